This design comes from an exercise in tuning for small area and a short achievable clock period on the open sky130 flow, not from production work.
RTL that was checked went through simulation tests only; none was proved equivalent to the original.
Order is by start time. A run may have started before the one above it ended, and the first run may already hold edits.
The series may have gaps, and a smaller design here may also do less where the tests do not look.
The RTL of runs 3, 4, 7 to 9 and 15 was laid out without a check of its function.

<file path="flow/design.v">
module cinema_system(
    input clk,
    input reset,
    input [1:0] theater_id,     
    input [3:0] row,
    input [3:0] col,
    input book_seat,
    input cancel_seat,
    input [1:0] seat_category,  
    input [1:0] time_slot,      
    input [2:0] day_type,       
    output reg [7:0] seat_status_out,
    output reg [7:0] total_booked,
    output reg [7:0] total_available,
    output reg [15:0] revenue,
    output reg [15:0] total_revenue
);
    parameter AVAILABLE = 1'b0;
    parameter BOOKED = 1'b1;
    parameter STANDARD = 2'b00;
    parameter PREMIUM = 2'b01;
    parameter VIP = 2'b10;
    parameter MORNING = 2'b00;
    parameter AFTERNOON = 2'b01;
    parameter EVENING = 2'b10;
    parameter WEEKDAY = 3'b000;
    parameter WEEKEND = 3'b001;
    parameter HOLIDAY = 3'b010;
    parameter BASE_STANDARD = 16'd150;
    parameter BASE_PREMIUM = 16'd200;
    parameter BASE_VIP = 16'd300;
    parameter MORNING_MULT = 8'd80;     
    parameter AFTERNOON_MULT = 8'd100;  
    parameter EVENING_MULT = 8'd120;    
    parameter WEEKDAY_MULT = 8'd100;    
    parameter WEEKEND_MULT = 8'd120;    
    parameter HOLIDAY_MULT = 8'd150;    
    reg [255:0] seat_status;
    reg [27:0] booked_count;
    reg [63:0] theater_revenue;
    reg [15:0] base_price;
    reg [7:0] time_multiplier;
    reg [7:0] day_multiplier;
    wire [15:0] calculated_price;
    reg [255:0] seat_status_n;
    reg [6:0] booked_n;
    reg [15:0] revenue_n;
    reg [15:0] total_revenue_n;
    wire in_range = (row < 8) && (col < 8);
    wire [7:0] seat_idx = {theater_id, row[2:0], col[2:0]};
    wire [4:0] row_idx = {theater_id, row[2:0]};
    always @(*) begin
        case(seat_category)
            STANDARD: base_price = BASE_STANDARD;
            PREMIUM: base_price = BASE_PREMIUM;
            VIP: base_price = BASE_VIP;
            default: base_price = BASE_STANDARD;
        endcase
        case(time_slot)
            MORNING: time_multiplier = MORNING_MULT;
            AFTERNOON: time_multiplier = AFTERNOON_MULT;
            EVENING: time_multiplier = EVENING_MULT;
            default: time_multiplier = AFTERNOON_MULT;
        endcase
        case(day_type)
            WEEKDAY: day_multiplier = WEEKDAY_MULT;
            WEEKEND: day_multiplier = WEEKEND_MULT;
            HOLIDAY: day_multiplier = HOLIDAY_MULT;
            default: day_multiplier = WEEKDAY_MULT;
        endcase
    end
    assign calculated_price = ({16'd0, base_price} * time_multiplier * day_multiplier) / 32'd10000;
    always @(*) begin
        seat_status_n = seat_status;
        booked_n = booked_count[theater_id*7 +: 7];
        revenue_n = theater_revenue[theater_id*16 +: 16];
        total_revenue_n = total_revenue;
        if (book_seat && in_range) begin
            if (!seat_status_n[seat_idx]) begin
                seat_status_n[seat_idx] = BOOKED;
                booked_n = booked_n + 1;
                revenue_n = revenue_n + calculated_price;
                total_revenue_n = total_revenue_n + calculated_price;
            end
        end
        if (cancel_seat && in_range) begin
            if (seat_status_n[seat_idx]) begin
                seat_status_n[seat_idx] = AVAILABLE;
                booked_n = booked_n - 1;
                revenue_n = revenue_n - calculated_price;
                total_revenue_n = total_revenue_n - calculated_price;
            end
        end
    end
    always @(posedge clk or posedge reset) begin
        if (reset) begin
            seat_status <= 256'd0;
            booked_count <= 28'd0;
            theater_revenue <= 64'd0;
            seat_status_out <= 8'd0;
            total_booked <= 8'd0;
            total_available <= 8'd64;
            revenue <= 16'd0;
            total_revenue <= 16'd0;
        end
        else begin
            seat_status <= seat_status_n;
            booked_count[theater_id*7 +: 7] <= booked_n;
            theater_revenue[theater_id*16 +: 16] <= revenue_n;
            total_revenue <= total_revenue_n;
            total_booked <= {1'b0, booked_n};
            total_available <= 8'd64 - {1'b0, booked_n};
            revenue <= revenue_n;
            seat_status_out <= (row < 8) ? seat_status_n[row_idx*8 +: 8] : 8'd0;
        end
    end
endmodule
</file>
<file path="flow/run.sh">
#!/bin/bash
# synth_recipe.tcl (not shown) runs the flow's synth.tcl, then flattens the netlist and writes it again
# the make line also repeats each setting of config.mk as NAME=value (left out here)
make -C /OpenROAD-flow-scripts/flow DESIGN_CONFIG=/design/flow/config.mk WORK_HOME=/design/flow/orfs CLKGATE_MAP_FILE= SYNTH_SCRIPT=/design/flow/synth_recipe.tcl finish
</file>
<file path="flow/config.mk">
export PLATFORM = sky130hd
export DESIGN_NAME = cinema_system
export DESIGN_NICKNAME = cinema_system
export VERILOG_FILES = /design/flow/design.v
export SDC_FILE = /design/flow/constraint.sdc
export NUM_CORES = 4
export LEC_CHECK = 0
export CAP_MARGIN = 20
export CORE_MARGIN = 2
export CORE_UTILIZATION = 40
export SLEW_MARGIN = 20
</file>
<file path="flow/constraint.sdc">
create_clock -name core_clock -period 32.0 [get_ports {clk}]
set_input_delay 6.4000 -clock core_clock [delete_from_list [all_inputs] [get_ports {clk}]]
set_output_delay 6.4000 -clock core_clock [all_outputs]
set_load 0.01 [all_outputs]
</file>
==> metrics.md, run 1 <==
| Metric | Value |
|---|---|
| Compound-Gate Fraction of Synth Area | 24.23% |
| Slew HR | 21.79% |
| Count of input and output buffers | 75 |
| Clk buf depth | 3 |
| CTS tree | built |
| Hold_sp | theater_revenue[9] |
| Tcrit/Tclk final | 95.92% |
| Antenna cell count | 0 |
| Mapped Cells | 3774 |
| Total Routing Usage GR | 26.17% |
| Synth Area in XOR/XNOR | 3.890% |
| Clk_skew | 0.03533 ns |
| CP startpoint | seat_category[0] |
| Ports | 77 |
| Total Wirelength | 119900 um |
| Fmax | 0.03258 GHz |
| First drt pass iteration count | 6 |
| Synth cell count leaders | a21oi_1 (683), dfrtp_1 (401), inv_1 (282) |
| Largest stage delay on the critical path | 0.57 ns |
| Starting Density | 40.39% |
| DR vias/cell | 6.276 |
| DR DRC count | 0 |
| Initial antenna violation count | 1 |
| Syn-to-layout area delta | 14.47% |
| Later-pin clock latency in the skew report | 0.62 ns |
| Synthesized area per cell | 9.299 um2 |
| Remaining Overflow, GRT | 0 |
| Detailed-route via count | 31590 |
| Ratio of cells with drive above 1 in the final layout | 18.51% |
| Hold crit path type | register to register |
| Initial DRC Count | 3341 |
| Die ar. | 90120 um2 |
| Most instantiated library cell after synthesis | a21oi_1 |
| Sink Count | 402 |
| Largest family of logic cells by synthesized area | compound AO/OA/AOI/OAI gates |
| Crit. End Element | register |
| GPL Wtd Cong | 0.9931 |
| Netlist Area Pre-Place | 35090 um2 |
| Num CTS Buffers | 44 |
| Sequential area share after synthesis | 28.67% |
| FFs w/ async S/R, synth | 100.0% |
| Largest net degree at the start of global routing | 116 |
| # rows | 108 |
| Synth warn | 1 |
| Primary FF master, synth | dfrtp_1 |
| Worst R2R Start | seat_status[128] |
| Routed length per instance | 23.83 um |
| Cell taking the most area after synthesis | dfrtp_1 |
| Slowest stage cell on the critical path | or4_4 |
| Die W | 300.2 um |
| Clock Root Buffer | clkbuf_16 |
| Nets | 4113 |
| Final hold vios | 0 |
| CP required | 32.42 ns |
| Startpoint types | input port |
| Slew @ Worst Pin | 1.173 ns |
| Fill count | 8293 |
| Minimum clock period | 30.69 ns |
| Final core utilization | 46.24% |
| CP arrival | 31.12 ns |
| Synth Area in Simple Gates | 11.50% |
| Die Ht | 300.2 um |
| Max cap viols | 0 |
| Synth top area cells | dfrtp_1 (29%), mux4_2 (13%), a21oi_1 (9.7%) |
| CP max FO | 11 |
| Max-slew violation count | 0 |
| Adder-Cell Fraction of Synth Area | 10.68% |
| First-pass GRT wire length | 184200 um |
| Core box area | 86890 um2 |
| Final setup viols | 0 |
| Mux contribution to synthesized area | 15.19% |
| Post-route ant nets | 0 |
| Share of the synthesized area in the top cell type | 28.59% |
| Post-DP HPWL | 86410 um |
| Worst-path clk slew | 0.06 ns |
| WS Path Type | input port to register |
| Vias in the first global route | 30290 |
| Synth Register Bits | 402 |
| Status | complete, no violations |
| Htree depth | 2 |
| Unique masters post-synth | 127 |
| EDFF count, synth | 0 |
==> routing by layer <==
metal | vias up | part of all wire [%] | track usage [%]
met5 | - | 0.011 | 0
met4 | 2 | 4.9 | 10.81
met3 | 251 | 8.9 | 4.885
met2 | 1626 | 45 | 40.36
met1 | 15520 | 42 | 36.24
li1 | 14190 | - | -
==> registers in the layout, summed over array words and instances, names as in the netlist <==
name	cells
total_booked	6
booked_count	28
seat_status	256
seat_status_out	8
theater_revenue	64
total_available	8
total_revenue	16
revenue	16
==> path summary, 6_finish.rpt <==
path	endpoint	slack [ns]	cells after the start
min reg2reg	theater_revenue[9]	0.53	2
min	theater_revenue[9]	0.53	2
max reg2reg	seat_status_out[7]	21.85	26
max	theater_revenue[63]	1.31	107
min in group asynchronous	total_revenue[6]	6.33	2
max in group asynchronous	seat_status[125]	23.43	4
==> layout make-up <==
class                      instances  area (um2)  area share (%)
clock buffer                      60        1241           3.089
clock inverter                    20       249.0          0.6198
inverter                         290        1101           2.741
multi-input combinational       2849       23980           59.69
sequential                       402       10060           25.04
tap                             1155        1445           3.597
timing repair buffer             257        2097           5.220
==> repair_timing <==
action	4_1_cts	5_1_grt
hold buffers	0	0
buffers inserted	0	26
setup endpoints to repair	0	76
gates resized for setup	0	171
==> kinds of logic after synthesis <==
group	Yosys count
flip-flops	402
XOR/XNOR	149
adder cells (fa/ha/maj)	251
multiplexers	283
AO/OA/AOI/OAI	1347
other	1
buffers and inverters	524
AND/OR/NAND/NOR	817
==> critical path: cells and delay by family <==
kind / cells / cell delay [ns]
and+or+nand+nor: 30 / 6.60
adders and majority gates: 15 / 5.84
muxes: 1 / 0.28
AOI/OAI and AO/OA: 40 / 8.94
xor gates and xnor gates: 6 / 1.06
buffers and inverters: 15 / 1.97
==> stage by stage <==
step	worst slack, ns	instances	setup TNS, ns	area, um2	hold slack, ns
detailed placement	-0.3198	4927	-3.211	37590	0.5189
CTS	0.1854	5007	0	39080	0.5285
global placement	-0.06802	4926	-0.2395	37580	0.5111
floorplan	1.557	3775	0	35100	0.5012
global route	-0.1487	5033	-1.097	40170	0.5404
finish	1.307	5033	0	40170	0.5274
==> placed cells by master (no fill, tap or decap), types with 56 or more instances in the layout <==
master and n:
nand3_1 56, inv_1 279, clkdlybuf4s50_1 67, o21ai_0 85, and2_1 84, dfrtp_1 401, nor2_1 231, buf_4 184
xnor2_1 90, ha_1 162, a21oi_1 671, mux4_2 196, o22ai_1 105, nand2_1 200, fa_1 82
Power of run 1 is left out: the tool's default activity adds up to more than one toggle a clock period on the data nets, which glitch-free logic cannot reach.
==> inputs of run 2 (changes only) <==
==> flow/design.v (replaced) <==
module cinema_system(
    input clk,
    input reset,
    input [1:0] theater_id,     
    input [3:0] row,
    input [3:0] col,
    input book_seat,
    input cancel_seat,
    input [1:0] seat_category,  
    input [1:0] time_slot,      
    input [2:0] day_type,       
    output [7:0] seat_status_out,
    output [7:0] total_booked,
    output [7:0] total_available,
    output [15:0] revenue,
    output [15:0] total_revenue
);
    reg [255:0] seat_status;
    reg [6:0]  cnt0, cnt1, cnt2, cnt3;
    reg [15:0] rev0, rev1, rev2, rev3;
    reg [15:0] trev;
    reg [1:0]  p_theater;
    reg [9:0]  p_price;
    reg        p_add, p_sub;
    reg [7:0]  status_q;
    reg [9:0] price;
    always @(*) begin
        case ({seat_category == 2'd2 ? 2'd2 : seat_category == 2'd1 ? 2'd1 : 2'd0,
               time_slot == 2'd0 ? 2'd0 : time_slot == 2'd2 ? 2'd2 : 2'd1,
               day_type == 3'd1 ? 2'd1 : day_type == 3'd2 ? 2'd2 : 2'd0})
            6'b00_00_00: price = 10'd120;
            6'b00_00_01: price = 10'd144;
            6'b00_00_10: price = 10'd180;
            6'b00_01_00: price = 10'd150;
            6'b00_01_01: price = 10'd180;
            6'b00_01_10: price = 10'd225;
            6'b00_10_00: price = 10'd180;
            6'b00_10_01: price = 10'd216;
            6'b00_10_10: price = 10'd270;
            6'b01_00_00: price = 10'd160;
            6'b01_00_01: price = 10'd192;
            6'b01_00_10: price = 10'd240;
            6'b01_01_00: price = 10'd200;
            6'b01_01_01: price = 10'd240;
            6'b01_01_10: price = 10'd300;
            6'b01_10_00: price = 10'd240;
            6'b01_10_01: price = 10'd288;
            6'b01_10_10: price = 10'd360;
            6'b10_00_00: price = 10'd240;
            6'b10_00_01: price = 10'd288;
            6'b10_00_10: price = 10'd360;
            6'b10_01_00: price = 10'd300;
            6'b10_01_01: price = 10'd360;
            6'b10_01_10: price = 10'd450;
            6'b10_10_00: price = 10'd360;
            6'b10_10_01: price = 10'd432;
            6'b10_10_10: price = 10'd540;
            default:     price = 10'bx;
        endcase
    end
    wire       row_ok = ~row[3];
    wire       col_ok = ~col[3];
    wire [4:0] row_idx = {theater_id, row[2:0]};
    wire [7:0] row_old = seat_status[row_idx*8 +: 8];
    wire [7:0] col_sel = (8'd1 << col[2:0]) & {8{row_ok & col_ok}};
    wire       old_bit = |(row_old & col_sel);
    wire       new_bit = ~cancel_seat & (old_bit | book_seat);
    wire [7:0] row_new = (row_old & ~col_sel) | (col_sel & {8{new_bit}});
    wire       op_add = |col_sel & ~old_bit & book_seat & ~cancel_seat;
    wire       op_sub = |col_sel & old_bit & cancel_seat;
    reg [6:0]  cnt_sel;
    reg [15:0] rev_sel;
    always @(*) begin
        case (p_theater)
            2'd0: begin cnt_sel = cnt0; rev_sel = rev0; end
            2'd1: begin cnt_sel = cnt1; rev_sel = rev1; end
            2'd2: begin cnt_sel = cnt2; rev_sel = rev2; end
            default: begin cnt_sel = cnt3; rev_sel = rev3; end
        endcase
    end
    wire [15:0] delta = p_sub ? ~{6'd0, p_price} : {6'd0, p_price & {10{p_add}}};
    wire [15:0] rev_now  = rev_sel + delta + {15'd0, p_sub};
    wire [15:0] trev_now = trev + delta + {15'd0, p_sub};
    wire [6:0]  cnt_now  = cnt_sel + {{6{p_sub}}, p_add | p_sub};
    assign seat_status_out = status_q;
    assign total_booked    = {1'b0, cnt_now};
    assign total_available = 8'd64 - {1'b0, cnt_now};
    assign revenue         = rev_now;
    assign total_revenue   = trev_now;
    integer i;
    always @(posedge clk or posedge reset) begin
        if (reset) begin
            seat_status <= 256'd0;
            cnt0 <= 7'd0; cnt1 <= 7'd0; cnt2 <= 7'd0; cnt3 <= 7'd0;
            rev0 <= 16'd0; rev1 <= 16'd0; rev2 <= 16'd0; rev3 <= 16'd0;
            trev <= 16'd0;
            p_theater <= 2'd0;
            p_price <= 10'd0;
            p_add <= 1'b0;
            p_sub <= 1'b0;
            status_q <= 8'd0;
        end else begin
            for (i = 0; i < 32; i = i + 1)
                if (row_idx == i) seat_status[i*8 +: 8] <= row_new;
            case (p_theater)
                2'd0: begin cnt0 <= cnt_now; rev0 <= rev_now; end
                2'd1: begin cnt1 <= cnt_now; rev1 <= rev_now; end
                2'd2: begin cnt2 <= cnt_now; rev2 <= rev_now; end
                default: begin cnt3 <= cnt_now; rev3 <= rev_now; end
            endcase
            trev <= trev_now;
            p_theater <= theater_id;
            p_price <= price;
            p_add <= op_add;
            p_sub <= op_sub;
            status_q <= row_ok ? row_new : 8'd0;
        end
    end
endmodule
==> metrics.md, run 2 <==
| Metric | Value |
|---|---|
| Post-DP HPWL | 30260 um (-65%) |
| Initial antenna violation count | 0 (-1) |
| Final hold vios | 0 (unchanged) |
| # rows | 80 (-26%) |
| Primary FF master, synth | dfrtp_1 |
| CTS tree | built |
| CTS-repair resized insts | 0 (unchanged) |
| Starting Density | 40.44% (+0.048 points) |
| Mapped Cells | 1850 (-51%) |
| Worst-path clk slew | 0.06 ns (about the same) |
| DR vias/cell | 5.364 (-15%) |
| CP max FO | 23 (+12) |
| Max FFs per register | 256 (unchanged) |
| Post-route setup slack | 20.17 ns (+18.87 ns) |
| CP arrival | 5.43 ns (-25.69 ns) |
| Max cap viols | 0 (unchanged) |
| Most instantiated library cell after synthesis | nand2_1 |
| Die ar. | 49940 um2 (-45%) |
| GPL Wtd Cong | 0.8592 (-13%) |
| Most frequent cells in the layout | nand2_1 (422), dfrtp_1 (385), o21ai_0 (213) |
| Num CTS Buffers | 43 (-2.3%) |
| Sink Count | 386 (-4.0%) |
| Remaining Overflow, GRT | 0 (unchanged) |
| Core box area | 47650 um2 (-45%) |
| Htree depth | 2 (unchanged) |
| RSZ-0062 raised after global routing | false |
| WS Path Type | register to output port |
| Hold-fix buffers, CTS | 0 (unchanged) |
| Die W | 223.5 um (-26%) |
| Most flops, register | seat_status |
| Ratio of cells with drive above 1 in the final layout | 16.11% (-2.4 points) |
| Final setup viols | 0 (unchanged) |
| Synth warn | 1 (unchanged) |
| Detailed-route via count | 13420 (-58%) |
| Share of the synthesized area in the top cell type | 50.13% (+22 points) |
| Die Ht | 223.5 um (-26%) |
| Final setup TNS | 0 ns (unchanged) |
| Layout Cells excl Fill | 2502 (-50%) |
| Setup Buffers After CTS | 0 (unchanged) |
| Synth Register Bits | 386 (-4.0%) |
| CP required | 25.60 ns (-6.82 ns) |
| Fmax | 0.08456 GHz (+160%) |
| Initial DRC Count | 806 (-76%) |
| Clock Root Buffer | clkbuf_16 |
| Status | complete, no violations |
| Max-slew violation count | 0 (unchanged) |
| Slew HR | 29.85% (+8.1 points) |
| Most common cell after layout, fill and taps aside | nand2_1 |
| Sequential area share after synthesis | 50.13% (+21 points) |
| First-pass GRT wire length | 75310 um (-59%) |
| Largest net degree at the start of global routing | 178 (+53%) |
| Synth top area cells | dfrtp_1 (50%), nand2_1 (8.2%), mux4_2 (7.4%) |
| Synthesized area per cell | 10.41 um2 (+12%) |
| Hold crit path type | register to register |
| First drt pass iteration count | 5 (-1) |
| Count of input and output buffers | 75 (unchanged) |
| Routed length per instance | 18.41 um (-23%) |
| Minimum clock period | 11.83 ns (-18.87 ns) |
| Cell taking the most area after synthesis | dfrtp_1 |
| FFs w/ async S/R, synth | 100.0% (unchanged) |
| Later-pin clock latency in the skew report | 0.57 ns (-0.05 ns) |
| Clk buf depth | 3 (unchanged) |
| Total Wirelength | 46070 um (-62%) |
| Total Routing Usage GR | 18.98% (-7.2 points) |
| Final core utilization | 45.23% (-1.0 points) |
| Unique masters post-synth | 61 (-52%) |
| Nets | 1922 (-53%) |
| Placed cells | 2428 (-51%) |
| Setup slack at placement | 20.26 ns (+20.58 ns) |
| Ports | 77 (unchanged) |
| Vias in the first global route | 13580 (-55%) |
| Fill count | 4505 (-46%) |
| Tcrit/Tclk final | 36.96% (-59 points) |
| Syn-to-layout area delta | 11.86% |
| DR DRC count | 0 (unchanged) |
| Synth cell count leaders | nand2_1 (423), dfrtp_1 (386), o21ai_0 (213) |
| EDFF count, synth | 0 (unchanged) |
| Slew @ Worst Pin | 1.049 ns (-0.1239 ns) |
| Crit. End Element | output port |
| Clk_skew | 0.02224 ns (-0.01310 ns) |
| Netlist Area Pre-Place | 19270 um2 (-45%) |
| Startpoint types | register |
| Post-route ant nets | 0 (unchanged) |
| Antenna cell count | 0 (unchanged) |
-- run 2: worst paths after layout --
check	from	end	slack (ns)	depth (start not counted)
max reg2reg	p_sub	rev0[14]	27.39	14
min	seat_status[63]	seat_status[63]	0.47	2
max	p_sub	revenue[14]	20.17	15
min in group asynchronous	reset	cnt1[0]	6.47	2
min reg2reg	seat_status[63]	seat_status[63]	0.47	2
max in group asynchronous	reset	seat_status[104]	24.06	3
-- run 2: cell type report --
type | count | area, um2 | share of cell area, %
clock buffers | 62 | 1239 | 5.747
clock inverters | 12 | 81.33 | 0.3774
inverters | 45 | 176.4 | 0.8186
multi-input cells | 1288 | 8723 | 40.48
flip-flops and latches | 386 | 9661 | 44.82
well taps | 615 | 769.5 | 3.570
repair buffers | 94 | 902.1 | 4.186
-- run 2: per-stage QoR --
stage	cell area (um2)	hold WS (ns)
after floorplan	19270	0.4444
after global placement	20220	0.4542
after detailed placement	20230	0.4599
after CTS	21550	0.4728
after global routing	21550	0.4860
final	21550	0.4720
-- run 2: cell families after synthesis --
kind of cell             Yosys count  share of synthesized area (%)
AND/OR/NAND/NOR                  565                          12.12
XOR/XNOR                          41                          1.864
AO/OA/AOI/OAI                    514                          17.54
adder cells (fa/ha/maj)           44                          3.039
other                              1                        0.01946
flip-flops                       386                          50.13
buffers and inverters            176                          4.617
multiplexers                     123                          10.66
-- run 2: critical path, cell delays in order (launching register included) --
cell and delay [ns]:
dfrtp_2 0.77, nor2b_1 0.30, nand2_1 0.13, o21ai_0 0.20, fa_1 0.48, inv_1 0.10
fa_1 0.21, nor2b_1 0.05, o21ai_0 0.25, a21boi_0 0.19, o41ai_1 0.54, o211ai_1 0.29
a31o_2 0.29, a211oi_1 0.48, inv_1 0.09, clkdlybuf4s50_1 0.49
-- run 2: metal layers --
| metal | track usage (%) | vias to the layer above | share of wire (%) |
|---|---|---|---|
| li1 | - | 6529 | - |
| met1 | 25.76 | 6586 | 46 |
| met2 | 31.49 | 236 | 48 |
| met4 | 6.366 | 0 | 2.8 |
| met3 | 2.529 | 70 | 3.6 |
| met5 | 0 | - | 0 |
Power of run 2 is not shown: the default activity estimate is doubtful for this run.
==> inputs of run 3 (changes only) <==
==> flow/design.v (replaced) <==
module hold_reg #(parameter W = 8) (
    input clk,
    input wr,
    input keep,
    input [W-1:0] n,
    output reg [W-1:0] q,
    output [W-1:0] d
);
    assign d = ({W{wr}} & n) | ({W{keep}} & q);
    always @(posedge clk) q <= d;
endmodule
module cinema_system(
    input clk,
    input reset,
    input [1:0] theater_id,     
    input [3:0] row,
    input [3:0] col,
    input book_seat,
    input cancel_seat,
    input [1:0] seat_category,  
    input [1:0] time_slot,      
    input [2:0] day_type,       
    output [7:0] seat_status_out,
    output [7:0] total_booked,
    output [7:0] total_available,
    output [15:0] revenue,
    output [15:0] total_revenue
);
    reg        valid;
    reg [1:0]  p_theater;
    reg [6:0]  p_cnt;
    reg [15:0] p_rev;
    reg [9:0]  p_price;
    reg        p_add, p_sub;
    reg [15:0] trev;
    reg [7:0]  status_q;
    reg [9:0] price;
    always @(*) begin
        case ({seat_category == 2'd2 ? 2'd2 : seat_category == 2'd1 ? 2'd1 : 2'd0,
               time_slot == 2'd0 ? 2'd0 : time_slot == 2'd2 ? 2'd2 : 2'd1,
               day_type == 3'd1 ? 2'd1 : day_type == 3'd2 ? 2'd2 : 2'd0})
            6'b00_00_00: price = 10'd120;
            6'b00_00_01: price = 10'd144;
            6'b00_00_10: price = 10'd180;
            6'b00_01_00: price = 10'd150;
            6'b00_01_01: price = 10'd180;
            6'b00_01_10: price = 10'd225;
            6'b00_10_00: price = 10'd180;
            6'b00_10_01: price = 10'd216;
            6'b00_10_10: price = 10'd270;
            6'b01_00_00: price = 10'd160;
            6'b01_00_01: price = 10'd192;
            6'b01_00_10: price = 10'd240;
            6'b01_01_00: price = 10'd200;
            6'b01_01_01: price = 10'd240;
            6'b01_01_10: price = 10'd300;
            6'b01_10_00: price = 10'd240;
            6'b01_10_01: price = 10'd288;
            6'b01_10_10: price = 10'd360;
            6'b10_00_00: price = 10'd240;
            6'b10_00_01: price = 10'd288;
            6'b10_00_10: price = 10'd360;
            6'b10_01_00: price = 10'd300;
            6'b10_01_01: price = 10'd360;
            6'b10_01_10: price = 10'd450;
            6'b10_10_00: price = 10'd360;
            6'b10_10_01: price = 10'd432;
            6'b10_10_10: price = 10'd540;
            default:     price = 10'bx;
        endcase
    end
    wire        row_ok = ~row[3];
    wire        col_ok = ~col[3];
    wire [4:0]  row_idx = {theater_id, row[2:0]};
    wire [31:0] row_wr = 32'd1 << row_idx;
    wire [31:0] row_keep = ~row_wr & {32{valid}};
    wire [255:0] seat_q;
    wire [7:0]  row_new;
    genvar g;
    generate for (g = 0; g < 32; g = g + 1) begin : seat_rows
        wire [7:0] unused_d;
        hold_reg #(8) u (.clk(clk), .wr(row_wr[g]), .keep(row_keep[g]), .n(row_new),
                         .q(seat_q[g*8 +: 8]), .d(unused_d));
    end endgenerate
    wire [7:0] row_old = seat_q[row_idx*8 +: 8] & {8{valid}};
    wire [7:0] col_sel = (8'd1 << col[2:0]) & {8{row_ok & col_ok}};
    wire       old_bit = |(row_old & col_sel);
    wire       new_bit = ~cancel_seat & (old_bit | book_seat);
    assign     row_new = (row_old & ~col_sel) | (col_sel & {8{new_bit}});
    wire       op_add = |col_sel & ~old_bit & book_seat & ~cancel_seat;
    wire       op_sub = |col_sel & old_bit & cancel_seat;
    wire [15:0] delta = {{6{p_sub}}, p_sub ? ~p_price : (p_price & {10{p_add}})};
    wire [16:0] rev_sum  = {p_rev, 1'b1} + {delta, p_sub};
    wire [16:0] trev_sum = {trev, 1'b1} + {delta, p_sub};
    wire [15:0] rev_now  = rev_sum[16:1];
    wire [15:0] trev_now = trev_sum[16:1];
    wire [6:0]  cnt_now  = p_cnt + {{6{p_sub}}, p_add | p_sub};
    wire [6:0]  avail_now = ~p_cnt + (p_add ? 7'd64 : p_sub ? 7'd66 : 7'd65);
    assign seat_status_out = status_q;
    assign total_booked    = {1'b0, cnt_now};
    assign total_available = {1'b0, avail_now};
    assign revenue         = rev_now;
    assign total_revenue   = trev_now;
    wire [3:0]  th_wr = 4'd1 << p_theater;
    wire [3:0]  th_keep = ~th_wr & {4{valid}};
    wire [22:0] th_d [0:3];
    generate for (g = 0; g < 4; g = g + 1) begin : theaters
        wire [22:0] q;
        hold_reg #(23) u (.clk(clk), .wr(th_wr[g]), .keep(th_keep[g]), .n({cnt_now, rev_now}),
                          .q(q), .d(th_d[g]));
    end endgenerate
    wire [22:0] th_sel = th_d[theater_id];
    always @(posedge clk or posedge reset) begin
        if (reset) begin
            valid <= 1'b0;
            trev <= 16'd0;
            p_theater <= 2'd0;
            p_cnt <= 7'd0;
            p_rev <= 16'd0;
            p_price <= 10'd0;
            p_add <= 1'b0;
            p_sub <= 1'b0;
            status_q <= 8'd0;
        end else begin
            valid <= 1'b1;
            trev <= trev_now;
            p_theater <= theater_id;
            {p_cnt, p_rev} <= th_sel;
            p_price <= price;
            p_add <= op_add;
            p_sub <= op_sub;
            status_q <= row_ok ? row_new : 8'd0;
        end
    end
endmodule
==> flow/flow/run.sh (new file) <==
#!/bin/bash
# Standard ORFS layout (standard.sh, standard synthesis), with the
# buffers ABC inserts removed at floorplan and timing repair asked to reach a
# setup slack margin, so that the achieved period is pushed down.
set -euo pipefail
MARGIN=$(cat flow/margin.txt)
TNS=$(cat flow/tns.txt)
bash standard.sh REMOVE_ABC_BUFFERS=1 SETUP_SLACK_MARGIN=$MARGIN TNS_END_PERCENT=$TNS finish > make_finish.log 2>&1
==> flow/flow/margin.txt (new file) <==
22
==> flow/flow/tns.txt (new file) <==
100
==> flow/standard.sh (new file) <==
#!/bin/bash
# synth_recipe.tcl (not shown) runs the flow's synth.tcl, then flattens the netlist and writes it again
# the make line also repeats each setting of config.mk as NAME=value (left out here)
make -C /OpenROAD-flow-scripts/flow DESIGN_CONFIG=/design/flow/config.mk WORK_HOME=/design/flow/orfs CLKGATE_MAP_FILE= SYNTH_SCRIPT=/design/flow/synth_recipe.tcl "${@:-finish}"
--- a/flow/config.mk
+++ b/flow/config.mk
@@ -7,5 +7,6 @@
 export LEC_CHECK = 0
 export CAP_MARGIN = 20
 export CORE_MARGIN = 2
-export CORE_UTILIZATION = 40
+export CORE_UTILIZATION = 50
 export SLEW_MARGIN = 20
+export SYNTH_HIERARCHICAL = 1
removed: flow/run.sh
==> metrics.md, run 3 <==
| Metric | Value |
|---|---|
| Status | complete, no violations |
| Die Ht | 196.5 um (-12%) |
| FFs w/ async S/R, synth | 15.12% (-85 points) |
| Initial antenna violation count | 0 (unchanged) |
| Synth Area in XOR/XNOR | 1.750% (-0.11 points) |
| First drt pass iteration count | 5 (unchanged) |
| Slew @ Worst Pin | 1.105 ns (+0.05522 ns) |
| Netlist Area Pre-Place | 18520 um2 (-3.9%) |
| CP arrival | 3.63 ns (-1.80 ns) |
| Clk buf depth | 3 (unchanged) |
| Minimum clock period | 10.03 ns (-1.794 ns) |
| Final setup TNS | 0 ns (unchanged) |
| Antenna cell count | 0 (unchanged) |
| Die W | 196.5 um (-12%) |
| Initial DRC Count | 1080 (+34%) |
| Core box area | 36520 um2 (-23%) |
| Syn-to-layout area delta | 16.39% |
| Synth cell count leaders | dfxtp_1 (348), a22o_1 (342), nor2_1 (121) |
| Final hold vios | 0 (unchanged) |
| Total Routing Usage GR | 26.72% (+7.7 points) |
| Remaining Overflow, GRT | 0 (unchanged) |
| Max FFs per register | 256 (unchanged) |
| Crit. End Element | output port |
| First-pass GRT wire length | 81520 um (+8.2%) |
| DR DRC count | 0 (unchanged) |
| Max cap viols | 0 (unchanged) |
| Clk_skew | 0.02437 ns (+0.002133 ns) |
| Post-DP HPWL | 31050 um (+2.6%) |
| Most frequent cells in the layout | dfxtp_1 (348), a22o_1 (342), nor2_1 (111) |
| Synth Register Bits | 410 (+6.2%) |
| Largest net degree at the start of global routing | 63 (-65%) |
| Largest family of logic cells by synthesized area | compound AO/OA/AOI/OAI gates |
| Tcrit/Tclk final | 31.35% (-5.6 points) |
| Count of input and output buffers | 74 (-1.3%) |
| Synth warn | 9 (+8) |
| WS Path Type | register to output port |
| Biggest regs | seat_rows.u.q: 256 flops, theaters.u.q: 92 flops |
| Synth Area in Simple Gates | 8.864% (-3.3 points) |
| Max-slew violation count | 0 (unchanged) |
| CTS tree | built |
| Later-pin clock latency in the skew report | 0.55 ns (-0.02 ns) |
| Slew HR | 25.80% (-4.1 points) |
| Unique masters post-synth | 72 (+18%) |
| Fmax | 0.09968 GHz (+18%) |
| # rows | 70 (-13%) |
| Nets | 1775 (-7.6%) |
| DR vias/cell | 6.362 (+19%) |
| Most instantiated library cell after synthesis | dfxtp_1 |
| Hold crit path type | register to register |
| Mux contribution to synthesized area | 9.411% (-1.3 points) |
| Most common cell after layout, fill and taps aside | dfxtp_1 |
| Detailed-route via count | 14070 (+4.9%) |
| Startpoint types | register |
| CP max FO | 5 (-78%) |
| GPL Wtd Cong | 0.8958 (+4.3%) |
| Clock Root Buffer | clkbuf_16 |
| Ratio of cells with drive above 1 in the final layout | 19.90% (+3.8 points) |
| Ports | 77 (unchanged) |
| Synth top area cells | dfxtp_1 (38%), a22o_1 (16%), mux4_2 (8.4%) |
| CP required | 25.60 ns (about the same) |
| Final setup viols | 0 (unchanged) |
| Num CTS Buffers | 44 (+2.3%) |
| EDFF count, synth | 0 (unchanged) |
| Sequential area share after synthesis | 45.99% (-4.1 points) |
| Vias in the first global route | 14100 (+3.9%) |
| Mapped Cells | 1660 (-10%) |
| Compound-Gate Fraction of Synth Area | 24.48% (+6.9 points) |
| Sink Count | 410 (+6.2%) |
| Starting Density | 50.71% (+10 points) |
| Worst-path clk slew | 0.06 ns (about the same) |
| Hold slack | 0.4616 ns (-0.01035 ns) |
| Routed length per instance | 23.50 um (+28%) |
| Post-route ant nets | 0 (unchanged) |
| DP Area | 19150 um2 (-5.3%) |
| Reg-to-reg slack, setup | 28.18 ns (+0.79 ns) |
| Most flops, register | seat_rows.u.q |
| RSZ-0062 raised after global routing | true |
| Primary FF master, synth | dfxtp_1 |
| Htree depth | 2 (unchanged) |
| Synthesized area per cell | 11.16 um2 (+7.1%) |
| Total Wirelength | 51980 um (+13%) |
| Hold-fix buffers, CTS | 0 (unchanged) |
| Share of the synthesized area in the top cell type | 37.62% (-13 points) |
| Cell taking the most area after synthesis | dfxtp_1 |
| Fill count | 2980 (-34%) |
| Die ar. | 38600 um2 (-23%) |
| Design area | 21560 um2 (about the same) |
| Adder-Cell Fraction of Synth Area | 3.135% (+0.096 points) |
==> run 3: changes by cell type after synthesis, moves of 47 or more <==
cell / change
nand2_1: -368
dfxtp_1: +348
a22o_1: +334
dfrtp_1: -324
o21ai_0: -182
o21ai_2: -111
nor2_1: +78
o21ai_1: -54
clkbuf_1: -47
==> run 3: worst paths after layout <==
| check | startpoint | end | cells past startpoint |
|---|---|---|---|
| min in group asynchronous | reset | status_q[4] | 3 |
| hold reg to reg | theaters[2].u.q[20] | theaters[2].u.q[20] | 1 |
| max in group asynchronous | reset | p_rev[11] | 3 |
| setup / recovery | p_sub | revenue[15] | 15 |
| hold / removal | theaters[2].u.q[20] | theaters[2].u.q[20] | 1 |
| setup reg to reg | p_sub | p_rev[13] | 18 |
==> run 3: timing repair <==
| item | CTS | global route |
|---|---|---|
| pin swaps | 28 | 16 |
| buffers inserted | 31 | 13 |
| endpoints found under the setup margin | 295 | 275 |
| cloned | 1 | 0 |
| gates resized for setup | 121 | 41 |
==> run 3: logic make-up after synthesis <==
logic type / Yosys count
AND/OR/NAND/NOR: 336
adder cells (fa/ha/maj): 44
buffers and inverters: 180
flip-flops: 410
multiplexers: 87
AO/OA/AOI/OAI: 564
other: 2
XOR/XNOR: 37
==> run 3: final cells by class <==
cell class	count	area, um2	area share (%)
clock buffers	75	1410	6.542
clock inverters	5	32.53	0.1509
inverters	33	127.6	0.5921
multi-input cells	1071	9535	44.24
flip-flops and latches	410	8519	39.52
well taps	468	585.6	2.717
repair buffers	150	1345	6.240
==> run 3: per-layer routing <==
layer	vias to the layer above	track usage [%]	share of wire [%]
met5	-	0	0
li1	6475	-	-
met3	87	3.217	4.6
met4	0	9.035	2.9
met1	7066	36.59	45
met2	445	44.08	48
==> run 3: critical path, stage by stage, from the launching register on <==
cell	delay (ns)
dfrtp_2	0.38
buf_12	0.12
clkinvlp_4	0.14
buf_4	0.18
o21ai_4	0.15
buf_4	0.15
ha_4	0.20
nor2b_4	0.14
o31ai_4	0.24
a211oi_4	0.11
a2111oi_2	0.35
buf_4	0.21
nor3_4	0.06
o211a_1	0.28
a211oi_4	0.19
buf_2	0.17
==> run 3: stage by stage <==
stage	util (%)	cells	setup slack, ns
after floorplan	-	1514	21.89
after global placement	52.42	2087	20.88
after detailed placement	52.42	2087	20.80
after CTS	58.32	2199	21.86
after global routing	59.02	2212	21.83
final	59.02	2212	21.97
Power of run 3 is not shown: the default activity estimate is doubtful for this run.
==> inputs of run 4 (changes only) <==
==> flow/flow/margin.txt (replaced) <==
0
==> metrics.md, run 4 <==
| Metric | Value |
|---|---|
| Status | complete, no violations |
| Vias in the first global route | 13710 (-2.8%) |
| CP max FO | 25 (+20) |
| EDFF count, synth | 0 (unchanged) |
| DP Area | 19150 um2 (unchanged) |
| Hold-fix buffers, CTS | 0 (unchanged) |
| WHS Path Cells | 1 (unchanged) |
| DR DRC count | 0 (unchanged) |
| Final setup TNS | 0 ns (unchanged) |
| Largest stage delay on the critical path | 0.67 ns (+0.29 ns) |
| Critical path, cell by cell | buf_4, nor2b_1, nand2_1, o21ai_0, inv_1, fa_1, nor2b_1, o31ai_1, a211oi_1, a2111oi_0, buf_4, nor3_1, nor2_1, a211oi_1, clkdlybuf4s50_1 |
| Design area | 20610 um2 (-4.4%) |
| Syn-to-layout area delta | 11.29% |
| Most common cell after layout, fill and taps aside | dfxtp_1 |
| Total Routing Usage GR | 25.96% (-0.77 points) |
| Die W | 196.5 um (unchanged) |
| Routed length per instance | 23.21 um (-1.3%) |
| Clk_skew | 0.02684 ns (+0.002467 ns) |
| Ratio of cells with drive above 1 in the final layout | 13.00% (-6.9 points) |
| Synth cell count leaders | dfxtp_1 (348), a22o_1 (342), nor2_1 (121) |
| Starting Density | 50.71% (unchanged) |
| Post-route setup slack | 20.31 ns (-1.660 ns) |
| WS Path Type | register to output port |
| Max-slew violation count | 0 (unchanged) |
| CTS tree | built |
| Post-DP HPWL | 31050 um (unchanged) |
| Mapped Cells | 1660 (unchanged) |
| Die Ht | 196.5 um (unchanged) |
| Slew HR | 26.33% (+0.53 points) |
| CP startpoint | p_sub |
| Synth warn | 9 (unchanged) |
| DR vias/cell | 6.385 (+0.36%) |
| Final setup viols | 0 (unchanged) |
| Clock Root Buffer | clkbuf_16 |
| Initial DRC Count | 1135 (+5.1%) |
| FFs w/ async S/R, synth | 15.12% (unchanged) |
| Htree depth | 2 (unchanged) |
| Netlist Area Pre-Place | 18520 um2 (unchanged) |
| Die ar. | 38600 um2 (unchanged) |
| CP arrival | 5.29 ns (+1.66 ns) |
| Cell taking the most area after synthesis | dfxtp_1 |
| Crit path buf inv count | 4 (-2) |
| Setup slack at placement | 20.80 ns (unchanged) |
| First drt pass iteration count | 6 (+1) |
| Biggest regs | seat_rows.u.q: 256 flops, theaters.u.q: 92 flops |
| CP required | 25.60 ns (about the same) |
| Most flops, register | seat_rows.u.q |
| Most instantiated library cell after synthesis | dfxtp_1 |
| Setup Buffers After CTS | 0 (-100%) |
| Unique masters post-synth | 72 (unchanged) |
| Synth Register Bits | 410 (unchanged) |
| GPL Wtd Cong | 0.8958 (unchanged) |
| Crit Reg-Reg Endpoint | p_rev[15] |
| Primary FF master, synth | dfxtp_1 |
| Largest net degree at the start of global routing | 63 (unchanged) |
| CTS-repair resized insts | 0 (-100%) |
| Hold_sp | theaters[2].u.q[20] |
| Ports | 77 (unchanged) |
| Most frequent cells in the layout | dfxtp_1 (348), a22o_1 (342), nor2_1 (113) |
| Synthesized area per cell | 11.16 um2 (unchanged) |
| First-pass GRT wire length | 79250 um (-2.8%) |
| Nets | 1731 (-2.5%) |
| R2R cell count | 16 (-2) |
| Initial antenna violation count | 0 (unchanged) |
| Remaining Overflow, GRT | 0 (unchanged) |
| Core box area | 36520 um2 (unchanged) |
| Fill count | 3088 (+3.6%) |
| Minimum clock period | 11.69 ns (+1.660 ns) |
| Final hold vios | 0 (unchanged) |
| Post-route ant nets | 0 (unchanged) |
| # rows | 70 (unchanged) |
| Detailed-route via count | 13840 (-1.6%) |
| Max cap viols | 0 (unchanged) |
| Reg-to-reg slack, setup | 27.33 ns (-0.85 ns) |
| Later-pin clock latency in the skew report | 0.55 ns (about the same) |
| Num CTS Buffers | 44 (unchanged) |
| Sequential area share after synthesis | 45.99% (unchanged) |
| Fmax | 0.08552 GHz (-14%) |
| Worst-path clk slew | 0.06 ns (about the same) |
| Sink Count | 410 (unchanged) |
| RSZ-0062 raised after global routing | false |
| Slew @ Worst Pin | 1.097 ns (-0.007927 ns) |
| Crit. End Element | output port |
| Max FFs per register | 256 (unchanged) |
| Hold crit path type | register to register |
| Total Wirelength | 50310 um (-3.2%) |
| Largest delay share family, worst path | compound AO/OA/AOI/OAI gates |
| Clk buf depth | 3 (unchanged) |
| Startpoint types | register |
| Worst R2R Start | p_sub |
| Count of input and output buffers | 74 (unchanged) |
| Antenna cell count | 0 (unchanged) |
| Hold EP | theaters[2].u.q[20] |
| Synth top area cells | dfxtp_1 (38%), a22o_1 (16%), mux4_2 (8.4%) |
| Tcrit/Tclk final | 36.54% (+5.2 points) |
| Share of the synthesized area in the top cell type | 37.62% (unchanged) |
| Slowest stage cell on the critical path | clkdlybuf4s50_1 |
-- run 4: worst max-delay path by stage --
stage | endpoint | slack [ns] | depth (start not counted)
floorplan | revenue[15] | 21.89 | 10
global placement | revenue[15] | 20.88 | 15
detailed placement | revenue[15] | 20.80 | 15
CTS | revenue[15] | 20.24 | 15
global route | revenue[15] | 19.85 | 15
finish | revenue[15] | 20.31 | 15
-- run 4: cell families after synthesis --
kind of cell / after synthesis / synth area share, %
AOI/OAI and AO/OA: 564 / 24.48
xor gates and xnor gates: 37 / 1.750
adders and majority gates: 44 / 3.135
buffers and inverters: 180 / 6.323
DFF: 410 / 45.99
muxes: 87 / 9.411
other: 2 / 0.04055
and+or+nand+nor: 336 / 8.864
-- run 4: cell type report --
type	count	area, um2	area share [%]
sequential	410	8518	41.33
clock inverter	5	32.53	0.1578
inverter	33	123.9	0.6010
tap	468	585.6	2.841
timing repair buffer	106	968.4	4.699
clock buffer	75	1410	6.841
multi-input combinational	1071	8972	43.53
-- run 4: routing by layer --
| metal | wire length (um) | share of wire [%] | up-vias | global-route usage (%) |
|---|---|---|---|---|
| met4 | 1323 | 2.6 | 0 | 8.418 |
| li1 | - | - | 6380 | - |
| met3 | 2666 | 5.3 | 70 | 3.097 |
| met2 | 23790 | 47 | 473 | 42.41 |
| met5 | 0 | 0 | - | 0 |
| met1 | 22530 | 45 | 6920 | 36.03 |
-- run 4: stage by stage --
stage / util [%] / hold slack, ns / instances
after global placement: 52.42 / 0.4429 / 2087
final: 56.43 / 0.4617 / 2168
after global routing: 56.43 / 0.4751 / 2168
after detailed placement: 52.42 / 0.4468 / 2087
after CTS: 56.37 / 0.4614 / 2167
after floorplan: - / 0.4310 / 1514
Power of run 4 is not shown: the default activity estimate is doubtful for this run.
==> inputs of run 5 (changes only) <==
--- a/flow/design.v
+++ b/flow/design.v
@@ -30,10 +30,12 @@
     reg [1:0]  p_theater;
     reg [6:0]  p_cnt;
     reg [15:0] p_rev;
-    reg [9:0]  p_price;
+    reg [9:0]  p_delta;    
     reg        p_add, p_sub;
     reg [15:0] trev;
     reg [7:0]  status_q;
+    reg        p_wr;
+    reg [4:0]  p_row;
     reg [9:0] price;
     always @(*) begin
         case ({seat_category == 2'd2 ? 2'd2 : seat_category == 2'd1 ? 2'd1 : 2'd0,
@@ -72,24 +74,24 @@
     wire        row_ok = ~row[3];
     wire        col_ok = ~col[3];
     wire [4:0]  row_idx = {theater_id, row[2:0]};
-    wire [31:0] row_wr = 32'd1 << row_idx;
+    wire [31:0] row_wr = {31'd0, p_wr} << p_row;
     wire [31:0] row_keep = ~row_wr & {32{valid}};
     wire [255:0] seat_q;
-    wire [7:0]  row_new;
     genvar g;
     generate for (g = 0; g < 32; g = g + 1) begin : seat_rows
         wire [7:0] unused_d;
-        hold_reg #(8) u (.clk(clk), .wr(row_wr[g]), .keep(row_keep[g]), .n(row_new),
+        hold_reg #(8) u (.clk(clk), .wr(row_wr[g]), .keep(row_keep[g]), .n(status_q),
                          .q(seat_q[g*8 +: 8]), .d(unused_d));
     end endgenerate
-    wire [7:0] row_old = seat_q[row_idx*8 +: 8] & {8{valid}};
+    wire       fwd = p_wr & (p_row == row_idx);
+    wire [7:0] row_old = fwd ? status_q : seat_q[row_idx*8 +: 8] & {8{valid}};
     wire [7:0] col_sel = (8'd1 << col[2:0]) & {8{row_ok & col_ok}};
     wire       old_bit = |(row_old & col_sel);
     wire       new_bit = ~cancel_seat & (old_bit | book_seat);
-    assign     row_new = (row_old & ~col_sel) | (col_sel & {8{new_bit}});
+    wire [7:0] row_new = (row_old & ~col_sel) | (col_sel & {8{new_bit}});
     wire       op_add = |col_sel & ~old_bit & book_seat & ~cancel_seat;
     wire       op_sub = |col_sel & old_bit & cancel_seat;
-    wire [15:0] delta = {{6{p_sub}}, p_sub ? ~p_price : (p_price & {10{p_add}})};
+    wire [15:0] delta = {{6{p_sub}}, p_delta};
     wire [16:0] rev_sum  = {p_rev, 1'b1} + {delta, p_sub};
     wire [16:0] trev_sum = {trev, 1'b1} + {delta, p_sub};
     wire [15:0] rev_now  = rev_sum[16:1];
@@ -110,26 +112,30 @@
                           .q(q), .d(th_d[g]));
     end endgenerate
     wire [22:0] th_sel = th_d[theater_id];
+    always @(posedge clk) begin
+        p_theater <= theater_id;
+        p_row <= row_idx;
+    end
     always @(posedge clk or posedge reset) begin
         if (reset) begin
             valid <= 1'b0;
             trev <= 16'd0;
-            p_theater <= 2'd0;
             p_cnt <= 7'd0;
             p_rev <= 16'd0;
-            p_price <= 10'd0;
+            p_delta <= 10'd0;
             p_add <= 1'b0;
             p_sub <= 1'b0;
             status_q <= 8'd0;
+            p_wr <= 1'b0;
         end else begin
             valid <= 1'b1;
             trev <= trev_now;
-            p_theater <= theater_id;
             {p_cnt, p_rev} <= th_sel;
-            p_price <= price;
+            p_delta <= op_sub ? ~price : op_add ? price : 10'd0;
             p_add <= op_add;
             p_sub <= op_sub;
             status_q <= row_ok ? row_new : 8'd0;
+            p_wr <= row_ok;
         end
     end
 endmodule
==> flow/flow/run.sh (replaced) <==
#!/bin/bash
# Standard ORFS layout (standard.sh, standard synthesis) with:
#  - the buffers ABC inserts removed at floorplan (REMOVE_ABC_BUFFERS),
#  - small port buffers,
#  - timing repair asked to reach a setup slack margin, so that the achieved
#    period is pushed down (the SDC and clock period are unchanged).
set -euo pipefail
MARGIN=$(cat flow/margin.txt)
bash standard.sh REMOVE_ABC_BUFFERS=1 SETUP_SLACK_MARGIN=$MARGIN \
  "BUFFER_PORTS_ARGS=-buffer_cell $(cat flow/portbuf.txt)" finish > make_finish.log 2>&1
==> flow/flow/margin.txt (replaced) <==
25
==> flow/flow/portbuf.txt (new file) <==
sky130_fd_sc_hd__buf_2
--- a/flow/config.mk
+++ b/flow/config.mk
@@ -7,6 +7,7 @@
 export LEC_CHECK = 0
 export CAP_MARGIN = 20
 export CORE_MARGIN = 2
-export CORE_UTILIZATION = 50
+export CORE_UTILIZATION = 60
+export CTS_BUF_LIST = sky130_fd_sc_hd__clkbuf_4 sky130_fd_sc_hd__clkbuf_8
 export SLEW_MARGIN = 20
 export SYNTH_HIERARCHICAL = 1
removed: flow/flow/tns.txt
==> metrics.md, run 5 <==
| Metric | Value |
|---|---|
| Status | complete, no violations |
| Reg-to-reg slack, setup | 28.44 ns (+1.11 ns) |
| Worst R2R Start | p_delta[0] |
| CTS tree | built |
| Routing usage on met2 | 54.66% (+12 points) |
| CP arrival | 3.28 ns (-2.01 ns) |
| Crit. End Element | output port |
| Most instantiated library cell after synthesis | dfxtp_1 |
| Slew HR | 27.61% (+1.3 points) |
| Synthesized area per cell | 11.41 um2 (+2.3%) |
| Core box area | 30430 um2 (-17%) |
| Max FFs per register | 256 (unchanged) |
| Later-pin clock latency in the skew report | 0.60 ns (+0.05 ns) |
| R2R cell count | 13 (-3) |
| Routed length per instance | 25.23 um (+8.7%) |
| Hold-fix buffers, CTS | 0 (unchanged) |
| Ports | 77 (unchanged) |
| Synth Register Bits | 414 (+0.98%) |
| Most common cell after layout, fill and taps aside | dfxtp_1 |
| Most frequent cells in the layout | dfxtp_1 (353), a22o_1 (343), buf_4 (110) |
| RSZ-0062 raised after global routing | true |
| Htree depth | 3 (+1) |
| Sink Count | 414 (+0.98%) |
| Worst-path clk slew | 0.06 ns (about the same) |
| Primary FF master, synth | dfxtp_1 |
| CP required | 25.60 ns (about the same) |
| DR DRC count | 0 (unchanged) |
| Initial DRC Count | 1501 (+32%) |
| Clk buf depth | 3 (unchanged) |
| Crit Reg-Reg Endpoint | p_rev[12] |
| Initial antenna violation count | 0 (unchanged) |
| WS Path Type | register to output port |
| Netlist Area Pre-Place | 18420 um2 (-0.55%) |
| Synth top area cells | dfxtp_1 (38%), a22o_1 (16%), mux4_2 (9.3%) |
| Slew @ Worst Pin | 1.085 ns (-0.01190 ns) |
| Clock Root Buffer | clkbuf_8 |
| Antenna cell count | 0 (unchanged) |
| Hold_sp | theaters[2].u.q[22] |
| Met1 usage | 45.44% (+9.4 points) |
| Die Ht | 179.2 um (-8.8%) |
| Post-DP HPWL | 31310 um (+0.81%) |
| FFs w/ async S/R, synth | 14.73% (-0.39 points) |
| GR peak layer | met2 |
| Ratio of cells with drive above 1 in the final layout | 32.30% (+19 points) |
| Post-route ant nets | 0 (unchanged) |
| Fill count | 2067 (-33%) |
| Synth cell count leaders | dfxtp_1 (353), a22o_1 (343), nor2_1 (116) |
| Count of input and output buffers | 74 (unchanged) |
| CP max FO | 2 (-92%) |
| Clk_skew | 0.03809 ns (+0.01125 ns) |
| Max cap viols | 0 (unchanged) |
| Vias in the first global route | 14170 (+3.3%) |
| Die W | 179.2 um (-8.8%) |
| Final setup viols | 0 (unchanged) |
| Share of the synthesized area in the top cell type | 38.37% (+0.75 points) |
| Biggest regs | seat_rows.u.q: 256 flops, theaters.u.q: 92 flops |
| Most flops, register | seat_rows.u.q |
| Syn-to-layout area delta | 22.56% |
| Met3 Resource Use GR | 6.361% (+3.3 points) |
| Fmax | 0.1034 GHz (+21%) |
| GPL Wtd Cong | 0.9173 (+2.4%) |
| Hold EP | theaters[2].u.q[22] |
| Cell taking the most area after synthesis | dfxtp_1 |
| Synth warn | 9 (unchanged) |
| Detailed-route via count | 14770 (+6.7%) |
| Max-slew violation count | 0 (unchanged) |
| Final hold vios | 0 (unchanged) |
| Remaining Overflow, GRT | 0 (unchanged) |
| Nets | 1852 (+7.0%) |
| Die ar. | 32110 um2 (-17%) |
| Mapped Cells | 1614 (-2.8%) |
| Num CTS Buffers | 70 (+59%) |
| Total Wirelength | 56400 um (+12%) |
| Final setup TNS | 0 ns (unchanged) |
| Hold crit path type | register to register |
| Unique masters post-synth | 64 (-11%) |
| Total Routing Usage GR | 34.20% (+8.2 points) |
| EDFF count, synth | 0 (unchanged) |
| First drt pass iteration count | 6 (unchanged) |
| Tcrit/Tclk final | 30.24% (-6.3 points) |
| WHS Path Cells | 1 (unchanged) |
| First-pass GRT wire length | 83570 um (+5.5%) |
| Minimum clock period | 9.676 ns (-2.017 ns) |
| Largest net degree at the start of global routing | 62 (-1.6%) |
| Starting Density | 60.53% (+9.8 points) |
| Register area | 8605 um2 (+1.0%) |
| DR vias/cell | 6.609 (+3.5%) |
| Startpoint types | register |
| # rows | 64 (-8.6%) |
| Sequential area share after synthesis | 46.66% (+0.66 points) |
| Multi-input gate area | 9527 um2 (+6.2%) |
## run 5: cell types whose count changed in the layout (fill, tap and decap cells not counted), sizes merged, moves of 7 or more
cell / previous run / this run
bufbuf: 0 / 8
mux4: 69 / 76
and3: 12 / 2
nor3: 47 / 27
mux2i: 11 / 38
clkdlybuf4s50: 69 / 0
nand2: 55 / 65
o31ai: 23 / 9
clkbuf: 75 / 112
buf: 37 / 227
## run 5: cells by family after synthesis
family / Yosys count / synth area share [%]
flops: 414 / 46.66
simple gates: 303 / 7.690
compound gates: 528 / 23.15
xor+xnor: 42 / 1.997
buf+inv: 166 / 5.897
mux: 116 / 11.48
other cells: 2 / 0.04078
fa+ha+maj: 43 / 3.084
## run 5: layer usage
| layer | routed length (um) | vias to the layer above |
|---|---|---|
| met1 | 23220 | 7303 |
| met3 | 4458 | 182 |
| met4 | 2776 | 0 |
| met5 | 0 | - |
| li1 | - | 6514 |
| met2 | 25940 | 772 |
## run 5: worst max path at each step
stage,startpoint,endpoint,cells after the start
5_1_grt,p_delta[0],total_revenue[12],12
2_1_floorplan,p_sub,revenue[15],10
4_1_cts,p_delta[0],revenue[14],10
3_5_place_dp,row[0],p_delta[8],11
6_report,p_delta[0],total_revenue[14],12
3_3_place_gp,row[0],p_delta[8],11
## run 5: area by class of cell
cell class / count / area share (%)
clock buffers: 111 / 6.103
clock inverters: 12 / 0.3825
inverters: 31 / 0.5709
multi-input cells: 1035 / 42.20
flip-flops and latches: 414 / 38.12
well taps: 396 / 2.195
repair buffers: 236 / 10.43
## run 5: through the flow
stage / instance area (um2) / instances / worst slack, ns / hold WS (ns) / util (%)
final: 22570 / 2235 / 22.32 / 0.4601 / 74.18
after global routing: 22570 / 2235 / 22.16 / 0.4724 / 74.18
after CTS: 22020 / 2198 / 22.23 / 0.4620 / 72.36
after detailed placement: 18500 / 1972 / 21.92 / 0.4475 / 60.80
after global placement: 18500 / 1972 / 21.96 / 0.4428 / 60.78
after floorplan: 17450 / 1480 / 22.68 / 0.4331 / -
## run 5: critical path, cell delays in order (launching register included)
cell       delay [ns]
dfrtp_1          0.41
buf_4            0.16
ha_1             0.28
a21oi_2          0.17
o21ai_2          0.10
o41a_1           0.34
a41o_1           0.24
o41ai_4          0.24
buf_4            0.17
o2111ai_2        0.11
a21oi_2          0.16
xnor2_1          0.15
buf_2            0.16
## run 5: timing repair
item	in CTS	in global routing
gates resized for setup	212	49
gates cloned	17	1
buffers inserted	86	36
setup endpoints to repair	98	74
pin swaps	77	52
Power of run 5 is not shown: the default activity estimate is doubtful for this run.
==> inputs of run 6 (changes only) <==
==> flow/flow/margin.txt (replaced) <==
23
==> metrics.md, run 6 <==
| Metric | Value |
|---|---|
| Status | complete, no violations |
| # rows | 64 (unchanged) |
| Tcrit/Tclk final | 30.31% (+0.070 points) |
| Post-route ant nets | 0 (unchanged) |
| Netlist Area Pre-Place | 18420 um2 (unchanged) |
| Core box area | 30430 um2 (unchanged) |
| First drt pass iteration count | 8 (+2) |
| Htree depth | 3 (unchanged) |
| Clock Root Buffer | clkbuf_8 |
| Biggest regs | seat_rows.u.q: 256 flops, theaters.u.q: 92 flops |
| Remaining Overflow, GRT | 0 (unchanged) |
| Fmax | 0.1031 GHz (-0.23%) |
| Vias in the first global route | 13550 (-4.3%) |
| Later-pin clock latency in the skew report | 0.60 ns (about the same) |
| FFs w/ async S/R, synth | 14.73% (unchanged) |
| Largest family of logic cells by synthesized area | compound AO/OA/AOI/OAI gates |
| CP required | 25.60 ns (about the same) |
| CP arrival | 3.30 ns (+0.02 ns) |
| Die W | 179.2 um (unchanged) |
| Synth Register Bits | 414 (unchanged) |
| Sink Count | 414 (unchanged) |
| First-pass GRT wire length | 77290 um (-7.5%) |
| WS Path Type | register to output port |
| Clk_skew | 0.04020 ns (+0.002108 ns) |
| Initial antenna violation count | 0 (unchanged) |
| Hold crit path type | register to register |
| Synth cell count leaders | dfxtp_1 (353), a22o_1 (343), nor2_1 (116) |
| Starting Density | 60.53% (unchanged) |
| Post-DP HPWL | 31310 um (unchanged) |
| Synth warn | 9 (unchanged) |
| Mux contribution to synthesized area | 11.48% (unchanged) |
| Final setup TNS | 0 ns (unchanged) |
| Primary FF master, synth | dfxtp_1 |
| Share of the synthesized area in the top cell type | 38.37% (unchanged) |
| DR vias/cell | 6.487 (-1.8%) |
| GPL Wtd Cong | 0.9173 (unchanged) |
| Nets | 1780 (-3.9%) |
| Worst-path clk slew | 0.06 ns (about the same) |
| Synth Area in XOR/XNOR | 1.997% (unchanged) |
| Final setup viols | 0 (unchanged) |
| Routed length per instance | 23.52 um (-6.8%) |
| Most frequent cells in the layout | dfxtp_1 (353), a22o_1 (343), nor2_1 (104) |
| Num CTS Buffers | 70 (unchanged) |
| Ratio of cells with drive above 1 in the final layout | 26.43% (-5.9 points) |
| Total Routing Usage GR | 31.06% (-3.1 points) |
| Max-slew violation count | 0 (unchanged) |
| Cell taking the most area after synthesis | dfxtp_1 |
| Most common cell after layout, fill and taps aside | dfxtp_1 |
| Compound-Gate Fraction of Synth Area | 23.15% (unchanged) |
| Die ar. | 32110 um2 (unchanged) |
| EDFF count, synth | 0 (unchanged) |
| Most instantiated library cell after synthesis | dfxtp_1 |
| RSZ-0062 raised after global routing | true |
| CP max FO | 5 (+3) |
| Largest net degree at the start of global routing | 62 (unchanged) |
| Slew HR | 26.54% (-1.1 points) |
| Crit. End Element | output port |
| Max cap viols | 0 (unchanged) |
| Reg-to-reg slack, setup | 28.39 ns (-0.05 ns) |
| Mapped Cells | 1614 (unchanged) |
| Minimum clock period | 9.698 ns (+0.02240 ns) |
| Max FFs per register | 256 (unchanged) |
| CTS tree | built |
| Clk buf depth | 3 (unchanged) |
| Ports | 77 (unchanged) |
| Most flops, register | seat_rows.u.q |
| Synthesized area per cell | 11.41 um2 (unchanged) |
| Slew @ Worst Pin | 1.101 ns (+0.01595 ns) |
| Adder-Cell Fraction of Synth Area | 3.084% (unchanged) |
| Count of input and output buffers | 74 (unchanged) |
| Sequential area share after synthesis | 46.66% (unchanged) |
| Unique masters post-synth | 64 (unchanged) |
| Total Wirelength | 50880 um (-9.8%) |
| Startpoint types | register |
| Syn-to-layout area delta | 14.33% |
| Die Ht | 179.2 um (unchanged) |
| Synth top area cells | dfxtp_1 (38%), a22o_1 (16%), mux4_2 (9.3%) |
| Antenna cell count | 0 (unchanged) |
| DR DRC count | 0 (unchanged) |
| Initial DRC Count | 1175 (-22%) |
| Detailed-route via count | 14030 (-5.0%) |
| Fill count | 2289 (+11%) |
| Synth Area in Simple Gates | 7.690% (unchanged) |
| Final hold vios | 0 (unchanged) |
## run 6: cell counts after synthesis
No cell type changed its count.
## run 6: cells by family (layout without fill, tap and decap cells)
kind of cell / count (synthesis) / count (layout)
AOI/OAI and AO/OA: 528 / 528
DFF: 414 / 414
and+or+nand+nor: 303 / 303
buffers and inverters: 166 / 318
muxes: 116 / 116
adders and majority gates: 43 / 43
xor gates and xnor gates: 42 / 42
other: 2 / 3
## run 6: cell type report
| cell class | count | area [um2] | area share [%] |
|---|---|---|---|
| timing repair buffer | 164 | 1147 | 5.449 |
| clock buffer | 111 | 1378 | 6.542 |
| sequential | 414 | 8594 | 40.81 |
| clock inverter | 12 | 86.33 | 0.4100 |
| multi-input combinational | 1035 | 9234 | 43.85 |
| tap | 396 | 495.5 | 2.353 |
| inverter | 31 | 122.6 | 0.5823 |
## run 6: critical path: stages (launching register included)
cell and delay (ns):
dfrtp_1 0.42, ha_1 0.35, and2_1 0.16, a22o_1 0.23, o41a_1 0.36, a41o_1 0.24
o41ai_4 0.32, o2111ai_2 0.15, a21oi_2 0.18, xnor2_2 0.16, buf_2 0.17
## run 6: through the flow
stage | hold slack [ns] | cell area (um2) | util, % | worst slack (ns) | cells
5_1_grt | 0.4724 | 21060 | 69.20 | 22.16 | 2163
6_report | 0.4597 | 21060 | 69.20 | 22.30 | 2163
2_1_floorplan | 0.4331 | 17450 | - | 22.68 | 1480
3_3_place_gp | 0.4428 | 18500 | 60.78 | 21.96 | 1972
4_1_cts | 0.4622 | 20680 | 67.95 | 22.23 | 2139
3_5_place_dp | 0.4475 | 18500 | 60.80 | 21.92 | 1972
## run 6: routing by layer
layer,track usage [%],wire length [um],vias up
met3,5.789,3414,107
met2,49.54,23680,571
li1,-,-,6373
met5,0,0,-
met4,12.57,1740,0
met1,41.86,22040,6981
## run 6: repair_timing
action                     CTS  global route
hold buffers                 0             0
cloned                       1             0
setup endpoints to repair   52            49
buffers inserted            43            24
pin swaps                   51            44
gates resized for setup     78            42
## run 6: final timing paths
kind,start,end,cells past startpoint
min in group asynchronous,reset,trev[13],3
max reg2reg,p_delta[2],p_rev[12],13
min,theaters[2].u.q[22],theaters[2].u.q[22],1
min reg2reg,theaters[2].u.q[22],theaters[2].u.q[22],1
max in group asynchronous,reset,p_sub,3
max,p_delta[2],revenue[14],10
Power of run 6 is not shown: the default activity estimate is doubtful for this run.
==> inputs of run 7 (changes only) <==
--- a/flow/design.v
+++ b/flow/design.v
@@ -8,6 +8,25 @@
 );
     assign d = ({W{wr}} & n) | ({W{keep}} & q);
     always @(posedge clk) q <= d;
+endmodule
+module rev_adder (
+    input [15:0] a,
+    input [9:0] d,
+    input s,
+    output [15:0] y
+);
+    wire [16:0] sum = {a, 1'b1} + {{6{s}}, d, s};
+    assign y = sum[16:1];
+endmodule
+module cnt_adder (
+    input [6:0] c,
+    input add,
+    input sub,
+    output [6:0] booked,
+    output [6:0] avail
+);
+    assign booked = c + {{6{sub}}, add | sub};
+    assign avail = ~c + (add ? 7'd64 : sub ? 7'd66 : 7'd65);
 endmodule
 module cinema_system(
     input clk,
@@ -91,13 +110,11 @@
     wire [7:0] row_new = (row_old & ~col_sel) | (col_sel & {8{new_bit}});
     wire       op_add = |col_sel & ~old_bit & book_seat & ~cancel_seat;
     wire       op_sub = |col_sel & old_bit & cancel_seat;
-    wire [15:0] delta = {{6{p_sub}}, p_delta};
-    wire [16:0] rev_sum  = {p_rev, 1'b1} + {delta, p_sub};
-    wire [16:0] trev_sum = {trev, 1'b1} + {delta, p_sub};
-    wire [15:0] rev_now  = rev_sum[16:1];
-    wire [15:0] trev_now = trev_sum[16:1];
-    wire [6:0]  cnt_now  = p_cnt + {{6{p_sub}}, p_add | p_sub};
-    wire [6:0]  avail_now = ~p_cnt + (p_add ? 7'd64 : p_sub ? 7'd66 : 7'd65);
+    wire [15:0] rev_now, trev_now;
+    wire [6:0]  cnt_now, avail_now;
+    rev_adder u_rev (.a(p_rev), .d(p_delta), .s(p_sub), .y(rev_now));
+    rev_adder u_trev (.a(trev), .d(p_delta), .s(p_sub), .y(trev_now));
+    cnt_adder u_cnt (.c(p_cnt), .add(p_add), .sub(p_sub), .booked(cnt_now), .avail(avail_now));
     assign seat_status_out = status_q;
     assign total_booked    = {1'b0, cnt_now};
     assign total_available = {1'b0, avail_now};
--- a/flow/config.mk
+++ b/flow/config.mk
@@ -8,6 +8,8 @@
 export CAP_MARGIN = 20
 export CORE_MARGIN = 2
 export CORE_UTILIZATION = 60
-export CTS_BUF_LIST = sky130_fd_sc_hd__clkbuf_4 sky130_fd_sc_hd__clkbuf_8
+export CTS_BUF_LIST = sky130_fd_sc_hd__clkbuf_8 sky130_fd_sc_hd__clkbuf_16
+export CTS_CLUSTER_DIAMETER = 60
+export CTS_CLUSTER_SIZE = 20
 export SLEW_MARGIN = 20
 export SYNTH_HIERARCHICAL = 1
==> metrics.md, run 7 <==
| Metric | Value |
|---|---|
| Nets | 1699 (-4.6%) |
| Count of input and output buffers | 74 (unchanged) |
| Final setup TNS | 0 ns (unchanged) |
| CP arrival | 2.79 ns (-0.51 ns) |
| Max FFs per register | 256 (unchanged) |
| GR peak layer | met2 |
| Slowest stage cell on the critical path | dfrtp_1 |
| DP Area | 18540 um2 (+0.19%) |
| Most instantiated library cell after synthesis | dfxtp_1 |
| Starting Density | 60.73% (+0.20 points) |
| Core box area | 30430 um2 (unchanged) |
| Hold slack | 0.4663 ns (+0.006610 ns) |
| Die W | 179.5 um (+0.16%) |
| Final hold vios | 0 (unchanged) |
| CP max FO | 7 (+2) |
| Num CTS Buffers | 36 (-49%) |
| Max cap viols | 0 (unchanged) |
| RSZ-0062 raised after global routing | true |
| Startpoint types | register |
| Ratio of cells with drive above 1 in the final layout | 23.36% (-3.1 points) |
| Routed length per instance | 24.71 um (+5.1%) |
| Synth top area cells | dfxtp_1 (38%), a22o_1 (16%), mux4_2 (9.5%) |
| Worst-path clk slew | 0.08 ns (+0.02 ns) |
| # rows | 64 (unchanged) |
| Cell taking the most area after synthesis | dfxtp_1 |
| Synthesized area per cell | 11.63 um2 (+1.9%) |
| CP required | 25.60 ns (about the same) |
| Max-slew violation count | 0 (unchanged) |
| Remaining Overflow, GRT | 0 (unchanged) |
| First-pass GRT wire length | 77410 um (+0.15%) |
| First drt pass iteration count | 5 (-3) |
| Synth warn | 9 (unchanged) |
| Later-pin clock latency in the skew report | 0.54 ns (-0.06 ns) |
| Post-DP HPWL | 31750 um (+1.4%) |
| Fmax | 0.1088 GHz (+5.5%) |
| Htree depth | 2 (-1) |
| Synth Register Bits | 414 (unchanged) |
| Synth cell count leaders | dfxtp_1 (353), a22o_1 (341), nor2_1 (109) |
| Biggest regs | seat_rows.u.q: 256 flops, theaters.u.q: 92 flops |
| Met3 Resource Use GR | 3.748% (-2.0 points) |
| Post-route ant nets | 0 (unchanged) |
| Met1 usage | 41.59% (-0.26 points) |
| Crit. End Element | output port |
| WS Path Type | register to output port |
| Clk_skew | 0.02211 ns (-0.01808 ns) |
| Design area | 20750 um2 (-1.5%) |
| Critical path, cell by cell | buf_12, fa_2, nand3_2, a21oi_2, o41a_1, nor4b_2, nor3_2, xor2_1, buf_2 |
| Mapped Cells | 1589 (-1.5%) |
| Clock Root Buffer | clkbuf_16 |
| Most flops, register | seat_rows.u.q |
| Total Routing Usage GR | 30.23% (-0.83 points) |
| Total Wirelength | 50880 um (about the same) |
| Initial antenna violation count | 3 (+3) |
| CTS tree | built |
| DR DRC count | 0 (unchanged) |
| Status | complete, no violations |
| Netlist Area Pre-Place | 18480 um2 (+0.33%) |
| Ports | 77 (unchanged) |
| Largest net degree at the start of global routing | 62 (unchanged) |
| Sink Count | 414 (unchanged) |
| Placed cells | 1947 (-1.3%) |
| Detailed-route via count | 13590 (-3.2%) |
| Sequential area share after synthesis | 46.50% (-0.15 points) |
| Initial DRC Count | 1084 (-7.7%) |
| Slew HR | 29.62% (+3.1 points) |
| Die ar. | 32220 um2 (+0.32%) |
| R2R cell count | 6 (-7) |
| Layout Cells excl Fill | 2059 (-4.8%) |
| Syn-to-layout area delta | 12.30% |
| Hold crit path type | register to register |
| Minimum clock period | 9.194 ns (-0.5038 ns) |
| GPL Wtd Cong | 0.9151 (-0.24%) |
| EDFF count, synth | 0 (unchanged) |
| Share of the synthesized area in the top cell type | 38.24% (-0.13 points) |
| Clk buf depth | 3 (unchanged) |
| Largest stage delay on the critical path | 0.41 ns (about the same) |
| Die Ht | 179.5 um (+0.16%) |
| Most common cell after layout, fill and taps aside | dfxtp_1 |
| WHS Path Cells | 1 (unchanged) |
| Routing usage on met2 | 49.33% (-0.20 points) |
| Slew @ Worst Pin | 1.055 ns (-0.04614 ns) |
| Most frequent cells in the layout | dfxtp_1 (353), a22o_1 (341), nor2_1 (105) |
| Primary FF master, synth | dfxtp_1 |
| Vias in the first global route | 13120 (-3.2%) |
| Tcrit/Tclk final | 28.73% (-1.6 points) |
| Unique masters post-synth | 67 (+4.7%) |
| DR vias/cell | 6.599 (+1.7%) |
| Final setup viols | 0 (unchanged) |
| FFs w/ async S/R, synth | 14.73% (unchanged) |
-- run 7: cell types whose count changed in the layout (fill, tap and decap cells not counted), sizes merged, moves of 6 or more --
| cell | previous run | this run |
|---|---|---|
| o21ai | 28 | 36 |
| nor2 | 116 | 109 |
| clkbuf | 111 | 38 |
| o31ai | 9 | 0 |
| buf | 163 | 140 |
| a211oi | 6 | 20 |
| nor2b | 10 | 16 |
| nand2 | 65 | 55 |
| mux2i | 38 | 54 |
| nor3 | 27 | 11 |
| a22oi | 16 | 3 |
| clkinv | 8 | 14 |
-- run 7: final timing paths --
kind / endpoint / from / slack (ns)
worst min-delay path: theaters[3].u.q[22] / theaters[3].u.q[22] / 0.47
max in group asynchronous: p_delta[0] / reset / 25.24
worst min register to register: theaters[3].u.q[22] / theaters[3].u.q[22] / 0.47
worst max-delay path: revenue[11] / p_sub / 22.81
min in group asynchronous: trev[15] / reset / 6.13
worst max register to register: p_rev[0] / p_row[3] / 28.78
-- run 7: cell families (layout without fill, tap and decap cells) --
| family | Yosys count | count (layout) | synth area share (%) |
|---|---|---|---|
| fa+ha+maj | 43 | 43 | 3.074 |
| other cells | 2 | 5 | 0.04064 |
| buf+inv | 154 | 225 | 5.755 |
| compound gates | 531 | 531 | 23.05 |
| simple gates | 262 | 262 | 6.649 |
| xor+xnor | 48 | 48 | 2.316 |
| flops | 414 | 414 | 46.50 |
| mux | 135 | 135 | 12.61 |
-- run 7: routing by layer --
| layer | vias to the layer above | routed length [um] |
|---|---|---|
| met5 | - | 7 |
| met4 | 2 | 1962 |
| met3 | 112 | 3140 |
| met2 | 526 | 23930 |
| met1 | 6754 | 21840 |
| li1 | 6193 | - |
-- run 7: final cells by class --
cell class              count  area (um2)
fillers                  2311        9678
multi-input cells        1022        9371
flip-flops and latches    414        8594
repair buffers            141       979.7
clock buffers              37       925.9
well taps                 396       495.5
clock inverters            27       304.0
inverters                  20       75.07
diodes                      2       5.005
-- run 7: metrics by stage --
step	util (%)	worst slack, ns
after floorplan	-	23.03
after global placement	60.90	21.97
after detailed placement	60.91	21.94
after CTS	66.44	22.82
after global routing	68.19	22.69
final	68.19	22.81
-- run 7: per-module statistics from Yosys (local to each module, per instance), excerpt --
module         times used  cell area [um2]  flops+latches
cinema_system           1             5901             66
rev_adder               2            724.4              0
cnt_adder               1            404.1              0
-- run 7: worst max-delay path: cells and delay by family (launching register included) --
kind,cells,cell delay (ns)
XOR/XNOR,1,0.23
AND/OR/NAND/NOR,3,0.46
adder cells (fa/ha/maj),1,0.35
AO/OA/AOI/OAI,2,0.47
flip-flops,1,0.41
buffers and inverters,2,0.34
-- run 7: repair_timing --
action	in CTS	in global routing
cloned	1	1
gates resized for setup	47	56
setup endpoints to repair	41	35
buffers inserted	19	25
pin swaps	18	24
hold buffers	0	0
Power of run 7 is not shown: the default activity estimate is doubtful for this run.
==> inputs of run 8 (changes only) <==
--- a/flow/design.v
+++ b/flow/design.v
@@ -25,8 +25,20 @@
     output [6:0] booked,
     output [6:0] avail
 );
-    assign booked = c + {{6{sub}}, add | sub};
-    assign avail = ~c + (add ? 7'd64 : sub ? 7'd66 : 7'd65);
+    wire [6:0] t, u;
+    assign t[0] = add | sub;
+    assign u[0] = ~add & ~sub;
+    genvar i;
+    generate for (i = 1; i < 7; i = i + 1) begin : g
+        assign t[i] = (add & (&c[i-1:0])) | (sub & ~(|c[i-1:0]));
+        if (i == 1) begin : g1
+            assign u[i] = (~add & ~sub & ~c[0]) | sub;
+        end else begin : g2
+            assign u[i] = (~add & ~sub & ~(|c[i-1:0])) | (sub & ~(|c[i-1:1]));
+        end
+    end endgenerate
+    assign booked = c ^ t;
+    assign avail = ~c ^ u ^ 7'b1000000;
 endmodule
 module cinema_system(
     input clk,
==> flow/config.mk (replaced) <==
export PLATFORM = sky130hd
export DESIGN_NAME = cinema_system
export DESIGN_NICKNAME = cinema_system
export VERILOG_FILES = /design/flow/design.v
export SDC_FILE = /design/flow/constraint.sdc
export NUM_CORES = 4
export LEC_CHECK = 0
export CAP_MARGIN = 20
export CORE_MARGIN = 2
export CORE_UTILIZATION = 65
export CTS_BUF_LIST = sky130_fd_sc_hd__clkbuf_16
export CTS_CLUSTER_DIAMETER = 100
export CTS_CLUSTER_SIZE = 30
export SLEW_MARGIN = 20
export SYNTH_HIERARCHICAL = 1
==> metrics.md, run 8 <==
| Metric | Value |
|---|---|
| Status | complete, but fails checks |
| SO Faults | antenna violations |
| EDFF count, synth | 0 (unchanged) |
| Max cap viols | 0 (unchanged) |
| WS Path Type | register to output port |
| Critical path, cell by cell | ha_2, a21oi_1, nor2_1, a211o_1, a31oi_2, a21o_1, xnor2_2, buf_2 |
| RSZ-0062 raised after global routing | true |
| Largest stage delay on the critical path | 0.47 ns (+0.06 ns) |
| Worst-path clk slew | 0.11 ns (+0.03 ns) |
| CP max FO | 5 (-2) |
| Final hold vios | 0 (unchanged) |
| Most instantiated library cell after synthesis | dfxtp_1 |
| Hold-fix buffers, CTS | 0 (unchanged) |
| Most frequent cells in the layout | dfxtp_1 (353), a22o_1 (341), nor2_1 (104) |
| Syn-to-layout area delta | 7.838% |
| Later-pin clock latency in the skew report | 0.57 ns (+0.03 ns) |
| CTS tree | built |
| # rows | 61 (-4.7%) |
| Critical Path Sink | total_revenue[15] |
| Synth Area in XOR/XNOR | 2.431% (+0.12 points) |
| Num CTS Buffers | 18 (-50%) |
| Synth top area cells | dfxtp_1 (38%), a22o_1 (16%), mux4_2 (9.6%) |
| First drt pass iteration count | 5 (unchanged) |
| Max-slew violation count | 0 (unchanged) |
| Unique masters post-synth | 67 (unchanged) |
| Htree depth | 1 (-1) |
| Sequential area share after synthesis | 46.77% (+0.26 points) |
| Crit. End Element | output port |
| Post-route ant nets | 1 (+1) |
| Max FFs per register | 256 (unchanged) |
| Synth warn | 9 (unchanged) |
| Ports | 77 (unchanged) |
| Starting Density | 66.14% (+5.4 points) |
| DR vias/cell | 6.857 (+3.9%) |
| CP startpoint | p_delta[8] |
| Vias in the first global route | 12580 (-4.1%) |
| Clock Root Buffer | clkbuf_16 |
| Clk_skew | 0.04046 ns (+0.01834 ns) |
| Slew @ Worst Pin | 1.073 ns (+0.01864 ns) |
| Met2 WL | 23270 um (-2.7%) |
| Synthesized area per cell | 11.65 um2 (+0.19%) |
| Routed met1 length | 20760 um (-4.9%) |
| Die Ht | 172.1 um (-4.1%) |
| R2R cell count | 11 (+5) |
| CP required | 25.60 ns (about the same) |
| First-pass GRT wire length | 74100 um (-4.3%) |
| Initial antenna violation count | 1 (-2) |
| Final setup viols | 0 (unchanged) |
| Biggest regs | seat_rows.u.q: 256 flops, theaters.u.q: 92 flops |
| Netlist Area Pre-Place | 18380 um2 (-0.56%) |
| Total Routing Usage GR | 32.36% (+2.1 points) |
| Routed length per instance | 24.82 um (+0.45%) |
| Synth Register Bits | 414 (unchanged) |
| Die W | 172.1 um (-4.1%) |
| Total Wirelength | 49190 um (-3.3%) |
| Die ar. | 29630 um2 (-8.0%) |
| Startpoint types | register |
| Tcrit/Tclk final | 28.67% (-0.058 points) |
| Final setup TNS | 0 ns (unchanged) |
| Metal3 WL | 3377 um (+7.5%) |
| Mapped Cells | 1577 (-0.76%) |
| Slew HR | 28.38% (-1.2 points) |
| Compound-Gate Fraction of Synth Area | 22.89% (-0.16 points) |
| CP arrival | 2.78 ns (about the same) |
| Synth cell count leaders | dfxtp_1 (353), a22o_1 (341), nor2_1 (108) |
| Mux contribution to synthesized area | 12.79% (+0.18 points) |
| Initial DRC Count | 1268 (+17%) |
| FFs w/ async S/R, synth | 14.73% (unchanged) |
| Minimum clock period | 9.176 ns (-0.01860 ns) |
| Largest net degree at the start of global routing | 62 (unchanged) |
| Share of the synthesized area in the top cell type | 38.46% (+0.22 points) |
| Slowest stage cell on the critical path | dfrtp_1 |
| Clk buf depth | 3 (unchanged) |
| Hold crit path type | register to register |
| Core box area | 27780 um2 (-8.7%) |
| DR DRC count | 0 (unchanged) |
| Most common cell after layout, fill and taps aside | dfxtp_1 |
| Worst R2R Start | p_delta[8] |
| Ratio of cells with drive above 1 in the final layout | 20.78% (-2.6 points) |
| Nets | 1644 (-3.2%) |
| Fmax | 0.1090 GHz (+0.20%) |
| Count of input and output buffers | 74 (unchanged) |
| Primary FF master, synth | dfxtp_1 |
| Synth Area in Simple Gates | 6.877% (+0.23 points) |
| DR top layer | met4 |
| Most flops, register | seat_rows.u.q |
| Adder-Cell Fraction of Synth Area | 2.397% (-0.68 points) |
| Post-DP HPWL | 30670 um (-3.4%) |
| Remaining Overflow, GRT | 0 (unchanged) |
| Cell taking the most area after synthesis | dfxtp_1 |
| Detailed-route via count | 13590 (+0.029%) |
| GPL Wtd Cong | 0.9341 (+2.1%) |
| Crit Reg-Reg Endpoint | p_rev[15] |
| Sink Count | 414 (unchanged) |
| Reg-to-reg slack, setup | 28.91 ns (+0.13 ns) |
| Largest family of logic cells by synthesized area | compound AO/OA/AOI/OAI gates |
-- run 8: cell count changes after synthesis, sizes merged, moves of 2 or more --
cell,change
fa,-2
a21oi,-4
o21ai,-2
nand3b,+3
xnor2,-2
mux2i,+2
ha,-7
xor2,+5
o22ai,+2
inv,-5
buf,+2
-- run 8: stage by stage --
| stage | instances | worst slack (ns) | utilization [%] | instance area, um2 | hold slack [ns] |
|---|---|---|---|---|---|
| floorplan | 1441 | 23.27 | - | 17370 | 0.4332 |
| global placement | 1912 | 22.05 | 66.11 | 18370 | 0.4443 |
| detailed placement | 1912 | 21.92 | 66.11 | 18370 | 0.4472 |
| CTS | 1957 | 22.82 | 69.50 | 19310 | 0.4748 |
| global route | 1976 | 22.72 | 71.27 | 19800 | 0.4851 |
| finish | 1982 | 22.82 | 71.33 | 19820 | 0.4748 |
-- run 8: kinds of logic (layout without fill, tap and decap cells) --
family                     count (synthesis)  count (layout)
xor gates and xnor gates                  51              51
muxes                                    137             137
AOI/OAI and AO/OA                        522             522
and+or+nand+nor                          265             265
buffers and inverters                    152             172
other                                      2               9
DFF                                      414             414
adders and majority gates                 34              34
-- run 8: worst max-delay path: cells and delay by family (launching register included) --
family                     cells  cell delay, ns
AOI/OAI and AO/OA              4            1.04
adders and majority gates      1            0.36
xor gates and xnor gates       1            0.12
DFF                            1            0.47
and+or+nand+nor                1            0.09
buffers and inverters          1            0.15
-- run 8: layer usage --
| metal | track usage, % | vias to the layer above |
|---|---|---|
| met4 | 11.29 | 0 |
| met5 | 0 | - |
| met1 | 45.55 | 6883 |
| met3 | 4.097 | 103 |
| met2 | 51.95 | 571 |
| li1 | - | 6034 |
-- run 8: worst min path at each step --
stage	startpoint	to	slack, ns	cells after the start
2_1_floorplan	theaters[2].u.q[0]	theaters[2].u.q[0]	0.43	1
3_3_place_gp	theaters[3].u.q[22]	theaters[3].u.q[22]	0.44	1
3_5_place_dp	theaters[0].u.q[2]	theaters[0].u.q[2]	0.45	1
4_1_cts	theaters[0].u.q[0]	theaters[0].u.q[0]	0.47	1
5_1_grt	theaters[2].u.q[22]	theaters[2].u.q[22]	0.49	1
6_report	theaters[2].u.q[15]	theaters[2].u.q[15]	0.47	1
-- run 8: timing repair --
| item | 4_1_cts | 5_1_grt |
|---|---|---|
| cloned | 1 | 0 |
| setup buffers | 15 | 18 |
| resized for setup | 41 | 56 |
| endpoints found under the setup margin | 36 | 36 |
| pin swaps | 14 | 27 |
-- run 8: area by class of cell --
cell class | instances | area, um2
Antenna cell | 6 | 15.01
Clock buffer | 18 | 450.4
Clock inverter | 11 | 87.58
Fill cell | 1993 | 7966
Inverter | 15 | 56.30
Multi-Input combinational cell | 1012 | 9269
Sequential cell | 414 | 8596
Tap cell | 378 | 473.0
Timing Repair Buffer | 128 | 868.3
-- run 8: per-module statistics from Yosys, one instance, submodules excluded, a selection --
| module | cells | flip-flops and latches | cell area, um2 | copies in the design |
|---|---|---|---|---|
| cnt_adder | 40 | 0 | 300.3 | 1 |
| rev_adder | 96 | 0 | 724.4 | 2 |
| cinema_system | 569 | 66 | 5901 | 1 |
Power of run 8 is not shown: the default activity estimate is doubtful for this run.
==> inputs of run 9 (changes only) <==
==> flow/flow/portbuf.txt (replaced) <==
sky130_fd_sc_hd__buf_1
--- a/flow/config.mk
+++ b/flow/config.mk
@@ -8,8 +8,8 @@
 export CAP_MARGIN = 20
 export CORE_MARGIN = 2
 export CORE_UTILIZATION = 65
-export CTS_BUF_LIST = sky130_fd_sc_hd__clkbuf_16
-export CTS_CLUSTER_DIAMETER = 100
-export CTS_CLUSTER_SIZE = 30
+export CTS_BUF_LIST = sky130_fd_sc_hd__clkbuf_8
+export CTS_CLUSTER_DIAMETER = 50
+export CTS_CLUSTER_SIZE = 16
 export SLEW_MARGIN = 20
 export SYNTH_HIERARCHICAL = 1
==> metrics.md, run 9 <==
| Metric | Value |
|---|---|
| Slowest stage cell on the critical path | dfrtp_2 |
| Minimum clock period | 9.276 ns (+0.1001 ns) |
| Htree depth | 2 (+1) |
| Register area | 8596 um2 (unchanged) |
| Synth top area cells | dfxtp_1 (38%), a22o_1 (16%), mux4_2 (9.6%) |
| Final hold vios | 0 (unchanged) |
| Slew HR | 27.50% (-0.88 points) |
| Total Routing Usage GR | 32.87% (+0.52 points) |
| Mapped Cells | 1577 (unchanged) |
| Routed length per instance | 24.72 um (-0.41%) |
| Cell taking the most area after synthesis | dfxtp_1 |
| Setup slack at placement | 21.93 ns (+0.006400 ns) |
| Worst-path clk slew | 0.10 ns (about the same) |
| Crit. End Element | output port |
| Post-DP HPWL | 30620 um (-0.18%) |
| DR vias/cell | 6.805 (-0.75%) |
| Synthesized area per cell | 11.65 um2 (unchanged) |
| Initial antenna violation count | 0 (-1) |
| Design area | 20100 um2 (+1.4%) |
| First-pass GRT wire length | 74810 um (+0.96%) |
| RSZ-0062 raised after global routing | true |
| Largest stage delay on the critical path | 0.44 ns (-0.03 ns) |
| Tcrit/Tclk final | 28.99% (+0.31 points) |
| Starting Density | 66.14% (unchanged) |
| # rows | 61 (unchanged) |
| Biggest regs | seat_rows.u.q: 256 flops, theaters.u.q: 92 flops |
| Die ar. | 29630 um2 (unchanged) |
| DR DRC count | 0 (unchanged) |
| Most instantiated library cell after synthesis | dfxtp_1 |
| Clk buf depth | 3 (unchanged) |
| Clk_skew | 0.02881 ns (-0.01165 ns) |
| Remaining Overflow, GRT | 0 (unchanged) |
| First drt pass iteration count | 5 (unchanged) |
| EDFF count, synth | 0 (unchanged) |
| Hold-fix buffers, CTS | 0 (unchanged) |
| Detailed-route via count | 13750 (+1.1%) |
| CTS tree | built |
| CP arrival | 2.88 ns (+0.10 ns) |
| Largest net degree at the start of global routing | 62 (unchanged) |
| Max cap viols | 0 (unchanged) |
| Fill count | 1980 (-0.65%) |
| Status | complete, no violations |
| Clock Root Buffer | clkbuf_8 |
| Post-route ant nets | 0 (-1) |
| Share of the synthesized area in the top cell type | 38.46% (unchanged) |
| Vias in the first global route | 13010 (+3.4%) |
| Synth warn | 9 (unchanged) |
| Count of input and output buffers | 74 (unchanged) |
| Hold slack | 0.4690 ns (-0.005787 ns) |
| Max FFs per register | 256 (unchanged) |
| Ratio of cells with drive above 1 in the final layout | 20.23% (-0.54 points) |
| Final setup viols | 0 (unchanged) |
| Multi-input gate area | 9291 um2 (+0.24%) |
| Initial DRC Count | 1444 (+14%) |
| Critical path, cell by cell | buf_12, fa_2, nand3_4, a21oi_2, o41a_1, nor4b_2, nor3_1, xor2_1, clkbuf_2 |
| Most common cell after layout, fill and taps aside | dfxtp_1 |
| Post-route setup slack | 22.72 ns (-0.1001 ns) |
| WS Path Type | register to output port |
| DP Area | 18290 um2 (-0.40%) |
| Nets | 1669 (+1.5%) |
| WHS Path Cells | 1 (unchanged) |
| Max-slew violation count | 0 (unchanged) |
| Most flops, register | seat_rows.u.q |
| Sequential area share after synthesis | 46.77% (unchanged) |
| Die W | 172.1 um (unchanged) |
| Unique masters post-synth | 67 (unchanged) |
| Sink Count | 414 (unchanged) |
| FFs w/ async S/R, synth | 14.73% (unchanged) |
| Slew @ Worst Pin | 1.086 ns (+0.01319 ns) |
| Primary FF master, synth | dfxtp_1 |
| Total Wirelength | 49930 um (+1.5%) |
| Synth cell count leaders | dfxtp_1 (353), a22o_1 (341), nor2_1 (108) |
| Startpoint types | register |
| Later-pin clock latency in the skew report | 0.58 ns (about the same) |
| Most frequent cells in the layout | dfxtp_1 (353), a22o_1 (341), nor2_1 (103) |
| Final setup TNS | 0 ns (unchanged) |
| Netlist Area Pre-Place | 18380 um2 (unchanged) |
| Hold crit path type | register to register |
| Syn-to-layout area delta | 9.397% |
| Core box area | 27780 um2 (unchanged) |
| Ports | 77 (unchanged) |
| Num CTS Buffers | 39 (+21) |
| Synth Register Bits | 414 (unchanged) |
| CP required | 25.60 ns (about the same) |
| GPL Wtd Cong | 0.8981 (-3.9%) |
| Die Ht | 172.1 um (unchanged) |
| CP max FO | 5 (unchanged) |
| Fmax | 0.1078 GHz (-1.1%) |
| R2R cell count | 12 (+1) |
run 9: cell types whose count changed in the layout (fill, tap and decap cells not counted), sizes merged:
cell	change
buf	-2
bufinv	+3
clkbuf	+30
clkinv	+5
clkinvlp	+3
diode	-5
inv	+4
run 9: final cells by class:
class	instances	area share [%]
Sequential cell	414	42.76
Clock buffer	42	2.876
Antenna cell	1	0.01245
Multi-Input combinational cell	1012	46.22
Clock inverter	26	1.338
Inverter	15	0.2801
Tap cell	378	2.353
Timing Repair Buffer	132	4.158
run 9: stage by stage:
| stage | utilization (%) | instances |
|---|---|---|
| final | 72.36 | 2020 |
| after global routing | 72.35 | 2019 |
| after CTS | 70.98 | 2003 |
| after detailed placement | 65.84 | 1913 |
| after global placement | 65.83 | 1913 |
| after floorplan | - | 1441 |
run 9: final timing paths:
| path | from | end | slack (ns) |
|---|---|---|---|
| worst max register to register | p_sub | p_rev[11] | 28.78 |
| worst min register to register | theaters[3].u.q[22] | theaters[3].u.q[22] | 0.47 |
| min in group asynchronous | reset | trev[13] | 6.05 |
| worst min-delay path | theaters[3].u.q[22] | theaters[3].u.q[22] | 0.47 |
| worst max-delay path | p_sub | revenue[11] | 22.72 |
| max in group asynchronous | reset | p_delta[0] | 25.34 |
run 9: layer usage:
| layer | global-route usage, % | vias to the layer above | routed length, um |
|---|---|---|---|
| li1 | - | 6103 | - |
| met1 | 44.61 | 6856 | 21170 |
| met2 | 52.31 | 655 | 22940 |
| met3 | 6.180 | 133 | 3760 |
| met4 | 13.30 | 0 | 2061 |
| met5 | 0 | - | 0 |
run 9: repair_timing:
item                       CTS  global route
buffers inserted            21            16
pin swaps                   25            21
setup endpoints to repair   38            36
gates cloned                 1             0
gates resized for setup     67            59
run 9: cell families (layout without fill, tap and decap cells):
family	Yosys count	after routing	synth area share [%]
compound gates	522	522	22.89
xor+xnor	51	51	2.431
fa+ha+maj	34	34	2.397
buf+inv	152	215	5.808
flops	414	414	46.77
mux	137	137	12.79
other cells	2	4	0.04087
simple gates	265	265	6.877
run 9: Yosys stat by module (local to each module, per instance), a selection:
| module | cells inside | copies in the design | flip-flops and latches |
|---|---|---|---|
| cinema_system | 569 | 1 | 66 |
| rev_adder | 96 | 2 | 0 |
| cnt_adder | 40 | 1 | 0 |
run 9: worst max-delay path: cells and delay by family (launching register included):
kind,cells,cell delay (ns)
compound gates,2,0.48
flops,1,0.44
fa+ha+maj,1,0.42
xor+xnor,1,0.21
simple gates,3,0.46
buf+inv,2,0.31
Power of run 9 is not shown: the default activity estimate is doubtful for this run.
==> inputs of run 10 (changes only) <==
--- a/flow/design.v
+++ b/flow/design.v
@@ -39,6 +39,12 @@
     end endgenerate
     assign booked = c ^ t;
     assign avail = ~c ^ u ^ 7'b1000000;
+endmodule
+module aoi3 (
+    input a0, s0, a1, s1, a2, s2,
+    output y
+);
+    assign y = ~((a0 & s0) | (a1 & s1) | (a2 & s2));
 endmodule
 module cinema_system(
     input clk,
@@ -114,8 +120,29 @@
         hold_reg #(8) u (.clk(clk), .wr(row_wr[g]), .keep(row_keep[g]), .n(status_q),
                          .q(seat_q[g*8 +: 8]), .d(unused_d));
     end endgenerate
-    wire       fwd = p_wr & (p_row == row_idx);
-    wire [7:0] row_old = fwd ? status_q : seat_q[row_idx*8 +: 8] & {8{valid}};
+    wire [3:0]  th_dec = 4'd1 << theater_id;
+    wire [7:0]  rw_dec = 8'd1 << row[2:0];
+    wire [31:0] row_rd;
+    generate for (g = 0; g < 32; g = g + 1) begin : rd
+        assign row_rd[g] = th_dec[g / 8] & rw_dec[g % 8] & row_keep[g];
+    end endgenerate
+    wire        fwd = p_wr & (p_row == row_idx);
+    wire [32:0] rd_sel = {fwd, row_rd};
+    wire [7:0]  row_old;
+    genvar b;
+    generate for (b = 0; b < 8; b = b + 1) begin : rdb
+        wire [32:0] v;
+        wire [10:0] n;
+        for (g = 0; g < 32; g = g + 1) begin : vv
+            assign v[g] = seat_q[g*8 + b];
+        end
+        assign v[32] = status_q[b];
+        for (g = 0; g < 11; g = g + 1) begin : t
+            aoi3 u (.a0(v[3*g]), .s0(rd_sel[3*g]), .a1(v[3*g+1]), .s1(rd_sel[3*g+1]),
+                    .a2(v[3*g+2]), .s2(rd_sel[3*g+2]), .y(n[g]));
+        end
+        assign row_old[b] = ~&n;
+    end endgenerate
     wire [7:0] col_sel = (8'd1 << col[2:0]) & {8{row_ok & col_ok}};
     wire       old_bit = |(row_old & col_sel);
     wire       new_bit = ~cancel_seat & (old_bit | book_seat);
==> metrics.md, run 10 <==
| Metric | Value |
|---|---|
| Startpoint types | register |
| Tcrit/Tclk final | 29.26% (+0.27 points) |
| RSZ-0062 raised after global routing | true |
| Register area | 8598 um2 (about the same) |
| DR vias/cell | 7.083 (+4.1%) |
| First-pass GRT wire length | 74840 um (about the same) |
| Share of the synthesized area in the top cell type | 40.18% (+1.7 points) |
| Crit. End Element | output port |
| Total Wirelength | 49710 um (-0.45%) |
| Ports | 77 (unchanged) |
| Most instantiated library cell after synthesis | dfxtp_1 |
| DR DRC count | 0 (unchanged) |
| Hold-fix buffers, CTS | 0 (unchanged) |
| Fmax | 0.1068 GHz (-0.93%) |
| Final hold vios | 0 (unchanged) |
| Starting Density | 65.81% (-0.33 points) |
| Most common cell after layout, fill and taps aside | dfxtp_1 |
| Antenna cell count | 0 (-1) |
| Detailed-route via count | 14070 (+2.4%) |
| CP max FO | 3 (-2) |
| Hold crit path type | register to register |
| FFs w/ async S/R, synth | 14.73% (unchanged) |
| Total Routing Usage GR | 33.40% (+0.53 points) |
| Max cap viols | 0 (unchanged) |
| Largest net degree at the start of global routing | 62 (unchanged) |
| CTS tree | built |
| Post-route ant nets | 0 (unchanged) |
| Initial DRC Count | 1720 (+19%) |
| Sequential area share after synthesis | 48.86% (+2.1 points) |
| # rows | 60 (-1.6%) |
| Synth warn | 9 (unchanged) |
| Later-pin clock latency in the skew report | 0.58 ns (about the same) |
| Sink Count | 414 (unchanged) |
| Netlist Area Pre-Place | 17590 um2 (-4.3%) |
| Slew @ Worst Pin | 1.204 ns (+0.1176 ns) |
| CP arrival | 2.96 ns (+0.08 ns) |
| Status | complete, no violations |
| Synth Register Bits | 414 (unchanged) |
| Htree depth | 2 (unchanged) |
| Core box area | 26730 um2 (-3.8%) |
| Synth cell count leaders | dfxtp_1 (353), a22o_1 (342), a222oi_1 (88) |
| GPL Wtd Cong | 0.9978 (+11%) |
| Count of input and output buffers | 74 (unchanged) |
| Biggest regs | seat_rows.u.q: 256 flops, theaters.u.q: 92 flops |
| Minimum clock period | 9.363 ns (+0.08720 ns) |
| Syn-to-layout area delta | 11.80% |
| Unique masters post-synth | 68 (+1.5%) |
| Remaining Overflow, GRT | 0 (unchanged) |
| Vias in the first global route | 13230 (+1.7%) |
| Final setup viols | 0 (unchanged) |
| Num CTS Buffers | 39 (unchanged) |
| Nets | 1675 (+0.36%) |
| Multi-input gate area | 8773 um2 (-5.6%) |
| Clk_skew | 0.04093 ns (+0.01212 ns) |
| Max-slew violation count | 0 (unchanged) |
| Initial antenna violation count | 0 (unchanged) |
| Slew HR | 19.73% (-7.8 points) |
| Synthesized area per cell | 11.31 um2 (-2.9%) |
| Worst-path clk slew | 0.09 ns (about the same) |
| Cell taking the most area after synthesis | dfxtp_1 |
| Die W | 168.5 um (-2.1%) |
| Primary FF master, synth | dfxtp_1 |
| Most flops, register | seat_rows.u.q |
| Clk buf depth | 3 (unchanged) |
| Die Ht | 168.5 um (-2.1%) |
| Ratio of cells with drive above 1 in the final layout | 19.56% (-0.67 points) |
| Synth top area cells | dfxtp_1 (40%), a22o_1 (17%), dfrtp_1 (8.7%) |
| Clock Root Buffer | clkbuf_8 |
| Fill count | 1861 (-6.0%) |
| First drt pass iteration count | 11 (+6) |
| CP required | 25.60 ns (about the same) |
| Post-DP HPWL | 30760 um (+0.47%) |
| Most frequent cells in the layout | dfxtp_1 (353), a22o_1 (342), a222oi_1 (88) |
| WS Path Type | register to output port |
| Max FFs per register | 256 (unchanged) |
| Final setup TNS | 0 ns (unchanged) |
| EDFF count, synth | 0 (unchanged) |
| Mapped Cells | 1555 (-1.4%) |
| Die ar. | 28390 um2 (-4.2%) |
| Routed length per instance | 25.02 um (+1.2%) |
-- run 10: cell count changes in the layout (fill, tap and decap cells not counted), sizes merged, moves of 8 or more --
cell    previous run  this run
a211oi            19        10
nand4              8        20
mux2i             56         7
nor2             108        70
nand2             55        36
nand3             20        29
a21oi             49        41
nor2b             16        47
a222oi             0        88
mux4              78        23
nor3              10        47
buf              123       140
-- run 10: critical path, cell delays in order (launching register included) --
cell and delay (ns):
dfrtp_2 0.44, buf_12 0.14, fa_2 0.38, nand3_4 0.09, a21oi_2 0.07, o41a_1 0.53
nor4b_2 0.28, nor3_2 0.07, xor2_1 0.23, buf_2 0.18
-- run 10: routing by layer --
| metal | track usage (%) | routed length, um |
|---|---|---|
| met1 | 46.04 | 21010 |
| met2 | 53.53 | 22920 |
| met3 | 4.349 | 3698 |
| met4 | 14.13 | 2079 |
| met5 | 0 | 0 |
-- run 10: kinds of logic after synthesis --
group | share of synthesized area, %
compound gates | 27.64
other cells | 0.04270
xor+xnor | 2.490
flops | 48.86
buf+inv | 5.577
mux | 3.344
simple gates | 9.419
fa+ha+maj | 2.632
-- run 10: Yosys stat by module, one instance, submodules excluded, excerpt --
module         flops+latches  cells  cell area, um2
rev_adder                  0     96           724.4
cnt_adder                  0     40           300.3
cinema_system             66    459            4233
aoi3                       0      1           10.01
-- run 10: worst paths after layout --
path                                     start             endpoint  slack (ns)  depth (start not counted)
max                                      p_sub          revenue[11]       22.64                          9
min                        theaters[0].u.q[13]  theaters[0].u.q[13]        0.48                          1
max reg2reg                           p_row[1]           p_delta[9]       27.58                         10
min reg2reg                theaters[0].u.q[13]  theaters[0].u.q[13]        0.48                          1
max in group asynchronous                reset                p_sub       25.29                          3
min in group asynchronous                reset          status_q[2]        6.04                          3
-- run 10: per-stage QoR --
step / instances / hold slack [ns] / worst slack, ns / util [%] / cell area (um2)
3_3_place_gp: 1860 / 0.4445 / 21.72 / 65.35 / 17470
6_report: 1987 / 0.4762 / 22.64 / 73.58 / 19660
5_1_grt: 1987 / 0.4839 / 22.56 / 73.58 / 19660
2_1_floorplan: 1432 / 0.4332 / 23.22 / - / 16660
4_1_cts: 1960 / 0.4733 / 22.68 / 71.31 / 19060
3_5_place_dp: 1860 / 0.4496 / 21.60 / 65.35 / 17470
-- run 10: timing repair --
item                       in CTS  in global routing
pin swaps                      37                 59
hold endpoints to repair        0                  0
gates cloned                    1                  1
gates resized for setup        88                 95
setup buffers                  31                 26
setup endpoints to repair      45                 42
-- run 10: layout make-up --
class                      instances  share of cell area (%)
timing repair buffer             145                   4.753
sequential                       414                   43.73
inverter                          13                  0.2482
clock buffer                      44                   3.080
tap                              341                   2.170
clock inverter                    24                   1.406
multi-input combinational       1006                   44.62
Power of run 10 is not shown: the default activity estimate is doubtful for this run.
==> inputs of run 11 (changes only) <==
==> flow/flow/run.sh (replaced) <==
#!/bin/bash
# Standard ORFS layout (standard.sh, so the standard synthesis,
# floorplan, power grid and tap cells are unchanged), with extra make
# variables from flow/knobs.txt, one VAR=value per line:
#  - REMOVE_ABC_BUFFERS=1: drop the buffers ABC inserts (resizer rebuffers),
#  - BUFFER_PORTS_ARGS: small port buffers,
#  - SETUP_SLACK_MARGIN / TNS_END_PERCENT: timing repair asked to reach a
#    setup slack margin, which pushes the achieved period down (the SDC and
#    the clock period are unchanged),
#  - CTS_ARGS: clock tree with large clusters and no dummy loads.
# make's output goes to make_finish.log; ORFS keeps each step's log under
# orfs/logs.
set -euo pipefail
args=()
while IFS= read -r line; do
  [[ -z "$line" || "$line" == \#* ]] && continue
  args+=("$line")
done < flow/knobs.txt
bash standard.sh "${args[@]}" finish > make_finish.log 2>&1
==> flow/flow/knobs.txt (new file) <==
REMOVE_ABC_BUFFERS=1
BUFFER_PORTS_ARGS=-buffer_cell sky130_fd_sc_hd__buf_1
SETUP_SLACK_MARGIN=23
TNS_END_PERCENT=100
CTS_ARGS=-sink_clustering_enable -repair_clock_nets -sink_clustering_size 24 -sink_clustering_max_diameter 80 -buf_list sky130_fd_sc_hd__clkbuf_16 -dont_use_dummy_load
--- a/flow/config.mk
+++ b/flow/config.mk
@@ -8,8 +8,5 @@
 export CAP_MARGIN = 20
 export CORE_MARGIN = 2
 export CORE_UTILIZATION = 65
-export CTS_BUF_LIST = sky130_fd_sc_hd__clkbuf_8
-export CTS_CLUSTER_DIAMETER = 50
-export CTS_CLUSTER_SIZE = 16
 export SLEW_MARGIN = 20
 export SYNTH_HIERARCHICAL = 1
removed: flow/flow/margin.txt
removed: flow/flow/portbuf.txt
==> metrics.md, run 11 <==
| Metric | Value |
|---|---|
| Largest net degree at the start of global routing | 62 (unchanged) |
| Slowest stage cell on the critical path | o41a_1 |
| FFs w/ async S/R, synth | 14.73% (unchanged) |
| Core box area | 26730 um2 (unchanged) |
| Crit path buf inv count | 1 (-1) |
| DR vias/cell | 7.159 (+1.1%) |
| Setup slack at placement | 21.60 ns (unchanged) |
| Sink Count | 414 (unchanged) |
| EDFF count, synth | 0 (unchanged) |
| WS Path Type | register to output port |
| Detailed-route via count | 13880 (-1.4%) |
| Later-pin clock latency in the skew report | 0.53 ns (-0.05 ns) |
| CP arrival | 2.88 ns (-0.08 ns) |
| Vias in the first global route | 12950 (-2.1%) |
| Antenna cell count | 0 (unchanged) |
| Routed length per instance | 25.25 um (+0.92%) |
| Startpoint types | register |
| Die Ht | 168.5 um (unchanged) |
| Hold slack | 0.4732 ns (-0.002989 ns) |
| # rows | 60 (unchanged) |
| Synthesized area per cell | 11.31 um2 (unchanged) |
| CTS tree | built |
| Clk_skew | 0.03400 ns (-0.006925 ns) |
| Primary FF master, synth | dfxtp_1 |
| Synth Register Bits | 414 (unchanged) |
| Remaining Overflow, GRT | 0 (unchanged) |
| Adder-Cell Fraction of Synth Area | 2.632% (unchanged) |
| Total Wirelength | 48930 um (-1.6%) |
| Post-route ant nets | 0 (unchanged) |
| Biggest regs | seat_rows.u.q: 256 flops, theaters.u.q: 92 flops |
| Tcrit/Tclk final | 29.01% (-0.25 points) |
| Total Routing Usage GR | 32.86% (-0.54 points) |
| Max-slew violation count | 0 (unchanged) |
| Count of input and output buffers | 74 (unchanged) |
| Netlist Area Pre-Place | 17590 um2 (unchanged) |
| GPL Wtd Cong | 0.9978 (unchanged) |
| Crit. End Element | output port |
| CP required | 25.60 ns (about the same) |
| Largest family of logic cells by synthesized area | compound AO/OA/AOI/OAI gates |
| Synth warn | 9 (unchanged) |
| Htree depth | 1 (-1) |
| Most used cell, CP | a21oi_2 |
| DR DRC count | 0 (unchanged) |
| Cell taking the most area after synthesis | dfxtp_1 |
| Register area | 8598 um2 (unchanged) |
| CP max FO | 4 (+1) |
| Hold-fix buffers, CTS | 0 (unchanged) |
| Minimum clock period | 9.284 ns (-0.07860 ns) |
| Hold crit path type | register to register |
| Critical path, cell by cell | ha_1, a21oi_2, a21oi_2, o41a_1, nor4b_2, nor3_2, xor2_1, buf_2 |
| Final setup viols | 0 (unchanged) |
| Most instantiated library cell after synthesis | dfxtp_1 |
| Initial antenna violation count | 0 (unchanged) |
| Clock Root Buffer | clkbuf_16 |
| Status | complete, no violations |
| Compound-Gate Fraction of Synth Area | 27.64% (unchanged) |
| Die W | 168.5 um (unchanged) |
| Most flops, register | seat_rows.u.q |
| Starting Density | 65.81% (unchanged) |
| RSZ-0062 raised after global routing | true |
| Fill count | 1919 (+3.1%) |
| Synth Area in XOR/XNOR | 2.490% (unchanged) |
| Synth cell count leaders | dfxtp_1 (353), a22o_1 (342), a222oi_1 (88) |
| Post-route setup slack | 22.72 ns (+0.07860 ns) |
| Largest stage delay on the critical path | 0.47 ns (-0.06 ns) |
| First drt pass iteration count | 10 (-1) |
| Multi-input gate area | 8680 um2 (-1.1%) |
| Synth Area in Simple Gates | 9.419% (unchanged) |
| Max cap viols | 0 (unchanged) |
| Mux contribution to synthesized area | 3.344% (unchanged) |
| Worst-path clk slew | 0.10 ns (about the same) |
| Clk buf depth | 3 (unchanged) |
| Fmax | 0.1077 GHz (+0.85%) |
| Unique masters post-synth | 68 (unchanged) |
| Mapped Cells | 1555 (unchanged) |
| Slew @ Worst Pin | 1.170 ns (-0.03383 ns) |
| Nets | 1655 (-1.2%) |
| Most common cell after layout, fill and taps aside | dfxtp_1 |
| Final hold vios | 0 (unchanged) |
| Synth top area cells | dfxtp_1 (40%), a22o_1 (17%), dfrtp_1 (8.7%) |
| Post-DP HPWL | 30760 um (unchanged) |
| Slew HR | 21.99% (+2.3 points) |
| Final core utilization | 71.84% (-1.7 points) |
| Largest delay share family, worst path | compound AO/OA/AOI/OAI gates |
| Most frequent cells in the layout | dfxtp_1 (353), a22o_1 (342), a222oi_1 (88) |
| Max FFs per register | 256 (unchanged) |
| Syn-to-layout area delta | 9.156% |
| Final setup TNS | 0 ns (unchanged) |
| Num CTS Buffers | 21 (-46%) |
| Share of the synthesized area in the top cell type | 40.18% (unchanged) |
| Die ar. | 28390 um2 (unchanged) |
| Sequential area share after synthesis | 48.86% (unchanged) |
| First-pass GRT wire length | 73700 um (-1.5%) |
| Ports | 77 (unchanged) |
| Ratio of cells with drive above 1 in the final layout | 16.72% (-2.8 points) |
| Initial DRC Count | 1808 (+5.1%) |
[run 11: changes by cell type in the layout (fill, tap and decap cells not counted), moves of 5 or more]
cell	before	now
nor3_1	7	12
inv_1	18	12
clkbuf_16	0	22
clkbuf_8	44	0
inv_6	5	0
[run 11: worst register-to-register path: stages (launching register included)]
cell      delay, ns
dfxtp_1        0.43
nor2b_1        0.21
nand3_1        0.28
nor2_1         0.66
nor3_2         0.22
a222oi_1       0.57
nand4_1        0.33
nor3_2         0.29
o22ai_2        0.16
buf_4          0.17
or4_4          0.57
o31ai_2        0.25
[run 11: worst paths after layout]
kind / from / end / slack (ns) / cells after the start
max in group asynchronous: reset / p_sub / 25.28 / 3
max: p_rev[2] / revenue[11] / 22.72 / 8
min reg2reg: theaters[0].u.q[13] / theaters[0].u.q[13] / 0.47 / 1
min: theaters[0].u.q[13] / theaters[0].u.q[13] / 0.47 / 1
min in group asynchronous: reset / status_q[0] / 6.07 / 3
max reg2reg: p_row[1] / p_delta[8] / 27.75 / 11
[run 11: layout make-up]
class	instances	area share [%]
Multi-Input combinational cell	1006	45.21
Sequential cell	414	44.79
Timing Repair Buffer	143	4.790
Clock buffer	21	2.737
Tap cell	341	2.222
Inverter	13	0.2542
[run 11: through the flow]
| step | std cells | area (um2) |
|---|---|---|
| 6_report | 1938 | 19200 |
| 5_1_grt | 1938 | 19200 |
| 4_1_cts | 1910 | 18640 |
| 3_5_place_dp | 1860 | 17470 |
| 3_3_place_gp | 1860 | 17470 |
| 2_1_floorplan | 1432 | 16660 |
[run 11: what timing repair did]
item,4_1_cts,5_1_grt
setup endpoints to repair,44,42
gates resized for setup,86,77
cloned,2,0
setup buffers,27,28
pin swaps,34,52
[run 11: per-layer routing]
layer	global-route usage (%)	part of all wire, %	vias up
met5	0	0	-
met1	45.35	42	6818
met4	12.74	4.0	0
met2	53.23	46	736
met3	4.185	7.4	120
li1	-	-	6201
[run 11: cells by family after synthesis]
family,after synthesis
buffers and inverters,137
AO/OA/AOI/OAI,578
flip-flops,414
AND/OR/NAND/NOR,308
adder cells (fa/ha/maj),36
multiplexers,30
other,2
XOR/XNOR,50
[run 11: Yosys stat by module, one instance, submodules excluded, a selection]
| module | cells | area (um2) |
|---|---|---|
| cnt_adder | 40 | 300.3 |
| rev_adder | 96 | 724.4 |
| aoi3 | 1 | 10.01 |
| cinema_system | 459 | 4233 |
Power of run 11 is not shown: the default activity estimate is doubtful for this run.
==> inputs of run 12 (changes only) <==
==> flow/flow/knobs.txt (replaced) <==
REMOVE_ABC_BUFFERS=1
BUFFER_PORTS_ARGS=-buffer_cell sky130_fd_sc_hd__buf_1
SETUP_SLACK_MARGIN=22.8
TNS_END_PERCENT=20
CTS_ARGS=-sink_clustering_enable -repair_clock_nets -sink_clustering_size 24 -sink_clustering_max_diameter 80 -buf_list sky130_fd_sc_hd__clkbuf_16 -dont_use_dummy_load
==> metrics.md, run 12 <==
| Metric | Value |
|---|---|
| WS Path Type | input port to register |
| Primary FF master, synth | dfxtp_1 |
| Placed cells | 1860 (unchanged) |
| DR DRC count | 0 (unchanged) |
| Remaining Overflow, GRT | 0 (unchanged) |
| Vias in the first global route | 12750 (-1.6%) |
| Nets | 1617 (-2.3%) |
| Worst-path clk slew | 0.09 ns (about the same) |
| Later-pin clock latency in the skew report | 0.54 ns (about the same) |
| Die Ht | 168.5 um (unchanged) |
| Slew HR | 22.49% (+0.50 points) |
| Most frequent cells in the layout | dfxtp_1 (353), a22o_1 (342), a222oi_1 (88) |
| R2R cell count | 10 (-1) |
| Worst R2R Start | p_row[1] |
| Post-DP HPWL | 30760 um (unchanged) |
| Setup slack at placement | 21.60 ns (unchanged) |
| Post-route ant nets | 0 (unchanged) |
| Max FFs per register | 256 (unchanged) |
| GR peak layer | met2 |
| Layout Cells excl Fill | 1900 (-2.0%) |
| Startpoint types | input port |
| Synth cell count leaders | dfxtp_1 (353), a22o_1 (342), a222oi_1 (88) |
| Sink Count | 414 (unchanged) |
| Core box area | 26730 um2 (unchanged) |
| Fmax | 0.1084 GHz (+0.68%) |
| Largest net degree at the start of global routing | 62 (unchanged) |
| DR vias/cell | 7.145 (-0.20%) |
| Biggest regs | seat_rows.u.q: 256 flops, theaters.u.q: 92 flops |
| Routing usage on met2 | 51.39% (-1.8 points) |
| Status | complete, no violations |
| First drt pass iteration count | 12 (+2) |
| Max cap viols | 0 (unchanged) |
| Clk_skew | 0.03712 ns (+0.003112 ns) |
| Synth Register Bits | 414 (unchanged) |
| Minimum clock period | 9.222 ns (-0.06240 ns) |
| Share of the synthesized area in the top cell type | 40.18% (unchanged) |
| Final setup viols | 0 (unchanged) |
| Htree depth | 1 (unchanged) |
| # rows | 60 (unchanged) |
| Synth warn | 9 (unchanged) |
| CP max FO | 15 (+11) |
| CP arrival | 9.67 ns (+6.79 ns) |
| Syn-to-layout area delta | 4.809% |
| Unique masters post-synth | 68 (unchanged) |
| Hold crit path type | register to register |
| Crit Reg-Reg Endpoint | p_delta[9] |
| GPL Wtd Cong | 0.9978 (unchanged) |
| Initial antenna violation count | 0 (unchanged) |
| Total Routing Usage GR | 32.10% (-0.77 points) |
| Synthesized area per cell | 11.31 um2 (unchanged) |
| Sequential area share after synthesis | 48.86% (unchanged) |
| Most instantiated library cell after synthesis | dfxtp_1 |
| Hold EP | theaters[3].u.q[22] |
| Die ar. | 28390 um2 (unchanged) |
| Design area | 18430 um2 (-4.0%) |
| Antenna cell count | 0 (unchanged) |
| WHS Path Cells | 1 (unchanged) |
| Tcrit/Tclk final | 28.82% (-0.20 points) |
| Most common cell after layout, fill and taps aside | dfxtp_1 |
| Most flops, register | seat_rows.u.q |
| Die W | 168.5 um (unchanged) |
| Num CTS Buffers | 21 (unchanged) |
| Hold-fix buffers, CTS | 0 (unchanged) |
| Hold_sp | theaters[3].u.q[22] |
| RSZ-0062 raised after global routing | true |
| Reg-to-reg slack, setup | 27.62 ns (-0.13 ns) |
| Total Wirelength | 47210 um (-3.5%) |
| FFs w/ async S/R, synth | 14.73% (unchanged) |
| Ratio of cells with drive above 1 in the final layout | 9.750% (-7.0 points) |
| Post-route setup slack | 22.78 ns (+0.06240 ns) |
| Crit. End Element | register |
| Detailed-route via count | 13580 (-2.2%) |
| Netlist Area Pre-Place | 17590 um2 (unchanged) |
| Final hold vios | 0 (unchanged) |
| Initial DRC Count | 1783 (-1.4%) |
| Routed length per instance | 24.84 um (-1.6%) |
| Met3 Resource Use GR | 3.671% (-0.51 points) |
| Slew @ Worst Pin | 1.163 ns (-0.007567 ns) |
| CP required | 32.45 ns (+6.85 ns) |
| Count of input and output buffers | 74 (unchanged) |
| Max-slew violation count | 0 (unchanged) |
| Cell taking the most area after synthesis | dfxtp_1 |
| First-pass GRT wire length | 72290 um (-1.9%) |
| Clk buf depth | 3 (unchanged) |
| Final setup TNS | 0 ns (unchanged) |
| DP Area | 17470 um2 (unchanged) |
| Synth top area cells | dfxtp_1 (40%), a22o_1 (17%), dfrtp_1 (8.7%) |
| Mapped Cells | 1555 (unchanged) |
| EDFF count, synth | 0 (unchanged) |
| Ports | 77 (unchanged) |
| Starting Density | 65.81% (unchanged) |
| Clock Root Buffer | clkbuf_16 |
| Met1 usage | 44.62% (-0.72 points) |
| CTS tree | built |
==> run 12: cell count changes in the layout (fill, tap and decap cells not counted), sizes merged <==
cell    previous run  this run
buf              136       100
bufbuf             1         0
or4                3         2
==> run 12: routing by layer <==
| metal | up-vias | routed length, um |
|---|---|---|
| met3 | 122 | 3283 |
| met1 | 6664 | 20330 |
| li1 | 6128 | - |
| met2 | 662 | 21670 |
| met4 | 0 | 1914 |
| met5 | - | 0 |
==> run 12: cell families after synthesis <==
kind of cell             share of synthesized area [%]
adder cells (fa/ha/maj)                          2.632
other                                          0.04270
AND/OR/NAND/NOR                                  9.419
flip-flops                                       48.86
multiplexers                                     3.344
XOR/XNOR                                         2.490
AO/OA/AOI/OAI                                    27.64
buffers and inverters                            5.577
==> run 12: worst max-delay path by stage <==
stage,cells after the start,slack (ns),from,endpoint
3_5_place_dp,10,21.60,theater_id[1],status_q[7]
3_3_place_gp,10,21.72,theater_id[1],status_q[7]
2_1_floorplan,9,23.22,theater_id[0],p_delta[1]
4_1_cts,9,22.70,p_sub,total_revenue[15]
5_1_grt,8,22.69,p_delta[0],revenue[8]
6_report,12,22.78,theater_id[0],p_delta[1]
==> run 12: through the flow <==
| step | hold WS [ns] | utilization [%] |
|---|---|---|
| 2_1_floorplan | 0.4332 | - |
| 3_3_place_gp | 0.4445 | 65.35 |
| 3_5_place_dp | 0.4496 | 65.35 |
| 4_1_cts | 0.4715 | 67.96 |
| 5_1_grt | 0.4829 | 68.97 |
| 6_report | 0.4707 | 68.97 |
==> run 12: repair_timing <==
action,CTS,global route
cloned,0,1
pin swaps,11,24
endpoints found under the setup margin,34,33
buffers inserted,10,7
gates resized for setup,22,38
==> run 12: cell type report <==
type	count	area [um2]
flip-flops and latches	414	8596
fillers	2049	8292
multi-input cells	1005	8237
repair buffers	106	600.6
clock buffers	21	525.5
well taps	341	426.7
inverters	13	48.80
==> run 12: critical path, cell delays in order <==
cell and delay (ns):
clkbuf_2 0.16, buf_12 0.19, nand3b_1 0.19, buf_4 0.20
nor3_1 0.76, a222oi_1 0.36, nand3_1 0.22, nor3_2 0.08
o22ai_1 0.33, nor4_4 0.13, or4_1 0.53, o21ai_1 0.08
==> run 12: modules after synthesis (local to each module, per instance), excerpt <==
module / area (um2) / times used / cells inside / flip-flops and latches
cnt_adder: 300.3 / 1 / 40 / 0
rev_adder: 724.4 / 2 / 96 / 0
aoi3: 10.01 / 88 / 1 / 0
cinema_system: 4233 / 1 / 459 / 66
Power of run 12 is not shown: the default activity estimate is doubtful for this run.
==> inputs of run 13 (changes only) <==
==> flow/flow/knobs.txt (replaced) <==
REMOVE_ABC_BUFFERS=1
BUFFER_PORTS_ARGS=-buffer_cell sky130_fd_sc_hd__buf_1
SETUP_SLACK_MARGIN=23
TNS_END_PERCENT=5
CTS_ARGS=-sink_clustering_enable -repair_clock_nets -sink_clustering_size 24 -sink_clustering_max_diameter 80 -buf_list sky130_fd_sc_hd__clkbuf_16 -dont_use_dummy_load
==> metrics.md, run 13 <==
| Metric | Value |
|---|---|
| Status | complete, no violations |
| Most instantiated library cell after synthesis | dfxtp_1 |
| Ports | 77 (unchanged) |
| Vias in the first global route | 12790 (+0.28%) |
| Cell taking the most area after synthesis | dfxtp_1 |
| Starting Density | 65.81% (unchanged) |
| CP max FO | 15 (unchanged) |
| Post-route ant nets | 0 (unchanged) |
| Clk_skew | 0.04165 ns (+0.004532 ns) |
| Total Routing Usage GR | 32.34% (+0.24 points) |
| Most flops, register | seat_rows.u.q |
| Initial antenna violation count | 0 (unchanged) |
| FFs w/ async S/R, synth | 14.73% (unchanged) |
| Max cap viols | 0 (unchanged) |
| Unique masters post-synth | 68 (unchanged) |
| Sequential area share after synthesis | 48.86% (unchanged) |
| Num CTS Buffers | 21 (unchanged) |
| Initial DRC Count | 1655 (-7.2%) |
| Slew HR | 22.08% (-0.41 points) |
| Reg-to-reg slack, setup | 27.59 ns (-0.03 ns) |
| CTS tree | built |
| EDFF count, synth | 0 (unchanged) |
| Synth Register Bits | 414 (unchanged) |
| Ratio of cells with drive above 1 in the final layout | 9.692% (-0.058 points) |
| Hold crit path type | register to register |
| Antenna cell count | 0 (unchanged) |
| Met3 Resource Use GR | 3.764% (+0.094 points) |
| Largest net degree at the start of global routing | 62 (unchanged) |
| GR peak layer | met2 |
| Remaining Overflow, GRT | 0 (unchanged) |
| CP required | 32.45 ns (about the same) |
| Slowest stage cell on the critical path | nor3_1 |
| Hold EP | theaters[3].u.q[22] |
| Mapped Cells | 1555 (unchanged) |
| Primary FF master, synth | dfxtp_1 |
| Detailed-route via count | 13470 (-0.77%) |
| WHS Path Cells | 1 (unchanged) |
| Syn-to-layout area delta | 4.738% (about the same) |
| Fmax | 0.1083 GHz (-0.10%) |
| Crit Reg-Reg Endpoint | p_delta[9] |
| Later-pin clock latency in the skew report | 0.54 ns (about the same) |
| Most common cell after layout, fill and taps aside | dfxtp_1 |
| Clk buf depth | 3 (unchanged) |
| Synth warn | 9 (unchanged) |
| Clock Root Buffer | clkbuf_16 |
| Met1 usage | 44.98% (+0.36 points) |
| Crit. End Element | register |
| Biggest regs | seat_rows.u.q: 256 flops, theaters.u.q: 92 flops |
| First drt pass iteration count | 10 (-2) |
| Synth top area cells | dfxtp_1 (40%), a22o_1 (17%), dfrtp_1 (8.7%) |
| Startpoint types | input port |
| Die W | 168.5 um (unchanged) |
| GPL Wtd Cong | 0.9978 (unchanged) |
| Netlist Area Pre-Place | 17590 um2 (unchanged) |
| Count of input and output buffers | 74 (unchanged) |
| Die ar. | 28390 um2 (unchanged) |
| Post-DP HPWL | 30760 um (unchanged) |
| Final hold vios | 0 (unchanged) |
| Die Ht | 168.5 um (unchanged) |
| Routing usage on met2 | 51.96% (+0.57 points) |
| Synth cell count leaders | dfxtp_1 (353), a22o_1 (342), a222oi_1 (88) |
| Sink Count | 414 (unchanged) |
| Most frequent cells in the layout | dfxtp_1 (353), a22o_1 (342), a222oi_1 (88) |
| Slew @ Worst Pin | 1.169 ns (+0.006156 ns) |
| CP arrival | 9.68 ns (about the same) |
| Minimum clock period | 9.231 ns (+0.009500 ns) |
| Hold-fix buffers, CTS | 0 (unchanged) |
| # rows | 60 (unchanged) |
| First-pass GRT wire length | 72710 um (+0.57%) |
| Synthesized area per cell | 11.31 um2 (unchanged) |
| Max FFs per register | 256 (unchanged) |
| DR DRC count | 0 (unchanged) |
| Worst R2R Start | p_row[1] |
| Core box area | 26730 um2 (unchanged) |
| Total Wirelength | 47370 um (+0.35%) |
| Final setup TNS | 0 ns (unchanged) |
| Share of the synthesized area in the top cell type | 40.18% (unchanged) |
| Htree depth | 1 (unchanged) |
| Hold_sp | theaters[3].u.q[22] |
| R2R cell count | 10 (unchanged) |
| RSZ-0062 raised after global routing | true |
| Final setup viols | 0 (unchanged) |
| Tcrit/Tclk final | 28.85% (+0.030 points) |
| Max-slew violation count | 0 (unchanged) |
| Largest stage delay on the critical path | 0.69 ns (-0.07 ns) |
| Critical path, cell by cell | clkbuf_2, buf_12, or3b_4, nor3_1, a222oi_1, nand4_1, nor3_2, o22ai_1, nor4_4, or4_1, o21ai_1 |
| Worst-path clk slew | 0.09 ns (about the same) |
| Routed length per instance | 24.95 um (+0.40%) |
| Nets | 1616 (-0.062%) |
| WS Path Type | input port to register |
| DR vias/cell | 7.094 (-0.71%) |
## run 13: cell count changes in the layout (fill, tap and decap cells not counted), sizes merged
cell    change
clkbuf      -4
bufbuf      +1
buf         +2
## run 13: kinds of logic after synthesis
family | count (synthesis) | share of synthesized area [%]
compound gates | 578 | 27.64
flops | 414 | 48.86
simple gates | 308 | 9.419
buf+inv | 137 | 5.577
xor+xnor | 50 | 2.490
fa+ha+maj | 36 | 2.632
mux | 30 | 3.344
other cells | 2 | 0.04270
## run 13: layout make-up
cell class / count / area (um2)
clock buffers: 21 / 525.5
fillers: 2048 / 8304
inverters: 13 / 48.80
multi-input cells: 1005 / 8247
flip-flops and latches: 414 / 8596
well taps: 341 / 426.7
repair buffers: 105 / 578.1
## run 13: worst max-delay path by stage
stage	cells after the start	slack, ns	from	end
3_5_place_dp	10	21.60	theater_id[1]	status_q[7]
5_1_grt	8	22.67	p_delta[0]	revenue[8]
6_report	11	22.77	theater_id[0]	p_delta[1]
4_1_cts	9	22.74	p_sub	revenue[11]
3_3_place_gp	10	21.72	theater_id[1]	status_q[7]
2_1_floorplan	9	23.22	theater_id[0]	p_delta[1]
## run 13: per-stage QoR
| stage | instance area (um2) | std cells | hold WS (ns) | util (%) | setup WS [ns] |
|---|---|---|---|---|---|
| after floorplan | 16660 | 1432 | 0.4332 | - | 23.22 |
| after global placement | 17470 | 1860 | 0.4445 | 65.35 | 21.72 |
| after detailed placement | 17470 | 1860 | 0.4496 | 65.35 | 21.60 |
| after CTS | 18290 | 1898 | 0.4715 | 68.44 | 22.74 |
| after global routing | 18420 | 1899 | 0.4829 | 68.93 | 22.67 |
| final | 18420 | 1899 | 0.4696 | 68.93 | 22.77 |
## run 13: layer usage
layer	vias up	part of all wire, %	routed length [um]
met5	-	0	0
met4	0	4.0	1903
met3	120	7.1	3371
met2	652	46	21790
met1	6575	43	20300
li1	6125	-	-
## run 13: Yosys stat by module, one instance, submodules excluded, a selection
| module | cells | flip-flops and latches | copies in the design | cell area [um2] |
|---|---|---|---|---|
| cnt_adder | 40 | 0 | 1 | 300.3 |
| cinema_system | 459 | 66 | 1 | 4233 |
| aoi3 | 1 | 0 | 88 | 10.01 |
| rev_adder | 96 | 0 | 2 | 724.4 |
## run 13: timing repair
item | in CTS | in global routing
setup endpoints to repair | 44 | 43
setup buffers | 16 | 1
resized for setup | 36 | 24
cloned | 1 | 0
pin swaps | 20 | 8
## run 13: worst max-delay path, delay by kind of cell
kind | cells | cell delay (ns)
AND/OR/NAND/NOR | 6 | 2.25
AO/OA/AOI/OAI | 3 | 0.68
buffers and inverters | 2 | 0.34
Power of run 13 is not shown: the default activity estimate is doubtful for this run.
==> inputs of run 14 (changes only) <==
--- a/flow/config.mk
+++ b/flow/config.mk
@@ -8,5 +8,6 @@
 export CAP_MARGIN = 20
 export CORE_MARGIN = 2
 export CORE_UTILIZATION = 65
+export PLACE_DENSITY = 0.75
 export SLEW_MARGIN = 20
 export SYNTH_HIERARCHICAL = 1
==> metrics.md, run 14 <==
| Metric | Value |
|---|---|
| Most common cell after layout, fill and taps aside | dfxtp_1 |
| Max cap viols | 0 (unchanged) |
| R2R cell count | 10 (unchanged) |
| Compound-Gate Fraction of Synth Area | 27.64% (unchanged) |
| CTS tree | built |
| Largest family of logic cells by synthesized area | compound AO/OA/AOI/OAI gates |
| Synth cell count leaders | dfxtp_1 (353), a22o_1 (342), a222oi_1 (88) |
| Die ar. | 28390 um2 (unchanged) |
| CP arrival | 2.87 ns (-6.81 ns) |
| Share of the synthesized area in the top cell type | 40.18% (unchanged) |
| Largest delay share family, worst path | compound AO/OA/AOI/OAI gates |
| # rows | 60 (unchanged) |
| Remaining Overflow, GRT | 0 (unchanged) |
| FFs w/ async S/R, synth | 14.73% (unchanged) |
| Netlist Area Pre-Place | 17590 um2 (unchanged) |
| Crit path buf inv count | 3 (+1) |
| Biggest regs | seat_rows.u.q: 256 flops, theaters.u.q: 92 flops |
| Total Routing Usage GR | 31.72% (-0.62 points) |
| Slew HR | 23.99% (+1.9 points) |
| Num CTS Buffers | 21 (unchanged) |
| Startpoint types | register |
| CP max FO | 4 (-11) |
| Die Ht | 168.5 um (unchanged) |
| Max-slew violation count | 0 (unchanged) |
| Ratio of cells with drive above 1 in the final layout | 9.731% (+0.039 points) |
| Largest net degree at the start of global routing | 62 (unchanged) |
| Synthesized area per cell | 11.31 um2 (unchanged) |
| Adder-Cell Fraction of Synth Area | 2.632% (unchanged) |
| Slowest stage cell on the critical path | o41a_1 |
| Reg-to-reg slack, setup | 27.52 ns (-0.07 ns) |
| Tcrit/Tclk final | 28.98% (+0.13 points) |
| Most instantiated library cell after synthesis | dfxtp_1 |
| Mux contribution to synthesized area | 3.344% (unchanged) |
| Post-DP HPWL | 30380 um (-1.3%) |
| Htree depth | 1 (unchanged) |
| Synth warn | 9 (unchanged) |
| DR DRC count | 0 (unchanged) |
| Critical Path Sink | revenue[11] |
| Final hold vios | 0 (unchanged) |
| CP Depth | 10 (-1) |
| Sink Count | 414 (unchanged) |
| WS Path Type | register to output port |
| CP startpoint | p_sub |
| Synth Area in XOR/XNOR | 2.490% (unchanged) |
| Crit. End Element | output port |
| Later-pin clock latency in the skew report | 0.54 ns (about the same) |
| Sequential area share after synthesis | 48.86% (unchanged) |
| Synth Area in Simple Gates | 9.419% (unchanged) |
| Starting Density | 65.81% (unchanged) |
| Core box area | 26730 um2 (unchanged) |
| Status | complete, no violations |
| Clk_skew | 0.03494 ns (-0.006712 ns) |
| Cell taking the most area after synthesis | dfxtp_1 |
| Synth top area cells | dfxtp_1 (40%), a22o_1 (17%), dfrtp_1 (8.7%) |
| Die W | 168.5 um (unchanged) |
| Routed length per instance | 24.84 um (-0.44%) |
| Clock Root Buffer | clkbuf_16 |
| Hold crit path type | register to register |
| Clk buf depth | 3 (unchanged) |
| Final setup viols | 0 (unchanged) |
| Crit Reg-Reg Endpoint | p_delta[9] |
| GPL Wtd Cong | 1.007 (+0.88%) |
| Final setup TNS | 0 ns (unchanged) |
| CP required | 25.60 ns (-6.85 ns) |
| EDFF count, synth | 0 (unchanged) |
| RSZ-0062 raised after global routing | true |
| Total Wirelength | 47260 um (-0.23%) |
| Critical path, cell by cell | buf_12, fa_2, nand3_4, a21oi_2, o41a_1, buf_6, nor4b_4, nor3_1, xor2_1, buf_2 |
| Fmax | 0.1078 GHz (-0.45%) |
| Initial antenna violation count | 0 (unchanged) |
| First drt pass iteration count | 13 (+3) |
| Count of input and output buffers | 74 (unchanged) |
| Worst R2R Start | p_wr |
| Slew @ Worst Pin | 1.140 ns (-0.02863 ns) |
| Ports | 77 (unchanged) |
| Nets | 1620 (+0.25%) |
| Most flops, register | seat_rows.u.q |
| First-pass GRT wire length | 71740 um (-1.3%) |
| Vias in the first global route | 12500 (-2.3%) |
| Synth Register Bits | 414 (unchanged) |
| Most frequent cells in the layout | dfxtp_1 (353), a22o_1 (342), a222oi_1 (88) |
| Max FFs per register | 256 (unchanged) |
| Primary FF master, synth | dfxtp_1 |
| Minimum clock period | 9.273 ns (+0.04170 ns) |
| Syn-to-layout area delta | 4.873% |
| Worst-path clk slew | 0.09 ns (about the same) |
| Largest stage delay on the critical path | 0.46 ns (-0.23 ns) |
| Detailed-route via count | 13750 (+2.1%) |
| DR vias/cell | 7.226 (+1.9%) |
| Post-route ant nets | 0 (unchanged) |
| Unique masters post-synth | 68 (unchanged) |
| Mapped Cells | 1555 (unchanged) |
| Antenna cell count | 0 (unchanged) |
| Initial DRC Count | 1915 (+16%) |
-- run 14: what timing repair did --
| item | CTS | global route |
|---|---|---|
| setup endpoints to repair | 44 | 44 |
| gates resized for setup | 23 | 38 |
| pin swaps | 10 | 23 |
| setup buffers | 12 | 10 |
| gates cloned | 0 | 2 |
| hold buffers | 0 | 0 |
-- run 14: how the worst min path moves through the flow --
stage / start / endpoint / slack (ns) / cells past startpoint
after detailed placement: theaters[0].u.q[5] / theaters[0].u.q[5] / 0.45 / 1
final: theaters[2].u.q[10] / theaters[2].u.q[10] / 0.47 / 1
after floorplan: theaters[2].u.q[0] / theaters[2].u.q[0] / 0.43 / 1
after global routing: theaters[3].u.q[0] / theaters[3].u.q[0] / 0.49 / 1
after CTS: theaters[2].u.q[11] / theaters[2].u.q[11] / 0.47 / 1
after global placement: theaters[2].u.q[0] / theaters[2].u.q[0] / 0.44 / 1
-- run 14: Yosys stat by module (local to each module, per instance), a selection --
module / cells inside / flip-flops and latches
cinema_system: 459 / 66
rev_adder: 96 / 0
cnt_adder: 40 / 0
aoi3: 1 / 0
-- run 14: per-stage QoR --
step	worst slack, ns	hold slack (ns)	instance area [um2]	util [%]	std cells
finish	22.73	0.4738	18450	69.02	1903
global route	22.58	0.4868	18450	69.02	1903
CTS	22.74	0.4737	18160	67.94	1891
detailed placement	21.67	0.4472	17450	65.29	1858
global placement	21.77	0.4414	17450	65.29	1858
floorplan	23.22	0.4332	16660	-	1432
-- run 14: cell type report --
class / instances / area (um2)
fillers: 1982 / 8280
repair buffers: 108 / 599.3
clock buffers: 21 / 525.5
well taps: 341 / 426.7
inverters: 13 / 48.80
flip-flops and latches: 414 / 8596
multi-input cells: 1006 / 8249
-- run 14: worst register-to-register path, stage by stage, from the launching register on --
cell	delay, ns
dfrtp_1	0.52
nor2b_1	0.30
nand2_1	0.21
nor2_1	0.58
nor3_1	0.31
a222oi_1	0.54
nand4_1	0.34
nor3_1	0.36
o22ai_1	0.25
or4_4	0.55
o41ai_2	0.40
-- run 14: cells by family (layout without fill, tap and decap cells) --
group	count (synthesis)	after routing
other	2	3
muxes	30	30
DFF	414	414
AOI/OAI and AO/OA	578	578
and+or+nand+nor	308	309
xor gates and xnor gates	50	50
buffers and inverters	137	142
adders and majority gates	36	36
-- run 14: layer usage --
layer  GRT usage (%)  routed length (um)
met5               0                   0
met2           50.37               21280
met3           3.484                4493
met1           45.82               19830
met4           10.31                1654
Power of run 14 is not shown: the default activity estimate is doubtful for this run.
==> inputs of run 15 (changes only) <==
--- a/flow/design.v
+++ b/flow/design.v
@@ -45,6 +45,27 @@
     output y
 );
     assign y = ~((a0 & s0) | (a1 & s1) | (a2 & s2));
+endmodule
+module nand11 (
+    input [10:0] n,
+    output y
+);
+    assign y = ~&n;
+endmodule
+module col_pick (
+    input [7:0] r,
+    input [7:0] sel,
+    output y
+);
+    assign y = |(r & sel);
+endmodule
+module sel2 #(parameter W = 1) (
+    input s,
+    input [W-1:0] a,
+    input [W-1:0] b,
+    output [W-1:0] y
+);
+    assign y = s ? a : b;
 endmodule
 module cinema_system(
     input clk,
@@ -141,14 +162,22 @@
             aoi3 u (.a0(v[3*g]), .s0(rd_sel[3*g]), .a1(v[3*g+1]), .s1(rd_sel[3*g+1]),
                     .a2(v[3*g+2]), .s2(rd_sel[3*g+2]), .y(n[g]));
         end
-        assign row_old[b] = ~&n;
-    end endgenerate
-    wire [7:0] col_sel = (8'd1 << col[2:0]) & {8{row_ok & col_ok}};
-    wire       old_bit = |(row_old & col_sel);
-    wire       new_bit = ~cancel_seat & (old_bit | book_seat);
-    wire [7:0] row_new = (row_old & ~col_sel) | (col_sel & {8{new_bit}});
-    wire       op_add = |col_sel & ~old_bit & book_seat & ~cancel_seat;
-    wire       op_sub = |col_sel & old_bit & cancel_seat;
+        nand11 u_or (.n(n), .y(row_old[b]));
+    end endgenerate
+    wire       in_rng = row_ok & col_ok;
+    wire [7:0] col_sel = (8'd1 << col[2:0]) & {8{in_rng}};
+    wire       old_bit;
+    col_pick u_col (.r(row_old), .sel(col_sel), .y(old_bit));
+    wire [7:0] row_new = (row_old & ~col_sel) |
+                         (col_sel & {8{~cancel_seat}} & (row_old | {8{book_seat}}));
+    wire       bk = in_rng & book_seat & ~cancel_seat;
+    wire       cn = in_rng & cancel_seat;
+    wire [9:0] d_free = {10{bk}} & price;
+    wire [9:0] d_booked = {10{cn}} & ~price;
+    wire       op_add, op_sub;
+    wire [9:0] op_delta;
+    sel2 #(12) u_op (.s(old_bit), .a({d_booked, 1'b0, cn}), .b({d_free, bk, 1'b0}),
+                     .y({op_delta, op_add, op_sub}));
     wire [15:0] rev_now, trev_now;
     wire [6:0]  cnt_now, avail_now;
     rev_adder u_rev (.a(p_rev), .d(p_delta), .s(p_sub), .y(rev_now));
@@ -187,7 +216,7 @@
             valid <= 1'b1;
             trev <= trev_now;
             {p_cnt, p_rev} <= th_sel;
-            p_delta <= op_sub ? ~price : op_add ? price : 10'd0;
+            p_delta <= op_delta;
             p_add <= op_add;
             p_sub <= op_sub;
             status_q <= row_ok ? row_new : 8'd0;
--- a/flow/config.mk
+++ b/flow/config.mk
@@ -8,6 +8,5 @@
 export CAP_MARGIN = 20
 export CORE_MARGIN = 2
 export CORE_UTILIZATION = 65
-export PLACE_DENSITY = 0.75
 export SLEW_MARGIN = 20
 export SYNTH_HIERARCHICAL = 1
==> metrics.md, run 15 <==
| Metric | Value |
|---|---|
| Compound-Gate Fraction of Synth Area | 27.48% (-0.15 points) |
| Status | complete, no violations |
| Count of input and output buffers | 74 (unchanged) |
| Largest net degree at the start of global routing | 62 (unchanged) |
| Slew @ Worst Pin | 1.107 ns (-0.03287 ns) |
| Vias in the first global route | 12930 (+3.4%) |
| Num CTS Buffers | 21 (unchanged) |
| Nets | 1622 (+0.12%) |
| Mapped Cells | 1569 (+0.90%) |
| Detailed-route via count | 13740 (-0.073%) |
| WS Path Type | input port to register |
| Most common cell after layout, fill and taps aside | dfxtp_1 |
| Minimum clock period | 9.254 ns (-0.01940 ns) |
| Ports | 77 (unchanged) |
| Die Ht | 169.3 um (+0.48%) |
| FFs w/ async S/R, synth | 14.73% (unchanged) |
| Post-DP HPWL | 31930 um (+5.1%) |
| Fmax | 0.1081 GHz (+0.21%) |
| Clock Root Buffer | clkbuf_16 |
| Synth warn | 9 (unchanged) |
| Mux contribution to synthesized area | 4.001% (+0.66 points) |
| Primary FF master, synth | dfxtp_1 |
| Core box area | 26880 um2 (+0.56%) |
| Clk_skew | 0.05173 ns (+0.01679 ns) |
| Post-route ant nets | 0 (unchanged) |
| Final setup TNS | 0 ns (unchanged) |
| Slew HR | 26.18% (+2.2 points) |
| RSZ-0062 raised after global routing | true |
| CP arrival | 9.64 ns (+6.77 ns) |
| Max FFs per register | 256 (unchanged) |
| Fill count | 2041 (+3.0%) |
| First drt pass iteration count | 12 (-1) |
| Crit Reg-Reg Endpoint | p_delta[8] |
| Remaining Overflow, GRT | 0 (unchanged) |
| GR peak layer | met2 |
| Max cap viols | 0 (unchanged) |
| Final core utilization | 69.21% (+0.19 points) |
| DR DRC count | 0 (unchanged) |
| Max-slew violation count | 0 (unchanged) |
| Total Routing Usage GR | 33.27% (+1.6 points) |
| Startpoint types | input port |
| Crit. End Element | register |
| Later-pin clock latency in the skew report | 0.55 ns (about the same) |
| Worst-path clk slew | 0.09 ns (about the same) |
| Initial DRC Count | 1805 (-5.7%) |
| Hold EP | theaters[0].u.q[0] |
| Most frequent cells in the layout | dfxtp_1 (353), a22o_1 (340), a222oi_1 (88) |
| Syn-to-layout area delta | 4.712% |
| Final hold vios | 0 (unchanged) |
| First-pass GRT wire length | 75400 um (+5.1%) |
| Synth Area in XOR/XNOR | 2.465% (-0.025 points) |
| Htree depth | 1 (unchanged) |
| Total Wirelength | 48870 um (+3.4%) |
| Placed cells | 1868 (+0.54%) |
| Synth cell count leaders | dfxtp_1 (353), a22o_1 (340), a222oi_1 (88) |
| Die W | 169.3 um (+0.48%) |
| Most flops, register | seat_rows.u.q |
| Ratio of cells with drive above 1 in the final layout | 10.86% (+1.1 points) |
| Synth Area in Simple Gates | 9.312% (-0.11 points) |
| CTS tree | built |
| WHS Path Cells | 1 (unchanged) |
| Routing usage on met2 | 52.97% (+2.6 points) |
| Synth Register Bits | 414 (unchanged) |
| # rows | 60 (unchanged) |
| Final setup viols | 0 (unchanged) |
| Met1 usage | 45.70% (-0.12 points) |
| Most instantiated library cell after synthesis | dfxtp_1 |
| Met3 Resource Use GR | 4.151% (+0.67 points) |
| CP required | 32.39 ns (+6.79 ns) |
| Netlist Area Pre-Place | 17760 um2 (+1.0%) |
| Sink Count | 414 (unchanged) |
| Initial antenna violation count | 1 (+1) |
| Share of the synthesized area in the top cell type | 39.78% (-0.40 points) |
| R2R cell count | 11 (+1) |
| Cell taking the most area after synthesis | dfxtp_1 |
| DR vias/cell | 7.206 (-0.28%) |
| EDFF count, synth | 0 (unchanged) |
| Starting Density | 66.09% (+0.28 points) |
| Unique masters post-synth | 70 (+2.9%) |
| Layout Cells excl Fill | 1907 (+0.21%) |
| Synth top area cells | dfxtp_1 (40%), a22o_1 (17%), dfrtp_1 (8.6%) |
| Adder-Cell Fraction of Synth Area | 2.536% (-0.096 points) |
| Reg-to-reg slack, setup | 27.87 ns (+0.35 ns) |
| GPL Wtd Cong | 1.047 (+4.0%) |
| Hold crit path type | register to register |
| Biggest regs | seat_rows.u.q: 256 flops, theaters.u.q: 92 flops |
| Clk buf depth | 3 (unchanged) |
| Routed length per instance | 25.63 um (+3.2%) |
| Hold-fix buffers, CTS | 0 (unchanged) |
| Hold_sp | theaters[0].u.q[0] |
| Largest family of logic cells by synthesized area | compound AO/OA/AOI/OAI gates |
| Tcrit/Tclk final | 28.92% (-0.061 points) |
| Synthesized area per cell | 11.32 um2 (about the same) |
| Die ar. | 28670 um2 (+0.97%) |
| Worst R2R Start | p_wr |
| Sequential area share after synthesis | 48.38% (-0.48 points) |
| CP max FO | 29 (+25) |
run 15: Yosys stat by module, one instance, submodules excluded, a selection:
module / cells / flops+latches
cnt_adder: 40 / 0
cinema_system: 423 / 66
rev_adder: 96 / 0
col_pick: 5 / 0
aoi3: 1 / 0
nand11: 4 / 0
run 15: worst max path at each step:
stage	startpoint	endpoint	cells past startpoint
detailed placement	theater_id[1]	p_delta[2]	10
finish	theater_id[1]	p_delta[8]	11
CTS	p_sub	total_revenue[15]	9
floorplan	theater_id[0]	p_delta[7]	8
global placement	theater_id[0]	p_delta[5]	10
global route	p_sub	total_revenue[15]	9
run 15: timing repair:
item,4_1_cts,5_1_grt
gates resized for setup,45,18
setup buffers,16,1
setup endpoints to repair,43,36
pin swaps,12,0
run 15: area by class of cell:
| type | instances | area, um2 | area share (%) |
|---|---|---|---|
| clock buffer | 21 | 525.5 | 2.825 |
| timing repair buffer | 102 | 519.2 | 2.792 |
| tap | 341 | 426.7 | 2.294 |
| antenna | 1 | 2.502 | 0.01345 |
| inverter | 16 | 60.06 | 0.3229 |
| sequential | 414 | 8600 | 46.23 |
| multi-input combinational | 1012 | 8467 | 45.52 |
run 15: kinds of logic after synthesis:
logic type / Yosys count
adder cells (fa/ha/maj): 35
flip-flops: 414
AO/OA/AOI/OAI: 579
AND/OR/NAND/NOR: 306
XOR/XNOR: 50
multiplexers: 37
buffers and inverters: 146
other: 2
run 15: per-layer routing:
layer  wire length [um]  part of all wire [%]
met3               4179                   8.6
met2              22550                    46
met1              20030                    41
met5                  0                     0
met4               2111                   4.3
run 15: through the flow:
| stage | instance area, um2 | hold slack (ns) | setup slack (ns) |
|---|---|---|---|
| final | 18600 | 0.4694 | 22.75 |
| after global routing | 18600 | 0.4798 | 22.72 |
| after CTS | 18490 | 0.4667 | 22.85 |
| after detailed placement | 17600 | 0.4468 | 21.55 |
| after global placement | 17600 | 0.4441 | 21.57 |
| after floorplan | 16810 | 0.4332 | 23.02 |
run 15: critical path, cell delays in order:
cell and delay [ns]:
clkbuf_2 0.07, buf_4 0.40, or3b_2 0.42, nor3_1 0.21, a222oi_1 0.51, nand4_1 0.27
or3_1 0.44, a22oi_1 0.24, nand4_1 0.11, buf_4 0.23, mux2_4 0.31
Power of run 15 is not shown: the default activity estimate is doubtful for this run.
==> inputs of run 16 (changes only) <==
--- a/flow/design.v
+++ b/flow/design.v
@@ -45,27 +45,6 @@
     output y
 );
     assign y = ~((a0 & s0) | (a1 & s1) | (a2 & s2));
-endmodule
-module nand11 (
-    input [10:0] n,
-    output y
-);
-    assign y = ~&n;
-endmodule
-module col_pick (
-    input [7:0] r,
-    input [7:0] sel,
-    output y
-);
-    assign y = |(r & sel);
-endmodule
-module sel2 #(parameter W = 1) (
-    input s,
-    input [W-1:0] a,
-    input [W-1:0] b,
-    output [W-1:0] y
-);
-    assign y = s ? a : b;
 endmodule
 module cinema_system(
     input clk,
@@ -162,22 +141,14 @@
             aoi3 u (.a0(v[3*g]), .s0(rd_sel[3*g]), .a1(v[3*g+1]), .s1(rd_sel[3*g+1]),
                     .a2(v[3*g+2]), .s2(rd_sel[3*g+2]), .y(n[g]));
         end
-        nand11 u_or (.n(n), .y(row_old[b]));
+        assign row_old[b] = ~&n;
     end endgenerate
-    wire       in_rng = row_ok & col_ok;
-    wire [7:0] col_sel = (8'd1 << col[2:0]) & {8{in_rng}};
-    wire       old_bit;
-    col_pick u_col (.r(row_old), .sel(col_sel), .y(old_bit));
-    wire [7:0] row_new = (row_old & ~col_sel) |
-                         (col_sel & {8{~cancel_seat}} & (row_old | {8{book_seat}}));
-    wire       bk = in_rng & book_seat & ~cancel_seat;
-    wire       cn = in_rng & cancel_seat;
-    wire [9:0] d_free = {10{bk}} & price;
-    wire [9:0] d_booked = {10{cn}} & ~price;
-    wire       op_add, op_sub;
-    wire [9:0] op_delta;
-    sel2 #(12) u_op (.s(old_bit), .a({d_booked, 1'b0, cn}), .b({d_free, bk, 1'b0}),
-                     .y({op_delta, op_add, op_sub}));
+    wire [7:0] col_sel = (8'd1 << col[2:0]) & {8{row_ok & col_ok}};
+    wire       old_bit = |(row_old & col_sel);
+    wire       new_bit = ~cancel_seat & (old_bit | book_seat);
+    wire [7:0] row_new = (row_old & ~col_sel) | (col_sel & {8{new_bit}});
+    wire       op_add = |col_sel & ~old_bit & book_seat & ~cancel_seat;
+    wire       op_sub = |col_sel & old_bit & cancel_seat;
     wire [15:0] rev_now, trev_now;
     wire [6:0]  cnt_now, avail_now;
     rev_adder u_rev (.a(p_rev), .d(p_delta), .s(p_sub), .y(rev_now));
@@ -216,7 +187,7 @@
             valid <= 1'b1;
             trev <= trev_now;
             {p_cnt, p_rev} <= th_sel;
-            p_delta <= op_delta;
+            p_delta <= op_sub ? ~price : op_add ? price : 10'd0;
             p_add <= op_add;
             p_sub <= op_sub;
             status_q <= row_ok ? row_new : 8'd0;
==> flow/flow/knobs.txt (replaced) <==
REMOVE_ABC_BUFFERS=1
BUFFER_PORTS_ARGS=-buffer_cell sky130_fd_sc_hd__buf_1
SETUP_SLACK_MARGIN=23.3
TNS_END_PERCENT=5
CTS_ARGS=-sink_clustering_enable -repair_clock_nets -sink_clustering_size 24 -sink_clustering_max_diameter 80 -buf_list sky130_fd_sc_hd__clkbuf_16 -dont_use_dummy_load
--- a/flow/config.mk
+++ b/flow/config.mk
@@ -7,6 +7,6 @@
 export LEC_CHECK = 0
 export CAP_MARGIN = 20
 export CORE_MARGIN = 2
-export CORE_UTILIZATION = 65
+export CORE_UTILIZATION = 70
 export SLEW_MARGIN = 20
 export SYNTH_HIERARCHICAL = 1
==> metrics.md, run 16 <==
| Metric | Value |
|---|---|
| Most common cell after layout, fill and taps aside | dfxtp_1 |
| Sink Count | 414 (unchanged) |
| Count of input and output buffers | 74 (unchanged) |
| Hold_sp | theaters[1].u.q[0] |
| Htree depth | 1 (unchanged) |
| Crit. End Element | output port |
| Nets | 1625 (+0.18%) |
| Starting Density | 70.66% (+4.6 points) |
| Hold EP | theaters[1].u.q[0] |
| Max cap viols | 0 (unchanged) |
| Status | complete, no violations |
| Unique masters post-synth | 68 (-2.9%) |
| Total Wirelength | 48810 um (-0.12%) |
| Antenna cell count | 0 (-1) |
| Synth Area in Simple Gates | 9.419% (+0.11 points) |
| Adder-Cell Fraction of Synth Area | 2.632% (+0.096 points) |
| R2R cell count | 11 (unchanged) |
| Startpoint types | register |
| Hold-fix buffers, CTS | 0 (unchanged) |
| Worst R2R Start | p_row[1] |
| Most frequent cells in the layout | dfxtp_1 (353), a22o_1 (342), a222oi_1 (88) |
| Die W | 162.5 um (-4.0%) |
| WS Path Type | register to output port |
| Crit path buf inv count | 3 (unchanged) |
| Die ar. | 26410 um2 (-7.9%) |
| # rows | 58 (-3.3%) |
| Compound-Gate Fraction of Synth Area | 27.64% (+0.15 points) |
| Minimum clock period | 9.219 ns (-0.03450 ns) |
| Primary FF master, synth | dfxtp_1 |
| Final setup viols | 0 (unchanged) |
| Critical path, cell by cell | buf_12, buf_4, ha_1, nand3_1, nor2_1, a211o_1, a31oi_4, xnor2_1, buf_1 |
| Most instantiated library cell after synthesis | dfxtp_1 |
| Die Ht | 162.5 um (-4.0%) |
| Fmax | 0.1085 GHz (+0.37%) |
| Remaining Overflow, GRT | 0 (unchanged) |
| Clk_skew | 0.04553 ns (-0.006204 ns) |
| Mapped Cells | 1555 (-0.89%) |
| FFs w/ async S/R, synth | 14.73% (unchanged) |
| Crit Reg-Reg Endpoint | status_q[7] |
| CP max FO | 5 (-83%) |
| Max-slew violation count | 0 (unchanged) |
| DR DRC count | 0 (unchanged) |
| CP arrival | 2.82 ns (-6.82 ns) |
| Initial antenna violation count | 1 (unchanged) |
| Slew @ Worst Pin | 1.101 ns (-0.005968 ns) |
| Largest family of logic cells by synthesized area | compound AO/OA/AOI/OAI gates |
| Fill count | 1746 (-14%) |
| GPL Wtd Cong | 1.010 (-3.6%) |
| Synth Register Bits | 414 (unchanged) |
| Synth top area cells | dfxtp_1 (40%), a22o_1 (17%), dfrtp_1 (8.7%) |
| Clk buf depth | 3 (unchanged) |
| Synth Area in XOR/XNOR | 2.490% (+0.025 points) |
| Share of the synthesized area in the top cell type | 40.18% (+0.40 points) |
| Synth warn | 9 (unchanged) |
| Multi-input gate area | 8327 um2 (-1.7%) |
| Tcrit/Tclk final | 28.81% (-0.11 points) |
| Later-pin clock latency in the skew report | 0.56 ns (about the same) |
| Num CTS Buffers | 21 (unchanged) |
| Ports | 77 (unchanged) |
| CTS tree | built |
| Total Routing Usage GR | 34.91% (+1.6 points) |
| Largest net degree at the start of global routing | 62 (unchanged) |
| Vias in the first global route | 12880 (-0.38%) |
| Detailed-route via count | 13940 (+1.4%) |
| Post-route ant nets | 0 (unchanged) |
| Ratio of cells with drive above 1 in the final layout | 11.30% (+0.43 points) |
| Largest delay share family, worst path | compound AO/OA/AOI/OAI gates |
| Largest stage delay on the critical path | 0.44 ns (-0.07 ns) |
| Hold crit path type | register to register |
| Max FFs per register | 256 (unchanged) |
| Worst-path clk slew | 0.09 ns (about the same) |
| CP required | 25.60 ns (-6.79 ns) |
| Final hold vios | 0 (unchanged) |
| Syn-to-layout area delta | 5.841% |
| Slew HR | 26.58% (+0.40 points) |
| Final setup TNS | 0 ns (unchanged) |
| Sequential area share after synthesis | 48.86% (+0.48 points) |
| Cell taking the most area after synthesis | dfxtp_1 |
| Reg-to-reg slack, setup | 27.54 ns (-0.33 ns) |
| Mux contribution to synthesized area | 3.344% (-0.66 points) |
| WHS Path Cells | 1 (unchanged) |
| Slowest stage cell on the critical path | dfrtp_2 |
| Synth cell count leaders | dfxtp_1 (353), a22o_1 (342), a222oi_1 (88) |
| RSZ-0062 raised after global routing | true |
| Post-DP HPWL | 30980 um (-3.0%) |
| Netlist Area Pre-Place | 17590 um2 (-0.99%) |
| Synthesized area per cell | 11.31 um2 (about the same) |
| Biggest regs | seat_rows.u.q: 256 flops, theaters.u.q: 92 flops |
| Core box area | 24890 um2 (-7.4%) |
| Register area | 8597 um2 (about the same) |
| First-pass GRT wire length | 72930 um (-3.3%) |
| First drt pass iteration count | 12 (unchanged) |
| Routed length per instance | 25.73 um (+0.41%) |
| Most flops, register | seat_rows.u.q |
| Initial DRC Count | 2058 (+14%) |
| Clock Root Buffer | clkbuf_16 |
| EDFF count, synth | 0 (unchanged) |
| DR vias/cell | 7.349 (+2.0%) |
-- run 16: cell count changes after synthesis, sizes merged, moves of 5 or more --
cell,change
mux2,-12
nand2,+11
a211oi,-9
o21ai,+8
or3,-7
a21oi,-6
o22ai,+6
buf,-5
mux2i,+5
nand3,+5
o31ai,+5
-- run 16: timing repair --
action,CTS,global route
gates resized for setup,25,72
pin swaps,7,32
setup endpoints to repair,52,51
cloned,0,3
buffers inserted,10,16
-- run 16: per-module statistics from Yosys, one instance, submodules excluded, a selection --
module	flops+latches	copies in the design	cell area, um2
aoi3	0	88	10.01
cnt_adder	0	1	300.3
cinema_system	66	1	4233
rev_adder	0	2	724.4
-- run 16: layout make-up --
class	count	share of cell area, %
Sequential cell	414	46.18
Multi-Input combinational cell	1006	44.73
Inverter	13	0.2621
Tap cell	330	2.218
Timing Repair Buffer	113	3.784
Clock buffer	21	2.823
-- run 16: worst max-delay path by stage --
stage	start	end	slack, ns	cells past startpoint
finish	p_sub	revenue[13]	22.78	9
global route	p_sub	total_revenue[15]	22.69	9
CTS	p_delta[0]	revenue[8]	22.75	8
detailed placement	theater_id[1]	status_q[6]	21.73	10
global placement	theater_id[1]	status_q[6]	21.81	10
floorplan	theater_id[0]	p_delta[1]	23.22	9
-- run 16: routing by layer --
metal / share of wire [%] / global-route usage [%] / wire [um]
met1: 41 / 47.69 / 19790
met2: 45 / 56.09 / 22190
met3: 9.8 / 5.679 / 4762
met4: 4.2 / 13.72 / 2054
met5: 0.027 / 0 / 13
-- run 16: cell families (layout without fill, tap and decap cells) --
kind of cell	Yosys count	count (layout)
other cells	2	3
fa+ha+maj	36	36
flops	414	414
simple gates	308	309
mux	30	30
buf+inv	137	147
compound gates	578	578
xor+xnor	50	50
-- run 16: metrics by stage --
step / area, um2 / utilization [%] / setup WS, ns / hold slack (ns) / std cells
after global routing: 18620 / 74.79 / 22.69 / 0.4857 / 1897
after CTS: 18150 / 72.91 / 22.75 / 0.4684 / 1878
after global placement: 17440 / 70.05 / 21.81 / 0.4429 / 1847
after detailed placement: 17440 / 70.05 / 21.73 / 0.4480 / 1847
after floorplan: 16660 / - / 23.22 / 0.4332 / 1432
final: 18620 / 74.79 / 22.78 / 0.4716 / 1897
Power of run 16 is not shown: the default activity estimate is doubtful for this run.
==> inputs of run 17 (changes only) <==
--- a/flow/config.mk
+++ b/flow/config.mk
@@ -7,6 +7,6 @@
 export LEC_CHECK = 0
 export CAP_MARGIN = 20
 export CORE_MARGIN = 2
-export CORE_UTILIZATION = 70
+export CORE_UTILIZATION = 65
 export SLEW_MARGIN = 20
 export SYNTH_HIERARCHICAL = 1
==> metrics.md, run 17 <==
| Metric | Value |
|---|---|
| Final hold vios | 0 (unchanged) |
| Clk_skew | 0.03807 ns (-0.007461 ns) |
| Unique masters post-synth | 68 (unchanged) |
| WHS Path Cells | 1 (unchanged) |
| Final setup TNS | 0 ns (unchanged) |
| Crit Reg-Reg Endpoint | p_delta[8] |
| Tcrit/Tclk final | 28.77% (-0.038 points) |
| Primary FF master, synth | dfxtp_1 |
| Hold crit path type | register to register |
| Detailed-route via count | 13630 (-2.2%) |
| Max cap viols | 0 (unchanged) |
| Count of input and output buffers | 74 (unchanged) |
| Hold EP | theaters[3].u.q[22] |
| Hold_sp | theaters[3].u.q[22] |
| Crit. End Element | output port |
| Antenna cell count | 0 (unchanged) |
| Core box area | 26730 um2 (+7.4%) |
| Synth Register Bits | 414 (unchanged) |
| Max-slew violation count | 0 (unchanged) |
| Later-pin clock latency in the skew report | 0.53 ns (-0.03 ns) |
| Starting Density | 65.81% (-4.8 points) |
| CP Depth | 9 (unchanged) |
| Largest net degree at the start of global routing | 62 (unchanged) |
| Worst-path clk slew | 0.09 ns (about the same) |
| Num CTS Buffers | 21 (unchanged) |
| Die W | 168.5 um (+3.7%) |
| Most frequent cells in the layout | dfxtp_1 (353), a22o_1 (342), a222oi_1 (88) |
| Synth top area cells | dfxtp_1 (40%), a22o_1 (17%), dfrtp_1 (8.7%) |
| DR DRC count | 0 (unchanged) |
| Reg-to-reg slack, setup | 27.62 ns (+0.08 ns) |
| Final setup viols | 0 (unchanged) |
| Slowest stage cell on the critical path | o41a_1 |
| Synthesized area per cell | 11.31 um2 (unchanged) |
| Hold-fix buffers, CTS | 0 (unchanged) |
| Worst R2R Start | p_row[1] |
| Post-DP HPWL | 30760 um (-0.69%) |
| DR vias/cell | 7.148 (-2.7%) |
| Crit path buf inv count | 2 (-1) |
| Critical path, cell by cell | buf_12, fa_2, nand3_4, a21oi_2, o41a_1, nor4b_2, nor3_2, xor2_1, buf_2 |
| Clk buf depth | 3 (unchanged) |
| Slew @ Worst Pin | 1.164 ns (+0.06286 ns) |
| Largest delay share family, worst path | compound AO/OA/AOI/OAI gates |
| Minimum clock period | 9.207 ns (-0.01230 ns) |
| Synth warn | 9 (unchanged) |
| RSZ-0062 raised after global routing | true |
| First-pass GRT wire length | 73180 um (+0.35%) |
| First drt pass iteration count | 10 (-2) |
| FFs w/ async S/R, synth | 14.73% (unchanged) |
| Ports | 77 (unchanged) |
| Total Routing Usage GR | 32.67% (-2.2 points) |
| CP startpoint | p_sub |
| Die ar. | 28390 um2 (+7.5%) |
| Nets | 1624 (-0.062%) |
| Share of the synthesized area in the top cell type | 40.18% (unchanged) |
| Largest stage delay on the critical path | 0.47 ns (+0.03 ns) |
| Syn-to-layout area delta | 5.833% (about the same) |
| Netlist Area Pre-Place | 17590 um2 (unchanged) |
| Routed length per instance | 25.21 um (-2.0%) |
| Die Ht | 168.5 um (+3.7%) |
| Mapped Cells | 1555 (unchanged) |
| Fill count | 2025 (+16%) |
| Final core utilization | 69.65% (-5.1 points) |
| GPL Wtd Cong | 0.9978 (-1.2%) |
| Status | complete, no violations |
| Biggest regs | seat_rows.u.q: 256 flops, theaters.u.q: 92 flops |
| Remaining Overflow, GRT | 0 (unchanged) |
| # rows | 60 (+3.4%) |
| Initial antenna violation count | 0 (-1) |
| CP max FO | 3 (-2) |
| Total Wirelength | 48070 um (-1.5%) |
| Clock Root Buffer | clkbuf_16 |
| Max FFs per register | 256 (unchanged) |
| Htree depth | 1 (unchanged) |
| Initial DRC Count | 1738 (-16%) |
| Most flops, register | seat_rows.u.q |
| Post-route ant nets | 0 (unchanged) |
| Startpoint types | register |
| Ratio of cells with drive above 1 in the final layout | 11.17% (-0.12 points) |
| CP arrival | 2.81 ns (about the same) |
| Synth cell count leaders | dfxtp_1 (353), a22o_1 (342), a222oi_1 (88) |
| WS Path Type | register to output port |
| Sink Count | 414 (unchanged) |
| Cell taking the most area after synthesis | dfxtp_1 |
| Sequential area share after synthesis | 48.86% (unchanged) |
| CP required | 25.60 ns (about the same) |
| Slew HR | 22.39% (-4.2 points) |
| Most common cell after layout, fill and taps aside | dfxtp_1 |
| EDFF count, synth | 0 (unchanged) |
| Most instantiated library cell after synthesis | dfxtp_1 |
| R2R cell count | 10 (-1) |
| Vias in the first global route | 12830 (-0.38%) |
| Fmax | 0.1086 GHz (+0.13%) |
| CTS tree | built |
==> run 17: cell counts after synthesis <==
Identical to the previous run, type by type.
==> run 17: metrics by stage <==
| step | hold WS [ns] | cell area (um2) | std cells | worst slack, ns |
|---|---|---|---|---|
| 2_1_floorplan | 0.4332 | 16660 | 1432 | 23.22 |
| 3_3_place_gp | 0.4445 | 17470 | 1860 | 21.72 |
| 5_1_grt | 0.4829 | 18610 | 1907 | 22.69 |
| 4_1_cts | 0.4715 | 18450 | 1905 | 22.74 |
| 6_report | 0.4698 | 18610 | 1907 | 22.79 |
| 3_5_place_dp | 0.4496 | 17470 | 1860 | 21.60 |
==> run 17: cell families after synthesis <==
logic type / Yosys count / share of synthesized area [%]
AOI/OAI and AO/OA: 578 / 27.64
DFF: 414 / 48.86
and+or+nand+nor: 308 / 9.419
buffers and inverters: 137 / 5.577
xor gates and xnor gates: 50 / 2.490
adders and majority gates: 36 / 2.632
muxes: 30 / 3.344
other: 2 / 0.04270
==> run 17: worst max-delay path by stage <==
stage / endpoint
after floorplan: p_delta[1]
after global placement: status_q[7]
after detailed placement: status_q[7]
after CTS: revenue[11]
after global routing: revenue[15]
final: revenue[11]
==> run 17: per-layer routing <==
layer,track usage [%],wire (um),share of wire [%],up-vias
met5,0,0,0,-
met4,13.76,1901,4.0,0
met3,4.138,3495,7.3,119
met2,52.10,21950,46,695
met1,45.33,20720,43,6660
li1,-,-,-,6157
==> run 17: modules after synthesis, one instance, submodules excluded, excerpt <==
module,flip-flops and latches,cell area (um2),cells,copies in the design
cinema_system,66,4233,459,1
cnt_adder,0,300.3,40,1
rev_adder,0,724.4,96,2
aoi3,0,10.01,1,88
==> run 17: timing repair <==
action	in CTS	in global routing
gates resized for setup	53	34
pin swaps	28	9
setup buffers	21	2
endpoints found under the setup margin	53	52
gates cloned	3	0
==> run 17: layout make-up <==
class | instances | area, um2 | area share (%)
Inverter | 13 | 48.80 | 0.2621
Multi-Input combinational cell | 1006 | 8341 | 44.81
Clock buffer | 21 | 525.5 | 2.823
Timing Repair Buffer | 112 | 675.6 | 3.630
Tap cell | 341 | 426.7 | 2.292
Sequential cell | 414 | 8597 | 46.19
==> run 17: worst reg2reg max path, delay by kind of cell (launching register included) <==
| family | cells | cell delay (ns) |
|---|---|---|
| compound gates | 3 | 1.03 |
| flops | 1 | 0.43 |
| simple gates | 7 | 2.81 |
Power of run 17 is not shown: the default activity estimate is doubtful for this run.
==> inputs of run 18 (changes only) <==
==> flow/flow/knobs.txt (replaced) <==
REMOVE_ABC_BUFFERS=1
BUFFER_PORTS_ARGS=-buffer_cell sky130_fd_sc_hd__buf_1
SETUP_SLACK_MARGIN=23
TNS_END_PERCENT=5
CTS_ARGS=-sink_clustering_enable -repair_clock_nets -sink_clustering_size 24 -sink_clustering_max_diameter 80 -buf_list sky130_fd_sc_hd__clkbuf_16 -dont_use_dummy_load
--- a/flow/config.mk
+++ b/flow/config.mk
@@ -7,6 +7,6 @@
 export LEC_CHECK = 0
 export CAP_MARGIN = 20
 export CORE_MARGIN = 2
-export CORE_UTILIZATION = 65
+export CORE_UTILIZATION = 70
 export SLEW_MARGIN = 20
 export SYNTH_HIERARCHICAL = 1
==> metrics.md, run 18 <==
| Metric | Value |
|---|---|
| Worst R2R Start | p_row[1] |
| First drt pass iteration count | 10 (unchanged) |
| Biggest regs | seat_rows.u.q: 256 flops, theaters.u.q: 92 flops |
| CP required | 25.60 ns (about the same) |
| Sink Count | 414 (unchanged) |
| Slew @ Worst Pin | 1.087 ns (-0.07692 ns) |
| Final hold vios | 0 (unchanged) |
| Hold crit path type | register to register |
| Netlist Area Pre-Place | 17590 um2 (unchanged) |
| Ratio of cells with drive above 1 in the final layout | 10.32% (-0.85 points) |
| Most instantiated library cell after synthesis | dfxtp_1 |
| Multi-input gate area | 8260 um2 (-0.96%) |
| Clk buf depth | 3 (unchanged) |
| FFs w/ async S/R, synth | 14.73% (unchanged) |
| Syn-to-layout area delta | 4.866% |
| Count of input and output buffers | 74 (unchanged) |
| Slew HR | 27.52% (+5.1 points) |
| Clock Root Buffer | clkbuf_16 |
| Minimum clock period | 9.221 ns (+0.01410 ns) |
| Synthesized area per cell | 11.31 um2 (unchanged) |
| Most common cell after layout, fill and taps aside | dfxtp_1 |
| Fmax | 0.1084 GHz (-0.15%) |
| Tcrit/Tclk final | 28.82% (+0.044 points) |
| Worst-path clk slew | 0.09 ns (about the same) |
| Die W | 162.5 um (-3.6%) |
| Sequential area share after synthesis | 48.86% (unchanged) |
| Most flops, register | seat_rows.u.q |
| Largest net degree at the start of global routing | 62 (unchanged) |
| Register area | 8597 um2 (unchanged) |
| Htree depth | 1 (unchanged) |
| Die ar. | 26410 um2 (-7.0%) |
| Final setup TNS | 0 ns (unchanged) |
| CP max FO | 5 (+2) |
| Cell taking the most area after synthesis | dfxtp_1 |
| Hold-fix buffers, CTS | 0 (unchanged) |
| Max-slew violation count | 0 (unchanged) |
| Nets | 1618 (-0.37%) |
| First-pass GRT wire length | 72930 um (-0.35%) |
| Synth warn | 9 (unchanged) |
| Total Wirelength | 48460 um (+0.82%) |
| CP arrival | 2.82 ns (about the same) |
| Mapped Cells | 1555 (unchanged) |
| Final setup viols | 0 (unchanged) |
| Clk_skew | 0.04047 ns (+0.002400 ns) |
| Initial antenna violation count | 1 (+1) |
| CTS tree | built |
| Core box area | 24890 um2 (-6.9%) |
| Share of the synthesized area in the top cell type | 40.18% (unchanged) |
| Crit. End Element | output port |
| Max FFs per register | 256 (unchanged) |
| Max cap viols | 0 (unchanged) |
| R2R cell count | 11 (+1) |
| Crit Reg-Reg Endpoint | status_q[7] |
| # rows | 58 (-3.3%) |
| Hold_sp | theaters[1].u.q[0] |
| Most frequent cells in the layout | dfxtp_1 (353), a22o_1 (342), a222oi_1 (88) |
| Synth top area cells | dfxtp_1 (40%), a22o_1 (17%), dfrtp_1 (8.7%) |
| WS Path Type | register to output port |
| Fill count | 1762 (-13%) |
| Detailed-route via count | 13910 (+2.0%) |
| WHS Path Cells | 1 (unchanged) |
| Hold EP | theaters[1].u.q[0] |
| GPL Wtd Cong | 1.010 (+1.2%) |
| Starting Density | 70.66% (+4.8 points) |
| Startpoint types | register |
| Routed length per instance | 25.64 um (+1.7%) |
| Later-pin clock latency in the skew report | 0.55 ns (+0.02 ns) |
| EDFF count, synth | 0 (unchanged) |
| Unique masters post-synth | 68 (unchanged) |
| DR vias/cell | 7.357 (+2.9%) |
| Antenna cell count | 0 (unchanged) |
| Num CTS Buffers | 21 (unchanged) |
| RSZ-0062 raised after global routing | true |
| Synth cell count leaders | dfxtp_1 (353), a22o_1 (342), a222oi_1 (88) |
| DR DRC count | 0 (unchanged) |
| Vias in the first global route | 12880 (+0.38%) |
| Die Ht | 162.5 um (-3.6%) |
| Post-DP HPWL | 30980 um (+0.69%) |
| Status | complete, no violations |
| Total Routing Usage GR | 34.91% (+2.2 points) |
| Synth Register Bits | 414 (unchanged) |
| Initial DRC Count | 2096 (+21%) |
| Reg-to-reg slack, setup | 27.58 ns (-0.04 ns) |
| Primary FF master, synth | dfxtp_1 |
| Remaining Overflow, GRT | 0 (unchanged) |
| Post-route ant nets | 0 (unchanged) |
| Ports | 77 (unchanged) |
-- run 18: cell types whose count changed in the layout (fill, tap and decap cells not counted), sizes merged --
cell    delta
buf        -7
bufbuf     -1
clkbuf     +2
-- run 18: worst max-delay path by stage --
stage / start / end / slack [ns] / cells after the start
final: p_sub / revenue[13] / 22.78 / 9
after detailed placement: theater_id[1] / status_q[6] / 21.73 / 10
after global placement: theater_id[1] / status_q[6] / 21.81 / 10
after CTS: p_delta[0] / revenue[8] / 22.75 / 8
after floorplan: theater_id[0] / p_delta[1] / 23.22 / 9
after global routing: p_sub / total_revenue[15] / 22.69 / 9
-- run 18: metal layers --
layer	share of wire, %	up-vias	track usage, %
li1	-	6128	-
met1	41	6815	47.69
met2	46	807	56.09
met3	9.4	153	5.679
met4	3.8	2	13.72
met5	0.027	-	0
-- run 18: layout make-up --
| cell class | instances | area share, % |
|---|---|---|
| Timing Repair Buffer | 106 | 3.249 |
| Tap cell | 330 | 2.239 |
| Sequential cell | 414 | 46.61 |
| Multi-Input combinational cell | 1006 | 44.79 |
| Inverter | 13 | 0.2646 |
| Clock buffer | 21 | 2.849 |
-- run 18: stage by stage --
step / std cells / utilization [%] / cell area [um2] / hold WS [ns] / worst slack, ns
floorplan: 1432 / - / 16660 / 0.4332 / 23.22
global placement: 1847 / 70.05 / 17440 / 0.4429 / 21.81
detailed placement: 1847 / 70.05 / 17440 / 0.4480 / 21.73
CTS: 1878 / 72.91 / 18150 / 0.4684 / 22.75
global route: 1890 / 74.10 / 18440 / 0.4857 / 22.69
finish: 1890 / 74.10 / 18440 / 0.4694 / 22.78
-- run 18: critical path, cell delays in order (launching register included) --
cell     delay, ns
dfrtp_2       0.44
buf_12        0.14
buf_4         0.14
ha_1          0.36
nand3_1       0.16
nor2_1        0.07
a211o_1       0.33
a31oi_4       0.18
xnor2_1       0.27
buf_1         0.20
-- run 18: timing repair --
item,in CTS,in global routing
buffers inserted,10,10
gates resized for setup,25,44
endpoints found under the setup margin,44,46
gates cloned,0,2
pin swaps,7,22
-- run 18: kinds of logic (layout without fill, tap and decap cells) --
family | Yosys count | count (layout) | synth area share, %
XOR/XNOR | 50 | 50 | 2.490
buffers and inverters | 137 | 140 | 5.577
AND/OR/NAND/NOR | 308 | 309 | 9.419
flip-flops | 414 | 414 | 48.86
other | 2 | 3 | 0.04270
multiplexers | 30 | 30 | 3.344
AO/OA/AOI/OAI | 578 | 578 | 27.64
adder cells (fa/ha/maj) | 36 | 36 | 2.632
-- run 18: modules after synthesis, one instance, submodules excluded, a selection --
module / flops+latches / cells inside / times used / area (um2)
cnt_adder: 0 / 40 / 1 / 300.3
rev_adder: 0 / 96 / 2 / 724.4
aoi3: 0 / 1 / 88 / 10.01
cinema_system: 66 / 459 / 1 / 4233
Power of run 18 is not shown: the default activity estimate is doubtful for this run.
==> inputs of run 19 (changes only) <==
==> flow/flow/knobs.txt (replaced) <==
REMOVE_ABC_BUFFERS=1
BUFFER_PORTS_ARGS=-buffer_cell sky130_fd_sc_hd__buf_1
SETUP_SLACK_MARGIN=23
TNS_END_PERCENT=5
CTS_ARGS=-sink_clustering_enable -repair_clock_nets -sink_clustering_size 28 -sink_clustering_max_diameter 90 -buf_list sky130_fd_sc_hd__clkbuf_16 -dont_use_dummy_load
==> metrics.md, run 19 <==
| Metric | Value |
|---|---|
| Max-slew violation count | 0 (unchanged) |
| Unique masters post-synth | 68 (unchanged) |
| Synth top area cells | dfxtp_1 (40%), a22o_1 (17%), dfrtp_1 (8.7%) |
| Slew HR | 27.31% (-0.21 points) |
| CP arrival | 2.82 ns (about the same) |
| Detailed-route via count | 13830 (-0.58%) |
| EDFF count, synth | 0 (unchanged) |
| DR vias/cell | 7.346 (-0.15%) |
| Later-pin clock latency in the skew report | 0.55 ns (about the same) |
| Clock Root Buffer | clkbuf_16 |
| Max cap viols | 0 (unchanged) |
| Starting Density | 70.66% (unchanged) |
| Worst R2R Start | p_row[1] |
| Initial antenna violation count | 1 (unchanged) |
| FFs w/ async S/R, synth | 14.73% (unchanged) |
| Routed length per instance | 25.59 um (-0.19%) |
| Synth Register Bits | 414 (unchanged) |
| Worst-path clk slew | 0.10 ns (about the same) |
| Netlist Area Pre-Place | 17590 um2 (unchanged) |
| Fmax | 0.1085 GHz (about the same) |
| Antenna cell count | 0 (unchanged) |
| Nets | 1610 (-0.49%) |
| Most instantiated library cell after synthesis | dfxtp_1 |
| Cell taking the most area after synthesis | dfxtp_1 |
| Slew @ Worst Pin | 1.090 ns (+0.003166 ns) |
| Clk buf depth | 3 (unchanged) |
| Post-DP HPWL | 30980 um (unchanged) |
| Count of input and output buffers | 74 (unchanged) |
| Synth warn | 9 (unchanged) |
| Most frequent cells in the layout | dfxtp_1 (353), a22o_1 (342), a222oi_1 (88) |
| Post-route setup slack | 22.78 ns (+0.004800 ns) |
| Register area | 8597 um2 (unchanged) |
| Final core utilization | 73.68% (-0.42 points) |
| Num CTS Buffers | 18 (-14%) |
| Die ar. | 26410 um2 (unchanged) |
| Final setup TNS | 0 ns (unchanged) |
| Hold_sp | theaters[1].u.q[0] |
| Startpoint types | register |
| Fill count | 1775 (+0.74%) |
| Initial DRC Count | 2158 (+3.0%) |
| Vias in the first global route | 12790 (-0.70%) |
| Hold crit path type | register to register |
| Ports | 77 (unchanged) |
| Max FFs per register | 256 (unchanged) |
| Core box area | 24890 um2 (unchanged) |
| Syn-to-layout area delta | 4.276% |
| CP max FO | 5 (unchanged) |
| First-pass GRT wire length | 72500 um (-0.59%) |
| Htree depth | 1 (unchanged) |
| WS Path Type | register to output port |
| Total Routing Usage GR | 34.64% (-0.27 points) |
| Biggest regs | seat_rows.u.q: 256 flops, theaters.u.q: 92 flops |
| Clk_skew | 0.05966 ns (+0.01919 ns) |
| Mapped Cells | 1555 (unchanged) |
| Minimum clock period | 9.216 ns (-0.004800 ns) |
| Setup slack at placement | 21.73 ns (unchanged) |
| DR DRC count | 0 (unchanged) |
| Final setup viols | 0 (unchanged) |
| Multi-input gate area | 8260 um2 (unchanged) |
| Sequential area share after synthesis | 48.86% (unchanged) |
| CTS tree | built |
| # rows | 58 (unchanged) |
| Most common cell after layout, fill and taps aside | dfxtp_1 |
| Primary FF master, synth | dfxtp_1 |
| Remaining Overflow, GRT | 0 (unchanged) |
| Crit. End Element | output port |
| Share of the synthesized area in the top cell type | 40.18% (unchanged) |
| Die W | 162.5 um (unchanged) |
| First drt pass iteration count | 15 (+5) |
| CP startpoint | p_rev[0] |
| Largest net degree at the start of global routing | 62 (unchanged) |
| Sink Count | 414 (unchanged) |
| Most flops, register | seat_rows.u.q |
| Synth cell count leaders | dfxtp_1 (353), a22o_1 (342), a222oi_1 (88) |
| RSZ-0062 raised after global routing | true |
| GPL Wtd Cong | 1.010 (unchanged) |
| Tcrit/Tclk final | 28.80% (about the same) |
| CP required | 25.60 ns (about the same) |
| Ratio of cells with drive above 1 in the final layout | 9.729% (-0.59 points) |
| Hold-fix buffers, CTS | 0 (unchanged) |
| Status | complete, no violations |
| Synthesized area per cell | 11.31 um2 (unchanged) |
| Total Wirelength | 48170 um (-0.62%) |
| Post-route ant nets | 0 (unchanged) |
| Final hold vios | 0 (unchanged) |
| Die Ht | 162.5 um (unchanged) |
run 19: repair_timing:
action	in CTS	in global routing
buffers inserted	9	6
cloned	0	2
pin swaps	7	22
resized for setup	27	39
setup endpoints to repair	43	43
run 19: path summary, 6_finish.rpt:
path                                      end  slack (ns)  cells after the start
max in group asynchronous          p_delta[0]       25.30                      3
min                        theaters[1].u.q[0]        0.47                      1
min in group asynchronous            p_rev[0]        6.08                      3
max                                revenue[8]       22.78                      8
max reg2reg                       status_q[0]       27.50                     11
min reg2reg                theaters[1].u.q[0]        0.47                      1
run 19: logic make-up (layout without fill, tap and decap cells):
kind of cell	count (synthesis)	count (layout)	share of synthesized area, %
fa+ha+maj	36	36	2.632
buf+inv	137	132	5.577
xor+xnor	50	50	2.490
mux	30	30	3.344
compound gates	578	578	27.64
simple gates	308	309	9.419
other cells	2	3	0.04270
flops	414	414	48.86
run 19: stage by stage:
| step | area, um2 | std cells | hold slack, ns |
|---|---|---|---|
| final | 18340 | 1882 | 0.4736 |
| after global routing | 18340 | 1882 | 0.4891 |
| after CTS | 18080 | 1874 | 0.4707 |
| after detailed placement | 17440 | 1847 | 0.4480 |
| after global placement | 17440 | 1847 | 0.4429 |
| after floorplan | 16660 | 1432 | 0.4332 |
run 19: per-module statistics from Yosys, one instance, submodules excluded, a selection:
module         cell area (um2)  cells inside  flops+latches  times used
aoi3                     10.01             1              0          88
cinema_system             4233           459             66           1
rev_adder                724.4            96              0           2
cnt_adder                300.3            40              0           1
run 19: worst max-delay path, cell delays in order, from the launching register on:
cell and delay (ns):
dfrtp_1 0.42, ha_1 0.32, a211oi_1 0.31, o211ai_1 0.21, and2_1 0.21, a21o_1 0.18, a21oi_1 0.23, xnor2_2 0.20
clkbuf_2 0.20
run 19: layer usage:
layer | GRT usage, % | share of wire [%] | up-vias
li1 | - | - | 6111
met1 | 47.80 | 41 | 6734
met2 | 55.94 | 46 | 832
met3 | 4.813 | 8.9 | 146
met4 | 13.19 | 4.0 | 2
met5 | 0 | 0.025 | -
run 19: cell type report:
cell class,count,share of cell area [%]
inverters,13,0.2661
well taps,330,2.251
multi-input cells,1006,45.04
flip-flops and latches,414,46.88
repair buffers,101,3.111
clock buffers,18,2.456
Power of run 19 is not shown: the default activity estimate is doubtful for this run.
==> inputs of run 20 (changes only) <==
==> flow/flow/knobs.txt (replaced) <==
REMOVE_ABC_BUFFERS=1
BUFFER_PORTS_ARGS=-buffer_cell sky130_fd_sc_hd__buf_1
SETUP_SLACK_MARGIN=23
TNS_END_PERCENT=0
CTS_ARGS=-sink_clustering_enable -repair_clock_nets -sink_clustering_size 24 -sink_clustering_max_diameter 80 -buf_list sky130_fd_sc_hd__clkbuf_16 -dont_use_dummy_load
==> metrics.md, run 20 <==
| Metric | Value |
|---|---|
| Synth warn | 9 (unchanged) |
| Clk_skew | 0.04361 ns (-0.01605 ns) |
| Netlist Area Pre-Place | 17590 um2 (unchanged) |
| Synth Register Bits | 414 (unchanged) |
| Count of input and output buffers | 74 (unchanged) |
| Antenna cell count | 0 (unchanged) |
| Clock Root Buffer | clkbuf_16 |
| Fmax | 0.1081 GHz (-0.33%) |
| Hold EP | theaters[3].u.q[11] |
| Final hold vios | 0 (unchanged) |
| Sink Count | 414 (unchanged) |
| Minimum clock period | 9.247 ns (+0.03040 ns) |
| Synth cell count leaders | dfxtp_1 (353), a22o_1 (342), a222oi_1 (88) |
| Mapped Cells | 1555 (unchanged) |
| Tcrit/Tclk final | 28.90% (+0.095 points) |
| Status | complete, no violations |
| Nets | 1605 (-0.31%) |
| Unique masters post-synth | 68 (unchanged) |
| Die W | 162.5 um (unchanged) |
| Reg-to-reg slack, setup | 27.49 ns (about the same) |
| Detailed-route via count | 13710 (-0.82%) |
| CP max FO | 15 (+10) |
| First drt pass iteration count | 14 (-1) |
| Post-DP HPWL | 30980 um (unchanged) |
| Starting Density | 70.66% (unchanged) |
| Vias in the first global route | 12860 (+0.52%) |
| # rows | 58 (unchanged) |
| Most instantiated library cell after synthesis | dfxtp_1 |
| Crit. End Element | output port |
| CP required | 25.60 ns (about the same) |
| Sequential area share after synthesis | 48.86% (unchanged) |
| Routed length per instance | 25.44 um (-0.59%) |
| Worst R2R Start | p_row[1] |
| Slew @ Worst Pin | 1.084 ns (-0.006529 ns) |
| Largest net degree at the start of global routing | 62 (unchanged) |
| Most common cell after layout, fill and taps aside | dfxtp_1 |
| First-pass GRT wire length | 72870 um (+0.51%) |
| Fill count | 1782 (+0.39%) |
| Hold_sp | theaters[3].u.q[11] |
| CP arrival | 2.85 ns (+0.03 ns) |
| Hold-fix buffers, CTS | 0 (unchanged) |
| CTS tree | built |
| Syn-to-layout area delta | 3.614% |
| Share of the synthesized area in the top cell type | 40.18% (unchanged) |
| DR DRC count | 0 (unchanged) |
| Ports | 77 (unchanged) |
| Max-slew violation count | 0 (unchanged) |
| EDFF count, synth | 0 (unchanged) |
| Crit Reg-Reg Endpoint | status_q[7] |
| DR vias/cell | 7.305 (-0.56%) |
| Die ar. | 26410 um2 (unchanged) |
| Hold crit path type | register to register |
| Most flops, register | seat_rows.u.q |
| Most frequent cells in the layout | dfxtp_1 (353), a22o_1 (342), a222oi_1 (88) |
| Final setup viols | 0 (unchanged) |
| Total Wirelength | 47760 um (-0.85%) |
| Initial DRC Count | 2115 (-2.0%) |
| Num CTS Buffers | 21 (+3) |
| RSZ-0062 raised after global routing | true |
| FFs w/ async S/R, synth | 14.73% (unchanged) |
| Htree depth | 1 (unchanged) |
| Cell taking the most area after synthesis | dfxtp_1 |
| Synth top area cells | dfxtp_1 (40%), a22o_1 (17%), dfrtp_1 (8.7%) |
| Ratio of cells with drive above 1 in the final layout | 8.339% (-1.4 points) |
| Die Ht | 162.5 um (unchanged) |
| Initial antenna violation count | 1 (unchanged) |
| GPL Wtd Cong | 1.010 (unchanged) |
| Post-route ant nets | 0 (unchanged) |
| Core box area | 24890 um2 (unchanged) |
| Later-pin clock latency in the skew report | 0.55 ns (about the same) |
| Total Routing Usage GR | 34.91% (+0.26 points) |
| Primary FF master, synth | dfxtp_1 |
| Startpoint types | register |
| WHS Path Cells | 1 (unchanged) |
| WS Path Type | register to output port |
| Final setup TNS | 0 ns (unchanged) |
| Max FFs per register | 256 (unchanged) |
| Slew HR | 27.74% (+0.44 points) |
| Clk buf depth | 3 (unchanged) |
| Remaining Overflow, GRT | 0 (unchanged) |
| Max cap viols | 0 (unchanged) |
| Biggest regs | seat_rows.u.q: 256 flops, theaters.u.q: 92 flops |
| Worst-path clk slew | 0.09 ns (about the same) |
| R2R cell count | 11 (unchanged) |
| Synthesized area per cell | 11.31 um2 (unchanged) |
run 20: cell counts after synthesis:
No cell type changed its count.
run 20: worst max path at each step:
stage	startpoint	slack [ns]	to	cells past startpoint
6_report	p_sub	22.75	revenue[11]	9
5_1_grt	p_sub	22.65	revenue[11]	9
4_1_cts	p_sub	22.75	revenue[11]	9
3_5_place_dp	theater_id[1]	21.73	status_q[6]	10
3_3_place_gp	theater_id[1]	21.81	status_q[6]	10
2_1_floorplan	theater_id[0]	23.22	p_delta[1]	9
run 20: repair_timing:
item                                    4_1_cts  5_1_grt
resized for setup                            22       22
setup buffers                                 7        2
pin swaps                                     7        1
endpoints found under the setup margin       44       41
run 20: modules after synthesis (local to each module, per instance), excerpt:
module	times used	cell area (um2)
rev_adder	2	724.4
cinema_system	1	4233
aoi3	88	10.01
cnt_adder	1	300.3
run 20: metrics by stage:
step	hold WS (ns)	area (um2)	setup slack, ns	util, %	cells
finish	0.4714	18220	22.75	73.21	1877
global route	0.4857	18220	22.65	73.21	1877
CTS	0.4684	18110	22.75	72.77	1875
detailed placement	0.4480	17440	21.73	70.05	1847
global placement	0.4429	17440	21.81	70.05	1847
floorplan	0.4332	16660	23.22	-	1432
run 20: worst max-delay path, stage by stage (launching register included):
cell	delay, ns
dfrtp_2	0.43
buf_6	0.17
fa_2	0.37
nand3_2	0.11
a21oi_1	0.09
o41a_1	0.43
nor4b_2	0.24
nor3_1	0.09
xor2_1	0.21
buf_2	0.17
run 20: layer usage:
metal	part of all wire, %	up-vias	track usage, %	routed length, um
met1	40	6681	47.78	19340
met2	46	812	56.05	22000
met3	9.7	127	5.653	4643
li1	-	6089	-	-
met5	0.027	-	0	13
met4	3.7	2	13.60	1764
run 20: cell families after synthesis:
family	share of synthesized area (%)
AOI/OAI and AO/OA	27.64
xor gates and xnor gates	2.490
DFF	48.86
other	0.04270
muxes	3.344
buffers and inverters	5.577
and+or+nand+nor	9.419
adders and majority gates	2.632
run 20: final cells by class:
type	instances	area (um2)	area share (%)
clock buffers	21	525.5	2.884
inverters	13	48.80	0.2678
multi-input cells	1005	8163	44.79
flip-flops and latches	414	8597	47.17
well taps	330	412.9	2.266
repair buffers	94	476.7	2.616
Power of run 20 is not shown: the default activity estimate is doubtful for this run.
==> inputs of run 21 (changes only) <==
==> flow/flow/knobs.txt (replaced) <==
REMOVE_ABC_BUFFERS=1
BUFFER_PORTS_ARGS=-buffer_cell sky130_fd_sc_hd__buf_1
SETUP_SLACK_MARGIN=22.9
TNS_END_PERCENT=0
CTS_ARGS=-sink_clustering_enable -repair_clock_nets -sink_clustering_size 24 -sink_clustering_max_diameter 80 -buf_list sky130_fd_sc_hd__clkbuf_16 -dont_use_dummy_load
==> metrics.md, run 21 <==
| Metric | Value |
|---|---|
| Htree depth | 1 (unchanged) |
| R2R cell count | 11 (unchanged) |
| Crit. End Element | output port |
| Synth cell count leaders | dfxtp_1 (353), a22o_1 (342), a222oi_1 (88) |
| Remaining Overflow, GRT | 0 (unchanged) |
| Slew HR | 27.74% (unchanged) |
| Count of input and output buffers | 74 (unchanged) |
| Reg-to-reg slack, setup | 27.49 ns (about the same) |
| Clock Root Buffer | clkbuf_16 |
| Max-slew violation count | 0 (unchanged) |
| Synth Register Bits | 414 (unchanged) |
| First-pass GRT wire length | 72870 um (unchanged) |
| Mapped Cells | 1555 (unchanged) |
| Die Ht | 162.5 um (unchanged) |
| Slew @ Worst Pin | 1.084 ns (unchanged) |
| Nets | 1605 (unchanged) |
| Post-DP HPWL | 30980 um (unchanged) |
| Max FFs per register | 256 (unchanged) |
| Ports | 77 (unchanged) |
| Synth warn | 9 (unchanged) |
| WHS Path Cells | 1 (unchanged) |
| Num CTS Buffers | 21 (unchanged) |
| Vias in the first global route | 12860 (unchanged) |
| GPL Wtd Cong | 1.010 (unchanged) |
| Syn-to-layout area delta | 3.614% (unchanged) |
| Core box area | 24890 um2 (unchanged) |
| Most flops, register | seat_rows.u.q |
| Minimum clock period | 9.247 ns (unchanged) |
| Die W | 162.5 um (unchanged) |
| Hold crit path type | register to register |
| Biggest regs | seat_rows.u.q: 256 flops, theaters.u.q: 92 flops |
| Most instantiated library cell after synthesis | dfxtp_1 |
| Synth Area in XOR/XNOR | 2.490% (unchanged) |
| Final setup TNS | 0 ns (unchanged) |
| Initial DRC Count | 2115 (unchanged) |
| Max cap viols | 0 (unchanged) |
| Antenna cell count | 0 (unchanged) |
| Mux contribution to synthesized area | 3.344% (unchanged) |
| # rows | 58 (unchanged) |
| Synth Area in Simple Gates | 9.419% (unchanged) |
| Compound-Gate Fraction of Synth Area | 27.64% (unchanged) |
| Routed length per instance | 25.44 um (unchanged) |
| Total Wirelength | 47760 um (unchanged) |
| Die ar. | 26410 um2 (unchanged) |
| Final hold vios | 0 (unchanged) |
| Later-pin clock latency in the skew report | 0.55 ns (about the same) |
| Largest family of logic cells by synthesized area | compound AO/OA/AOI/OAI gates |
| Sink Count | 414 (unchanged) |
| Primary FF master, synth | dfxtp_1 |
| Synthesized area per cell | 11.31 um2 (unchanged) |
| Status | complete, no violations |
| Initial antenna violation count | 1 (unchanged) |
| Total Routing Usage GR | 34.91% (unchanged) |
| EDFF count, synth | 0 (unchanged) |
| Crit Reg-Reg Endpoint | status_q[7] |
| Worst R2R Start | p_row[1] |
| Starting Density | 70.66% (unchanged) |
| Tcrit/Tclk final | 28.90% (unchanged) |
| WS Path Type | register to output port |
| Post-route ant nets | 0 (unchanged) |
| Adder-Cell Fraction of Synth Area | 2.632% (unchanged) |
| Hold_sp | theaters[3].u.q[11] |
| DR vias/cell | 7.305 (unchanged) |
| CP required | 25.60 ns (about the same) |
| Clk_skew | 0.04361 ns (unchanged) |
| CP max FO | 15 (unchanged) |
| Hold EP | theaters[3].u.q[11] |
| Share of the synthesized area in the top cell type | 40.18% (unchanged) |
| Detailed-route via count | 13710 (unchanged) |
| FFs w/ async S/R, synth | 14.73% (unchanged) |
| CP arrival | 2.85 ns (about the same) |
| Netlist Area Pre-Place | 17590 um2 (unchanged) |
| Cell taking the most area after synthesis | dfxtp_1 |
| RSZ-0062 raised after global routing | true |
| Final setup viols | 0 (unchanged) |
| DR DRC count | 0 (unchanged) |
| Fmax | 0.1081 GHz (unchanged) |
| Ratio of cells with drive above 1 in the final layout | 8.339% (unchanged) |
| Worst-path clk slew | 0.09 ns (about the same) |
| Unique masters post-synth | 68 (unchanged) |
| Clk buf depth | 3 (unchanged) |
| Largest net degree at the start of global routing | 62 (unchanged) |
| CTS tree | built |
| Startpoint types | register |
| Most common cell after layout, fill and taps aside | dfxtp_1 |
| First drt pass iteration count | 14 (unchanged) |
| Hold-fix buffers, CTS | 0 (unchanged) |
| Sequential area share after synthesis | 48.86% (unchanged) |
| Most frequent cells in the layout | dfxtp_1 (353), a22o_1 (342), a222oi_1 (88) |
| Synth top area cells | dfxtp_1 (40%), a22o_1 (17%), dfrtp_1 (8.7%) |
[run 21: cell counts after synthesis]
Identical to the previous run, type by type.
[run 21: worst max-delay path by stage]
| stage | start | to | slack, ns | depth (start not counted) |
|---|---|---|---|---|
| 4_1_cts | p_sub | revenue[11] | 22.75 | 9 |
| 2_1_floorplan | theater_id[0] | p_delta[1] | 23.22 | 9 |
| 3_5_place_dp | theater_id[1] | status_q[6] | 21.73 | 10 |
| 6_report | p_sub | revenue[11] | 22.75 | 9 |
| 3_3_place_gp | theater_id[1] | status_q[6] | 21.81 | 10 |
| 5_1_grt | p_sub | revenue[11] | 22.65 | 9 |
[run 21: routing by layer]
layer,vias to the layer above,wire [um],GRT usage (%)
met5,-,13,0
met2,812,22000,56.05
met4,2,1764,13.60
li1,6089,-,-
met3,127,4643,5.653
met1,6681,19340,47.78
[run 21: cell families (layout without fill, tap and decap cells)]
group | count (synthesis) | count (layout)
compound gates | 578 | 578
xor+xnor | 50 | 50
fa+ha+maj | 36 | 36
buf+inv | 137 | 128
flops | 414 | 414
mux | 30 | 30
other cells | 2 | 3
simple gates | 308 | 308
[run 21: critical path, stage by stage, from the launching register on]
cell,delay [ns]
dfrtp_2,0.43
buf_6,0.17
fa_2,0.37
nand3_2,0.11
a21oi_1,0.09
o41a_1,0.43
nor4b_2,0.24
nor3_1,0.09
xor2_1,0.21
buf_2,0.17
[run 21: final cells by class]
cell class	count	area, um2
fillers	1782	6668
clock buffers	21	525.5
repair buffers	94	476.7
multi-input cells	1005	8163
inverters	13	48.80
flip-flops and latches	414	8597
well taps	330	412.9
[run 21: timing repair]
action                                  CTS  global route
endpoints found under the setup margin   39            39
buffers inserted                          7             2
pin swaps                                 7             1
gates resized for setup                  22            22
[run 21: through the flow]
stage / setup WS [ns] / area [um2] / cells / hold slack (ns) / utilization, %
after floorplan: 23.22 / 16660 / 1432 / 0.4332 / -
after CTS: 22.75 / 18110 / 1875 / 0.4684 / 72.77
after detailed placement: 21.73 / 17440 / 1847 / 0.4480 / 70.05
after global routing: 22.65 / 18220 / 1877 / 0.4857 / 73.21
after global placement: 21.81 / 17440 / 1847 / 0.4429 / 70.05
final: 22.75 / 18220 / 1877 / 0.4714 / 73.21
[run 21: Yosys stat by module (local to each module, per instance), excerpt]
module,times used,cell area (um2),flops+latches,cells inside
rev_adder,2,724.4,0,96
aoi3,88,10.01,0,1
cinema_system,1,4233,66,459
cnt_adder,1,300.3,0,40
Power of run 21 is not shown: the default activity estimate is doubtful for this run.

## separate check: timing with driven ports
How much do the figures lean on ideal ports? The routed layouts below were timed once more, with nothing changed but the port constraints. Step 1 assumes that a clkbuf_16 drives the clock port and a buf_2 every other input. Step 2, shift: input delay + t, output delay - t, t = (earliest + latest rising clock arrival at the registers) / 2. This alone moves slack from input paths to output paths. Three values: ideal ports, drivers, drivers and shift; two values: the first two.
run | t, ns | setup slack, ns | hold WS [ns]
run 1 | 0.667 | 1.307 / 1.346 / 0.678 | 0.527 / 0.527 / 0.527
run 2 | 0.607 | 20.174 / 20.124 / 20.341 | 0.472 / 0.472 / 0.472
run 3 | 0.598 | 21.968 / 21.911 / 21.630 | 0.462 / 0.462 / 0.462
run 4 | 0.597 | 20.307 / 20.251 / 20.847 | 0.462 / 0.462 / 0.462
run 5 | 0.631 | 22.324 / 22.274 / 22.887 | 0.460 / 0.460 / 0.460
run 6 | 0.629 | 22.302 / 22.250 / 22.621 | 0.460 / 0.460 / 0.460
run 7 | 0.585 | 22.806 / 22.749 / 22.540 | 0.466 / 0.466 / 0.466
run 8 | 0.599 | 22.824 / 22.771 / 22.520 | 0.475 / 0.475 / 0.475
run 9 | 0.609 | 22.724 / 22.675 / 22.606 | 0.469 / 0.469 / 0.469
run 10 | 0.605 | 22.637 / 22.590 / 22.327 | 0.476 / 0.476 / 0.476
run 11 | 0.574 | 22.716 / 22.662 / 22.451 | 0.473 / 0.473 / 0.473
run 12 | 0.576 | 22.778 / 22.742 / 22.236 | 0.471 / 0.471 / 0.471
run 13 | 0.577 | 22.769 / 22.738 / 22.225 | 0.470 / 0.470 / 0.470
run 14 | 0.578 | 22.727 / 22.676 / 22.203 | 0.474 / 0.474 / 0.474
run 15 | 0.573 | 22.746 / 22.772 / 22.199 | 0.469 / 0.469 / 0.469
run 16 | 0.587 | 22.781 / 22.727 / 22.307 | 0.472 / 0.472 / 0.472
run 17 | 0.574 | 22.793 / 22.738 / 22.240 | 0.470 / 0.470 / 0.470
run 18 | 0.584 | 22.779 / 22.725 / 22.328 | 0.469 / 0.469 / 0.469
run 19 | 0.566 | 22.784 / 22.737 / 22.241 | 0.474 / 0.474 / 0.474
run 20 | 0.585 | 22.753 / 22.700 / 22.232 | 0.471 / 0.471 / 0.471
run 21 | 0.585 | 22.753 / 22.700 / 22.232 | 0.471 / 0.471 / 0.471
The setup slack of run 1, which loses most, moves by +0.039 ns with the drivers and by -0.629 ns with both steps.
